Background: an optimization exercise with open tools, aiming at small area, a short achievable clock period and few clock cycles. Do not read the settings as production practice. RTL that was checked went through simulation tests only; none was proved equivalent to the original. Runs are listed by start time; runs that overlapped did not see each other's results, and the first one shown may already differ from the original design. Not every run is shown, and edits may drop behaviour that the tests do not exercise. Only the layout flow was run in runs 4 to 11, 13 to 22, 25 and 30 to 32; the RTL was not checked for function there. Power is estimated from default activity; no workload was simulated.

==> design/flow/design.v <==
module L1_cache
(
	input clk,
	input rst,
	input [31:0] mem_address, mem_wdata,
	input logic mem_read, mem_write,
	input [3:0] mem_byte_enable,
	output [31:0] mem_rdata,
	output logic mem_resp,
	input logic pmem_resp,
	input [255:0] pmem_rdata,
	output pmem_read, pmem_write,
	output logic [31:0] pmem_address,
	output [255:0] pmem_wdata
);
logic [255:0] line;
logic [26:0] tag;
logic valid, dirty;
logic rd_q, wr_q, resp_q;
logic [2:0] off;
logic [3:0] be;
logic st;
wire idle = ~(rd_q | wr_q | resp_q);
wire req  = mem_read | mem_write;
wire hit  = valid & (tag == mem_address[31:5]);
assign pmem_read    = rd_q;
assign pmem_write   = wr_q;
assign mem_resp     = resp_q;
assign pmem_address = {tag, 5'b0};
assign pmem_wdata   = line;
assign mem_rdata    = line[32*off +: 32];
always_ff @(posedge clk) begin
	if (rst) begin
		rd_q <= 1'b0;
		wr_q <= 1'b0;
		resp_q <= 1'b0;
		valid <= 1'b0;
		dirty <= 1'b0;
	end else begin
		if (idle & req) begin
			if (hit) resp_q <= 1'b1;
			else if (dirty) wr_q <= 1'b1;
			else rd_q <= 1'b1;
		end
		if (wr_q & pmem_resp) begin
			wr_q <= 1'b0;
			rd_q <= 1'b1;
			dirty <= 1'b0;
		end
		if (rd_q & pmem_resp) begin
			rd_q <= 1'b0;
			resp_q <= 1'b1;
			valid <= 1'b1;
		end
		if (resp_q) begin
			resp_q <= 1'b0;
			if (st) dirty <= 1'b1;
		end
	end
end
always_ff @(posedge clk) begin
	if (idle) begin
		off <= mem_address[4:2];
		be <= mem_byte_enable;
		st <= mem_write;
	end
	if ((idle & req & ~dirty) | (wr_q & pmem_resp))
		tag <= mem_address[31:5];
end
always_ff @(posedge clk) begin
	for (int k = 0; k < 32; k++) begin
		logic m;
		m = st & (off == 3'(k / 4)) & be[k % 4] & (rd_q | resp_q);
		if (rd_q | m)
			line[8*k +: 8] <= m ? mem_wdata[8*(k%4) +: 8] : pmem_rdata[8*k +: 8];
	end
end
endmodule
==> design/flow/run.sh <==
#!/bin/bash
# synth_recipe.tcl (not shown) runs the flow's synth.tcl, then flattens the netlist and writes it again
# the make line also repeats each setting of config.mk as NAME=value (left out here)
make -C /OpenROAD-flow-scripts/flow DESIGN_CONFIG=/design/flow/config.mk WORK_HOME=/design/flow/orfs CLKGATE_MAP_FILE= SYNTH_SCRIPT=/design/flow/synth_recipe.tcl finish
==> design/flow/config.mk <==
export PLATFORM = sky130hd
export DESIGN_NAME = L1_cache
export DESIGN_NICKNAME = L1_cache
export VERILOG_FILES = /design/flow/design.v
export SDC_FILE = /design/flow/constraint.sdc
export NUM_CORES = 4
export LEC_CHECK = 0
export CAP_MARGIN = 20
export CORE_MARGIN = 2
export CORE_UTILIZATION = 45
export PLACE_DENSITY = 0.6
export SETUP_SLACK_MARGIN = 0.2
export SLEW_MARGIN = 20
==> design/flow/constraint.sdc <==
create_clock -name core_clock -period 10.0 [get_ports {clk}]
set_input_delay 2.0000 -clock core_clock [delete_from_list [all_inputs] [get_ports {clk}]]
set_output_delay 2.0000 -clock core_clock [all_outputs]
set_load 0.01 [all_outputs]
==> results_dict.tcl, run 1 <==
set metrics [dict create \
    numCtsBuffers 35 \
    hold_class "register to register" \
    reg2reg_depth 5 \
    yosysUniqueCellTypes 37 \
    worst_slew_pin_slew_ns 1.058 \
    grt_max_degree 54 \
    drc 0 \
    finalSetupTns_ns 0 \
    syn2layout_area_growth_pct 54.34 \
    power_w 0.004171 \
    fin_cells 1960 \
    netlist.area_leader.share 0.5950 \
    drtAntennaViolNets 0 \
    cts_tree "yes" \
    post-cts-setup-buffers 0 \
    start_util 0.4537 \
    track_usage 0.3366 \
    synth-seq-area-share 0.6018 \
    portBuffers 644 \
    synth_edf_count 291 \
    cp.arrival_ns 4.18 \
    cp-end-kind "output pin" \
    drive_gt1_frac 0.2869 \
    netlist_area_um2 14690 \
    rsz0062_at_grt "no" \
    period_minus_slack_ns 6.175 \
    path_clk_slew_ns 0.05 \
    clock_latency_ns 0.51 \
    wire_per_inst_um 30.05 \
    drt_pass1_iterations 7 \
    rows 66 \
    worstPathRequired_ns 8.00 \
    start_kind "register" \
    drt_iter0_markers 626 \
    grt_pass1_vias 11400 \
    avgSynthCellArea_um2 17.72 \
    synthFlopType "edfxtp_1" \
    cts_root_buf "clkbuf_16" \
    place.detailed.hpwl_um 46530 \
    setup_violations 0 \
    cts_hold_buffers 0 \
    hold_path_depth 2 \
    post-place-ws_ns 4.219 \
    path_class "register to output pin" \
    yosysWarnings 1 \
    maxCapViolations 0 \
    max_freq_mhz 161.9 \
    fin_worst_skew_ns 0.01805 \
    globalplace.congestion 0.8802 \
    peakVddDrop_mv 0.1763 \
    yosys_register_bits 296 \
    die_x_um 184.7 \
    final_max_slew_viol_count 0 \
    overflow 0 \
    totalWireLength_um 58900 \
    synth_top_area_cell "edfxtp_1" \
    grt_pass1_wl_um 81210 \
    netlist_instances 829 \
    clkSinkCount 296 \
    hold_viol_final 0 \
    fill_cells 2322 \
    nets 1814 \
    status "timing/DRC/antenna clean" \
    fp.coreArea_um2 32370 \
    via_per_inst 5.616 \
    path_max_fanout 40 \
    antenna_found_initial 12 \
    cts-resized-gates 0 \
    dp_cells 1890 \
    dieArea_um2 34100 \
    die_y_um 184.7 \
    h-tree-depth 2 \
    post-route-util 0.7003 \
    vias 11010 \
    synth.area.top_cells "edfxtp_1, mux2_2, mux4_2" \
    ios 652 \
    maxSlewHeadroom 0.2949 \
    fin_crit_sh 0.6175 \
    clk_path_buf_depth 3 \
    async_flop_share 0 \
    power_leakage_nw 7.777 \
    p_per_area_nw_per_um2 184.0 \
    setup_ws_ns 3.825 \
]
per-layer routing:
metal  part of all wire  GRT usage  vias to the layer above
met5                  0          0                        -
met4              0.034     0.1105                        0
met3              0.098     0.1089                      107
met2               0.51     0.5874                      589
met1               0.36     0.3925                     5647
li1                   -          -                     4664
power breakdown:
part	switching [W]	total [W]	leakage [nW]	internal (W)
Sequential	0.000123	0.00172	2.79	0.00160
Combinational	0.000560	0.00125	4.47	0.000685
Clock	0.000501	0.00120	0.522	0.000702
cells by family after synthesis:
group / after synthesis / synth area share
AO/OA/AOI/OAI: 12 / 0.004771
XOR/XNOR: 27 / 0.01610
buffers and inverters: 35 / 0.01201
flip-flops: 296 / 0.6018
multiplexers: 352 / 0.3190
other: 1 / 0.0002553
AND/OR/NAND/NOR: 106 / 0.04609
path summary, 6_finish.rpt:
check | from | endpoint | slack (ns)
max | off[0] | mem_rdata[10] | 3.82
min | valid | valid | 0.49
max reg2reg | off[0] | line[243] | 5.96
min reg2reg | valid | valid | 0.49
cells in the final DEF (no fill, tap or decap), types with 5 or more instances in the layout:
cell type	instances
diode_2	12
buf_4	5
mux4_2	64
nand2_1	10
nand2b_1	18
nor2_1	8
clkbuf_16	37
xnor2_1	27
conb_1	5
mux2_1	17
clkdlybuf4s50_1	644
edfxtp_1	291
nand4_1	11
clkbuf_1	8
nor2_2	16
mux2_2	271
or2_2	16
flip-flops by register name, summed over array words and instances, names as in the netlist, 3 cells and up:
name / count
line: 256
tag: 27
be: 4
off: 3
worst max-delay path, cell delays in order, from the launching register on:
cell,delay [ns]
edfxtp_1,0.97
buf_4,0.80
buf_4,0.51
mux4_2,0.58
mux2_2,0.28
clkdlybuf4s50_1,0.50
cells in the mapped netlist, drive strengths merged, types with 4 or more instances:
master  instances
a21oi           4
nand2b         18
nor2           24
nor2b           4
nand2          18
edfxtp        291
nor4            4
mux2          288
or2            16
xnor2          27
buf            22
dfxtp           5
o21ai           5
mux4           64
nand4          11
clkbuf         12
per-stage QoR:
| step | hold slack (ns) | instance area [um2] |
|---|---|---|
| floorplan | 0.4364 | 14700 |
| global placement | 0.4754 | 21580 |
| detailed placement | 0.4704 | 21580 |
| CTS | 0.4948 | 22640 |
| global route | 0.6016 | 22660 |
| finish | 0.4941 | 22670 |
final cells by class:
type	instances	area, um2	share of cell area
Tap cell	442	553.0	0.02440
Sequential cell	296	8840	0.3900
Clock buffer	49	1011	0.04460
Antenna cell	12	30.03	0.001325
Clock inverter	9	46.29	0.002042
Multi-Input combinational cell	502	5700	0.2515
Timing Repair Buffer	649	6484	0.2860
Inverter	1	3.754	0.0001656
Testbench counts, summed over its fixed seeds: cycles 149,555.
==> run 2, diff against run 1 <==
--- a/design/flow/config.mk
+++ b/design/flow/config.mk
@@ -10,4 +10,4 @@
 export CORE_UTILIZATION = 45
 export PLACE_DENSITY = 0.6
-export SETUP_SLACK_MARGIN = 0.2
+export SETUP_SLACK_MARGIN = 5
 export SLEW_MARGIN = 20
==> run 2 against run 1 <==
Worst setup slack better by 1.3 ns. Clock power is essentially flat. Die area is the same. Still clean on timing, DRC and antenna. Design area rose by 0.34%. Largest power group unchanged. Non-clock buffer count grew 4. Highest routed layer unchanged. Critical path depth is the same. Clock skew is 0.0019 ns higher. Wire length up 0.47%.
==> results_dict.tcl, run 2 <==
set metrics [dict create \
    status "timing/DRC/antenna clean" \
    nets 1818 \
    dp_cells 1890 \
    whs_ns 0.4952 \
    portBuffers 644 \
    synth.area.top_cells "edfxtp_1, mux2_2, mux4_2" \
    final_common_cell "clkdlybuf4s50_1" \
    wire_per_inst_um 30.11 \
    period_minus_slack_ns 4.863 \
    syn2layout_area_growth_pct 54.87 \
    hold_class "register to register" \
    drtAntennaViolNets 0 \
    rsz0062_at_grt "no" \
    place.detailed.hpwl_um 46530 \
    numCtsBuffers 35 \
    synth_edf_count 291 \
    cts_root_buf "clkbuf_16" \
    start_kind "register" \
    totalWireLength_um 59170 \
    cp.arrival_ns 2.86 \
    mostFrequentLayoutCells "clkdlybuf4s50_1, edfxtp_1, mux2_2, mux4_2, clkbuf_16" \
    hold_path_depth 2 \
    maxCapViolations 0 \
    hold_viol_final 0 \
    yosysWarnings 1 \
    overflow 0 \
    top_register "line" \
    rr_startpoint "off[2]" \
    setup_ws_ns 5.137 \
    post-place-ws_ns 4.219 \
    synth-seq-area-share 0.6018 \
    via_per_inst 5.603 \
    synthFlopType "edfxtp_1" \
    ios 652 \
    path_class "register to output pin" \
    cts_tree "yes" \
    slowest_stage "mux4_2" \
    clock_latency_ns 0.51 \
    setup_violations 0 \
    yosysMostFrequentCell "edfxtp_1" \
    fin_cells 1965 \
    track_usage 0.3372 \
    r2r-end "line[165]" \
    clk_path_buf_depth 3 \
    max_freq_mhz 205.6 \
    netlist_top_cells_count "edfxtp_1, mux2_2, mux4_2" \
    die_y_um 184.7 \
    netlist.area_leader.share 0.5950 \
    h-tree-depth 2 \
    rows 66 \
    vias 11010 \
    maxSlewHeadroom 0.4897 \
    grt_pass1_vias 11400 \
    cp-endpoint "mem_rdata[10]" \
    start_util 0.4537 \
    peakVddDrop_mv 0.1769 \
    power_leakage_nw 7.814 \
    netlist_area_um2 14690 \
    largest_register_ffs 256 \
    path_max_fanout 20 \
    fin_crit_sh 0.4863 \
    largestRegisters "line: 256 flops, tag: 27 flops, be: 4 flops" \
    path_clk_slew_ns 0.05 \
    crit_start "off[0]" \
    yosysUniqueCellTypes 37 \
    drc 0 \
    worstPathRequired_ns 8.00 \
    cp-end-kind "output pin" \
    drt_iter0_markers 731 \
    drive_gt1_frac 0.2887 \
    finalSetupTns_ns 0 \
    dieArea_um2 34100 \
    drt_pass1_iterations 8 \
    fin_worst_skew_ns 0.01997 \
    netlist_instances 829 \
    synth_top_area_cell "edfxtp_1" \
    fp.coreArea_um2 32370 \
    globalplace.congestion 0.8802 \
    grt_max_degree 54 \
    reg2reg_depth 4 \
    cts_hold_buffers 0 \
    async_flop_share 0 \
    clkSinkCount 296 \
    antenna_found_initial 12 \
    worst_slew_pin_slew_ns 0.7585 \
    fill_cells 2313 \
    yosys_register_bits 296 \
    cpPeakStageDelay_ns 0.54 \
    cp_cell_sequence "clkbuf_16 -> buf_12 -> mux4_2 -> mux2_2 -> clkdlybuf4s50_1" \
    avgSynthCellArea_um2 17.72 \
    die_x_um 184.7 \
    final_max_slew_viol_count 0 \
    grt_pass1_wl_um 81300 \
    p_per_area_nw_per_um2 184.0 \
    r2r_slack_ns 6.90 \
]
run 2: cell count changes in the layout (fill, tap and decap cells not counted), sizes merged:
cell,before,now
buf,5,8
clkbuf,49,50
diode,12,13
run 2: worst min-delay path by stage:
stage,from,end,slack [ns]
after floorplan,valid,valid,0.44
after global placement,valid,valid,0.48
after detailed placement,valid,valid,0.47
after CTS,valid,valid,0.49
after global routing,valid,valid,0.60
final,valid,valid,0.50
run 2: cell type report:
| cell class | count | area (um2) | share of cell area |
|---|---|---|---|
| Clock inverter | 9 | 46.29 | 0.002035 |
| Clock buffer | 49 | 1011 | 0.04445 |
| Antenna cell | 13 | 32.53 | 0.001430 |
| Multi-Input combinational cell | 502 | 5700 | 0.2506 |
| Sequential cell | 296 | 8840 | 0.3886 |
| Inverter | 1 | 3.754 | 0.0001650 |
| Tap cell | 442 | 553.0 | 0.02431 |
| Timing Repair Buffer | 653 | 6559 | 0.2884 |
run 2: per-layer routing:
| layer | share of wire | global-route usage |
|---|---|---|
| met1 | 0.36 | 0.3961 |
| met4 | 0.036 | 0.1127 |
| met2 | 0.51 | 0.5874 |
| met5 | 0 | 0 |
| met3 | 0.094 | 0.1047 |
run 2: kinds of logic after synthesis:
| kind of cell | share of synthesized area |
|---|---|
| other cells | 0.0002553 |
| flops | 0.6018 |
| compound gates | 0.004771 |
| xor+xnor | 0.01610 |
| buf+inv | 0.01201 |
| mux | 0.3190 |
| simple gates | 0.04609 |
run 2: critical path, delay by kind of cell (launching register included):
kind | cells | cell delay, ns
buf+inv | 3 | 1.04
mux | 2 | 0.82
flops | 1 | 0.47
run 2: timing repair:
item / 4_1_cts / 5_1_grt
setup buffers: 3 / 0
gates cloned: 0 / 1
hold endpoints to repair: 0 / 0
endpoints found under the setup margin: 31 / 11
resized for setup: 6 / 3
run 2: metrics by stage:
stage / power (W) / cell area (um2) / utilization
final: 0.004186 / 22750 / 0.7027
after global routing: 0.004310 / 22730 / 0.7022
after CTS: 0.004190 / 22690 / 0.7009
after detailed placement: 0.002987 / 21580 / 0.6667
after global placement: 0.002974 / 21580 / 0.6667
after floorplan: 0.002237 / 14700 / -
run 2: where the power goes:
group	total [W]	switching (W)	internal, W
clock network	0.00121	0.000504	0.000702
registers	0.00171	0.000113	0.00160
logic	0.00127	0.000576	0.000693
total	0.00419	0.00119	0.00299
==> run 3, diff against run 2 <==
--- a/design/flow/config.mk
+++ b/design/flow/config.mk
@@ -6,8 +6,9 @@
 export NUM_CORES = 4
 export LEC_CHECK = 0
+export ABC_CLOCK_PERIOD_IN_PS = 2500
 export CAP_MARGIN = 20
 export CORE_MARGIN = 2
-export CORE_UTILIZATION = 45
-export PLACE_DENSITY = 0.6
+export CORE_UTILIZATION = 60
+export PLACE_DENSITY = 0.7
 export SETUP_SLACK_MARGIN = 5
 export SLEW_MARGIN = 20
==> run 3 against run 2 <==
The flow now stops in I/O pin placement. Synthesized cell count unchanged. Synthesized area unchanged.
==> results_dict.tcl, run 3 <==
set metrics [dict create \
    die_y_um 160.5 \
    netlist_instances 829 \
    lastStage "I/O pin placement" \
    yosys_register_bits 296 \
    synth-seq-area-share 0.6018 \
    synth_compound_area_frac 0.004771 \
    netlist_area_um2 14690 \
    start_util 0.6075 \
    synth_top_area_cell "edfxtp_1" \
    synthFlopType "edfxtp_1" \
    synthXorXnorAreaFrac 0.01610 \
    rows 57 \
    netlist_top_cells_count "edfxtp_1, mux2_2, mux4_2" \
    synthAdderAreaFrac 0 \
    stop_error "[ERROR PPL-0024] Number of IO pins (652) exceeds maximum number of available positions (574). Increase the die perimeter from 641.82um to 886.72um." \
    synthMuxAreaShare 0.3190 \
    yosysMostFrequentCell "edfxtp_1" \
    status "did not finish" \
    async_flop_share 0 \
    die_x_um 160.5 \
    synth-simple-area-share 0.04609 \
    netlist.area_leader.share 0.5950 \
    avgSynthCellArea_um2 17.72 \
    yosysUniqueCellTypes 37 \
    synth_top_family_by_area "multiplexers" \
    yosysWarnings 1 \
    synth.area.top_cells "edfxtp_1, mux2_2, mux4_2" \
    synth_edf_count 291 \
]
==> run 3: cell families after synthesis <==
family | count (synthesis)
DFF | 296
other | 1
and+or+nand+nor | 106
xor gates and xnor gates | 27
muxes | 352
buffers and inverters | 35
AOI/OAI and AO/OA | 12
==> run 4, diff against run 3 <==
--- a/design/flow/design.v
+++ b/design/flow/design.v
@@ -18,7 +18,6 @@
 logic valid, dirty;
 logic rd_q, wr_q, resp_q;
-logic [2:0] off;
-logic [3:0] be;
-logic st;
+logic [7:0] wsel;      
+logic [3:0] wbe;       
 wire idle = ~(rd_q | wr_q | resp_q);
 wire req  = mem_read | mem_write;
@@ -29,5 +28,9 @@
 assign pmem_address = {tag, 5'b0};
 assign pmem_wdata   = line;
-assign mem_rdata    = line[32*off +: 32];
+always_comb begin
+	mem_rdata = '0;
+	for (int w = 0; w < 8; w++)
+		mem_rdata = mem_rdata | ({32{wsel[w]}} & line[32*w +: 32]);
+end
 always_ff @(posedge clk) begin
 	if (rst) begin
@@ -55,5 +58,5 @@
 		if (resp_q) begin
 			resp_q <= 1'b0;
-			if (st) dirty <= 1'b1;
+			if (|wbe) dirty <= 1'b1;
 		end
 	end
@@ -61,18 +64,24 @@
 always_ff @(posedge clk) begin
 	if (idle) begin
-		off <= mem_address[4:2];
-		be <= mem_byte_enable;
-		st <= mem_write;
+		for (int w = 0; w < 8; w++)
+			wsel[w] <= (mem_address[4:2] == 3'(w));
+		wbe <= mem_write ? mem_byte_enable : 4'b0;
 	end
 	if ((idle & req & ~dirty) | (wr_q & pmem_resp))
 		tag <= mem_address[31:5];
 end
-always_ff @(posedge clk) begin
+logic [255:0] line_d;
+always_comb begin
 	for (int k = 0; k < 32; k++) begin
-		logic m;
-		m = st & (off == 3'(k / 4)) & be[k % 4] & (rd_q | resp_q);
-		if (rd_q | m)
-			line[8*k +: 8] <= m ? mem_wdata[8*(k%4) +: 8] : pmem_rdata[8*k +: 8];
+		logic m, f, h;
+		m = wsel[k / 4] & wbe[k % 4] & (rd_q | resp_q);
+		f = rd_q & ~m;
+		h = ~rd_q & ~m;
+		line_d[8*k +: 8] = ({8{m}} & mem_wdata[8*(k%4) +: 8])
+		                 | ({8{f}} & pmem_rdata[8*k +: 8])
+		                 | ({8{h}} & line[8*k +: 8]);
 	end
 end
+always_ff @(posedge clk)
+	line <= line_d;
 endmodule
==> design/flow/flow/run.sh (new file) <==
#!/bin/bash
# Standard layout, with plain buffers on the ports and timing repair aimed at
# a larger setup margin. The whole ORFS output goes to standard_flow.log.
set -euo pipefail
bash standard.sh "BUFFER_PORTS_ARGS=-buffer_cell sky130_fd_sc_hd__buf_2" SETUP_SLACK_MARGIN=7 finish > standard_flow.log 2>&1
==> design/flow/standard.sh (new file) <==
#!/bin/bash
# synth_recipe.tcl (not shown) runs the flow's synth.tcl, then flattens the netlist and writes it again
# the make line also repeats each setting of config.mk as NAME=value (left out here)
make -C /OpenROAD-flow-scripts/flow DESIGN_CONFIG=/design/flow/config.mk WORK_HOME=/design/flow/orfs CLKGATE_MAP_FILE= SYNTH_SCRIPT=/design/flow/synth_recipe.tcl "${@:-finish}"
==> design/flow/config.mk (replaced) <==
export PLATFORM = sky130hd
export DESIGN_NAME = L1_cache
export DESIGN_NICKNAME = L1_cache
export VERILOG_FILES = /design/flow/design.v
export SDC_FILE = /design/flow/constraint.sdc
export NUM_CORES = 4
export LEC_CHECK = 0
export ABC_AREA = 1
export CAP_MARGIN = 20
export CORE_MARGIN = 2
export CORE_UTILIZATION = 45
export PLACE_DENSITY = 0.6
export SLEW_MARGIN = 20
removed: design/flow/run.sh
==> run 4 against run 3 <==
The flow again stops in I/O pin placement. Synthesized area down 8.5%. Synthesized cell count is 110% higher.
==> results_dict.tcl, run 4 <==
set metrics [dict create \
    die_x_um 176.8 \
    synth-simple-area-share 0.2651 \
    netlist_top_cells_count "nand2_1, dfxtp_1, o211ai_1" \
    synth_edf_count 39 \
    async_flop_share 0 \
    netlist.area_leader.share 0.3888 \
    yosysMostFrequentCell "nand2_1" \
    synth.area.top_cells "dfxtp_1, nand2_1, o211ai_1" \
    stop_error "[ERROR PPL-0024] Number of IO pins (652) exceeds maximum number of available positions (632). Increase the die perimeter from 707.28um to 886.72um." \
    synth_top_area_cell "dfxtp_1" \
    yosys_register_bits 300 \
    netlist_instances 1758 \
    yosysUniqueCellTypes 31 \
    start_util 0.4547 \
    synthAdderAreaFrac 0 \
    die_y_um 176.8 \
    avgSynthCellArea_um2 7.645 \
    synthFlopType "dfxtp_1" \
    synth-seq-area-share 0.4759 \
    lastStage "I/O pin placement" \
    synth_top_family_by_area "simple AND/OR/NAND/NOR gates" \
    yosysWarnings 10 \
    status "did not finish" \
    synthXorXnorAreaFrac 0 \
    rows 63 \
    synthMuxAreaShare 0 \
    netlist_area_um2 13440 \
    synth_compound_area_frac 0.1906 \
]
## run 4: cell types whose count changed after synthesis, moves of 35 or more
cell      delta
o211ai_1   +231
nand3_1     +79
nor2_1      +94
o221ai_1    +35
mux4_2      -64
inv_1      +173
nand2_1    +659
dfxtp_1    +256
edfxtp_1   -252
mux2_2     -271
## run 4: cells by family after synthesis
group / count (synthesis)
compound gates: 337
buf+inv: 230
simple gates: 890
flops: 300
other cells: 1
==> run 5, diff against run 4 <==
==> design/flow/flow/run.sh (replaced) <==
#!/bin/bash
# Standard layout, with plain buffers on the ports and timing repair aimed at
# a larger setup margin. The whole ORFS output goes to standard_flow.log.
set -euo pipefail
bash standard.sh "BUFFER_PORTS_ARGS=-buffer_cell sky130_fd_sc_hd__buf_2" SETUP_SLACK_MARGIN=5 finish > standard_flow.log 2>&1
==> run 5 against run 4 <==
The run again fails in I/O pin placement. Synthesized area unchanged. Synthesized cell count unchanged.
==> results_dict.tcl, run 5 <==
set metrics [dict create \
    die_x_um 176.8 \
    die_y_um 176.8 \
    async_flop_share 0 \
    rows 63 \
    yosysWarnings 10 \
    stop_error "[ERROR PPL-0024] Number of IO pins (652) exceeds maximum number of available positions (632). Increase the die perimeter from 707.28um to 886.72um." \
    synth_top_area_cell "dfxtp_1" \
    netlist.area_leader.share 0.3888 \
    synth-simple-area-share 0.2651 \
    netlist_top_cells_count "nand2_1, dfxtp_1, o211ai_1" \
    avgSynthCellArea_um2 7.645 \
    synth-seq-area-share 0.4759 \
    start_util 0.4547 \
    yosysMostFrequentCell "nand2_1" \
    synthXorXnorAreaFrac 0 \
    synth.area.top_cells "dfxtp_1, nand2_1, o211ai_1" \
    synthAdderAreaFrac 0 \
    synthMuxAreaShare 0 \
    synth_edf_count 39 \
    yosys_register_bits 300 \
    lastStage "I/O pin placement" \
    yosysUniqueCellTypes 31 \
    synth_top_family_by_area "simple AND/OR/NAND/NOR gates" \
    status "did not finish" \
    synth_compound_area_frac 0.1906 \
    netlist_area_um2 13440 \
    synthFlopType "dfxtp_1" \
    netlist_instances 1758 \
]
[run 5: cell families after synthesis]
group,Yosys count
other cells,1
compound gates,337
buf+inv,230
flops,300
simple gates,890
==> run 6, diff against run 5 <==
==> design/flow/flow/run.sh (replaced) <==
#!/bin/bash
# Standard layout, with plain buffers on the ports and timing repair aimed at
# a larger setup margin. The whole ORFS output goes to standard_flow.log.
set -euo pipefail
bash standard.sh "BUFFER_PORTS_ARGS=-buffer_cell sky130_fd_sc_hd__buf_2" SETUP_SLACK_MARGIN=7 finish > standard_flow.log 2>&1
--- a/design/flow/config.mk
+++ b/design/flow/config.mk
@@ -8,6 +8,6 @@
 export ABC_AREA = 1
 export CAP_MARGIN = 20
-export CORE_MARGIN = 2
-export CORE_UTILIZATION = 45
+export CORE_AREA = 4 4 226 226
+export DIE_AREA = 0 0 230 230
 export PLACE_DENSITY = 0.6
 export SLEW_MARGIN = 20
==> run 6 against run 5 <==
The run now finishes clean. Synthesized cell count unchanged. Synthesized area did not move.
==> results_dict.tcl, run 6 <==
set metrics [dict create \
    reg2reg_depth 6 \
    worstPathRequired_ns 8.00 \
    finalSetupTns_ns 0 \
    vias 16690 \
    mostFrequentLayoutCells "nand2_1, buf_2, o211ai_1, buf_6, dfxtp_2" \
    cts_hold_buffers 0 \
    antenna_found_initial 11 \
    globalplace.congestion 0.9547 \
    syn2layout_area_growth_pct 64.38 \
    p_per_area_nw_per_um2 292.7 \
    synth.area.top_cells "dfxtp_1, nand2_1, o211ai_1" \
    netlist_instances 1758 \
    yosysMostFrequentCell "nand2_1" \
    synth-seq-area-share 0.4759 \
    worst_slew_pin_slew_ns 0.8153 \
    rows 81 \
    period_minus_slack_ns 4.184 \
    drtAntennaViolNets 0 \
    grt_max_degree 101 \
    r2r_slack_ns 7.36 \
    setup_violations 0 \
    drive_gt1_frac 0.4539 \
    clk_path_buf_depth 3 \
    multi_input_area_um2 6689 \
    synthFlopType "dfxtp_1" \
    start_kind "register" \
    cts_tree "yes" \
    avgSynthCellArea_um2 7.645 \
    clkSinkCount 300 \
    cp_cell_sequence "buf_12 -> nand2_1 -> o211ai_1 -> a221oi_2 -> nand4_1 -> buf_2" \
    cpPeakStageDelay_ns 0.43 \
    max_freq_mhz 239.0 \
    cts_root_buf "clkbuf_16" \
    crit_start "wsel[0]" \
    seqCellArea_um2 6928 \
    wire_per_inst_um 24.20 \
    largestRegisters "line: 256 flops, tag: 27 flops, wsel: 8 flops" \
    die_y_um 230 \
    async_flop_share 0 \
    top_register "line" \
    yosys_register_bits 300 \
    start_util 0.2751 \
    r2r-end "tag[19]" \
    die_x_um 230 \
    min_to "valid" \
    hold_viol_final 0 \
    synth_edf_count 39 \
    h-tree-depth 2 \
    netlist_area_um2 13440 \
    place.detailed.hpwl_um 53230 \
    track_usage 0.2684 \
    rsz0062_at_grt "yes" \
    dp_cells 3025 \
    power_w 0.006467 \
    portBuffers 644 \
    grt_pass1_wl_um 107300 \
    netlist.area_leader.share 0.3888 \
    internal_power_w 0.003984 \
    rr_startpoint "rd_q" \
    yosysUniqueCellTypes 31 \
    drt_pass1_iterations 5 \
    power_leakage_nw 10.02 \
    yosysWarnings 10 \
    netlist_top_cells_count "nand2_1, dfxtp_1, o211ai_1" \
    power_switching_share 0.3840 \
    p_clk_frac 0.203 \
    nets 2812 \
    status "timing/DRC/antenna clean" \
    fp.coreArea_um2 48850 \
    ios 652 \
    fin_cells 3177 \
    dieArea_um2 52900 \
    drc 0 \
    drt_iter0_markers 1385 \
    via_per_inst 5.253 \
    fill_cells 4769 \
    path_class "register to output pin" \
    slowest_stage "edfxtp_1" \
    maxSlewHeadroom 0.4545 \
    hold_path_depth 2 \
    maxCapViolations 0 \
    synth_top_area_cell "dfxtp_1" \
    overflow 0 \
    clock_latency_ns 0.54 \
    grt_pass1_vias 16290 \
    power_switching_w 0.002483 \
    cp-end-kind "output pin" \
    numCtsBuffers 36 \
    final_max_slew_viol_count 0 \
    p_seq_frac 0.363 \
    cp.arrival_ns 2.18 \
    largest_register_ffs 256 \
    fin_worst_skew_ns 0.02495 \
    fin_crit_sh 0.4184 \
    peakVddDrop_mv 0.1362 \
    hold_class "register to register" \
    hold_start "valid" \
    totalWireLength_um 76870 \
    path_clk_slew_ns 0.06 \
    p_comb_frac 0.434 \
    path_max_fanout 25 \
    final_common_cell "nand2_1" \
]
-- run 6: worst max path at each step --
stage | to | cells after the start
after detailed placement | mem_rdata[26] | 5
after global routing | mem_rdata[26] | 6
after CTS | mem_rdata[8] | 6
final | mem_rdata[26] | 6
after floorplan | mem_rdata[19] | 6
after global placement | mem_rdata[26] | 5
-- run 6: layout make-up --
type	count	area share
antenna	8	0.0009061
clock buffer	56	0.05012
tap	664	0.03760
timing repair buffer	734	0.2591
inverter	177	0.03228
clock inverter	4	0.001982
sequential	300	0.3136
multi-input combinational	1232	0.3028
timing repair inverter	2	0.001642
-- run 6: repair_timing --
action	CTS	global route
buffers inserted	48	26
gates cloned	8	2
setup endpoints to repair	345	332
pin swaps	17	33
gates resized for setup	586	174
-- run 6: critical path, delay by kind of cell (launching register included) --
family,cells,cell delay (ns)
AO/OA/AOI/OAI,2,0.49
flip-flops,1,0.43
buffers and inverters,2,0.41
AND/OR/NAND/NOR,2,0.29
-- run 6: power groups by stage --
| stage | registers [W] | logic (W) | clock network, W |
|---|---|---|---|
| 3_3_place_gp | 0.00211 | 0.00204 | 0 |
| 4_1_cts | 0.00226 | 0.00262 | 0.00133 |
| 2_1_floorplan | 0.00219 | 0.000897 | 0 |
| 3_5_place_dp | 0.00212 | 0.00207 | 0 |
| 6_report | 0.00235 | 0.00281 | 0.00131 |
| 5_1_grt | 0.00238 | 0.00298 | 0.00137 |
-- run 6: kinds of logic after synthesis --
family	share of synthesized area
AOI/OAI and AO/OA	0.1906
and+or+nand+nor	0.2651
DFF	0.4759
other	0.0002790
buffers and inverters	0.06814
-- run 6: per-stage QoR --
stage / hold WS, ns / utilization / worst slack (ns) / area, um2
detailed placement: 0.4563 / 0.3567 / 5.189 / 17420
global route: 0.4866 / 0.4520 / 5.723 / 22080
CTS: 0.4651 / 0.4319 / 5.800 / 21100
global placement: 0.4495 / 0.3567 / 5.214 / 17420
finish: 0.4671 / 0.4523 / 5.816 / 22090
floorplan: 0.4301 / - / 6.857 / 13660
-- run 6: layer usage --
layer / global-route usage / vias to the layer above / part of all wire / wire (um)
li1: - / 7506 / - / -
met1: 0.3364 / 7958 / 0.40 / 30560
met2: 0.4476 / 1036 / 0.47 / 35880
met3: 0.07730 / 181 / 0.10 / 7696
met4: 0.08374 / 8 / 0.035 / 2681
met5: 0 / - / 0.00061 / 47
==> run 7, diff against run 6 <==
==> design/flow/flow/run.sh (replaced) <==
#!/bin/bash
# Standard layout, with plain buffers on the ports and timing repair aimed at
# a larger setup margin. The whole ORFS output goes to standard_flow.log.
set -euo pipefail
bash standard.sh "BUFFER_PORTS_ARGS=-buffer_cell sky130_fd_sc_hd__buf_2" SETUP_SLACK_MARGIN=5 finish > standard_flow.log 2>&1
==> run 7 against run 6 <==
Die area did not move. Design area fell by 16%. Non-clock buffer count fell by 81. Clock skew fell by 0.0014 ns. Hold slack got worse by 0.0035 ns. Final cell count fell by 2.4%. Count of clock-buffer cells in the layout fell by 1. Register-to-register slack got worse by 0.80 ns. Still clean.
==> results_dict.tcl, run 7 <==
set metrics [dict create \
    grtUsageMet1 0.3191 \
    globalplace.congestion 0.9658 \
    largestRegisters "line: 256 flops, tag: 27 flops, wsel: 8 flops" \
    drive_gt1_frac 0.3004 \
    yosysWarnings 10 \
    totalWireLength_um 71420 \
    start_util 0.2751 \
    cts-resized-gates 0 \
    internal_power_w 0.003310 \
    p_per_area_nw_per_um2 299.4 \
    hold_viol_final 0 \
    final_max_slew_viol_count 0 \
    post-cts-setup-buffers 0 \
    synth_top_area_cell "dfxtp_1" \
    fin_worst_skew_ns 0.02359 \
    power_switching_w 0.002268 \
    top_register "line" \
    max_freq_mhz 207.4 \
    whs_ns 0.4636 \
    path_class "register to output pin" \
    vias 15990 \
    clock_latency_ns 0.54 \
    cp_cell_sequence "buf_4 -> inv_1 -> o22ai_1 -> a221oi_1 -> nand3_1 -> buf_2" \
    start_kind "register" \
    grt_max_degree 101 \
    fin_cells 3100 \
    finalSetupTns_ns 0 \
    mostFrequentLayoutCells "nand2_1, buf_2, dfxtp_1, o211ai_1, inv_1" \
    maxSlewHeadroom 0.2703 \
    grt_pass1_vias 15760 \
    track_usage 0.2543 \
    met2_usage 0.4311 \
    synth.area.top_cells "dfxtp_1, nand2_1, o211ai_1" \
    place.detailed.hpwl_um 54660 \
    drt_iter0_markers 1279 \
    numCtsBuffers 37 \
    final_common_cell "nand2_1" \
    period_minus_slack_ns 4.822 \
    crit_buf_inv 3 \
    yosysUniqueCellTypes 31 \
    drc 0 \
    power_switching_share 0.4067 \
    setup_violations 0 \
    grtUsageMet3 0.05897 \
    h-tree-depth 2 \
    worst_slew_pin_slew_ns 1.095 \
    netlist_area_um2 13440 \
    rsz0062_at_grt "no" \
    dieArea_um2 52900 \
    p_clk_frac 0.252 \
    status "timing/DRC/antenna clean" \
    wire_per_inst_um 23.04 \
    p_seq_frac 0.376 \
    fp.coreArea_um2 48850 \
    netlist.area_leader.share 0.3888 \
    fin_crit_sh 0.4822 \
    drt_pass1_iterations 5 \
    via_per_inst 5.157 \
    clk_path_buf_depth 3 \
    clkSinkCount 300 \
    power_leakage_nw 8.803 \
    cts_tree "yes" \
    rows 81 \
    ios 652 \
    yosys_register_bits 300 \
    die_x_um 230 \
    synth-seq-area-share 0.4759 \
    path_clk_slew_ns 0.06 \
    overflow 0 \
    drtAntennaViolNets 0 \
    portBuffers 644 \
    cts_root_buf "clkbuf_16" \
    maxCapViolations 0 \
    hold_class "register to register" \
    largest_register_ffs 256 \
    fill_cells 5176 \
    synth_edf_count 39 \
    cp-end-kind "output pin" \
    cpPeakStageDelay_ns 0.59 \
    syn2layout_area_growth_pct 38.60 \
    avgSynthCellArea_um2 7.645 \
    grt_pass1_wl_um 103000 \
    die_y_um 230 \
    grt.busiest_layer "met2" \
    netlist_instances 1758 \
    dp_cells 3026 \
    cts_hold_buffers 0 \
    cp.arrival_ns 2.82 \
    worstPathRequired_ns 8.00 \
    p_comb_frac 0.372 \
    nets 2730 \
    netlist_top_cells_count "nand2_1, dfxtp_1, o211ai_1" \
    critical_path.top_delay_family "buffers and inverters" \
    async_flop_share 0 \
    synthFlopType "dfxtp_1" \
    peakVddDrop_mv 0.1318 \
    slowest_stage "inv_1" \
    yosysMostFrequentCell "nand2_1" \
    path_max_fanout 26 \
    antenna_found_initial 10 \
]
==> run 7: cell counts after synthesis <==
No cell type changed its count.
==> run 7: layer usage <==
metal | share of wire | vias to the layer above
met3 | 0.089 | 153
met4 | 0.032 | 6
li1 | - | 7318
met1 | 0.40 | 7622
met2 | 0.48 | 888
met5 | 0.00048 | -
==> run 7: layout make-up <==
class                      instances  area [um2]  area share
clock inverter                    13       130.1    0.006985
clock buffer                      55        1146     0.06153
antenna                            6       15.01   0.0008060
multi-input combinational       1232        6146      0.3299
timing repair buffer             653        3291      0.1767
inverter                         177       671.9     0.03607
sequential                       300        6397      0.3434
tap                              664       830.8     0.04460
==> run 7: worst reg2reg max path: stages (launching register included) <==
cell     delay (ns)
dfxtp_2        0.58
inv_8          0.59
nand2_8        0.16
nor2_1         0.82
o21a_1         0.28
nand2_1        0.10
nand2_2        0.53
==> run 7: final timing paths <==
path / startpoint / slack (ns) / depth (start not counted) / end
max: wsel[0] / 5.18 / 6 / mem_rdata[13]
min: valid / 0.46 / 2 / valid
max reg2reg: rd_q / 6.56 / 6 / tag[23]
min reg2reg: valid / 0.46 / 2 / valid
==> run 7: cell families (layout without fill, tap and decap cells) <==
group                  Yosys count  after routing  share of synthesized area
DFF                            300            300                     0.4759
buffers and inverters          230            898                    0.06814
other                            1             11                  0.0002790
AOI/OAI and AO/OA              337            337                     0.1906
and+or+nand+nor                890            890                     0.2651
==> run 7: power by group through the flow <==
stage | Clock (W) | Sequential (W) | Combinational [W]
global placement | 0 | 0.00210 | 0.00205
finish | 0.00141 | 0.00210 | 0.00207
CTS | 0.00144 | 0.00208 | 0.00208
global route | 0.00148 | 0.00214 | 0.00224
floorplan | 0 | 0.00218 | 0.000862
detailed placement | 0 | 0.00210 | 0.00207
==> run 7: stage by stage <==
step / total power, W / instance area (um2) / setup slack, ns / util
floorplan: 0.003045 / 13460 / 6.786 / -
global placement: 0.004144 / 17330 / 5.762 / 0.3548
detailed placement: 0.004175 / 17340 / 5.725 / 0.3549
CTS: 0.005599 / 18610 / 5.133 / 0.3810
global route: 0.005867 / 18620 / 5.005 / 0.3812
finish: 0.005578 / 18630 / 5.178 / 0.3813
==> run 8, diff against run 7 <==
--- a/design/flow/design.v
+++ b/design/flow/design.v
@@ -20,4 +20,5 @@
 logic [7:0] wsel;      
 logic [3:0] wbe;       
+logic [31:0] rdata_q;  
 wire idle = ~(rd_q | wr_q | resp_q);
 wire req  = mem_read | mem_write;
@@ -28,9 +29,5 @@
 assign pmem_address = {tag, 5'b0};
 assign pmem_wdata   = line;
-always_comb begin
-	mem_rdata = '0;
-	for (int w = 0; w < 8; w++)
-		mem_rdata = mem_rdata | ({32{wsel[w]}} & line[32*w +: 32]);
-end
+assign mem_rdata    = rdata_q;
 always_ff @(posedge clk) begin
 	if (rst) begin
@@ -85,3 +82,14 @@
 always_ff @(posedge clk)
 	line <= line_d;
+logic [7:0] rsel;
+logic [31:0] rdata_d;
+always_comb begin
+	for (int w = 0; w < 8; w++)
+		rsel[w] = idle ? (mem_address[4:2] == 3'(w)) : wsel[w];
+	rdata_d = '0;
+	for (int w = 0; w < 8; w++)
+		rdata_d = rdata_d | ({32{rsel[w]}} & line_d[32*w +: 32]);
+end
+always_ff @(posedge clk)
+	rdata_q <= rdata_d;
 endmodule
==> design/flow/flow/run.sh (replaced) <==
#!/bin/bash
# Standard layout, with plain buffers on the ports and timing repair aimed at
# a larger setup margin. The whole ORFS output goes to standard_flow.log.
set -euo pipefail
bash standard.sh "BUFFER_PORTS_ARGS=-buffer_cell sky130_fd_sc_hd__buf_2" SETUP_SLACK_MARGIN=7 finish > standard_flow.log 2>&1
==> run 8 against run 7 <==
Still clean on timing, DRC and antenna. Sequential power is 9.5% higher. Flip-flop and latch count is 32 higher. Global-route usage is 1.9 points higher. Critical path depth is 4 lower. Synthesized area is 13% higher. Non-clock buffer count is 78 higher. Count of clock-buffer cells in the layout is 10 higher. Wire length is 8.3% higher. Synthesized cell count is 28% higher. Die area stayed put. Sequential share of layout area is 2.8 points lower. Critical path type unchanged.
==> results_dict.tcl, run 8 <==
set metrics [dict create \
    fin_worst_skew_ns 0.01063 \
    slowest_stage "dfxtp_4" \
    drt_iter0_markers 1085 \
    cp-end-kind "output pin" \
    overflow 0 \
    fin_crit_sh 0.3145 \
    finalInstanceArea_um2 23250 \
    status "timing/DRC/antenna clean" \
    vias 18080 \
    h-tree-depth 2 \
    hold_viol_final 0 \
    grt_pass1_vias 17910 \
    reg2reg_depth 11 \
    final_max_slew_viol_count 0 \
    path_depth 2 \
    setup_violations 0 \
    rr_startpoint "rd_q" \
    peakVddDrop_mv 0.1572 \
    yosys_register_bits 332 \
    top_register "line" \
    r2r_slack_ns 7.08 \
    crit_buf_inv 2 \
    fill_cells 4922 \
    power_leakage_nw 11.45 \
    clk_path_buf_depth 3 \
    finalSetupTns_ns 0 \
    synth.area.top_cells "dfxtp_1, nand2_1, nand3_1" \
    crit_start "rd_q" \
    drtAntennaViolNets 0 \
    worst_slew_pin_slew_ns 1.098 \
    path_clk_slew_ns 0.06 \
    critical_path.top_delay_family "flip-flops" \
    largestRegisters "line: 256 flops, rdata_q: 32 flops, tag: 27 flops" \
    start_kind "register" \
    cpPeakStageDelay_ns 0.36 \
    grt_pass1_wl_um 111300 \
    cp_cell_sequence "buf_16 -> buf_6" \
    yosysUniqueCellTypes 30 \
    wire_per_inst_um 21.25 \
    portBuffers 644 \
    die_y_um 230 \
    p_per_area_nw_per_um2 269.7 \
    totalWireLength_um 77330 \
    rsz0062_at_grt "yes" \
    max_freq_mhz 317.9 \
    hold_path_depth 2 \
    worstPathRequired_ns 8.00 \
    synth_top_area_cell "dfxtp_1" \
    path_max_fanout 2 \
    globalplace.congestion 0.9651 \
    yosysMostFrequentCell "nand2_1" \
    yosysWarnings 1 \
    clkSinkCount 332 \
    fp.coreArea_um2 48850 \
    path_class "register to output pin" \
    track_usage 0.2737 \
    final_common_cell "nand2_1" \
    clock_latency_ns 0.55 \
    grt_max_degree 64 \
    synth_edf_count 31 \
    cp-endpoint "pmem_read" \
    syn2layout_area_growth_pct 53.02 \
    die_x_um 230 \
    hold_class "register to register" \
    cts_tree "yes" \
    netlist_top_cells_count "nand2_1, nand3_1, dfxtp_1" \
    r2r-end "rdata_q[19]" \
    maxCapViolations 0 \
    async_flop_share 0 \
    antenna_found_initial 14 \
    rows 81 \
    cts_root_buf "clkbuf_16" \
    period_minus_slack_ns 3.145 \
    nets 3268 \
    post-route-util 0.4761 \
    avgSynthCellArea_um2 6.736 \
    via_per_inst 4.969 \
    netlist_area_um2 15200 \
    mostFrequentLayoutCells "nand2_1, nand3_1, buf_2, buf_6, dfxtp_2" \
    place_area_um2 18990 \
    drc 0 \
    drt_pass1_iterations 5 \
    drive_gt1_frac 0.3844 \
    dieArea_um2 52900 \
    start_util 0.3111 \
    synthFlopType "dfxtp_1" \
    netlist.area_leader.share 0.3965 \
    synth-seq-area-share 0.4578 \
    ios 652 \
    largest_register_ffs 256 \
    numCtsBuffers 40 \
    cp.arrival_ns 1.15 \
    place.detailed.hpwl_um 57130 \
    maxSlewHeadroom 0.2651 \
    netlist_instances 2256 \
]
[run 8: cell count changes after synthesis, sizes merged, moves of 40 or more]
| cell | delta |
|---|---|
| nor2 | +58 |
| nand2 | +421 |
| inv | -98 |
| nand3 | +374 |
| dfxtp | +40 |
| o211ai | -231 |
[run 8: how the worst min path moves through the flow]
stage              start         to  slack [ns]
6_report           valid      valid        0.48
5_1_grt         line[12]   line[12]        0.50
4_1_cts            valid      valid        0.48
3_5_place_dp   line[208]  line[208]        0.46
3_3_place_gp   line[109]  line[109]        0.46
2_1_floorplan      valid      valid        0.43
[run 8: power breakdown]
| part | internal [W] | switching [W] |
|---|---|---|
| Combinational | 0.00124 | 0.00128 |
| Sequential | 0.00193 | 0.000374 |
| Clock | 0.000865 | 0.000592 |
[run 8: cell families (layout without fill, tap and decap cells)]
family / count (synthesis) / in the layout / synth area share
AND/OR/NAND/NOR: 1722 / 1723 / 0.4819
flip-flops: 332 / 332 / 0.4578
buffers and inverters: 176 / 879 / 0.04841
AO/OA/AOI/OAI: 19 / 21 / 0.008233
XOR/XNOR: 6 / 6 / 0.003458
other: 1 / 14 / 0.0002468
[run 8: through the flow]
step                hold WS [ns]  total power (W)  setup WS (ns)  instances
floorplan                 0.4301         0.003044          7.009       2260
global placement          0.4598         0.003968          6.394       3478
detailed placement        0.4624         0.003988          6.382       3479
CTS                       0.4810         0.006210          6.812       3602
global route              0.5037         0.006562          6.809       3633
finish                    0.4828         0.006271          6.855       3639
[run 8: timing repair]
| action | CTS | global route |
|---|---|---|
| resized for setup | 634 | 21 |
| pin swaps | 1 | 0 |
| cloned | 4 | 1 |
| hold buffers | 0 | 0 |
| setup buffers | 50 | 26 |
| setup endpoints to repair | 468 | 333 |
| endpoints found under the hold margin | 0 | 0 |
[run 8: final cells by class]
type	count	area, um2	share of cell area
Antenna cell	9	22.52	0.0009685
Clock buffer	65	1197	0.05149
Clock inverter	4	70.07	0.003013
Inverter	79	299.0	0.01286
Multi-Input combinational cell	1755	7637	0.3284
Sequential cell	332	7341	0.3157
Tap cell	664	830.8	0.03573
Timing Repair Buffer	731	5857	0.2519
[run 8: layer usage]
| layer | part of all wire | global-route usage | vias up |
|---|---|---|---|
| met2 | 0.48 | 0.4695 | 888 |
| met3 | 0.083 | 0.06838 | 178 |
| met4 | 0.042 | 0.1098 | 10 |
| met5 | 0.00065 | 0 | - |
| met1 | 0.39 | 0.3288 | 8413 |
| li1 | - | - | 8593 |
[run 8: tightest hold or removal path: cells and delay by family (launching register included)]
| family | cells | cell delay, ns |
|---|---|---|
| flops | 1 | 0.30 |
| buf+inv | 1 | 0.08 |
| compound gates | 1 | 0.07 |
==> run 9, diff against run 8 <==
==> design/flow/flow/run.sh (replaced) <==
#!/bin/bash
# Standard layout, with plain buffers on the ports and timing repair aimed at
# a larger setup margin. The whole ORFS output goes to standard_flow.log.
set -euo pipefail
bash standard.sh "BUFFER_PORTS_ARGS=-buffer_cell sky130_fd_sc_hd__buf_2" SETUP_SLACK_MARGIN=6 finish > standard_flow.log 2>&1
==> run 9 against run 8 <==
Still clean on timing, DRC and antenna. Worst setup slack worse by 0.67 ns. Synthesized area stayed put. Flip-flop and latch count stayed put. Die area stayed put. Highest routed layer unchanged.
==> results_dict.tcl, run 9 <==
set metrics [dict create \
    synthFlopType "dfxtp_1" \
    hold_viol_final 0 \
    dieArea_um2 52900 \
    critical_path.top_delay_family "buffers and inverters" \
    netlist_area_um2 15200 \
    peakVddDrop_mv 0.1322 \
    drc 0 \
    whs_ns 0.4812 \
    h-tree-depth 2 \
    top_register "line" \
    syn2layout_area_growth_pct 34.23 \
    fin_cells 3558 \
    r2r_slack_ns 6.66 \
    wire_per_inst_um 20.91 \
    synthXorXnorAreaFrac 0.003458 \
    cts_tree "yes" \
    netlist_top_cells_count "nand2_1, nand3_1, dfxtp_1" \
    cp.arrival_ns 1.82 \
    drive_gt1_frac 0.2715 \
    yosysWarnings 1 \
    clkSinkCount 332 \
    rows 81 \
    final_max_slew_viol_count 0 \
    grt_pass1_wl_um 108300 \
    max_freq_mhz 261.9 \
    synthMuxAreaShare 0 \
    netlist.area_leader.share 0.3965 \
    mostFrequentLayoutCells "nand2_1, buf_2, nand3_1, dfxtp_1, nor2_1" \
    dr_wl_met2_um 34600 \
    top_layer "met5" \
    cts_root_buf "clkbuf_16" \
    synth_compound_area_frac 0.008233 \
    ios 652 \
    synth_top_area_cell "dfxtp_1" \
    post-cts-setup-buffers 0 \
    hold_class "register to register" \
    drt_pass1_iterations 7 \
    setup_ws_ns 6.182 \
    track_usage 0.2661 \
    reg2reg_depth 10 \
    yosysMostFrequentCell "nand2_1" \
    synthAdderAreaFrac 0 \
    finalSetupTns_ns 0 \
    path_class "register to output pin" \
    period_minus_slack_ns 3.818 \
    cts-resized-gates 1 \
    drtAntennaViolNets 0 \
    slowest_stage "dfxtp_4" \
    numCtsBuffers 40 \
    fin_worst_skew_ns 0.01232 \
    nets 3191 \
    fin_crit_sh 0.3818 \
    route.met3.wl_um 6554 \
    via_per_inst 4.997 \
    status "timing/DRC/antenna clean" \
    rsz0062_at_grt "no" \
    hold_path_depth 2 \
    wl_met1_um 30210 \
    rr_startpoint "rd_q" \
    yosysUniqueCellTypes 30 \
    synth-simple-area-share 0.4819 \
    crit_start "rd_q" \
    netlist_instances 2256 \
    clk_path_buf_depth 3 \
    worst_slew_pin_slew_ns 0.8744 \
    post-place-ws_ns 6.347 \
    synth_top_family_by_area "simple AND/OR/NAND/NOR gates" \
    totalWireLength_um 74410 \
    die_y_um 230 \
    r2r-end "rdata_q[7]" \
    avgSynthCellArea_um2 6.736 \
    async_flop_share 0 \
    dp_cells 3482 \
    start_util 0.3111 \
    yosys_register_bits 332 \
    maxSlewHeadroom 0.4109 \
    grt_max_degree 69 \
    drt_iter0_markers 1255 \
    globalplace.congestion 0.9587 \
    crit_buf_inv 2 \
    cp-endpoint "pmem_read" \
    synth_edf_count 31 \
    largestRegisters "line: 256 flops, rdata_q: 32 flops, tag: 27 flops" \
    cp-end-kind "output pin" \
    worstPathRequired_ns 8.00 \
    p_per_area_nw_per_um2 269.1 \
    path_max_fanout 59 \
    grt_pass1_vias 17170 \
    setup_violations 0 \
    antenna_found_initial 10 \
    largest_register_ffs 256 \
    die_x_um 230 \
    vias 17780 \
    place.detailed.hpwl_um 57440 \
    cpPeakStageDelay_ns 0.54 \
    path_depth 2 \
    portBuffers 644 \
    clock_latency_ns 0.55 \
    maxCapViolations 0 \
    cp_cell_sequence "buf_6 -> buf_2" \
    synth.area.top_cells "dfxtp_1, nand2_1, nand3_1" \
    cts_hold_buffers 0 \
    fp.coreArea_um2 48850 \
    start_kind "register" \
    power_leakage_nw 10.53 \
    final_common_cell "nand2_1" \
    overflow 0 \
    post-route-util 0.4176 \
    path_clk_slew_ns 0.06 \
    synth-seq-area-share 0.4578 \
]
## run 9: cell counts after synthesis
Identical to the previous run, type by type.
## run 9: layout make-up
| cell class | instances | area (um2) |
|---|---|---|
| clock inverter | 9 | 101.3 |
| clock buffer | 62 | 1227 |
| inverter | 79 | 299.0 |
| tap | 664 | 830.8 |
| sequential | 332 | 6960 |
| multi-input combinational | 1752 | 7587 |
| fill | 5236 | 28450 |
| antenna | 3 | 7.507 |
| timing repair buffer | 657 | 3385 |
## run 9: logic make-up after synthesis
| group | after synthesis |
|---|---|
| AND/OR/NAND/NOR | 1722 |
| other | 1 |
| flip-flops | 332 |
| buffers and inverters | 176 |
| XOR/XNOR | 6 |
| AO/OA/AOI/OAI | 19 |
## run 9: per-stage QoR
step | total power, W | instance area [um2]
floorplan | 0.003043 | 15210
global placement | 0.003974 | 18980
detailed placement | 0.003994 | 19000
CTS | 0.005501 | 20340
global route | 0.005779 | 20390
finish | 0.005488 | 20400
## run 9: where the power goes
part	total [W]	internal, W	switching, W	leakage (nW)
combinational	0.00188	0.000663	0.00122	7.05
sequential	0.00212	0.00182	0.000294	2.83
clock	0.00149	0.000896	0.000595	0.653
total	0.00549	0.00338	0.00210	10.5
## run 9: how the worst min path moves through the flow
| stage | to | start |
|---|---|---|
| floorplan | valid | valid |
| global placement | line[205] | line[205] |
| detailed placement | line[251] | line[251] |
| CTS | line[223] | line[223] |
| global route | line[12] | line[12] |
| finish | line[223] | line[223] |
## run 9: worst min-delay path: stages (launching register included)
cell     delay [ns]
dfxtp_1        0.32
nand2_1        0.05
nand3_1        0.08
## run 9: routing by layer
metal  global-route usage  vias up
met3              0.06492      173
li1                     -     8438
met2               0.4391      954
met1               0.3378     8199
met4               0.1000       14
met5                    0        -
==> run 10, diff against run 9 <==
--- a/design/flow/design.v
+++ b/design/flow/design.v
@@ -24,7 +24,8 @@
 wire req  = mem_read | mem_write;
 wire hit  = valid & (tag == mem_address[31:5]);
-assign pmem_read    = rd_q;
-assign pmem_write   = wr_q;
-assign mem_resp     = resp_q;
+logic rd_o, wr_o, resp_o;
+assign pmem_read    = rd_o;
+assign pmem_write   = wr_o;
+assign mem_resp     = resp_o;
 assign pmem_address = {tag, 5'b0};
 assign pmem_wdata   = line;
@@ -57,4 +58,28 @@
 			if (|wbe) dirty <= 1'b1;
 		end
+	end
+end
+wire idle_o = ~(rd_o | wr_o | resp_o);
+always_ff @(posedge clk) begin
+	if (rst) begin
+		rd_o <= 1'b0;
+		wr_o <= 1'b0;
+		resp_o <= 1'b0;
+	end else begin
+		if (idle_o & req) begin
+			if (hit) resp_o <= 1'b1;
+			else if (dirty) wr_o <= 1'b1;
+			else rd_o <= 1'b1;
+		end
+		if (wr_o & pmem_resp) begin
+			wr_o <= 1'b0;
+			rd_o <= 1'b1;
+		end
+		if (rd_o & pmem_resp) begin
+			rd_o <= 1'b0;
+			resp_o <= 1'b1;
+		end
+		if (resp_o)
+			resp_o <= 1'b0;
 	end
 end
==> design/flow/flow/run.sh (replaced) <==
#!/bin/bash
# Standard layout, with plain buffers on the ports and timing repair aimed at
# a larger setup margin. The whole ORFS output goes to standard_flow.log.
set -euo pipefail
bash standard.sh "BUFFER_PORTS_ARGS=-buffer_cell sky130_fd_sc_hd__buf_1" SETUP_SLACK_MARGIN=6.9 finish > standard_flow.log 2>&1
==> run 10 against run 9 <==
Die area did not move. Sequential share of layout area rose by 0.97 points. Critical path depth fell by 1. Global-route usage fell by 1.9 points. Sequential power barely moved. Clock skew fell by 0.0024 ns. Clock power barely moved. Largest cell class unchanged.
==> results_dict.tcl, run 10 <==
set metrics [dict create \
    syn2layout_area_growth_pct 33.21 \
    start_kind "register" \
    nets 3226 \
    synthFlopType "dfxtp_1" \
    yosys_register_bits 335 \
    avgSynthCellArea_um2 6.740 \
    yosysWarnings 1 \
    fp.coreArea_um2 48850 \
    hold_viol_final 0 \
    drt_iter0_markers 1027 \
    path_max_fanout 2 \
    netlist_area_um2 15080 \
    hold_path_depth 2 \
    track_usage 0.2472 \
    async_flop_share 0 \
    grt_pass1_vias 16290 \
    synth.area.top_cells "dfxtp_1, nand2_1, nand3_1" \
    maxCapViolations 0 \
    die_y_um 230 \
    place_area_um2 18190 \
    totalWireLength_um 69070 \
    yosysUniqueCellTypes 31 \
    die_x_um 230 \
    rows 81 \
    largest_register_ffs 256 \
    synth-seq-area-share 0.4654 \
    reg2reg_depth 11 \
    vias 17020 \
    diodes 0 \
    netlist_instances 2237 \
    worst_slew_pin_slew_ns 0.8766 \
    worstPathRequired_ns 8.00 \
    cp-end-kind "output pin" \
    place.detailed.hpwl_um 54120 \
    status "timing/DRC/antenna clean" \
    slowest_stage "edfxtp_1" \
    peakVddDrop_mv 0.1170 \
    cts_root_buf "clkbuf_16" \
    power_leakage_nw 9.648 \
    clock_latency_ns 0.54 \
    globalplace.congestion 0.9725 \
    overflow 0 \
    path_class "register to output pin" \
    clkSinkCount 335 \
    drc 0 \
    p_per_area_nw_per_um2 270.8 \
    final_max_slew_viol_count 0 \
    clk_path_buf_depth 3 \
    multi_input_area_um2 7576 \
    critical_path.top_delay_family "flip-flops" \
    wire_per_inst_um 19.26 \
    largestRegisters "line: 256 flops, rdata_q: 32 flops, tag: 27 flops" \
    path_clk_slew_ns 0.06 \
    synth_top_area_cell "dfxtp_1" \
    rsz0062_at_grt "yes" \
    h-tree-depth 2 \
    grt_pass1_wl_um 100500 \
    cpPeakStageDelay_ns 0.42 \
    cts_tree "yes" \
    top_register "line" \
    maxSlewHeadroom 0.4135 \
    final_common_cell "nand2_1" \
    antenna_found_initial 2 \
    max_freq_mhz 320.1 \
    fin_worst_skew_ns 0.009950 \
    cp.arrival_ns 1.12 \
    seqCellArea_um2 7049 \
    start_util 0.3087 \
    cp_cell_sequence "buf_2" \
    hold_class "register to register" \
    finalSetupTns_ns 0 \
    netlist.area_leader.share 0.4036 \
    synth_edf_count 31 \
    fin_crit_sh 0.3124 \
    netlist_top_cells_count "nand2_1, dfxtp_1, nand3_1" \
    drt_pass1_iterations 5 \
    drive_gt1_frac 0.1372 \
    portBuffers 644 \
    dieArea_um2 52900 \
    cts_hold_buffers 0 \
    numCtsBuffers 39 \
    crit_buf_inv 1 \
    ios 652 \
    path_depth 1 \
    fill_cells 5376 \
    yosysMostFrequentCell "nand2_1" \
    period_minus_slack_ns 3.124 \
    grt_max_degree 35 \
    finalInstanceArea_um2 20090 \
    via_per_inst 4.747 \
    setup_violations 0 \
    mostFrequentLayoutCells "nand2_1, buf_1, dfxtp_1, nand3_1, nor2_1" \
    drtAntennaViolNets 0 \
]
-- run 10: cell types whose count changed after synthesis, moves of 4 or more --
cell	delta
a21oi_1	+4
buf_1	+22
buf_2	-13
clkbuf_1	-34
nand2_1	+188
nand2_2	-7
nand2_4	+5
nand3_1	-190
nor2_1	-9
nor2_2	+8
nor2_4	+5
nor2_8	+7
o21ai_1	+6
o21ai_2	-6
-- run 10: final cells by class --
class	instances	area share
clock buffers	60	0.06167
multi-input cells	1761	0.3772
clock inverters	6	0.004111
flip-flops and latches	335	0.3510
repair buffers	685	0.1504
well taps	664	0.04136
inverters	75	0.01427
-- run 10: logic make-up after synthesis --
family | synth area share
other | 0.0002487
AOI/OAI and AO/OA | 0.007136
and+or+nand+nor | 0.4837
DFF | 0.4654
xor gates and xnor gates | 0.003486
buffers and inverters | 0.04008
-- run 10: repair_timing --
item / in CTS / in global routing
gates resized for setup: 133 / 105
cloned: 0 / 0
setup buffers: 22 / 9
endpoints found under the setup margin: 160 / 136
-- run 10: per-stage QoR --
| step | setup slack (ns) | cells | util | power (W) | hold slack [ns] |
|---|---|---|---|---|---|
| 6_report | 6.876 | 3586 | 0.4112 | 0.005439 | 0.4549 |
| 5_1_grt | 6.825 | 3586 | 0.4112 | 0.005736 | 0.4937 |
| 4_1_cts | 6.844 | 3577 | 0.4065 | 0.005415 | 0.4584 |
| 3_5_place_dp | 6.281 | 3489 | 0.3724 | 0.003854 | 0.4492 |
| 3_3_place_gp | 6.267 | 3489 | 0.3724 | 0.003853 | 0.4430 |
| 2_1_floorplan | 6.945 | 2241 | - | 0.003039 | 0.4301 |
-- run 10: where the power goes --
group	internal [W]	leakage, nW	switching (W)
clock network	0.000900	0.653	0.000588
registers	0.00184	2.86	0.000272
logic	0.000601	6.13	0.00123
total	0.00335	9.65	0.00209
-- run 10: layer usage --
metal	vias to the layer above	GRT usage	routed length (um)
met3	162	0.05178	5035
met5	-	0	13
met4	2	0.1064	3221
li1	8313	-	-
met2	730	0.4209	32780
met1	7816	0.3027	28020
-- run 10: worst paths after layout --
check | startpoint | end | slack, ns
worst min-delay path | valid | valid | 0.45
worst max register to register | rd_q | rdata_q[0] | 7.14
worst max-delay path | tag[1] | pmem_address[6] | 6.88
worst min register to register | valid | valid | 0.45
==> run 11, diff against run 10 <==
==> design/flow/flow/run.sh (replaced) <==
#!/bin/bash
# Standard layout, with plain buffers on the ports and timing repair aimed at
# a larger setup margin. The whole ORFS output goes to standard_flow.log.
set -euo pipefail
bash standard.sh "BUFFER_PORTS_ARGS=-buffer_cell sky130_fd_sc_hd__buf_2" SETUP_SLACK_MARGIN=6.9 finish > standard_flow.log 2>&1
==> run 11 against run 10 <==
Power grew 2.0%. Largest power group unchanged. Count of clock-buffer cells in the layout shrank 2. Final cell count grew 0.50%. Still clean. Highest routed layer unchanged.
==> results_dict.tcl, run 11 <==
set metrics [dict create \
    status "timing/DRC/antenna clean" \
    drt_pass1_iterations 5 \
    finalSetupTns_ns 0 \
    post-place-ws_ns 6.384 \
    clk_path_buf_depth 3 \
    portBuffers 644 \
    largestRegisters "line: 256 flops, rdata_q: 32 flops, tag: 27 flops" \
    power_switching_share 0.3825 \
    async_flop_share 0 \
    fin_worst_skew_ns 0.02440 \
    clkSinkCount 335 \
    p_seq_frac 0.386 \
    dp_cells 3489 \
    final_common_cell "nand2_1" \
    hold_viol_final 0 \
    grt_pass1_vias 17210 \
    h-tree-depth 2 \
    p_comb_frac 0.346 \
    ios 652 \
    die_y_um 230 \
    power_leakage_nw 10.97 \
    grt_pass1_wl_um 104700 \
    peakVddDrop_mv 0.1372 \
    final_max_slew_viol_count 0 \
    cpPeakStageDelay_ns 0.41 \
    cts_hold_buffers 0 \
    rr_startpoint "rd_q" \
    path_max_fanout 2 \
    maxSlewHeadroom 0.4221 \
    top_register "line" \
    totalWireLength_um 71640 \
    syn2layout_area_growth_pct 37.73 \
    p_per_area_nw_per_um2 267.1 \
    cp.arrival_ns 1.14 \
    via_per_inst 4.849 \
    cp_cell_sequence "buf_2" \
    synth_top_area_cell "dfxtp_1" \
    reg2reg_depth 11 \
    path_clk_slew_ns 0.06 \
    dieArea_um2 52900 \
    synth_edf_count 31 \
    cp-end-kind "output pin" \
    max_freq_mhz 318.7 \
    netlist_top_cells_count "nand2_1, dfxtp_1, nand3_1" \
    fin_cells 3604 \
    nets 3233 \
    period_minus_slack_ns 3.138 \
    fp.coreArea_um2 48850 \
    place.detailed.hpwl_um 56300 \
    track_usage 0.2570 \
    clock_latency_ns 0.57 \
    yosys_register_bits 335 \
    netlist.area_leader.share 0.4036 \
    maxCapViolations 0 \
    power_switching_w 0.002122 \
    internal_power_w 0.003426 \
    globalplace.congestion 0.9653 \
    die_x_um 230 \
    synth.area.top_cells "dfxtp_1, nand2_1, nand3_1" \
    mostFrequentLayoutCells "nand2_1, buf_2, nand3_1, dfxtp_1, nor2_1" \
    r2r-end "rdata_q[0]" \
    hold_start "valid" \
    yosysWarnings 1 \
    worst_slew_pin_slew_ns 0.8636 \
    largest_register_ffs 256 \
    p_clk_frac 0.267 \
    wire_per_inst_um 19.88 \
    worstPathRequired_ns 8.00 \
    drt_iter0_markers 1134 \
    synth-seq-area-share 0.4654 \
    rows 81 \
    min_to "valid" \
    start_kind "register" \
    yosysUniqueCellTypes 31 \
    setup_ws_ns 6.862 \
    setup_violations 0 \
    vias 17480 \
    power_w 0.005548 \
    cts_root_buf "clkbuf_16" \
    critical_path.top_delay_family "flip-flops" \
    r2r_slack_ns 7.18 \
    slowest_stage "edfxtp_1" \
    antenna_found_initial 14 \
    yosysMostFrequentCell "nand2_1" \
    netlist_area_um2 15080 \
    path_class "register to output pin" \
    crit_buf_inv 1 \
    fill_cells 5127 \
    cts_tree "yes" \
    fin_crit_sh 0.3138 \
    drc 0 \
    hold_class "register to register" \
    numCtsBuffers 40 \
    drive_gt1_frac 0.3022 \
    drtAntennaViolNets 0 \
    netlist_instances 2237 \
    overflow 0 \
    post-route-util 0.4251 \
    start_util 0.3087 \
    grt_max_degree 35 \
    avgSynthCellArea_um2 6.740 \
    hold_path_depth 2 \
    rsz0062_at_grt "yes" \
    synthFlopType "dfxtp_1" \
]
run 11: cell counts after synthesis:
Identical to the previous run, type by type.
run 11: worst max path at each step:
stage / start / end / slack [ns] / cells past startpoint
finish: tag[12] / pmem_address[17] / 6.86 / 1
global route: tag[23] / pmem_address[28] / 6.82 / 1
CTS: tag[26] / pmem_address[31] / 6.83 / 1
detailed placement: mem_address[2] / rdata_q[20] / 6.38 / 9
global placement: mem_address[2] / rdata_q[20] / 6.39 / 9
floorplan: mem_write / tag[0] / 6.94 / 4
run 11: power by group through the flow:
stage	sequential [W]	clock (W)	combinational, W
final	0.00214	0.00148	0.00192
after CTS	0.00213	0.00150	0.00191
after floorplan	0.00230	0	0.000743
after global placement	0.00213	0	0.00186
after detailed placement	0.00214	0	0.00187
after global routing	0.00218	0.00156	0.00210
run 11: kinds of logic (layout without fill, tap and decap cells):
logic type	after synthesis	after routing	share of synthesized area
xor+xnor	6	6	0.003486
buf+inv	145	833	0.04008
simple gates	1730	1730	0.4837
flops	335	335	0.4654
other cells	1	16	0.0002487
compound gates	20	20	0.007136
run 11: worst register-to-register path: cells and delay by family, from the launching register on:
family | cells | cell delay, ns
compound gates | 1 | 0.20
flops | 1 | 0.35
simple gates | 7 | 1.11
buf+inv | 3 | 1.08
run 11: routing by layer:
metal	up-vias	part of all wire	track usage
met5	-	0.00081	0
met4	8	0.037	0.09452
met3	155	0.082	0.05946
met2	856	0.49	0.4507
met1	8101	0.39	0.3071
li1	8356	-	-
run 11: stage by stage:
stage               instance area, um2  hold slack, ns
floorplan                        15100          0.4301
global placement                 19000          0.4508
detailed placement               19000          0.4538
CTS                              20560          0.4630
global route                     20760          0.4977
finish                           20770          0.4574
run 11: cell type report:
type,instances,area [um2],area share
repair buffers,691,3657,0.1761
clock inverters,9,130.1,0.006266
clock buffers,58,1170,0.05633
flip-flops and latches,335,7089,0.3414
multi-input cells,1761,7574,0.3647
well taps,664,830.8,0.04000
diodes,11,27.53,0.001325
inverters,75,289.0,0.01392
run 11: timing repair:
action,4_1_cts,5_1_grt
endpoints found under the setup margin,90,60
pin swaps,0,0
setup buffers,21,16
gates resized for setup,49,35
==> run 12, diff against run 11 <==
==> design/flow/design.v (replaced) <==
module L1_cache
(
	input clk,
	input rst,
	input [31:0] mem_address, mem_wdata,
	input logic mem_read, mem_write,
	input [3:0] mem_byte_enable,
	output [31:0] mem_rdata,
	output logic mem_resp,
	input logic pmem_resp,
	input [255:0] pmem_rdata,
	output pmem_read, pmem_write,
	output logic [31:0] pmem_address,
	output [255:0] pmem_wdata
);
logic [255:0] line;
logic [26:0] tag;
logic valid, dirty;
logic [7:0] wsel;      
logic [3:0] wbe;       
logic [31:0] rdata_q;  
logic [3:0] s, o;
wire req     = mem_read | mem_write;
wire hit     = valid & (tag == mem_address[31:5]);
wire st_done = s[1] & (|wbe);       
function automatic logic [3:0] next(input logic [3:0] q, input logic rq,
	input logic ht, input logic dn, input logic pr);
	logic rd, wr, rs, pd, cidle, miss, rd_start;
	{rd, wr, rs, pd} = q;
	cidle = ~(rd | rs | pd);
	miss = cidle & rq & ~ht;
	rd_start = (miss & ~dn) | (pd & wr & pr);
	next[3] = rd ? ~pr : rd_start;
	next[2] = wr ? ~pr : (~rd & dn);
	next[1] = (cidle & rq & ht) | (rd & pr);
	next[0] = pd ? ~(wr & pr) : (miss & dn);
endfunction
wire dirty_n = st_done | (dirty & ~(s[2] & pmem_resp));
always_ff @(posedge clk) begin
	if (rst) begin
		s <= 4'b0;
		o <= 4'b0;
		valid <= 1'b0;
		dirty <= 1'b0;
	end else begin
		s <= next(s, req, hit, dirty_n, pmem_resp);
		o <= next(o, req, hit, dirty_n, pmem_resp);
		dirty <= dirty_n;
		if (s[3] & pmem_resp) valid <= 1'b1;
	end
end
assign pmem_read    = o[3];
assign pmem_write   = o[2];
assign mem_resp     = o[1];
assign pmem_address = {tag, 5'b0};
assign pmem_wdata   = line;
assign mem_rdata    = rdata_q;
wire cidle = ~(s[3] | s[1] | s[0]);
always_ff @(posedge clk) begin
	if (cidle) begin
		for (int w = 0; w < 8; w++)
			wsel[w] <= (mem_address[4:2] == 3'(w));
		wbe <= mem_write ? mem_byte_enable : 4'b0;
	end
	if ((cidle & req & ~dirty_n) | (s[0] & s[2] & pmem_resp))
		tag <= mem_address[31:5];
end
logic [255:0] line_d;
always_comb begin
	for (int k = 0; k < 32; k++) begin
		logic m, f, h;
		m = wsel[k / 4] & wbe[k % 4] & (s[3] | s[1]);
		f = s[3] & ~m;
		h = ~s[3] & ~m;
		line_d[8*k +: 8] = ({8{m}} & mem_wdata[8*(k%4) +: 8])
		                 | ({8{f}} & pmem_rdata[8*k +: 8])
		                 | ({8{h}} & line[8*k +: 8]);
	end
end
always_ff @(posedge clk)
	line <= line_d;
logic [7:0] rsel;
logic [31:0] rdata_d;
always_comb begin
	for (int w = 0; w < 8; w++)
		rsel[w] = cidle ? (mem_address[4:2] == 3'(w)) : wsel[w];
	rdata_d = '0;
	for (int w = 0; w < 8; w++)
		rdata_d = rdata_d | ({32{rsel[w]}} & line_d[32*w +: 32]);
end
always_ff @(posedge clk)
	rdata_q <= rdata_d;
endmodule
==> design/flow/flow/run.sh (replaced) <==
#!/bin/bash
# Standard layout, with plain buffers on the ports and timing repair aimed at
# a larger setup margin. The whole ORFS output goes to standard_flow.log.
set -euo pipefail
bash standard.sh "BUFFER_PORTS_ARGS=-buffer_cell sky130_fd_sc_hd__buf_1" SETUP_SLACK_MARGIN=6.9 finish > standard_flow.log 2>&1
==> run 12 against run 11 <==
Worst setup slack gained 0.032 ns. Still clean. Synthesized area grew 1.4%. Sequential share of layout area grew 0.81 points.
==> results_dict.tcl, run 12 <==
set metrics [dict create \
    drive_gt1_frac 0.1586 \
    cts_root_buf "clkbuf_16" \
    netlist_area_um2 15280 \
    fin_crit_sh 0.3105 \
    multi_input_area_um2 7764 \
    hold_class "register to register" \
    dieArea_um2 52900 \
    yosysWarnings 1 \
    synth-simple-area-share 0.4865 \
    grt_max_degree 26 \
    yosys_register_bits 337 \
    totalWireLength_um 71040 \
    fp.coreArea_um2 48850 \
    top_register "line" \
    maxCapViolations 0 \
    rr_startpoint "s[3]" \
    async_flop_share 0 \
    critical_path.top_delay_family "flip-flops" \
    start_util 0.3129 \
    hold_viol_final 0 \
    drc 0 \
    avgSynthCellArea_um2 6.824 \
    status "timing/DRC/antenna clean" \
    path_clk_slew_ns 0.06 \
    r2r_slack_ns 7.16 \
    period_minus_slack_ns 3.105 \
    synthFlopType "dfxtp_1" \
    path_max_fanout 3 \
    synth_top_area_cell "dfxtp_1" \
    worstPathRequired_ns 8.00 \
    netlist_top_cells_count "nand2_1, dfxtp_1, nand3_1" \
    netlist_instances 2240 \
    clkSinkCount 337 \
    grt_pass1_vias 16190 \
    synthMuxAreaShare 0 \
    hold_start "valid" \
    slowest_stage "edfxtp_1" \
    dp_cells 3491 \
    setup_violations 0 \
    fin_cells 3603 \
    worst_slew_pin_slew_ns 0.8984 \
    die_y_um 230 \
    nets 3240 \
    fill_cells 5299 \
    crit_buf_inv 1 \
    h-tree-depth 2 \
    max_freq_mhz 322.0 \
    drt_iter0_markers 1101 \
    min_to "valid" \
    r2r-end "rdata_q[3]" \
    synthAdderAreaFrac 0 \
    synth_edf_count 31 \
    drtAntennaViolNets 0 \
    cts_tree "yes" \
    path_depth 1 \
    maxSlewHeadroom 0.3988 \
    portBuffers 644 \
    largestRegisters "line: 256 flops, rdata_q: 32 flops, tag: 27 flops" \
    p_per_area_nw_per_um2 290.1 \
    grt_pass1_wl_um 102200 \
    rsz0062_at_grt "yes" \
    seqCellArea_um2 7099 \
    synthXorXnorAreaFrac 0.004011 \
    via_per_inst 4.747 \
    track_usage 0.2537 \
    cp_cell_sequence "clkbuf_2" \
    numCtsBuffers 39 \
    mostFrequentLayoutCells "nand2_1, buf_1, dfxtp_1, nand3_1, buf_2" \
    cp.arrival_ns 1.11 \
    cp-end-kind "output pin" \
    fin_worst_skew_ns 0.01814 \
    ios 652 \
    antenna_found_initial 2 \
    die_x_um 230 \
    globalplace.congestion 0.9457 \
    cpPeakStageDelay_ns 0.41 \
    reg2reg_depth 11 \
    synth_compound_area_frac 0.007613 \
    hold_path_depth 2 \
    drt_pass1_iterations 5 \
    synth.area.top_cells "dfxtp_1, nand2_1, nand3_1" \
    clk_path_buf_depth 3 \
    final_max_slew_viol_count 0 \
    wire_per_inst_um 19.72 \
    vias 17100 \
    synth_top_family_by_area "simple AND/OR/NAND/NOR gates" \
    final_common_cell "nand2_1" \
    netlist.area_leader.share 0.4008 \
    place.detailed.hpwl_um 54040 \
    peakVddDrop_mv 0.1455 \
    yosysMostFrequentCell "nand2_1" \
    power_leakage_nw 9.694 \
    path_class "register to output pin" \
    largest_register_ffs 256 \
    finalSetupTns_ns 0 \
    rows 81 \
    yosysUniqueCellTypes 30 \
    syn2layout_area_growth_pct 32.92 \
    clock_latency_ns 0.55 \
    synth-seq-area-share 0.4617 \
    overflow 0 \
    start_kind "register" \
]
==> run 12: logic make-up after synthesis <==
| family | count (synthesis) |
|---|---|
| compound gates | 22 |
| xor+xnor | 7 |
| buf+inv | 145 |
| flops | 337 |
| other cells | 1 |
| simple gates | 1728 |
==> run 12: final cells by class <==
type	instances	area share
Sequential cell	337	0.3494
Clock inverter	14	0.003818
Multi-Input combinational cell	1763	0.3822
Timing Repair Buffer	696	0.1559
Inverter	74	0.01392
Clock buffer	54	0.05377
Antenna cell	1	0.0001232
Tap cell	664	0.04089
==> run 12: worst max-delay path by stage <==
stage,start,slack [ns],end
floorplan,pmem_resp,6.73,tag[0]
global placement,mem_write,5.88,tag[14]
detailed placement,mem_write,5.90,tag[8]
CTS,tag[22],6.86,pmem_address[27]
global route,tag[25],6.85,pmem_address[30]
finish,tag[22],6.89,pmem_address[27]
==> run 12: per-layer routing <==
metal / global-route usage / vias up / wire length, um
met5: 0 / - / 19
met4: 0.08979 / 2 / 2322
met3: 0.05092 / 114 / 5462
met2: 0.4363 / 798 / 34140
met1: 0.3167 / 7834 / 29100
li1: - / 8355 / -
==> run 12: report_power, final <==
part           switching, W  total, W  internal, W
registers          0.000332   0.00228      0.00195
clock network      0.000586   0.00135     0.000763
logic               0.00150   0.00226     0.000764
total               0.00242   0.00589      0.00348
==> run 12: repair_timing <==
action,in CTS,in global routing
gates cloned,1,0
hold buffers,0,0
resized for setup,138,117
endpoints found under the setup margin,209,120
setup buffers,31,11
pin swaps,6,0
==> run 12: stage by stage <==
step                      hold slack [ns]  cell area [um2]  total power (W)    util  setup slack [ns]
after global routing               0.4937            20320         0.006228  0.4159             6.850
after CTS                          0.4736            20060         0.005840  0.4107             6.858
after floorplan                    0.4362            15330         0.003400       -             6.727
after global placement             0.4574            18410         0.004375  0.3769             5.880
final                              0.4648            20320         0.005894  0.4159             6.895
after detailed placement           0.4646            18410         0.004372  0.3769             5.895
Testbench counts for the RTL of run 12, summed over its fixed seeds: cycles 139,757.
==> run 13, diff against run 12 <==
--- a/design/flow/design.v
+++ b/design/flow/design.v
@@ -22,4 +22,5 @@
 logic [3:0] s, o;
 wire req     = mem_read | mem_write;
+wire cidle   = ~(s[3] | s[1] | s[0]);
 wire hit     = valid & (tag == mem_address[31:5]);
 wire st_done = s[1] & (|wbe);       
@@ -48,4 +49,5 @@
 		dirty <= dirty_n;
 		if (s[3] & pmem_resp) valid <= 1'b1;
+		else if (cidle & ~req & ~dirty_n) valid <= 1'b0;
 	end
 end
@@ -56,5 +58,4 @@
 assign pmem_wdata   = line;
 assign mem_rdata    = rdata_q;
-wire cidle = ~(s[3] | s[1] | s[0]);
 always_ff @(posedge clk) begin
 	if (cidle) begin
@@ -63,5 +64,5 @@
 		wbe <= mem_write ? mem_byte_enable : 4'b0;
 	end
-	if ((cidle & req & ~dirty_n) | (s[0] & s[2] & pmem_resp))
+	if ((cidle & ~dirty_n) | (s[0] & s[2] & pmem_resp))
 		tag <= mem_address[31:5];
 end
==> run 13 against run 12 <==
Still clean. Hold slack better by 0.014 ns. Sequential share of layout area is 0.16 points lower. Register-to-register slack worse by 0.16 ns. Synthesized area is 1.8% lower. Worst setup slack worse by 0.016 ns. Largest cell class unchanged.
==> results_dict.tcl, run 13 <==
set metrics [dict create \
    status "timing/DRC/antenna clean" \
    fp.coreArea_um2 48850 \
    grt.busiest_layer "met2" \
    vias 17240 \
    whs_ns 0.4784 \
    p_seq_frac 0.366 \
    antenna_found_initial 5 \
    grtUsageMet1 0.3296 \
    place.detailed.hpwl_um 54270 \
    portBuffers 644 \
    h-tree-depth 2 \
    critical_path.top_delay_family "flip-flops" \
    synth_top_area_cell "dfxtp_1" \
    worstPathRequired_ns 8.00 \
    netlist_area_um2 15000 \
    clk_path_buf_depth 3 \
    maxCapViolations 0 \
    synth.area.top_cells "dfxtp_1, nand2_1, nand3_1" \
    netlist_top_cells_count "nand2_1, dfxtp_1, nand3_1" \
    mostFrequentLayoutCells "nand2_1, buf_1, dfxtp_1, nand3_1, buf_2" \
    internal_power_w 0.003788 \
    totalWireLength_um 71080 \
    hold_viol_final 0 \
    numCtsBuffers 41 \
    p_clk_frac 0.268 \
    max_freq_mhz 320.4 \
    cpPeakStageDelay_ns 0.42 \
    slowest_stage "edfxtp_1" \
    final_max_slew_viol_count 0 \
    largest_register_ffs 256 \
    synthFlopType "dfxtp_1" \
    nets 3239 \
    globalplace.congestion 0.9298 \
    cp.arrival_ns 1.12 \
    drtAntennaViolNets 0 \
    drc 0 \
    start_util 0.3072 \
    grt_max_degree 36 \
    grt_pass1_vias 16590 \
    ios 652 \
    wire_per_inst_um 19.71 \
    yosysUniqueCellTypes 29 \
    path_max_fanout 3 \
    top_register "line" \
    via_per_inst 4.780 \
    drive_gt1_frac 0.1557 \
    cts_tree "yes" \
    start_kind "register" \
    cp_cell_sequence "clkbuf_2" \
    clock_latency_ns 0.55 \
    power_switching_w 0.002430 \
    peakVddDrop_mv 0.1551 \
    syn2layout_area_growth_pct 36.07 \
    synth-seq-area-share 0.4703 \
    fin_cells 3607 \
    place_area_um2 18120 \
    power_w 0.006218 \
    power_leakage_nw 9.709 \
    finalInstanceArea_um2 20420 \
    netlist.area_leader.share 0.4083 \
    met2_usage 0.4285 \
    rsz0062_at_grt "yes" \
    final_common_cell "nand2_1" \
    largestRegisters "line: 256 flops, rdata_q: 32 flops, tag: 27 flops" \
    fin_worst_skew_ns 0.02403 \
    overflow 0 \
    cts_root_buf "clkbuf_16" \
    async_flop_share 0 \
    avgSynthCellArea_um2 6.692 \
    drt_iter0_markers 1040 \
    p_comb_frac 0.365 \
    p_per_area_nw_per_um2 304.5 \
    crit_buf_inv 1 \
    power_switching_share 0.3908 \
    track_usage 0.2547 \
    yosys_register_bits 337 \
    worst_slew_pin_slew_ns 0.7585 \
    clkSinkCount 337 \
    grt_pass1_wl_um 103500 \
    die_y_um 230 \
    cp-end-kind "output pin" \
    yosysMostFrequentCell "nand2_1" \
    finalSetupTns_ns 0 \
    die_x_um 230 \
    period_minus_slack_ns 3.121 \
    dp_cells 3493 \
    yosysWarnings 1 \
    netlist_instances 2242 \
    dieArea_um2 52900 \
    setup_violations 0 \
    grtUsageMet3 0.05748 \
    path_clk_slew_ns 0.06 \
    maxSlewHeadroom 0.4925 \
    drt_pass1_iterations 5 \
    rows 81 \
    cts_hold_buffers 0 \
    synth_edf_count 31 \
    hold_class "register to register" \
    path_class "register to output pin" \
    fin_crit_sh 0.3121 \
]
## run 13: changes by cell type in the layout (fill, tap and decap cells not counted), moves of 7 or more
cell,before,now
nor2_1,81,122
buf_2,100,127
buf_1,438,415
nor2_2,47,24
clkbuf_2,91,78
nor2_4,40,30
dfxtp_2,28,36
nor2_8,8,0
bufinv_16,0,7
## run 13: final timing paths
check,cells past startpoint,startpoint,slack (ns),endpoint
setup / recovery,1,tag[5],6.88,pmem_address[10]
hold / removal,2,line[93],0.48,line[93]
setup reg to reg,12,s[3],7.00,rdata_q[1]
hold reg to reg,2,line[93],0.48,line[93]
## run 13: cell families after synthesis
family                    share of synthesized area
buffers and inverters                       0.03903
and+or+nand+nor                              0.4769
AOI/OAI and AO/OA                          0.009423
other                                     0.0002499
xor gates and xnor gates                   0.004086
DFF                                          0.4703
## run 13: repair_timing
action / CTS / global route
pin swaps: 2 / 1
setup buffers: 24 / 12
gates resized for setup: 184 / 117
cloned: 2 / 0
endpoints found under the setup margin: 257 / 146
## run 13: routing by layer
metal,part of all wire,up-vias,routed length [um]
met4,0.026,8,1851
met3,0.081,118,5768
met1,0.42,8019,29670
met2,0.47,736,33730
li1,-,8362,-
met5,0.00082,-,58
## run 13: area by class of cell
cell class	count	area, um2
timing repair buffer	689	3163
sequential	337	7102
clock inverter	17	266.5
inverter	75	289.0
tap	664	830.8
clock buffer	57	1251
multi-input combinational	1766	7510
fill	5361	28430
antenna	2	5.005
## run 13: power by group through the flow
stage | logic (W) | clock network (W) | registers (W)
6_report | 0.00227 | 0.00167 | 0.00228
5_1_grt | 0.00248 | 0.00175 | 0.00233
4_1_cts | 0.00221 | 0.00170 | 0.00226
3_5_place_dp | 0.00207 | 0 | 0.00228
3_3_place_gp | 0.00207 | 0 | 0.00228
2_1_floorplan | 0.000891 | 0 | 0.00249
## run 13: metrics by stage
step | utilization | setup slack, ns
floorplan | - | 6.701
global placement | 0.3710 | 6.087
detailed placement | 0.3710 | 6.129
CTS | 0.4121 | 6.835
global route | 0.4179 | 6.820
finish | 0.4180 | 6.879
==> run 14, diff against run 13 <==
==> design/flow/flow/run.sh (replaced) <==
#!/bin/bash
# Standard layout, with plain buffers on the ports, a clock tree without
# dummy loads and timing repair aimed at a larger setup margin. The whole
# ORFS output goes to standard_flow.log.
set -euo pipefail
bash standard.sh "BUFFER_PORTS_ARGS=-buffer_cell sky130_fd_sc_hd__buf_1" \
  "CTS_ARGS=-sink_clustering_enable -repair_clock_nets -dont_use_dummy_load -buf_list sky130_fd_sc_hd__clkbuf_8 -root_buf sky130_fd_sc_hd__clkbuf_16" \
  SETUP_SLACK_MARGIN=6.9 finish > standard_flow.log 2>&1
==> run 14 against run 13 <==
Non-clock buffer count decreased by 2. Synthesized cell count unchanged. Wire length about the same. Count of clock-buffer cells in the layout increased by 3. Critical path type unchanged. Clock power decreased by 33%. Largest cell class unchanged. Still clean on timing, DRC and antenna.
==> results_dict.tcl, run 14 <==
set metrics [dict create \
    maxSlewHeadroom 0.4734 \
    cp-endpoint "pmem_address[18]" \
    clock_latency_ns 0.54 \
    cts_tree "yes" \
    largestRegisters "line: 256 flops, rdata_q: 32 flops, tag: 27 flops" \
    max_freq_mhz 321.5 \
    critical_path.top_delay_family "flip-flops" \
    synth_top_area_cell "dfxtp_1" \
    hold_class "register to register" \
    place_area_um2 18120 \
    r2r_slack_ns 7.03 \
    synth-seq-area-share 0.4703 \
    final_max_slew_viol_count 0 \
    worst_slew_pin_slew_ns 0.7870 \
    wire_per_inst_um 19.77 \
    synthFlopType "dfxtp_1" \
    post-place-ws_ns 6.129 \
    cts_root_buf "clkbuf_16" \
    worstPathRequired_ns 8.00 \
    crit_buf_inv 1 \
    netlist_area_um2 15000 \
    mostFrequentLayoutCells "nand2_1, buf_1, dfxtp_1, nand3_1, nor2_1" \
    overflow 0 \
    path_depth 1 \
    status "timing/DRC/antenna clean" \
    portBuffers 644 \
    nets 3256 \
    drtAntennaViolNets 0 \
    globalplace.congestion 0.9298 \
    h-tree-depth 2 \
    die_x_um 230 \
    largest_register_ffs 256 \
    yosys_register_bits 337 \
    crit_start "tag[13]" \
    grt.busiest_layer "met2" \
    reg2reg_depth 12 \
    antenna_found_initial 6 \
    cpPeakStageDelay_ns 0.42 \
    async_flop_share 0 \
    netlist_top_cells_count "nand2_1, dfxtp_1, nand3_1" \
    synth.area.top_cells "dfxtp_1, nand2_1, nand3_1" \
    cp_cell_sequence "buf_6" \
    post-route-util 0.4018 \
    rr_startpoint "s[3]" \
    fp.coreArea_um2 48850 \
    die_y_um 230 \
    place.detailed.hpwl_um 54270 \
    numCtsBuffers 60 \
    yosysWarnings 1 \
    drc 0 \
    r2r-end "rdata_q[1]" \
    finalSetupTns_ns 0 \
    netlist_instances 2242 \
    grtUsageMet3 0.05600 \
    drt_pass1_iterations 6 \
    met2_usage 0.4289 \
    ios 652 \
    top_register "line" \
    yosysMostFrequentCell "nand2_1" \
    dieArea_um2 52900 \
    period_minus_slack_ns 3.110 \
    cp.arrival_ns 1.11 \
    start_kind "register" \
    fin_crit_sh 0.3110 \
    track_usage 0.2551 \
    maxCapViolations 0 \
    clk_path_buf_depth 3 \
    totalWireLength_um 71010 \
    path_max_fanout 3 \
    power_leakage_nw 9.197 \
    finalInstanceArea_um2 19630 \
    grtUsageMet1 0.3280 \
    synth_edf_count 31 \
    start_util 0.3072 \
    power_w 0.005605 \
    final_common_cell "nand2_1" \
    rsz0062_at_grt "yes" \
    grt_pass1_vias 16620 \
    slowest_stage "edfxtp_1" \
    vias 17260 \
    via_per_inst 4.806 \
    peakVddDrop_mv 0.1246 \
    fin_worst_skew_ns 0.03482 \
    rows 81 \
    netlist.area_leader.share 0.4083 \
    setup_ws_ns 6.890 \
    syn2layout_area_growth_pct 30.82 \
    p_per_area_nw_per_um2 285.6 \
    clkSinkCount 337 \
    cp-end-kind "output pin" \
    yosysUniqueCellTypes 29 \
    path_class "register to output pin" \
    path_clk_slew_ns 0.06 \
    hold_viol_final 0 \
    avgSynthCellArea_um2 6.692 \
    setup_violations 0 \
    drive_gt1_frac 0.1231 \
    grt_max_degree 36 \
    grt_pass1_wl_um 103500 \
    drt_iter0_markers 1143 \
]
run 14: worst min-delay path by stage:
stage | from | endpoint | slack [ns] | cells past startpoint
after floorplan | valid | valid | 0.44 | 2
after global placement | line[93] | line[93] | 0.47 | 2
after detailed placement | line[93] | line[93] | 0.47 | 2
after CTS | line[93] | line[93] | 0.48 | 2
after global routing | line[77] | line[77] | 0.50 | 2
final | line[93] | line[93] | 0.48 | 2
run 14: timing repair:
item                                    4_1_cts  5_1_grt
gates cloned                                  2        0
endpoints found under the setup margin      219      107
setup buffers                                21       13
resized for setup                           138       67
pin swaps                                     3        2
hold buffers                                  0        0
run 14: kinds of logic (layout without fill, tap and decap cells):
logic type      count (synthesis)  in the layout  share of synthesized area
flops                         337            337                     0.4703
buf+inv                       145            822                    0.03903
compound gates                 22             23                   0.009423
simple gates                 1730           1731                     0.4769
other cells                     1              7                  0.0002499
xor+xnor                        7              7                   0.004086
run 14: per-layer routing:
layer  share of wire  vias up
li1                -     8362
met1            0.41     7970
met2            0.47      785
met3           0.083      132
met4           0.029       10
met5          0.0010        -
run 14: stage by stage:
step / hold slack [ns] / cells
after detailed placement: 0.4659 / 3493
after floorplan: 0.4399 / 2246
after global routing: 0.5005 / 3589
final: 0.4767 / 3591
after global placement: 0.4661 / 3493
after CTS: 0.4775 / 3576
run 14: tightest hold or removal path, delay by kind of cell, from the launching register on:
family | cells | cell delay, ns
flops | 1 | 0.32
simple gates | 2 | 0.12
run 14: area by class of cell:
class / count / area, um2
fillers: 5466 / 29220
multi-input cells: 1766 / 7517
flip-flops and latches: 337 / 7072
repair buffers: 687 / 3028
clock buffers: 60 / 882.1
well taps: 664 / 830.8
inverters: 75 / 294.0
diodes: 2 / 5.005
run 14: power by group:
group	switching [W]	internal, W
Clock	0.000546	0.000573
Combinational	0.00149	0.000729
Sequential	0.000319	0.00195
==> run 15, diff against run 14 <==
==> design/flow/flow/run.sh (replaced) <==
#!/bin/bash
# Standard layout, with plain buffers on the ports, a clock tree without
# dummy loads and timing repair aimed at a larger setup margin. The whole
# ORFS output goes to standard_flow.log.
set -euo pipefail
bash standard.sh "BUFFER_PORTS_ARGS=-buffer_cell sky130_fd_sc_hd__buf_1" \
  "CTS_ARGS=-sink_clustering_enable -repair_clock_nets -dont_use_dummy_load" \
  SETUP_SLACK_MARGIN=6.9 finish > standard_flow.log 2>&1
==> run 15 against run 14 <==
Sequential share of layout area fell by 0.32 points. Worst setup slack worse by 0.0028 ns. Design area increased by 0.98%. Critical endpoint is now pmem_address[10]. Largest power group unchanged.
==> results_dict.tcl, run 15 <==
set metrics [dict create \
    status "timing/DRC/antenna clean" \
    synth_top_area_cell "dfxtp_1" \
    portBuffers 644 \
    path_clk_slew_ns 0.06 \
    cp-end-kind "output pin" \
    top_register "line" \
    mostFrequentLayoutCells "nand2_1, buf_1, dfxtp_1, nand3_1, nor2_1" \
    avgSynthCellArea_um2 6.692 \
    place.detailed.hpwl_um 54270 \
    track_usage 0.2546 \
    drtAntennaViolNets 0 \
    wire_per_inst_um 19.85 \
    drt_iter0_markers 1076 \
    slowest_stage "edfxtp_1" \
    drc 0 \
    globalplace.congestion 0.9298 \
    yosysUniqueCellTypes 29 \
    hold_class "register to register" \
    dieArea_um2 52900 \
    vias 17220 \
    multi_input_area_um2 7515 \
    r2r_slack_ns 7.03 \
    p_per_area_nw_per_um2 291.3 \
    start_util 0.3072 \
    fp.coreArea_um2 48850 \
    cpPeakStageDelay_ns 0.42 \
    final_common_cell "nand2_1" \
    antenna_found_initial 6 \
    grt_max_degree 36 \
    fin_worst_skew_ns 0.03961 \
    hold_start "line[93]" \
    netlist_instances 2242 \
    path_class "register to output pin" \
    min_to "line[93]" \
    yosys_register_bits 337 \
    synthFlopType "dfxtp_1" \
    netlist_top_cells_count "nand2_1, dfxtp_1, nand3_1" \
    cp_cell_sequence "clkbuf_2" \
    cp.arrival_ns 1.11 \
    setup_ws_ns 6.887 \
    hold_path_depth 2 \
    netlist.area_leader.share 0.4083 \
    rsz0062_at_grt "yes" \
    grt_pass1_wl_um 103200 \
    die_x_um 230 \
    yosysWarnings 1 \
    finalSetupTns_ns 0 \
    path_max_fanout 3 \
    yosysMostFrequentCell "nand2_1" \
    critical_path.top_delay_family "flip-flops" \
    setup_violations 0 \
    whs_ns 0.4791 \
    rows 81 \
    post-place-ws_ns 6.129 \
    worst_slew_pin_slew_ns 0.7784 \
    cts_root_buf "clkbuf_16" \
    clk_path_buf_depth 3 \
    largestRegisters "line: 256 flops, rdata_q: 32 flops, tag: 27 flops" \
    largest_register_ffs 256 \
    syn2layout_area_growth_pct 32.10 \
    fill_cells 5417 \
    clkSinkCount 337 \
    crit_buf_inv 1 \
    maxCapViolations 0 \
    clock_latency_ns 0.55 \
    power_leakage_nw 9.304 \
    netlist_area_um2 15000 \
    peakVddDrop_mv 0.1422 \
    seqCellArea_um2 7078 \
    drt_pass1_iterations 6 \
    grt_pass1_vias 16450 \
    overflow 0 \
    h-tree-depth 2 \
    numCtsBuffers 41 \
    cts_tree "yes" \
    max_freq_mhz 321.2 \
    rr_startpoint "s[3]" \
    synth-seq-area-share 0.4703 \
    fin_crit_sh 0.3113 \
    synth.area.top_cells "dfxtp_1, nand2_1, nand3_1" \
    nets 3239 \
    via_per_inst 4.819 \
    hold_viol_final 0 \
    totalWireLength_um 70920 \
    period_minus_slack_ns 3.113 \
    start_kind "register" \
    power_w 0.005775 \
    reg2reg_depth 12 \
    drive_gt1_frac 0.1248 \
    async_flop_share 0 \
    synth_edf_count 31 \
    maxSlewHeadroom 0.4791 \
    die_y_um 230 \
    ios 652 \
    r2r-end "rdata_q[1]" \
    final_max_slew_viol_count 0 \
    worstPathRequired_ns 8.00 \
]
## run 15: worst max-delay path by stage
stage                         start                to  slack, ns  cells past startpoint
final                        tag[5]  pmem_address[10]       6.89                      1
after global routing         tag[5]  pmem_address[10]       6.83                      1
after CTS                    tag[5]  pmem_address[10]       6.85                      1
after detailed placement  pmem_resp           tag[10]       6.13                      5
after global placement    pmem_resp            tag[2]       6.09                      5
after floorplan           pmem_resp            tag[0]       6.70                      4
## run 15: report_power, final
group / internal, W / leakage [nW] / switching [W] / total (W)
sequential: 0.00195 / 2.88 / 0.000318 / 0.00227
clock: 0.000717 / 0.505 / 0.000549 / 0.00127
combinational: 0.000744 / 5.92 / 0.00150 / 0.00224
## run 15: cell type report
cell class                      count  area share
Sequential cell                   337      0.3571
Clock buffer                       41     0.05176
Inverter                           75     0.01458
Tap cell                          664     0.04191
Antenna cell                        1   0.0001262
Multi-Input combinational cell   1766      0.3791
Timing Repair Buffer              689      0.1554
## run 15: repair_timing
action / 4_1_cts / 5_1_grt
setup buffers: 23 / 13
hold buffers: 0 / 0
gates cloned: 2 / 0
setup endpoints to repair: 224 / 130
gates resized for setup: 142 / 83
hold endpoints to repair: 0 / 0
pin swaps: 2 / 2
## run 15: metal layers
metal	GRT usage	routed length [um]	vias to the layer above
met4	0.07070	1804	10
met2	0.4281	33680	775
met3	0.05810	6026	116
li1	-	-	8335
met1	0.3292	29340	7981
met5	0	69	-
## run 15: per-stage QoR
| stage | area (um2) | utilization | instances |
|---|---|---|---|
| after floorplan | 15040 | - | 2246 |
| after global placement | 18120 | 0.3710 | 3493 |
| after detailed placement | 18120 | 0.3710 | 3493 |
| after CTS | 19560 | 0.4004 | 3559 |
| after global routing | 19820 | 0.4057 | 3572 |
| final | 19820 | 0.4058 | 3573 |
## run 15: kinds of logic (layout without fill, tap and decap cells)
logic type      after synthesis  count (layout)  synth area share
compound gates               22              23          0.009423
buf+inv                     145             805           0.03903
flops                       337             337            0.4703
other cells                   1               6         0.0002499
simple gates               1730            1731            0.4769
xor+xnor                      7               7          0.004086
==> run 16, diff against run 15 <==
--- a/design/flow/flow/run.sh
+++ b/design/flow/flow/run.sh
@@ -5,4 +5,4 @@
 set -euo pipefail
 bash standard.sh "BUFFER_PORTS_ARGS=-buffer_cell sky130_fd_sc_hd__buf_1" \
-  "CTS_ARGS=-sink_clustering_enable -repair_clock_nets -dont_use_dummy_load" \
+  "CTS_ARGS=-sink_clustering_enable -repair_clock_nets -dont_use_dummy_load -buf_list sky130_fd_sc_hd__clkbuf_8 -root_buf sky130_fd_sc_hd__clkbuf_16" \
   SETUP_SLACK_MARGIN=6.9 finish > standard_flow.log 2>&1
--- a/design/flow/config.mk
+++ b/design/flow/config.mk
@@ -10,4 +10,4 @@
 export CORE_AREA = 4 4 226 226
 export DIE_AREA = 0 0 230 230
-export PLACE_DENSITY = 0.6
+export PLACE_DENSITY = 0.45
 export SLEW_MARGIN = 20
==> run 16 against run 15 <==
Via count decreased by 0.19%. First-iteration DRC count rose by 2.0%. Clock skew is 0.015 ns lower. Largest power group unchanged. Highest routed layer unchanged.
==> results_dict.tcl, run 16 <==
set metrics [dict create \
    netlist_area_um2 15000 \
    final_max_slew_viol_count 0 \
    clk_path_buf_depth 3 \
    portBuffers 644 \
    critical_path.top_delay_family "flip-flops" \
    hold_viol_final 0 \
    place.detailed.hpwl_um 57360 \
    cts_tree "yes" \
    largest_register_ffs 256 \
    drt_pass1_iterations 5 \
    grt_pass1_vias 16620 \
    drtAntennaViolNets 0 \
    yosysMostFrequentCell "nand2_1" \
    synth_top_area_cell "dfxtp_1" \
    async_flop_share 0 \
    path_max_fanout 3 \
    r2r_slack_ns 7.22 \
    mostFrequentLayoutCells "nand2_1, buf_1, dfxtp_1, nand3_1, nor2_1" \
    final_common_cell "nand2_1" \
    rows 81 \
    whs_ns 0.4805 \
    p_per_area_nw_per_um2 289.7 \
    largestRegisters "line: 256 flops, rdata_q: 32 flops, tag: 27 flops" \
    nets 3258 \
    rsz0062_at_grt "yes" \
    crit_buf_inv 1 \
    cp-end-kind "output pin" \
    synthFlopType "dfxtp_1" \
    drt_iter0_markers 1098 \
    fin_crit_sh 0.3107 \
    status "timing/DRC/antenna clean" \
    post-route-util 0.4052 \
    start_kind "register" \
    cts_hold_buffers 0 \
    wire_per_inst_um 20.42 \
    synth_edf_count 31 \
    place_area_um2 18200 \
    worst_slew_pin_slew_ns 0.7741 \
    synth.area.top_cells "dfxtp_1, nand2_1, nand3_1" \
    netlist_top_cells_count "nand2_1, dfxtp_1, nand3_1" \
    dp_cells 3492 \
    rr_startpoint "s[3]" \
    period_minus_slack_ns 3.107 \
    vias 17180 \
    yosysUniqueCellTypes 29 \
    hold_class "register to register" \
    path_clk_slew_ns 0.05 \
    finalSetupTns_ns 0 \
    netlist_instances 2242 \
    cpPeakStageDelay_ns 0.41 \
    fin_cells 3595 \
    top_register "line" \
    start_util 0.3072 \
    maxCapViolations 0 \
    netlist.area_leader.share 0.4083 \
    grt_pass1_wl_um 105900 \
    clkSinkCount 337 \
    max_freq_mhz 321.9 \
    power_leakage_nw 9.294 \
    numCtsBuffers 66 \
    clock_latency_ns 0.54 \
    setup_violations 0 \
    fin_worst_skew_ns 0.02440 \
    die_y_um 230 \
    avgSynthCellArea_um2 6.692 \
    globalplace.congestion 0.8928 \
    drive_gt1_frac 0.1274 \
    die_x_um 230 \
    h-tree-depth 3 \
    cts_root_buf "clkbuf_16" \
    maxSlewHeadroom 0.4820 \
    overflow 0 \
    totalWireLength_um 73400 \
    hold_path_depth 2 \
    fp.coreArea_um2 48850 \
    r2r-end "rdata_q[16]" \
    cp.arrival_ns 1.11 \
    syn2layout_area_growth_pct 31.93 \
    synth-seq-area-share 0.4703 \
    reg2reg_depth 11 \
    cp_cell_sequence "clkbuf_2" \
    via_per_inst 4.780 \
    yosys_register_bits 337 \
    track_usage 0.2638 \
    grt_max_degree 36 \
    finalInstanceArea_um2 19800 \
    dieArea_um2 52900 \
    drc 0 \
    min_to "line[181]" \
    yosysWarnings 1 \
    antenna_found_initial 7 \
    hold_start "line[181]" \
    slowest_stage "edfxtp_1" \
    ios 652 \
    worstPathRequired_ns 8.00 \
    peakVddDrop_mv 0.1137 \
    path_class "register to output pin" \
]
## run 16: cell counts after synthesis
Identical to the previous run, type by type.
## run 16: layout make-up
| class | count | area [um2] |
|---|---|---|
| inverter | 75 | 286.5 |
| antenna | 4 | 10.01 |
| fill | 5448 | 29050 |
| tap | 664 | 830.8 |
| sequential | 337 | 7077 |
| clock buffer | 66 | 1010 |
| multi-input combinational | 1766 | 7500 |
| timing repair buffer | 683 | 3082 |
## run 16: what timing repair did
action                     in CTS  in global routing
pin swaps                       2                  1
setup endpoints to repair     271                 85
cloned                          2                  0
resized for setup             152                 56
setup buffers                  19                 12
## run 16: kinds of logic after synthesis
group | Yosys count | share of synthesized area
simple gates | 1730 | 0.4769
compound gates | 22 | 0.009423
xor+xnor | 7 | 0.004086
buf+inv | 145 | 0.03903
flops | 337 | 0.4703
other cells | 1 | 0.0002499
## run 16: worst max path at each step
| stage | start | slack, ns | to | cells after the start |
|---|---|---|---|---|
| 5_1_grt | tag[9] | 6.83 | pmem_address[14] | 1 |
| 3_3_place_gp | pmem_resp | 6.06 | tag[1] | 5 |
| 3_5_place_dp | pmem_resp | 6.04 | tag[1] | 5 |
| 4_1_cts | tag[9] | 6.84 | pmem_address[14] | 1 |
| 6_report | tag[9] | 6.89 | pmem_address[14] | 1 |
| 2_1_floorplan | pmem_resp | 6.70 | tag[0] | 4 |
## run 16: power by group
group	internal [W]	switching, W	total (W)	leakage [nW]
sequential	0.00195	0.000326	0.00228	2.88
combinational	0.000739	0.00149	0.00223	5.89
clock	0.000662	0.000562	0.00122	0.521
total	0.00335	0.00238	0.00573	9.29
## run 16: routing by layer
metal  vias up  wire length [um]  track usage
li1       8371                 -            -
met1      8068             30810       0.3313
met2       617             35220       0.4452
met3       122              5331      0.06492
met4         6              2002      0.08715
met5         -                34            0
## run 16: metrics by stage
| step | worst slack (ns) | power [W] |
|---|---|---|
| finish | 6.893 | 0.005734 |
| global route | 6.831 | 0.006104 |
| CTS | 6.842 | 0.005747 |
| detailed placement | 6.038 | 0.004384 |
| global placement | 6.060 | 0.004361 |
| floorplan | 6.701 | 0.003379 |
==> run 17, diff against run 16 <==
--- a/design/flow/flow/run.sh
+++ b/design/flow/flow/run.sh
@@ -6,3 +6,3 @@
 bash standard.sh "BUFFER_PORTS_ARGS=-buffer_cell sky130_fd_sc_hd__buf_1" \
   "CTS_ARGS=-sink_clustering_enable -repair_clock_nets -dont_use_dummy_load -buf_list sky130_fd_sc_hd__clkbuf_8 -root_buf sky130_fd_sc_hd__clkbuf_16" \
-  SETUP_SLACK_MARGIN=6.9 finish > standard_flow.log 2>&1
+  SETUP_SLACK_MARGIN=7.0 finish > standard_flow.log 2>&1
--- a/design/flow/config.mk
+++ b/design/flow/config.mk
@@ -10,4 +10,4 @@
 export CORE_AREA = 4 4 226 226
 export DIE_AREA = 0 0 230 230
-export PLACE_DENSITY = 0.45
+export PLACE_DENSITY = 0.6
 export SLEW_MARGIN = 20
==> run 17 against run 16 <==
Flip-flop and latch count stayed put. Die area unchanged. Fmax down 0.34%. Register-to-register slack worse by 0.20 ns. Worst setup slack got worse by 0.011 ns. Clock power decreased by 8%. Design area up 12%. Critical path depth stayed put. Synthesized cell count is the same. Wire length down 1.2%. Hold slack gained 0.0022 ns. Sequential power increased by 9.2%. Critical path type unchanged. Largest power group is now combinational logic. Highest routed layer unchanged.
==> results_dict.tcl, run 17 <==
set metrics [dict create \
    status "timing/DRC/antenna clean" \
    drtAntennaViolNets 0 \
    netlist_instances 2242 \
    nets 3283 \
    overflow 0 \
    worstPathRequired_ns 8.00 \
    yosysWarnings 1 \
    cp_cell_sequence "clkbuf_2" \
    max_freq_mhz 320.8 \
    cp.arrival_ns 1.12 \
    start_kind "register" \
    netlist_top_cells_count "nand2_1, dfxtp_1, nand3_1" \
    die_x_um 230 \
    finalSetupTns_ns 0 \
    clk_path_buf_depth 3 \
    r2r_slack_ns 7.02 \
    cp-end-kind "output pin" \
    maxSlewHeadroom 0.5015 \
    synth-seq-area-share 0.4703 \
    drt_iter0_markers 1269 \
    rr_startpoint "s[3]" \
    top_register "line" \
    largest_register_ffs 256 \
    vias 17580 \
    slowest_stage "edfxtp_1" \
    setup_violations 0 \
    portBuffers 644 \
    netlist.area_leader.share 0.4083 \
    crit_start "tag[5]" \
    die_y_um 230 \
    mostFrequentLayoutCells "nand2_1, buf_1, buf_6, dfxtp_2, nand3_1" \
    antenna_found_initial 9 \
    path_class "register to output pin" \
    synthFlopType "dfxtp_1" \
    maxCapViolations 0 \
    path_depth 1 \
    rows 81 \
    final_max_slew_viol_count 0 \
    via_per_inst 4.854 \
    largestRegisters "line: 256 flops, rdata_q: 32 flops, tag: 27 flops" \
    r2r-end "rdata_q[1]" \
    grt_pass1_vias 17190 \
    synth.area.top_cells "dfxtp_1, nand2_1, nand3_1" \
    clock_latency_ns 0.54 \
    cp-endpoint "pmem_address[10]" \
    crit_buf_inv 1 \
    p_per_area_nw_per_um2 294.7 \
    cts_root_buf "clkbuf_16" \
    grt_max_degree 36 \
    worst_slew_pin_slew_ns 0.7450 \
    synth_edf_count 31 \
    syn2layout_area_growth_pct 47.51 \
    drc 0 \
    track_usage 0.2610 \
    h-tree-depth 2 \
    avgSynthCellArea_um2 6.692 \
    peakVddDrop_mv 0.1479 \
    synth_top_area_cell "dfxtp_1" \
    netlist_area_um2 15000 \
    reg2reg_depth 12 \
    dieArea_um2 52900 \
    place_area_um2 18120 \
    drive_gt1_frac 0.2754 \
    totalWireLength_um 72530 \
    fin_crit_sh 0.3117 \
    fp.coreArea_um2 48850 \
    critical_path.top_delay_family "flip-flops" \
    globalplace.congestion 0.9298 \
    power_leakage_nw 10.34 \
    cpPeakStageDelay_ns 0.42 \
    path_clk_slew_ns 0.06 \
    fill_cells 5073 \
    cts_tree "yes" \
    drt_pass1_iterations 5 \
    start_util 0.3072 \
    fin_worst_skew_ns 0.03355 \
    final_common_cell "nand2_1" \
    wire_per_inst_um 20.03 \
    async_flop_share 0 \
    numCtsBuffers 60 \
    ios 652 \
    hold_class "register to register" \
    rsz0062_at_grt "yes" \
    place.detailed.hpwl_um 54270 \
    grt_pass1_wl_um 106200 \
    finalInstanceArea_um2 22130 \
    yosysUniqueCellTypes 29 \
    yosys_register_bits 337 \
    hold_viol_final 0 \
    clkSinkCount 337 \
    period_minus_slack_ns 3.117 \
    yosysMostFrequentCell "nand2_1" \
    path_max_fanout 3 \
]
## run 17: cell counts after synthesis
No cell type changed its count.
## run 17: final cells by class
cell class                 count  area [um2]  share of cell area
sequential                   337        7428              0.3356
multi-input combinational   1766        7537              0.3406
clock buffer                  60       882.1             0.03986
tap                          664       830.8             0.03754
antenna                        5       12.51           0.0005653
timing repair buffer         714        5147              0.2326
inverter                      75       294.0             0.01329
## run 17: kinds of logic (layout without fill, tap and decap cells)
family / count (synthesis) / count (layout) / share of synthesized area
simple gates: 1730 / 1731 / 0.4769
compound gates: 22 / 23 / 0.009423
xor+xnor: 7 / 7 / 0.004086
flops: 337 / 337 / 0.4703
buf+inv: 145 / 849 / 0.03903
other cells: 1 / 10 / 0.0002499
## run 17: worst min path at each step
stage | from | end | slack (ns) | cells after the start
detailed placement | line[93] | line[93] | 0.47 | 2
global placement | line[93] | line[93] | 0.47 | 2
finish | line[93] | line[93] | 0.48 | 2
global route | line[77] | line[77] | 0.50 | 2
CTS | line[93] | line[93] | 0.48 | 2
floorplan | valid | valid | 0.44 | 2
## run 17: repair_timing
action | 4_1_cts | 5_1_grt
setup endpoints to repair | 412 | 323
hold buffers | 0 | 0
setup buffers | 39 | 22
hold endpoints to repair | 0 | 0
pin swaps | 3 | 1
gates cloned | 2 | 0
resized for setup | 909 | 61
## run 17: per-layer routing
layer / track usage / vias up / wire length (um)
met4: 0.08941 / 10 / 2505
met5: 0 / - / 71
met3: 0.05897 / 154 / 6287
met2: 0.4408 / 827 / 34490
met1: 0.3296 / 8174 / 29180
li1: - / 8411 / -
## run 17: metrics by stage
step	util	hold WS [ns]	std cells	setup slack (ns)	power, W
after global placement	0.3710	0.4661	3493	6.087	0.004348
after detailed placement	0.3710	0.4659	3493	6.129	0.004351
after global routing	0.4529	0.5026	3618	6.830	0.006882
after CTS	0.4453	0.4840	3594	6.838	0.006437
after floorplan	-	0.4399	2246	6.701	0.003379
final	0.4531	0.4826	3621	6.883	0.006523
## run 17: power by group
part           total [W]  switching (W)  internal (W)
Combinational    0.00292        0.00152       0.00139
Clock            0.00112       0.000548      0.000573
Sequential       0.00249       0.000424       0.00206
==> run 18, diff against run 17 <==
==> design/flow/flow/run.sh (replaced) <==
#!/bin/bash
# Standard layout, with plain buffers on the ports, a clock tree without
# dummy loads and timing repair aimed at a larger setup margin. The whole
# ORFS output goes to standard_flow.log.
set -euo pipefail
bash standard.sh "BUFFER_PORTS_ARGS=-buffer_cell sky130_fd_sc_hd__buf_1" \
  "CTS_ARGS=-sink_clustering_enable -repair_clock_nets -dont_use_dummy_load -buf_list sky130_fd_sc_hd__clkbuf_8 -root_buf sky130_fd_sc_hd__clkbuf_16 -sink_clustering_size 16 -sink_clustering_max_diameter 60" \
  SETUP_SLACK_MARGIN=6.9 finish > standard_flow.log 2>&1
==> run 18 against run 17 <==
Global-route usage fell by 0.82 points. Synthesized cell count unchanged. Sequential power shrank 8.8%. Wire length fell by 2.9%. Worst setup slack got worse by 0.013 ns. Sequential share of layout area up 3.3 points. Clock skew grew 0.017 ns. Hold slack improved by 0.00060 ns. Die area stayed put. Largest cell class unchanged. Highest routed layer unchanged.
==> results_dict.tcl, run 18 <==
set metrics [dict create \
    h-tree-depth 2 \
    cp.arrival_ns 1.13 \
    synthFlopType "dfxtp_1" \
    fin_cells 3561 \
    grtUsageMet3 0.05810 \
    netlist_top_cells_count "nand2_1, dfxtp_1, nand3_1" \
    yosys_register_bits 337 \
    die_x_um 230 \
    finalInstanceArea_um2 19220 \
    drtAntennaViolNets 0 \
    cp_cell_sequence "buf_6" \
    path_max_fanout 3 \
    cts_root_buf "clkbuf_16" \
    clkSinkCount 337 \
    p_per_area_nw_per_um2 276.7 \
    status "timing/DRC/antenna clean" \
    path_depth 1 \
    setup_violations 0 \
    clk_path_buf_depth 3 \
    power_switching_share 0.4316 \
    final_max_slew_viol_count 0 \
    largest_register_ffs 256 \
    rows 81 \
    grt_pass1_wl_um 102600 \
    p_seq_frac 0.427 \
    dieArea_um2 52900 \
    grtUsageMet1 0.3289 \
    dp_cells 3493 \
    slowest_stage "edfxtp_1" \
    rr_startpoint "s[3]" \
    syn2layout_area_growth_pct 28.09 \
    grt_pass1_vias 16280 \
    drt_iter0_markers 1236 \
    track_usage 0.2528 \
    cp-endpoint "pmem_address[18]" \
    yosysMostFrequentCell "nand2_1" \
    mostFrequentLayoutCells "nand2_1, buf_1, dfxtp_1, nand3_1, nor2_1" \
    r2r_slack_ns 7.05 \
    fin_crit_sh 0.3130 \
    grt_max_degree 36 \
    hold_viol_final 0 \
    async_flop_share 0 \
    yosysUniqueCellTypes 29 \
    start_util 0.3072 \
    cp-end-kind "output pin" \
    yosysWarnings 1 \
    nets 3225 \
    via_per_inst 4.790 \
    p_clk_frac 0.157 \
    r2r-end "rdata_q[14]" \
    internal_power_w 0.003023 \
    drive_gt1_frac 0.1196 \
    drc 0 \
    path_class "register to output pin" \
    clock_latency_ns 0.53 \
    worst_slew_pin_slew_ns 0.7752 \
    power_leakage_nw 8.970 \
    crit_buf_inv 1 \
    drt_pass1_iterations 5 \
    final_common_cell "nand2_1" \
    met2_usage 0.4283 \
    antenna_found_initial 7 \
    hold_class "register to register" \
    netlist_instances 2242 \
    cpPeakStageDelay_ns 0.44 \
    synth_top_area_cell "dfxtp_1" \
    ios 652 \
    synth_edf_count 31 \
    vias 17060 \
    critical_path.top_delay_family "flip-flops" \
    die_y_um 230 \
    grt.busiest_layer "met2" \
    cts_tree "yes" \
    maxSlewHeadroom 0.4813 \
    post-route-util 0.3934 \
    fin_worst_skew_ns 0.05030 \
    avgSynthCellArea_um2 6.692 \
    totalWireLength_um 70430 \
    worstPathRequired_ns 8.00 \
    place.detailed.hpwl_um 54270 \
    rsz0062_at_grt "yes" \
    wire_per_inst_um 19.78 \
    portBuffers 644 \
    synth.area.top_cells "dfxtp_1, nand2_1, nand3_1" \
    max_freq_mhz 319.5 \
    globalplace.congestion 0.9298 \
    netlist_area_um2 15000 \
    reg2reg_depth 12 \
    peakVddDrop_mv 0.1491 \
    synth-seq-area-share 0.4703 \
    netlist.area_leader.share 0.4083 \
    crit_start "tag[13]" \
    numCtsBuffers 34 \
    maxCapViolations 0 \
    p_comb_frac 0.416 \
    period_minus_slack_ns 3.130 \
    path_clk_slew_ns 0.11 \
    start_kind "register" \
    place_area_um2 18120 \
    overflow 0 \
    top_register "line" \
    finalSetupTns_ns 0 \
    power_switching_w 0.002295 \
    largestRegisters "line: 256 flops, rdata_q: 32 flops, tag: 27 flops" \
    fp.coreArea_um2 48850 \
]
[run 18: cell counts after synthesis]
No cell type changed its count.
[run 18: cell type report]
class / count / area, um2
fillers: 5502 / 29630
multi-input cells: 1766 / 7505
flip-flops and latches: 337 / 7094
repair buffers: 682 / 2972
well taps: 664 / 830.8
clock buffers: 34 / 524.3
inverters: 75 / 286.5
diodes: 3 / 7.507
[run 18: metrics by stage]
step / hold WS, ns / setup WS, ns / power, W
floorplan: 0.4399 / 6.701 / 0.003379
global placement: 0.4661 / 6.087 / 0.004348
detailed placement: 0.4659 / 6.129 / 0.004351
CTS: 0.4845 / 6.839 / 0.005266
global route: 0.5034 / 6.817 / 0.005653
finish: 0.4832 / 6.870 / 0.005318
[run 18: power groups by stage]
stage	combinational (W)	clock, W	sequential [W]
floorplan	0.000891	0	0.00249
global placement	0.00207	0	0.00228
detailed placement	0.00207	0	0.00228
CTS	0.00215	0.000859	0.00226
global route	0.00241	0.000911	0.00233
finish	0.00221	0.000836	0.00227
[run 18: cells by family (layout without fill, tap and decap cells)]
family / Yosys count / count (layout) / share of synthesized area
AO/OA/AOI/OAI: 22 / 23 / 0.009423
XOR/XNOR: 7 / 7 / 0.004086
buffers and inverters: 145 / 791 / 0.03903
flip-flops: 337 / 337 / 0.4703
other: 1 / 8 / 0.0002499
AND/OR/NAND/NOR: 1730 / 1731 / 0.4769
[run 18: how the worst min path moves through the flow]
stage,slack (ns),start,to,cells after the start
detailed placement,0.47,line[93],line[93],2
CTS,0.48,line[171],line[171],2
global route,0.50,line[77],line[77],2
floorplan,0.44,valid,valid,2
global placement,0.47,line[93],line[93],2
finish,0.48,line[171],line[171],2
[run 18: repair_timing]
item	4_1_cts	5_1_grt
cloned	2	0
pin swaps	3	3
endpoints found under the setup margin	183	138
hold buffers	0	0
resized for setup	103	111
buffers inserted	15	14
[run 18: metal layers]
| metal | wire length (um) | part of all wire | vias up |
|---|---|---|---|
| li1 | - | - | 8296 |
| met1 | 29370 | 0.42 | 7943 |
| met2 | 33650 | 0.48 | 712 |
| met3 | 5829 | 0.083 | 96 |
| met4 | 1504 | 0.021 | 10 |
| met5 | 78 | 0.0011 | - |
==> run 19, diff against run 18 <==
--- a/design/flow/flow/run.sh
+++ b/design/flow/flow/run.sh
@@ -6,3 +6,3 @@
 bash standard.sh "BUFFER_PORTS_ARGS=-buffer_cell sky130_fd_sc_hd__buf_1" \
   "CTS_ARGS=-sink_clustering_enable -repair_clock_nets -dont_use_dummy_load -buf_list sky130_fd_sc_hd__clkbuf_8 -root_buf sky130_fd_sc_hd__clkbuf_16 -sink_clustering_size 16 -sink_clustering_max_diameter 60" \
-  SETUP_SLACK_MARGIN=6.9 finish > standard_flow.log 2>&1
+  SETUP_SLACK_MARGIN=6.85 finish > standard_flow.log 2>&1
==> run 19 against run 18 <==
Synthesized cell count did not move. Non-clock buffer count fell by 20. Register-to-register slack worse by 0.17 ns. Die area unchanged. First-iteration DRC count shrank 6.6%. Sequential power about the same. Fmax shrank 1.1%. Utilization decreased by 0.81 points. Flip-flop and latch count did not move. Synthesized area did not move. Final cell count is 0.56% lower. Via count fell by 0.81%.
==> results_dict.tcl, run 19 <==
set metrics [dict create \
    cp-end-kind "register" \
    whs_ns 0.4831 \
    overflow 0 \
    netlist_instances 2242 \
    antenna_found_initial 7 \
    track_usage 0.2521 \
    cts_tree "yes" \
    nets 3205 \
    path_max_fanout 24 \
    dr_wl_met2_um 33470 \
    drt_pass1_iterations 7 \
    numCtsBuffers 34 \
    netlist_top_cells_count "nand2_1, dfxtp_1, nand3_1" \
    grt_pass1_vias 16170 \
    worst_slew_pin_slew_ns 0.7844 \
    route.met3.wl_um 5910 \
    path_class "input port to register" \
    p_per_area_nw_per_um2 276.8 \
    clk_path_buf_depth 3 \
    fin_crit_sh 0.3166 \
    mostFrequentLayoutCells "nand2_1, buf_1, dfxtp_1, nand3_1, nor2_1" \
    rows 81 \
    place.detailed.hpwl_um 54270 \
    maxCapViolations 0 \
    synth_compound_area_frac 0.009423 \
    portBuffers 644 \
    peakVddDrop_mv 0.1435 \
    drtAntennaViolNets 0 \
    hold_class "register to register" \
    h-tree-depth 2 \
    drive_gt1_frac 0.05706 \
    final_max_slew_viol_count 0 \
    fill_cells 5547 \
    period_minus_slack_ns 3.166 \
    synth.area.top_cells "dfxtp_1, nand2_1, nand3_1" \
    drt_iter0_markers 1154 \
    top_layer "met5" \
    final_common_cell "nand2_1" \
    largestRegisters "line: 256 flops, rdata_q: 32 flops, tag: 27 flops" \
    async_flop_share 0 \
    grt_max_degree 36 \
    max_freq_mhz 315.9 \
    clock_latency_ns 0.53 \
    syn2layout_area_growth_pct 25.46 \
    wire_per_inst_um 19.84 \
    clkSinkCount 337 \
    r2r_slack_ns 6.88 \
    fp.coreArea_um2 48850 \
    synthAdderAreaFrac 0 \
    via_per_inst 4.778 \
    globalplace.congestion 0.9298 \
    drc 0 \
    yosysMostFrequentCell "nand2_1" \
    yosys_register_bits 337 \
    fin_worst_skew_ns 0.05065 \
    avgSynthCellArea_um2 6.692 \
    synth_edf_count 31 \
    synth_top_family_by_area "simple AND/OR/NAND/NOR gates" \
    path_clk_slew_ns 0.09 \
    status "timing/DRC/antenna clean" \
    synth_top_area_cell "dfxtp_1" \
    netlist_area_um2 15000 \
    worstPathRequired_ns 10.38 \
    synthFlopType "dfxtp_1" \
    largest_register_ffs 256 \
    maxSlewHeadroom 0.4751 \
    rsz0062_at_grt "yes" \
    cts_hold_buffers 0 \
    synth-seq-area-share 0.4703 \
    finalSetupTns_ns 0 \
    yosysWarnings 1 \
    multi_input_area_um2 7497 \
    wl_met1_um 29380 \
    synth-simple-area-share 0.4769 \
    dieArea_um2 52900 \
    cp.arrival_ns 3.55 \
    start_kind "input port" \
    start_util 0.3072 \
    synthXorXnorAreaFrac 0.004086 \
    die_y_um 230 \
    power_leakage_nw 8.439 \
    netlist.area_leader.share 0.4083 \
    vias 16920 \
    seqCellArea_um2 7063 \
    yosysUniqueCellTypes 29 \
    totalWireLength_um 70260 \
    grt_pass1_wl_um 102200 \
    top_register "line" \
    ios 652 \
    synthMuxAreaShare 0 \
    setup_violations 0 \
    cts_root_buf "clkbuf_16" \
    die_x_um 230 \
    hold_viol_final 0 \
]
run 19: routing by layer:
| metal | GRT usage | vias up |
|---|---|---|
| met2 | 0.4263 | 757 |
| met3 | 0.05674 | 91 |
| met5 | 0 | - |
| li1 | - | 8260 |
| met1 | 0.3290 | 7801 |
| met4 | 0.05860 | 10 |
run 19: path summary, 6_finish.rpt:
kind / from / endpoint / depth (start not counted)
setup / recovery: mem_address[3] / rdata_q[1] / 9
hold / removal: line[171] / line[171] / 2
setup reg to reg: s[3] / rdata_q[14] / 12
hold reg to reg: line[171] / line[171] / 2
run 19: kinds of logic after synthesis:
logic type	Yosys count
simple gates	1730
xor+xnor	7
buf+inv	145
compound gates	22
other cells	1
flops	337
run 19: what timing repair did:
item	4_1_cts	5_1_grt
cloned	2	0
pin swaps	2	2
endpoints found under the setup margin	91	45
gates resized for setup	22	19
buffers inserted	2	7
run 19: power by group:
| part | leakage [nW] | switching (W) | internal, W |
|---|---|---|---|
| registers | 2.88 | 0.000324 | 0.00194 |
| logic | 5.29 | 0.00148 | 0.000632 |
| clock network | 0.270 | 0.000485 | 0.000351 |
| total | 8.44 | 0.00229 | 0.00292 |
run 19: cell type report:
type | instances | area share
well taps | 664 | 0.04413
inverters | 75 | 0.01522
flip-flops and latches | 337 | 0.3752
repair buffers | 662 | 0.1389
multi-input cells | 1766 | 0.3983
diodes | 3 | 0.0003988
clock buffers | 34 | 0.02785
run 19: through the flow:
stage               total power (W)  cells  setup slack, ns  utilization  cell area, um2
finish                     0.005211   3541            6.834       0.3854           18820
global route               0.005547   3539            6.738       0.3853           18820
CTS                        0.005215   3531            6.839       0.3834           18730
detailed placement         0.004351   3493            6.129       0.3710           18120
global placement           0.004348   3493            6.087       0.3710           18120
floorplan                  0.003379   2246            6.701            -           15040
run 19: worst max-delay path, stage by stage:
cell     delay (ns)
buf_1          0.18
inv_1          0.12
nand4_1        0.15
o21ai_4        0.15
buf_4          0.32
nand2_1        0.13
nand2_1        0.06
nor2_1         0.30
nand2_1        0.11
==> run 20, diff against run 19 <==
--- a/design/flow/flow/run.sh
+++ b/design/flow/flow/run.sh
@@ -6,3 +6,3 @@
 bash standard.sh "BUFFER_PORTS_ARGS=-buffer_cell sky130_fd_sc_hd__buf_1" \
   "CTS_ARGS=-sink_clustering_enable -repair_clock_nets -dont_use_dummy_load -buf_list sky130_fd_sc_hd__clkbuf_8 -root_buf sky130_fd_sc_hd__clkbuf_16 -sink_clustering_size 16 -sink_clustering_max_diameter 60" \
-  SETUP_SLACK_MARGIN=6.85 finish > standard_flow.log 2>&1
+  SETUP_SLACK_MARGIN=6.8 finish > standard_flow.log 2>&1
==> run 20 against run 19 <==
Still clean on timing, DRC and antenna. Clock power barely moved. First-iteration DRC count is 0.35% higher. Register-to-register slack improved by 0.04 ns. Hold slack improved by 0.0011 ns. Worst setup slack gained 0.0022 ns. Via count about the same. Non-clock buffer count decreased by 9. Power shrank 0.49%. Clock skew increased by 0.0019 ns. Sequential power hardly changed. Synthesized cell count unchanged. Critical endpoint unchanged.
==> results_dict.tcl, run 20 <==
set metrics [dict create \
    status "timing/DRC/antenna clean" \
    grt_pass1_vias 16150 \
    synth-seq-area-share 0.4703 \
    avgSynthCellArea_um2 6.692 \
    reg2reg_depth 12 \
    hold_path_depth 2 \
    synthFlopType "dfxtp_1" \
    dieArea_um2 52900 \
    start_util 0.3072 \
    wire_per_inst_um 19.88 \
    synthXorXnorAreaFrac 0.004086 \
    rr_startpoint "s[3]" \
    setup_violations 0 \
    r2r_slack_ns 6.92 \
    largestRegisters "line: 256 flops, rdata_q: 32 flops, tag: 27 flops" \
    portBuffers 644 \
    cp_cell_sequence "buf_1 -> inv_1 -> nand4_1 -> o21ai_4 -> buf_4 -> nand2_1 -> nand2_1 -> nor2_1 -> nand2_1" \
    clock_latency_ns 0.53 \
    netlist.area_leader.share 0.4083 \
    largest_register_ffs 256 \
    rsz0062_at_grt "yes" \
    synthMuxAreaShare 0 \
    fin_worst_skew_ns 0.05251 \
    p_per_area_nw_per_um2 277.3 \
    die_y_um 230 \
    final_max_slew_viol_count 0 \
    cp.arrival_ns 3.54 \
    cp-end-kind "register" \
    final_common_cell "nand2_1" \
    synth_top_area_cell "dfxtp_1" \
    post-route-util 0.3828 \
    grt_pass1_wl_um 102200 \
    globalplace.congestion 0.9298 \
    power_switching_w 0.002286 \
    hold_start "line[171]" \
    synthAdderAreaFrac 0 \
    h-tree-depth 2 \
    vias 16920 \
    track_usage 0.2520 \
    cp_common_cell "nand2_1" \
    p_comb_frac 0.402 \
    rows 81 \
    slowest_stage "buf_4" \
    drt_pass1_iterations 6 \
    path_max_fanout 24 \
    finalSetupTns_ns 0 \
    die_x_um 230 \
    mostFrequentLayoutCells "nand2_1, buf_1, dfxtp_1, nand3_1, nor2_1" \
    grt_max_degree 36 \
    clkSinkCount 337 \
    via_per_inst 4.792 \
    path_class "input port to register" \
    max_freq_mhz 316.1 \
    peakVddDrop_mv 0.1418 \
    synth_compound_area_frac 0.009423 \
    synth-simple-area-share 0.4769 \
    netlist_instances 2242 \
    r2r-end "rdata_q[14]" \
    internal_power_w 0.002899 \
    finalInstanceArea_um2 18700 \
    totalWireLength_um 70230 \
    async_flop_share 0 \
    maxCapViolations 0 \
    path_clk_slew_ns 0.09 \
    place.detailed.hpwl_um 54270 \
    start_kind "input port" \
    fin_cells 3532 \
    drive_gt1_frac 0.04363 \
    top_register "line" \
    synth.area.top_cells "dfxtp_1, nand2_1, nand3_1" \
    whs_ns 0.4842 \
    post-cts-setup-buffers 0 \
    power_switching_share 0.4409 \
    antenna_found_initial 7 \
    min_to "line[171]" \
    cpPeakStageDelay_ns 0.31 \
    power_leakage_nw 8.308 \
    yosysMostFrequentCell "nand2_1" \
    cts_root_buf "clkbuf_16" \
    syn2layout_area_growth_pct 24.63 \
    nets 3196 \
    worst_slew_pin_slew_ns 0.7606 \
    cts_hold_buffers 0 \
    hold_class "register to register" \
    worstPathRequired_ns 10.38 \
    synth_edf_count 31 \
    p_clk_frac 0.161 \
    cts_tree "yes" \
    yosysWarnings 1 \
    overflow 0 \
    fill_cells 5559 \
    numCtsBuffers 34 \
    hold_viol_final 0 \
    clk_path_buf_depth 3 \
    maxSlewHeadroom 0.4911 \
    dp_cells 3493 \
    synth_top_family_by_area "simple AND/OR/NAND/NOR gates" \
    fin_crit_sh 0.3163 \
    place_area_um2 18120 \
    yosys_register_bits 337 \
    drc 0 \
    fp.coreArea_um2 48850 \
    period_minus_slack_ns 3.163 \
    netlist_area_um2 15000 \
    ios 652 \
    drt_iter0_markers 1158 \
    drtAntennaViolNets 0 \
    netlist_top_cells_count "nand2_1, dfxtp_1, nand3_1" \
    yosysUniqueCellTypes 29 \
    p_seq_frac 0.437 \
]
run 20: cell count changes in the layout (fill, tap and decap cells not counted):
cell,previous run,this run
buf_12,1,0
dfxtp_1,301,305
clkbuf_2,19,3
dfxtp_2,5,1
buf_2,9,0
buf_4,16,8
buf_6,1,0
buf_1,615,641
run 20: how the worst max path moves through the flow:
stage / endpoint / start / slack [ns]
finish: rdata_q[1] / mem_address[3] / 6.84
global route: rdata_q[14] / s[3] / 6.74
CTS: pmem_wdata[48] / line[48] / 6.81
detailed placement: tag[10] / pmem_resp / 6.13
global placement: tag[2] / pmem_resp / 6.09
floorplan: tag[0] / pmem_resp / 6.70
run 20: cell families (layout without fill, tap and decap cells):
family / count (synthesis) / after routing
AND/OR/NAND/NOR: 1730 / 1731
flip-flops: 337 / 337
buffers and inverters: 145 / 762
AO/OA/AOI/OAI: 22 / 23
XOR/XNOR: 7 / 7
other: 1 / 8
run 20: metal layers:
metal | GRT usage | wire, um | vias up
li1 | - | - | 8243
met1 | 0.3290 | 29710 | 7875
met2 | 0.4262 | 33430 | 709
met3 | 0.05686 | 5619 | 87
met4 | 0.05841 | 1390 | 10
met5 | 0 | 78 | -
run 20: repair_timing:
action / in CTS / in global routing
pin swaps: 2 / 0
setup endpoints to repair: 67 / 9
gates resized for setup: 6 / 3
gates cloned: 2 / 0
endpoints found under the hold margin: 0 / 0
run 20: cell type report:
type | count | area [um2] | share of cell area
tap | 664 | 830.8 | 0.04443
antenna | 3 | 7.507 | 0.0004014
inverter | 75 | 286.5 | 0.01532
clock buffer | 34 | 524.3 | 0.02803
sequential | 337 | 7058 | 0.3774
timing repair buffer | 653 | 2496 | 0.1335
multi-input combinational | 1766 | 7497 | 0.4009
run 20: critical path: cells and delay by family:
family	cells	cell delay, ns
buffers and inverters	3	0.61
AND/OR/NAND/NOR	5	0.74
AO/OA/AOI/OAI	1	0.15
run 20: stage by stage:
stage / power [W] / worst slack, ns
after CTS: 0.005206 / 6.810
after global routing: 0.005519 / 6.738
after detailed placement: 0.004351 / 6.129
final: 0.005186 / 6.837
after floorplan: 0.003379 / 6.701
after global placement: 0.004348 / 6.087
run 20: power by group through the flow:
stage	registers (W)	logic, W	clock network (W)
2_1_floorplan	0.00249	0.000891	0
3_3_place_gp	0.00228	0.00207	0
3_5_place_dp	0.00228	0.00207	0
4_1_cts	0.00226	0.00209	0.000859
5_1_grt	0.00232	0.00229	0.000911
6_report	0.00227	0.00208	0.000837
==> run 21, diff against run 20 <==
==> design/flow/flow/run.sh (replaced) <==
#!/bin/bash
# Standard layout, with plain buffers on the ports, a clock tree without
# dummy loads and timing repair aimed at a larger setup margin. The whole
# ORFS output goes to standard_flow.log.
set -euo pipefail
bash standard.sh "BUFFER_PORTS_ARGS=-buffer_cell sky130_fd_sc_hd__buf_1" \
  "CTS_ARGS=-sink_clustering_enable -repair_clock_nets -dont_use_dummy_load -buf_list sky130_fd_sc_hd__clkbuf_16 -root_buf sky130_fd_sc_hd__clkbuf_16 -sink_clustering_size 24 -sink_clustering_max_diameter 120 -distance_between_buffers 400" \
  SETUP_SLACK_MARGIN=6.9 finish > standard_flow.log 2>&1
==> run 21 against run 20 <==
Still clean on timing, DRC and antenna. Hold slack improved by 0.0022 ns. Via count rose by 0.87%. Wire length rose by 0.15%. Flip-flop and latch count did not move. Synthesized area did not move. Power rose by 1.9%. Fmax rose by 1.6%. Design area rose by 2.8%. First-iteration DRC count fell by 4.9%. Critical endpoint is now pmem_address[18]. Largest cell class unchanged.
==> results_dict.tcl, run 21 <==
set metrics [dict create \
    die_y_um 230 \
    synth-seq-area-share 0.4703 \
    globalplace.congestion 0.9298 \
    cp-end-kind "output pin" \
    slowest_stage "edfxtp_1" \
    netlist_area_um2 15000 \
    netlist.area_leader.share 0.4083 \
    crit_start "tag[13]" \
    numCtsBuffers 18 \
    wire_per_inst_um 19.82 \
    drive_gt1_frac 0.1225 \
    clk_path_buf_depth 3 \
    yosysMostFrequentCell "nand2_1" \
    portBuffers 644 \
    drtAntennaViolNets 0 \
    drt_iter0_markers 1101 \
    vias 17070 \
    cpPeakStageDelay_ns 0.43 \
    finalInstanceArea_um2 19220 \
    dp_cells 3493 \
    p_per_area_nw_per_um2 275.0 \
    totalWireLength_um 70330 \
    maxSlewHeadroom 0.4734 \
    fin_crit_sh 0.3114 \
    finalSetupTns_ns 0 \
    path_class "register to output pin" \
    clock_latency_ns 0.54 \
    drc 0 \
    hold_start "valid" \
    cp_cell_sequence "buf_6" \
    cts_root_buf "clkbuf_16" \
    yosysWarnings 1 \
    ios 652 \
    overflow 0 \
    track_usage 0.2503 \
    netlist_top_cells_count "nand2_1, dfxtp_1, nand3_1" \
    nets 3213 \
    rows 81 \
    rsz0062_at_grt "yes" \
    cp-endpoint "pmem_address[18]" \
    die_x_um 230 \
    whs_ns 0.4864 \
    hold_viol_final 0 \
    largestRegisters "line: 256 flops, rdata_q: 32 flops, tag: 27 flops" \
    rr_startpoint "s[3]" \
    yosys_register_bits 337 \
    synth_top_area_cell "dfxtp_1" \
    syn2layout_area_growth_pct 28.13 \
    grt_pass1_vias 16220 \
    path_max_fanout 2 \
    worstPathRequired_ns 8.00 \
    synthFlopType "dfxtp_1" \
    hold_class "register to register" \
    post-route-util 0.3936 \
    netlist_instances 2242 \
    final_common_cell "nand2_1" \
    h-tree-depth 1 \
    path_clk_slew_ns 0.10 \
    peakVddDrop_mv 0.1388 \
    reg2reg_depth 12 \
    cts_tree "yes" \
    period_minus_slack_ns 3.114 \
    antenna_found_initial 7 \
    setup_violations 0 \
    dieArea_um2 52900 \
    avgSynthCellArea_um2 6.692 \
    grt_max_degree 36 \
    largest_register_ffs 256 \
    maxCapViolations 0 \
    place_area_um2 18120 \
    worst_slew_pin_slew_ns 0.7871 \
    yosysUniqueCellTypes 29 \
    power_leakage_nw 9.005 \
    synth.area.top_cells "dfxtp_1, nand2_1, nand3_1" \
    cp.arrival_ns 1.11 \
    crit_buf_inv 1 \
    r2r-end "rdata_q[16]" \
    fin_cells 3548 \
    clkSinkCount 337 \
    drt_pass1_iterations 6 \
    hold_path_depth 2 \
    fp.coreArea_um2 48850 \
    async_flop_share 0 \
    final_max_slew_viol_count 0 \
    status "timing/DRC/antenna clean" \
    max_freq_mhz 321.2 \
    critical_path.top_delay_family "flip-flops" \
    fin_worst_skew_ns 0.04800 \
    fill_cells 5480 \
    synth_edf_count 31 \
    mostFrequentLayoutCells "nand2_1, buf_1, dfxtp_1, nand3_1, nor2_1" \
    place.detailed.hpwl_um 54270 \
    start_kind "register" \
    start_util 0.3072 \
    path_depth 1 \
    via_per_inst 4.811 \
    r2r_slack_ns 7.06 \
    grt_pass1_wl_um 102100 \
    top_register "line" \
]
-- run 21: cell counts after synthesis --
No cell type changed its count.
-- run 21: per-layer routing --
metal / wire length, um / vias up / track usage
met2: 33390 / 727 / 0.4278
met4: 1710 / 10 / 0.06200
met1: 29430 / 7957 / 0.3280
met3: 5730 / 96 / 0.04584
met5: 71 / - / 0
li1: - / 8281 / -
-- run 21: worst min path at each step --
stage,slack (ns),endpoint
floorplan,0.44,valid
global placement,0.47,line[93]
detailed placement,0.47,line[93]
CTS,0.49,line[93]
global route,0.51,line[77]
finish,0.49,valid
-- run 21: logic make-up after synthesis --
family | after synthesis | synth area share
other cells | 1 | 0.0002499
buf+inv | 145 | 0.03903
compound gates | 22 | 0.009423
xor+xnor | 7 | 0.004086
simple gates | 1730 | 0.4769
flops | 337 | 0.4703
-- run 21: area by class of cell --
class / count / area [um2] / share of cell area
tap: 664 / 830.8 / 0.04322
antenna: 2 / 5.005 / 0.0002603
clock buffer: 18 / 450.4 / 0.02343
inverter: 75 / 289.0 / 0.01503
sequential: 337 / 7096 / 0.3691
timing repair buffer: 686 / 3039 / 0.1581
multi-input combinational: 1766 / 7515 / 0.3909
-- run 21: report_power, final --
group / internal (W) / leakage, nW / switching (W)
combinational: 0.000734 / 5.90 / 0.00149
clock: 0.000325 / 0.222 / 0.000469
sequential: 0.00195 / 2.88 / 0.000319
-- run 21: timing repair --
item | in CTS | in global routing
cloned | 2 | 0
setup buffers | 16 | 17
resized for setup | 124 | 116
hold buffers | 0 | 0
pin swaps | 3 | 2
setup endpoints to repair | 208 | 142
-- run 21: through the flow --
step / setup slack (ns) / total power, W
floorplan: 6.701 / 0.003379
global placement: 6.087 / 0.004348
CTS: 6.857 / 0.005223
global route: 6.848 / 0.005606
detailed placement: 6.129 / 0.004351
finish: 6.886 / 0.005286
==> run 22, diff against run 21 <==
==> design/flow/flow/run.sh (replaced) <==
#!/bin/bash
# Standard layout, with plain buffers on the ports, a clock tree without
# dummy loads and timing repair aimed at a larger setup margin. The whole
# ORFS output goes to standard_flow.log.
set -euo pipefail
bash standard.sh "BUFFER_PORTS_ARGS=-buffer_cell sky130_fd_sc_hd__buf_1" \
  "CTS_ARGS=-sink_clustering_enable -repair_clock_nets -dont_use_dummy_load -buf_list sky130_fd_sc_hd__clkbuf_8 -root_buf sky130_fd_sc_hd__clkbuf_16 -sink_clustering_size 12 -sink_clustering_max_diameter 60 -sink_clustering_levels 1" \
  SETUP_SLACK_MARGIN=6.9 finish > standard_flow.log 2>&1
==> run 22 against run 21 <==
Largest cell class unchanged. Hold slack got worse by 0.0015 ns. Final cell count rose by 0.54%. Critical path depth did not move. Worst setup slack got worse by 0.0020 ns. Synthesized area did not move. Global-route usage rose by 0.35 points. Critical path type unchanged. Wire length rose by 0.63%. Combinational power barely moved. Still clean.
==> results_dict.tcl, run 22 <==
set metrics [dict create \
    wire_per_inst_um 19.84 \
    slowest_stage "edfxtp_1" \
    max_freq_mhz 321.0 \
    antenna_found_initial 5 \
    rsz0062_at_grt "yes" \
    hold_class "register to register" \
    die_x_um 230 \
    status "timing/DRC/antenna clean" \
    netlist_top_cells_count "nand2_1, dfxtp_1, nand3_1" \
    top_register "line" \
    avgSynthCellArea_um2 6.692 \
    crit_buf_inv 1 \
    power_switching_w 0.002312 \
    place.detailed.hpwl_um 54270 \
    maxSlewHeadroom 0.4711 \
    p_clk_frac 0.165 \
    synth.area.top_cells "dfxtp_1, nand2_1, nand3_1" \
    multi_input_area_um2 7510 \
    fin_crit_sh 0.3116 \
    grt_pass1_wl_um 103000 \
    yosysMostFrequentCell "nand2_1" \
    nets 3232 \
    clock_latency_ns 0.53 \
    fill_cells 5499 \
    post-route-util 0.3945 \
    via_per_inst 4.805 \
    power_switching_share 0.4313 \
    cp.arrival_ns 1.12 \
    drt_iter0_markers 1035 \
    peakVddDrop_mv 0.1501 \
    p_seq_frac 0.423 \
    mostFrequentLayoutCells "nand2_1, buf_1, dfxtp_1, nand3_1, nor2_1" \
    worstPathRequired_ns 8.00 \
    final_max_slew_viol_count 0 \
    h-tree-depth 2 \
    path_max_fanout 3 \
    post-place-ws_ns 6.129 \
    fin_cells 3567 \
    globalplace.congestion 0.9298 \
    setup_violations 0 \
    cts_root_buf "clkbuf_16" \
    largest_register_ffs 256 \
    clk_path_buf_depth 3 \
    async_flop_share 0 \
    path_class "register to output pin" \
    cp-end-kind "output pin" \
    largestRegisters "line: 256 flops, rdata_q: 32 flops, tag: 27 flops" \
    cp_cell_sequence "buf_6" \
    synth_top_area_cell "dfxtp_1" \
    r2r_slack_ns 6.98 \
    final_common_cell "nand2_1" \
    grt_pass1_vias 16360 \
    track_usage 0.2538 \
    vias 17140 \
    cts_tree "yes" \
    netlist_area_um2 15000 \
    critical_path.top_delay_family "flip-flops" \
    finalSetupTns_ns 0 \
    synth_edf_count 31 \
    clkSinkCount 337 \
    yosysWarnings 1 \
    syn2layout_area_growth_pct 28.44 \
    p_per_area_nw_per_um2 278.1 \
    hold_viol_final 0 \
    netlist.area_leader.share 0.4083 \
    yosysUniqueCellTypes 29 \
    power_leakage_nw 8.980 \
    drc 0 \
    dieArea_um2 52900 \
    internal_power_w 0.003048 \
    worst_slew_pin_slew_ns 0.7904 \
    synth-seq-area-share 0.4703 \
    period_minus_slack_ns 3.116 \
    path_clk_slew_ns 0.09 \
    setup_ws_ns 6.884 \
    drt_pass1_iterations 6 \
    fin_worst_skew_ns 0.04693 \
    start_kind "register" \
    finalInstanceArea_um2 19270 \
    dp_cells 3493 \
    seqCellArea_um2 7076 \
    portBuffers 644 \
    numCtsBuffers 38 \
    ios 652 \
    rows 81 \
    cpPeakStageDelay_ns 0.43 \
    die_y_um 230 \
    place_area_um2 18120 \
    synthFlopType "dfxtp_1" \
    yosys_register_bits 337 \
    overflow 0 \
    drive_gt1_frac 0.1124 \
    netlist_instances 2242 \
    fp.coreArea_um2 48850 \
    p_comb_frac 0.412 \
    totalWireLength_um 70780 \
    drtAntennaViolNets 0 \
    maxCapViolations 0 \
    start_util 0.3072 \
    grt_max_degree 36 \
]
[run 22: cell count changes in the layout (fill, tap and decap cells not counted), sizes merged]
| cell | previous run | this run |
|---|---|---|
| clkbuf | 99 | 119 |
| buf | 605 | 604 |
[run 22: final cells by class]
class                      count  share of cell area
timing repair buffer         685              0.1548
sequential                   337              0.3671
inverter                      75             0.01500
antenna                        2           0.0002597
multi-input combinational   1766              0.3897
tap                          664             0.04311
clock buffer                  38             0.03006
[run 22: power by group through the flow]
stage	registers [W]	logic, W	clock network, W
2_1_floorplan	0.00249	0.000891	0
3_3_place_gp	0.00228	0.00207	0
3_5_place_dp	0.00228	0.00207	0
4_1_cts	0.00225	0.00215	0.000907
5_1_grt	0.00232	0.00241	0.000959
6_report	0.00227	0.00221	0.000886
[run 22: final timing paths]
kind         startpoint               end  depth (start not counted)
max             tag[13]  pmem_address[18]                          1
min            line[93]          line[93]                          2
max reg2reg        s[3]        rdata_q[1]                         12
min reg2reg    line[93]          line[93]                          2
[run 22: per-layer routing]
layer,wire length [um],vias up,part of all wire,GRT usage
met2,33610,775,0.47,0.4277
met5,64,-,0.00090,0
met3,6007,103,0.085,0.05463
li1,-,8311,-,-
met4,1659,8,0.023,0.06427
met1,29430,7944,0.42,0.3320
[run 22: repair_timing]
action	CTS	global route
endpoints found under the setup margin	181	142
buffers inserted	19	13
pin swaps	3	3
hold buffers	0	0
gates cloned	2	0
resized for setup	87	97
[run 22: stage by stage]
stage                     total power (W)  hold WS, ns
after floorplan                  0.003379       0.4399
after detailed placement         0.004351       0.4659
after CTS                        0.005309       0.4849
after global placement           0.004348       0.4661
after global routing             0.005694       0.5075
final                            0.005360       0.4849
[run 22: logic make-up after synthesis]
kind of cell / after synthesis / share of synthesized area
XOR/XNOR: 7 / 0.004086
buffers and inverters: 145 / 0.03903
other: 1 / 0.0002499
AND/OR/NAND/NOR: 1730 / 0.4769
flip-flops: 337 / 0.4703
AO/OA/AOI/OAI: 22 / 0.009423
==> run 23, diff against run 22 <==
--- a/design/flow/design.v
+++ b/design/flow/design.v
@@ -33,9 +33,11 @@
 	rd_start = (miss & ~dn) | (pd & wr & pr);
 	next[3] = rd ? ~pr : rd_start;
-	next[2] = wr ? ~pr : (~rd & dn);
+	next[2] = wr ? ~pr : ((~rd | pr) & dn);
 	next[1] = (cidle & rq & ht) | (rd & pr);
 	next[0] = pd ? ~(wr & pr) : (miss & dn);
 endfunction
-wire dirty_n = st_done | (dirty & ~(s[2] & pmem_resp));
+wire st_hit  = cidle & mem_write & (|mem_byte_enable) & hit;
+wire st_fill = s[3] & pmem_resp & (|wbe);
+wire dirty_n = st_done | st_hit | st_fill | (dirty & ~(s[2] & pmem_resp));
 always_ff @(posedge clk) begin
 	if (rst) begin
==> design/flow/flow/run.sh (replaced) <==
#!/bin/bash
# Standard layout, with plain buffers on the ports, a clock tree without
# dummy loads and timing repair aimed at a larger setup margin. The whole
# ORFS output goes to standard_flow.log.
set -euo pipefail
bash standard.sh "BUFFER_PORTS_ARGS=-buffer_cell sky130_fd_sc_hd__buf_1" \
  "CTS_ARGS=-sink_clustering_enable -repair_clock_nets -dont_use_dummy_load -buf_list sky130_fd_sc_hd__clkbuf_16 -root_buf sky130_fd_sc_hd__clkbuf_16 -sink_clustering_size 24 -sink_clustering_max_diameter 120 -distance_between_buffers 400" \
  SETUP_SLACK_MARGIN=6.9 finish > standard_flow.log 2>&1
==> run 23 against run 22 <==
Still clean on timing, DRC and antenna. Design area is 1.3% lower. Power is 31% higher. Register-to-register slack better by 0.32 ns. Critical path type unchanged. Critical endpoint is now pmem_address[17].
==> results_dict.tcl, run 23 <==
set metrics [dict create \
    cp-end-kind "output pin" \
    power_leakage_nw 8.267 \
    peakVddDrop_mv 0.1471 \
    start_kind "register" \
    yosysMostFrequentCell "nand2_1" \
    maxSlewHeadroom 0.3785 \
    async_flop_share 0 \
    nets 2978 \
    drive_gt1_frac 0.1522 \
    place.detailed.hpwl_um 54900 \
    cp.arrival_ns 1.14 \
    die_y_um 230 \
    hold_class "register to register" \
    status "timing/DRC/antenna clean" \
    netlist_area_um2 14440 \
    synth_edf_count 31 \
    die_x_um 230 \
    grt_pass1_vias 16610 \
    cpPeakStageDelay_ns 0.45 \
    track_usage 0.2503 \
    synthMuxAreaShare 0 \
    vias 16730 \
    max_freq_mhz 318.6 \
    grt_pass1_wl_um 102800 \
    hold_viol_final 0 \
    start_util 0.2956 \
    fp.coreArea_um2 48850 \
    setup_violations 0 \
    cp_cell_sequence "clkbuf_2" \
    synth_compound_area_frac 0.1413 \
    fin_crit_sh 0.3139 \
    post-place-ws_ns 5.905 \
    whs_ns 0.4746 \
    largestRegisters "line: 256 flops, rdata_q: 32 flops, tag: 27 flops" \
    rr_startpoint "s[3]" \
    drt_iter0_markers 1183 \
    cts_tree "yes" \
    final_common_cell "nand2_1" \
    path_class "register to output pin" \
    period_minus_slack_ns 3.139 \
    mostFrequentLayoutCells "nand2_1, buf_1, dfxtp_1, o211ai_1, nor2_1" \
    grt_max_degree 50 \
    synth-simple-area-share 0.3156 \
    finalSetupTns_ns 0 \
    critical_path.top_delay_family "flip-flops" \
    top_register "line" \
    cts_root_buf "clkbuf_16" \
    via_per_inst 5.052 \
    synth_top_area_cell "dfxtp_1" \
    power_w 0.007031 \
    slowest_stage "edfxtp_1" \
    r2r-end "rdata_q[20]" \
    clock_latency_ns 0.54 \
    worst_slew_pin_slew_ns 0.9322 \
    synthFlopType "dfxtp_1" \
    min_to "valid" \
    worstPathRequired_ns 8.00 \
    fill_cells 5310 \
    synth.area.top_cells "dfxtp_1, nand2_1, o211ai_1" \
    synthAdderAreaFrac 0 \
    clkSinkCount 337 \
    netlist.area_leader.share 0.4242 \
    ios 652 \
    setup_ws_ns 6.861 \
    avgSynthCellArea_um2 7.334 \
    path_max_fanout 2 \
    rsz0062_at_grt "yes" \
    wire_per_inst_um 21.41 \
    dieArea_um2 52900 \
    portBuffers 644 \
    path_clk_slew_ns 0.10 \
    reg2reg_depth 12 \
    antenna_found_initial 0 \
    h-tree-depth 1 \
    yosysWarnings 1 \
    globalplace.congestion 0.9616 \
    hold_start "valid" \
    crit_buf_inv 1 \
    yosys_register_bits 337 \
    largest_register_ffs 256 \
    rows 81 \
    maxCapViolations 0 \
    netlist_instances 1969 \
    yosysUniqueCellTypes 28 \
    seqCellArea_um2 7136 \
    cts_hold_buffers 0 \
    drc 0 \
    r2r_slack_ns 7.30 \
    fin_worst_skew_ns 0.06672 \
    synth_top_family_by_area "simple AND/OR/NAND/NOR gates" \
    synthXorXnorAreaFrac 0.007278 \
    overflow 0 \
    drt_pass1_iterations 7 \
    hold_path_depth 2 \
    totalWireLength_um 70900 \
    numCtsBuffers 18 \
    synth-seq-area-share 0.4887 \
    drtAntennaViolNets 0 \
    final_max_slew_viol_count 0 \
    multi_input_area_um2 6854 \
    netlist_top_cells_count "nand2_1, dfxtp_1, o211ai_1" \
    clk_path_buf_depth 3 \
    syn2layout_area_growth_pct 31.73 \
    p_per_area_nw_per_um2 369.6 \
]
## run 23: cell count changes in the layout (fill, tap and decap cells not counted), sizes merged, moves of 3 or more
cell	before	now
a21oi	9	42
buf	604	585
clkbuf	119	130
inv	75	126
nand2	1278	922
nand3	266	85
nand4	8	13
nor2	176	140
o211ai	0	232
xnor2	4	12
xor2	3	0
## run 23: timing repair
action                                  4_1_cts  5_1_grt
resized for setup                           167      170
pin swaps                                     2        1
buffers inserted                             27       16
endpoints found under the setup margin      181      205
cloned                                        1        0
endpoints found under the hold margin         0        0
## run 23: routing by layer
layer  GRT usage  part of all wire  wire length [um]  vias up
li1            -                 -                 -     7841
met4     0.07713             0.033              2345        0
met3     0.04732             0.080              5686      133
met1      0.3135              0.40             28350     7921
met5           0                 0                 0        -
met2      0.4368              0.49             34520      836
## run 23: through the flow
step / cells / utilization / instance area (um2)
6_report: 3312 / 0.3894 / 19020
2_1_floorplan: 1973 / - / 14500
3_3_place_gp: 3248 / 0.3620 / 17680
3_5_place_dp: 3249 / 0.3626 / 17710
4_1_cts: 3295 / 0.3813 / 18630
5_1_grt: 3311 / 0.3894 / 19020
## run 23: cell type report
type	instances	share of cell area
Clock buffer	18	0.02368
Timing Repair Buffer	697	0.1711
Tap cell	664	0.04368
Multi-Input combinational cell	1468	0.3603
Antenna cell	1	0.0001316
Inverter	127	0.02598
Sequential cell	337	0.3751
## run 23: worst max-delay path by stage
stage / start / depth (start not counted) / slack, ns / to
after global placement: mem_address[8] / 11 / 5.94 / tag[24]
after CTS: tag[23] / 1 / 6.84 / pmem_address[28]
final: tag[12] / 1 / 6.86 / pmem_address[17]
after global routing: tag[12] / 1 / 6.82 / pmem_address[17]
after detailed placement: mem_address[8] / 11 / 5.91 / tag[12]
after floorplan: mem_address[8] / 11 / 6.57 / tag[0]
## run 23: worst min-delay path: cells and delay by family (launching register included)
family / cells / cell delay, ns
AO/OA/AOI/OAI: 1 / 0.05
flip-flops: 1 / 0.33
AND/OR/NAND/NOR: 1 / 0.06
## run 23: cells by family (layout without fill, tap and decap cells)
family	Yosys count	in the layout
compound gates	286	287
flops	337	337
simple gates	1164	1164
buf+inv	169	842
xor+xnor	12	12
other cells	1	6
## run 23: power breakdown
part / internal [W] / switching [W]
logic: 0.00130 / 0.00242
registers: 0.00212 / 0.000403
clock network: 0.000324 / 0.000466
total: 0.00374 / 0.00329
Testbench counts for the RTL of run 23, summed over its fixed seeds: cycles 134,489.
==> run 24, diff against run 23 <==
==> design/flow/flow/run.sh (replaced) <==
#!/bin/bash
# Standard layout, with plain buffers on the ports, a clock tree without
# dummy loads and timing repair aimed at a larger setup margin. The whole
# ORFS output goes to standard_flow.log.
set -euo pipefail
bash standard.sh "BUFFER_PORTS_ARGS=-buffer_cell sky130_fd_sc_hd__buf_1" \
  "CTS_ARGS=-sink_clustering_enable -repair_clock_nets -dont_use_dummy_load -buf_list sky130_fd_sc_hd__clkbuf_8 -root_buf sky130_fd_sc_hd__clkbuf_16 -sink_clustering_size 16 -sink_clustering_max_diameter 60" \
  SETUP_SLACK_MARGIN=6.9 finish > standard_flow.log 2>&1
==> run 24 against run 23 <==
Wire length barely moved. Global-route usage rose by 0.16 points. Highest routed layer unchanged. Final cell count rose by 0.51%.
==> results_dict.tcl, run 24 <==
set metrics [dict create \
    status "timing/DRC/antenna clean" \
    crit_buf_inv 1 \
    rsz0062_at_grt "yes" \
    syn2layout_area_growth_pct 30.53 \
    grt_pass1_wl_um 102800 \
    grt_pass1_vias 16730 \
    cts_root_buf "clkbuf_16" \
    slowest_stage "edfxtp_1" \
    yosysWarnings 1 \
    clock_latency_ns 0.54 \
    netlist_area_um2 14440 \
    clkSinkCount 337 \
    netlist.area_leader.share 0.4242 \
    place.detailed.hpwl_um 54900 \
    synth_edf_count 31 \
    largest_register_ffs 256 \
    yosysUniqueCellTypes 28 \
    maxSlewHeadroom 0.3805 \
    drive_gt1_frac 0.1003 \
    hold_viol_final 0 \
    crit_start "tag[23]" \
    peakVddDrop_mv 0.1405 \
    mostFrequentLayoutCells "nand2_1, buf_1, dfxtp_1, o211ai_1, nor2_1" \
    power_leakage_nw 7.930 \
    p_seq_frac 0.359 \
    final_common_cell "nand2_1" \
    cp.arrival_ns 1.11 \
    internal_power_w 0.003670 \
    dieArea_um2 52900 \
    synthFlopType "dfxtp_1" \
    path_depth 1 \
    path_class "register to output pin" \
    drc 0 \
    yosysMostFrequentCell "nand2_1" \
    finalInstanceArea_um2 18850 \
    start_kind "register" \
    start_util 0.2956 \
    grt_max_degree 50 \
    netlist_top_cells_count "nand2_1, dfxtp_1, o211ai_1" \
    synth.area.top_cells "dfxtp_1, nand2_1, o211ai_1" \
    rr_startpoint "s[3]" \
    post-route-util 0.3859 \
    maxCapViolations 0 \
    top_register "line" \
    synth-seq-area-share 0.4887 \
    critical_path.top_delay_family "flip-flops" \
    rows 81 \
    drt_iter0_markers 1224 \
    numCtsBuffers 35 \
    worst_slew_pin_slew_ns 0.9292 \
    totalWireLength_um 70870 \
    max_freq_mhz 321.3 \
    synth_top_area_cell "dfxtp_1" \
    p_clk_frac 0.121 \
    vias 16810 \
    yosys_register_bits 337 \
    p_comb_frac 0.519 \
    netlist_instances 1969 \
    finalSetupTns_ns 0 \
    track_usage 0.2519 \
    ios 652 \
    hold_start "s[2]" \
    power_switching_w 0.003307 \
    cp_cell_sequence "clkbuf_2" \
    r2r_slack_ns 7.33 \
    final_max_slew_viol_count 0 \
    fin_worst_skew_ns 0.05969 \
    period_minus_slack_ns 3.112 \
    cpPeakStageDelay_ns 0.43 \
    async_flop_share 0 \
    clk_path_buf_depth 3 \
    hold_class "register to register" \
    largestRegisters "line: 256 flops, rdata_q: 32 flops, tag: 27 flops" \
    portBuffers 644 \
    wire_per_inst_um 21.29 \
    drtAntennaViolNets 0 \
    worstPathRequired_ns 8.00 \
    globalplace.congestion 0.9616 \
    r2r-end "rdata_q[20]" \
    p_per_area_nw_per_um2 370.2 \
    die_x_um 230 \
    path_clk_slew_ns 0.09 \
    cp-endpoint "pmem_address[28]" \
    fin_crit_sh 0.3112 \
    h-tree-depth 2 \
    place_area_um2 17710 \
    reg2reg_depth 12 \
    cts_tree "yes" \
    path_max_fanout 3 \
    nets 2994 \
    cp-end-kind "output pin" \
    die_y_um 230 \
    antenna_found_initial 1 \
    setup_violations 0 \
    power_switching_share 0.4740 \
    overflow 0 \
    via_per_inst 5.051 \
    drt_pass1_iterations 5 \
    fp.coreArea_um2 48850 \
    avgSynthCellArea_um2 7.334 \
]
-- run 24: cell counts after synthesis --
Identical to the previous run, type by type.
-- run 24: repair_timing --
| item | CTS | global route |
|---|---|---|
| gates resized for setup | 78 | 88 |
| endpoints found under the setup margin | 116 | 136 |
| cloned | 1 | 0 |
| hold buffers | 0 | 0 |
| buffers inserted | 25 | 17 |
| pin swaps | 2 | 1 |
-- run 24: worst min-delay path by stage --
stage | to | slack, ns | cells past startpoint
final | s[2] | 0.47 | 2
after global routing | s[2] | 0.49 | 2
after CTS | s[2] | 0.47 | 2
after detailed placement | s[2] | 0.46 | 2
after global placement | s[2] | 0.45 | 2
after floorplan | valid | 0.43 | 2
-- run 24: power by group through the flow --
stage	Clock, W	Combinational, W	Sequential [W]
after CTS	0.000872	0.00351	0.00249
after global placement	0	0.00330	0.00251
after global routing	0.000916	0.00396	0.00257
after detailed placement	0	0.00334	0.00252
final	0.000848	0.00362	0.00251
after floorplan	0	0.00168	0.00274
-- run 24: tightest hold or removal path, stage by stage (launching register included) --
cell     delay, ns
dfxtp_1       0.32
inv_1         0.05
a21oi_1       0.05
-- run 24: final cells by class --
cell class / count / area [um2]
timing repair buffer: 696 / 3042
tap: 664 / 830.8
multi-input combinational: 1468 / 6854
clock buffer: 35 / 538.0
antenna: 2 / 5.005
fill: 5338 / 30000
sequential: 337 / 7086
inverter: 127 / 494.2
-- run 24: through the flow --
step,std cells,power (W),hold slack (ns),setup WS [ns]
after CTS,3310,0.006875,0.4690,6.841
after global placement,3248,0.005818,0.4509,5.941
after floorplan,1973,0.004424,0.4332,6.570
final,3329,0.006977,0.4699,6.888
after detailed placement,3249,0.005865,0.4604,5.905
after global routing,3328,0.007446,0.4920,6.850
-- run 24: cell families (layout without fill, tap and decap cells) --
family / Yosys count / after routing / share of synthesized area
buffers and inverters: 169 / 858 / 0.04688
other: 1 / 7 / 0.0002597
and+or+nand+nor: 1164 / 1164 / 0.3156
xor gates and xnor gates: 12 / 12 / 0.007278
DFF: 337 / 337 / 0.4887
AOI/OAI and AO/OA: 286 / 287 / 0.1413
-- run 24: layer usage --
metal,wire length (um),track usage,up-vias
met5,0,0,-
met2,34120,0.4318,842
met1,28330,0.3146,7944
li1,-,-,7872
met4,2631,0.08790,0
met3,5781,0.05278,156
==> run 25, diff against run 24 <==
--- a/design/flow/design.v
+++ b/design/flow/design.v
@@ -37,5 +37,5 @@
 	next[0] = pd ? ~(wr & pr) : (miss & dn);
 endfunction
-wire st_hit  = cidle & mem_write & (|mem_byte_enable) & hit;
+wire st_hit  = cidle & (|wbe) & hit;
 wire st_fill = s[3] & pmem_resp & (|wbe);
 wire dirty_n = st_done | st_hit | st_fill | (dirty & ~(s[2] & pmem_resp));
@@ -60,13 +60,12 @@
 assign pmem_wdata   = line;
 assign mem_rdata    = rdata_q;
-always_ff @(posedge clk) begin
-	if (cidle) begin
-		for (int w = 0; w < 8; w++)
-			wsel[w] <= (mem_address[4:2] == 3'(w));
-		wbe <= mem_write ? mem_byte_enable : 4'b0;
-	end
+always_comb begin
+	for (int w = 0; w < 8; w++)
+		wsel[w] = (mem_address[4:2] == 3'(w));
+	wbe = mem_write ? mem_byte_enable : 4'b0;
+end
+always_ff @(posedge clk)
 	if ((cidle & ~dirty_n) | (s[0] & s[2] & pmem_resp))
 		tag <= mem_address[31:5];
-end
 logic [255:0] line_d;
 always_comb begin
@@ -83,12 +82,9 @@
 always_ff @(posedge clk)
 	line <= line_d;
-logic [7:0] rsel;
 logic [31:0] rdata_d;
 always_comb begin
-	for (int w = 0; w < 8; w++)
-		rsel[w] = cidle ? (mem_address[4:2] == 3'(w)) : wsel[w];
 	rdata_d = '0;
 	for (int w = 0; w < 8; w++)
-		rdata_d = rdata_d | ({32{rsel[w]}} & line_d[32*w +: 32]);
+		rdata_d = rdata_d | ({32{wsel[w]}} & line_d[32*w +: 32]);
 end
 always_ff @(posedge clk)
==> run 25 against run 24 <==
Register-to-register slack gained 0.07 ns. First-iteration DRC count rose by 6.2%. Fmax shrank 2.0%. Non-clock buffer count up 57. Sequential power down 6%. Synthesized area down 1.9%. Clock skew up 0.0045 ns. Still clean. Count of clock-buffer cells in the layout is 4 lower.
==> results_dict.tcl, run 25 <==
set metrics [dict create \
    status "timing/DRC/antenna clean" \
    worst_slew_pin_slew_ns 0.9435 \
    clk_path_buf_depth 3 \
    track_usage 0.2520 \
    maxSlewHeadroom 0.3710 \
    portBuffers 644 \
    synth-seq-area-share 0.4785 \
    whs_ns 0.4664 \
    dr_wl_met2_um 34170 \
    period_minus_slack_ns 3.176 \
    avgSynthCellArea_um2 7.130 \
    synth_edf_count 27 \
    fill_cells 5228 \
    synthFlopType "dfxtp_1" \
    die_x_um 230 \
    totalWireLength_um 71760 \
    dieArea_um2 52900 \
    hold_path_depth 2 \
    vias 17260 \
    drtAntennaViolNets 0 \
    hold_class "register to register" \
    cts_root_buf "clkbuf_16" \
    setup_violations 0 \
    netlist.area_leader.share 0.4213 \
    hold_viol_final 0 \
    die_y_um 230 \
    r2r_slack_ns 7.40 \
    synth.area.top_cells "dfxtp_1, nand2_1, o211ai_1" \
    netlist_instances 1986 \
    drive_gt1_frac 0.2225 \
    cp.arrival_ns 3.63 \
    grt_pass1_vias 16680 \
    fin_crit_sh 0.3176 \
    hold_start "s[2]" \
    mostFrequentLayoutCells "nand2_1, buf_1, dfxtp_1, o211ai_1" \
    cp-end-kind "register" \
    final_common_cell "nand2_1" \
    cts_tree "yes" \
    path_clk_slew_ns 0.08 \
    async_flop_share 0 \
    h-tree-depth 1 \
    wl_met1_um 29650 \
    clkSinkCount 325 \
    rr_startpoint "s[3]" \
    drt_iter0_markers 1300 \
    start_kind "input port" \
    overflow 0 \
    place.detailed.hpwl_um 54900 \
    fin_worst_skew_ns 0.06415 \
    min_to "s[2]" \
    grt_max_degree 43 \
    p_per_area_nw_per_um2 292.1 \
    crit_start "mem_address[2]" \
    maxCapViolations 0 \
    yosysUniqueCellTypes 27 \
    nets 3068 \
    largest_register_ffs 256 \
    start_util 0.2899 \
    fp.coreArea_um2 48850 \
    yosysWarnings 1 \
    rsz0062_at_grt "yes" \
    netlist_area_um2 14160 \
    numCtsBuffers 31 \
    clock_latency_ns 0.57 \
    wire_per_inst_um 21.09 \
    max_freq_mhz 314.8 \
    power_leakage_nw 8.723 \
    drc 0 \
    top_layer "met4" \
    finalSetupTns_ns 0 \
    final_max_slew_viol_count 0 \
    via_per_inst 5.071 \
    drt_pass1_iterations 6 \
    reg2reg_depth 11 \
    synth_top_area_cell "dfxtp_1" \
    grt_pass1_wl_um 103400 \
    antenna_found_initial 2 \
    top_register "line" \
    syn2layout_area_growth_pct 40.42 \
    netlist_top_cells_count "nand2_1, dfxtp_1, o211ai_1" \
    worstPathRequired_ns 10.45 \
    yosys_register_bits 325 \
    rows 81 \
    yosysMostFrequentCell "nand2_1" \
    globalplace.congestion 0.9563 \
    path_class "input port to register" \
    path_max_fanout 7 \
    largestRegisters "line: 256 flops, rdata_q: 32 flops, tag: 27 flops" \
    peakVddDrop_mv 0.1511 \
    ios 652 \
    r2r-end "rdata_q[1]" \
    route.met3.wl_um 5614 \
]
-- run 25: cell count changes in the layout (fill, tap and decap cells not counted), sizes merged, moves of 9 or more --
cell      delta
nand2       +48
clkbuf      +35
o211ai      -24
buf         +18
clkinvlp    +14
nand3       +14
a21oi        -9
nand3b       +9
-- run 25: cell type report --
| type | instances | area (um2) | share of cell area |
|---|---|---|---|
| Timing Repair Buffer | 753 | 3722 | 0.1872 |
| Inverter | 142 | 603.1 | 0.03033 |
| Multi-Input combinational cell | 1486 | 7393 | 0.3718 |
| Sequential cell | 325 | 6870 | 0.3455 |
| Antenna cell | 2 | 5.005 | 0.0002517 |
| Clock buffer | 31 | 460.4 | 0.02315 |
| Tap cell | 664 | 830.8 | 0.04178 |
-- run 25: report_power, final --
group / leakage (nW) / switching, W / total (W) / internal [W]
clock: 0.238 / 0.000465 / 0.000768 / 0.000304
combinational: 5.71 / 0.00168 / 0.00268 / 0.000998
sequential: 2.78 / 0.000371 / 0.00236 / 0.00199
total: 8.72 / 0.00252 / 0.00581 / 0.00329
-- run 25: metrics by stage --
step	cells	utilization	area, um2	setup WS (ns)	total power [W]
6_report	3403	0.4071	19890	6.824	0.005808
4_1_cts	3370	0.3941	19250	6.838	0.005661
3_3_place_gp	3269	0.3566	17420	5.707	0.004624
3_5_place_dp	3269	0.3566	17420	5.667	0.004653
2_1_floorplan	1990	-	14270	6.526	0.003585
5_1_grt	3402	0.4070	19880	6.742	0.006130
-- run 25: how the worst max path moves through the flow --
stage	slack (ns)	to	cells after the start
2_1_floorplan	6.53	tag[0]	5
4_1_cts	6.84	pmem_address[30]	1
6_report	6.82	rdata_q[29]	12
3_5_place_dp	5.67	rdata_q[26]	8
3_3_place_gp	5.71	rdata_q[26]	8
5_1_grt	6.74	rdata_q[1]	11
-- run 25: metal layers --
metal,vias up,track usage
met3,144,0.04076
met1,8210,0.3282
met4,0,0.07826
met2,936,0.4292
li1,7966,-
met5,-,0
-- run 25: logic make-up after synthesis --
group,share of synthesized area
simple gates,0.3440
flops,0.4785
compound gates,0.1235
buf+inv,0.04939
xor+xnor,0.004329
other cells,0.0002648
-- run 25: critical path: stages --
cell and delay (ns):
buf_12 0.11, clkinvlp_4 0.10, buf_12 0.12, nand3_4 0.12
buf_6 0.17, nor2_4 0.18, clkinvlp_4 0.24, o211ai_1 0.31
nand2_1 0.09, nand2_1 0.08, nor2_1 0.04, nand4_1 0.06
-- run 25: timing repair --
action / in CTS / in global routing
gates cloned: 1 / 0
endpoints found under the setup margin: 445 / 214
hold buffers: 0 / 0
gates resized for setup: 321 / 201
pin swaps: 45 / 37
buffers inserted: 69 / 31
endpoints found under the hold margin: 0 / 0
==> run 26, diff against run 25 <==
--- a/design/flow/design.v
+++ b/design/flow/design.v
@@ -37,5 +37,5 @@
 	next[0] = pd ? ~(wr & pr) : (miss & dn);
 endfunction
-wire st_hit  = cidle & (|wbe) & hit;
+wire st_hit  = cidle & mem_write & (|mem_byte_enable) & hit;
 wire st_fill = s[3] & pmem_resp & (|wbe);
 wire dirty_n = st_done | st_hit | st_fill | (dirty & ~(s[2] & pmem_resp));
@@ -60,12 +60,13 @@
 assign pmem_wdata   = line;
 assign mem_rdata    = rdata_q;
-always_comb begin
-	for (int w = 0; w < 8; w++)
-		wsel[w] = (mem_address[4:2] == 3'(w));
-	wbe = mem_write ? mem_byte_enable : 4'b0;
-end
-always_ff @(posedge clk)
+always_ff @(posedge clk) begin
+	if (cidle) begin
+		for (int w = 0; w < 8; w++)
+			wsel[w] <= (mem_address[4:2] == 3'(w));
+		wbe <= mem_write ? mem_byte_enable : 4'b0;
+	end
 	if ((cidle & ~dirty_n) | (s[0] & s[2] & pmem_resp))
 		tag <= mem_address[31:5];
+end
 logic [255:0] line_d;
 always_comb begin
@@ -82,9 +83,12 @@
 always_ff @(posedge clk)
 	line <= line_d;
+logic [7:0] rsel;
 logic [31:0] rdata_d;
 always_comb begin
+	for (int w = 0; w < 8; w++)
+		rsel[w] = cidle ? (mem_address[4:2] == 3'(w)) : wsel[w];
 	rdata_d = '0;
 	for (int w = 0; w < 8; w++)
-		rdata_d = rdata_d | ({32{wsel[w]}} & line_d[32*w +: 32]);
+		rdata_d = rdata_d | ({32{rsel[w]}} & line_d[32*w +: 32]);
 end
 always_ff @(posedge clk)
==> design/flow/flow/run.sh (replaced) <==
#!/bin/bash
# Standard layout, with plain buffers on the ports, closer port pins, a
# clock tree without dummy loads and timing repair aimed at a larger setup
# margin. The whole ORFS output goes to standard_flow.log.
set -euo pipefail
bash standard.sh "BUFFER_PORTS_ARGS=-buffer_cell sky130_fd_sc_hd__buf_1" \
  "CTS_ARGS=-sink_clustering_enable -repair_clock_nets -dont_use_dummy_load -buf_list sky130_fd_sc_hd__clkbuf_8 -root_buf sky130_fd_sc_hd__clkbuf_16 -sink_clustering_size 16 -sink_clustering_max_diameter 60" \
  "PLACE_PINS_ARGS=-min_distance 1 -min_distance_in_tracks" \
  SETUP_SLACK_MARGIN=6.9 finish > standard_flow.log 2>&1
--- a/design/flow/config.mk
+++ b/design/flow/config.mk
@@ -8,6 +8,7 @@
 export ABC_AREA = 1
 export CAP_MARGIN = 20
-export CORE_AREA = 4 4 226 226
-export DIE_AREA = 0 0 230 230
-export PLACE_DENSITY = 0.6
+export CORE_AREA = 4 4 181 181
+export DIE_AREA = 0 0 185 185
+export GPL_TIMING_DRIVEN = 0
+export PLACE_DENSITY = 0.75
 export SLEW_MARGIN = 20
==> run 26 against run 25 <==
Flip-flop and latch count rose by 12. Sequential power grew 6%. Power up 19%. Critical endpoint is now pmem_address[12]. Critical path depth shrank 11. Sequential share of layout area is 3.9 points higher. Highest routed layer is now met5. Count of clock-buffer cells in the layout stayed put.
==> results_dict.tcl, run 26 <==
set metrics [dict create \
    cp_cell_sequence "clkbuf_2" \
    maxCapViolations 0 \
    wire_per_inst_um 21.99 \
    synth_top_area_cell "dfxtp_1" \
    rows 64 \
    final_max_slew_viol_count 0 \
    largest_register_ffs 256 \
    post-route-util 0.5987 \
    netlist_area_um2 14440 \
    track_usage 0.3688 \
    grt_max_degree 17 \
    netlist_instances 1969 \
    via_per_inst 5.669 \
    top_register "line" \
    netlist.area_leader.share 0.4242 \
    hold_class "register to register" \
    fp.coreArea_um2 30750 \
    fin_worst_skew_ns 0.04598 \
    fin_crit_sh 0.3138 \
    setup_violations 0 \
    dp_cells 3013 \
    synth_edf_count 31 \
    start_kind "register" \
    rsz0062_at_grt "yes" \
    cp.arrival_ns 1.14 \
    place.detailed.hpwl_um 53090 \
    power_leakage_nw 7.986 \
    critical_path.top_delay_family "flip-flops" \
    h-tree-depth 1 \
    clkSinkCount 337 \
    final_common_cell "nand2_1" \
    fin_cells 3084 \
    mostFrequentLayoutCells "nand2_1, buf_1, dfxtp_1, o211ai_1, nor2_1" \
    drc 0 \
    numCtsBuffers 31 \
    syn2layout_area_growth_pct 27.48 \
    largestRegisters "line: 256 flops, rdata_q: 32 flops, tag: 27 flops" \
    path_max_fanout 3 \
    grt_pass1_wl_um 96650 \
    dieArea_um2 34230 \
    drive_gt1_frac 0.1052 \
    synth.area.top_cells "dfxtp_1, nand2_1, o211ai_1" \
    path_clk_slew_ns 0.09 \
    worstPathRequired_ns 8.00 \
    cp-end-kind "output pin" \
    drt_pass1_iterations 8 \
    worst_slew_pin_slew_ns 0.8749 \
    synthFlopType "dfxtp_1" \
    yosysWarnings 1 \
    avgSynthCellArea_um2 7.334 \
    power_switching_w 0.003316 \
    drt_iter0_markers 1713 \
    internal_power_w 0.003594 \
    p_clk_frac 0.111 \
    die_y_um 185 \
    slowest_stage "edfxtp_1" \
    yosys_register_bits 337 \
    grt_pass1_vias 16420 \
    die_x_um 185 \
    hold_viol_final 0 \
    netlist_top_cells_count "nand2_1, dfxtp_1, o211ai_1" \
    drtAntennaViolNets 0 \
    overflow 0 \
    period_minus_slack_ns 3.138 \
    peakVddDrop_mv 0.1437 \
    globalplace.congestion 1.029 \
    p_per_area_nw_per_um2 375.4 \
    synth-seq-area-share 0.4887 \
    clock_latency_ns 0.55 \
    antenna_found_initial 13 \
    cts_tree "yes" \
    power_switching_share 0.4799 \
    p_seq_frac 0.363 \
    yosysMostFrequentCell "nand2_1" \
    max_freq_mhz 318.7 \
    start_util 0.4696 \
    portBuffers 644 \
    vias 17480 \
    yosysUniqueCellTypes 28 \
    ios 652 \
    path_class "register to output pin" \
    nets 3011 \
    totalWireLength_um 67830 \
    crit_buf_inv 1 \
    p_comb_frac 0.525 \
    status "timing/DRC/antenna clean" \
    clk_path_buf_depth 3 \
    maxSlewHeadroom 0.4167 \
    finalSetupTns_ns 0 \
    cpPeakStageDelay_ns 0.44 \
    async_flop_share 0 \
    cts_root_buf "clkbuf_16" \
]
run 26: cell count changes after synthesis, sizes merged, moves of 5 or more:
cell,delta
nand3b,-9
nand3,-14
nand2,-48
xnor2,+5
a21oi,+9
inv,-16
o211ai,+24
o21ai,+8
dfxtp,+8
nand4,+7
run 26: layout make-up:
cell class              count  area [um2]
diodes                      8       20.02
flip-flops and latches    337        7074
plain buffers              42       212.7
clock buffers              31       460.4
multi-input cells        1468        6785
well taps                 396       495.5
repair buffers            675        2867
fillers                  3041       12340
inverters                 127       494.2
run 26: cells by family after synthesis:
group | after synthesis | synth area share
flip-flops | 337 | 0.4887
buffers and inverters | 169 | 0.04688
AND/OR/NAND/NOR | 1164 | 0.3156
other | 1 | 0.0002597
AO/OA/AOI/OAI | 286 | 0.1413
XOR/XNOR | 12 | 0.007278
run 26: path summary, 6_finish.rpt:
path | from | end | slack (ns) | cells past startpoint
min reg2reg | valid | valid | 0.47 | 2
min | valid | valid | 0.47 | 2
max reg2reg | s[3] | rdata_q[22] | 7.65 | 9
max | tag[7] | pmem_address[12] | 6.86 | 1
run 26: metal layers:
metal / share of wire / track usage / vias up
li1: - / - / 7917
met1: 0.38 / 0.4655 / 8083
met2: 0.43 / 0.5737 / 1209
met3: 0.11 / 0.09544 / 265
met4: 0.073 / 0.2099 / 10
met5: 0.00099 / 0.01143 / -
run 26: timing repair:
action | 4_1_cts | 5_1_grt
cloned | 1 | 0
buffers inserted | 21 | 10
gates resized for setup | 62 | 129
setup endpoints to repair | 120 | 162
hold buffers | 0 | 0
pin swaps | 3 | 1
run 26: power by group through the flow:
stage | registers (W) | clock network, W | logic, W
floorplan | 0.00274 | 0 | 0.00168
global placement | 0.00250 | 0 | 0.00324
detailed placement | 0.00251 | 0 | 0.00330
CTS | 0.00248 | 0.000769 | 0.00344
global route | 0.00256 | 0.000822 | 0.00392
finish | 0.00251 | 0.000770 | 0.00363
run 26: through the flow:
step / setup WS (ns) / total power [W] / cell area (um2) / hold WS (ns)
floorplan: 6.570 / 0.004424 / 14500 / 0.4332
global placement: 5.971 / 0.005744 / 17420 / 0.4494
detailed placement: 5.916 / 0.005810 / 17420 / 0.4610
CTS: 6.861 / 0.006689 / 18140 / 0.4716
global route: 6.825 / 0.007304 / 18410 / 0.4921
finish: 6.862 / 0.006910 / 18410 / 0.4664
Testbench counts for the RTL of run 26, summed over its fixed seeds: cycles 134,489.
==> run 27, diff against run 26 <==
--- a/design/flow/config.mk
+++ b/design/flow/config.mk
@@ -8,7 +8,6 @@
 export ABC_AREA = 1
 export CAP_MARGIN = 20
-export CORE_AREA = 4 4 181 181
-export DIE_AREA = 0 0 185 185
-export GPL_TIMING_DRIVEN = 0
-export PLACE_DENSITY = 0.75
+export CORE_AREA = 4 4 156 156
+export DIE_AREA = 0 0 160 160
+export PLACE_DENSITY = 0.85
 export SLEW_MARGIN = 20
==> run 27 against run 26 <==
Clock skew increased by 0.016 ns. Via count increased by 5.2%. Critical endpoint is now pmem_address[16]. Flip-flop and latch count unchanged. Synthesized area unchanged. Critical path type unchanged. Final cell count decreased by 4.9%. Design area decreased by 1.2%. Worst setup slack got worse by 0.19 ns. Sequential share of layout area increased by 0.59 points. Fmax decreased by 5.7%. Utilization increased by 20 points. Sequential power increased by 2%. Largest cell class unchanged.
==> results_dict.tcl, run 27 <==
set metrics [dict create \
    cts_tree "yes" \
    grt_pass1_wl_um 93400 \
    finalSetupTns_ns 0 \
    die_y_um 160 \
    cp.arrival_ns 1.33 \
    path_max_fanout 2 \
    met2_usage 0.6936 \
    fp.coreArea_um2 22710 \
    fin_worst_skew_ns 0.06155 \
    synthFlopType "dfxtp_1" \
    drive_gt1_frac 0.09383 \
    yosysMostFrequentCell "nand2_1" \
    antenna_found_initial 10 \
    fin_crit_sh 0.3329 \
    hold_class "register to register" \
    largest_register_ffs 256 \
    max_freq_mhz 300.4 \
    totalWireLength_um 65590 \
    clk_path_buf_depth 3 \
    h-tree-depth 1 \
    grtUsageMet1 0.5353 \
    grtUsageMet3 0.1716 \
    cts_root_buf "clkbuf_16" \
    avgSynthCellArea_um2 7.334 \
    final_max_slew_viol_count 0 \
    top_register "line" \
    die_x_um 160 \
    hold_viol_final 0 \
    crit_buf_inv 1 \
    ios 652 \
    start_util 0.6359 \
    seqCellArea_um2 7097 \
    grt_max_degree 50 \
    async_flop_share 0 \
    rows 55 \
    path_class "register to output pin" \
    overflow 0 \
    nets 2974 \
    dieArea_um2 25600 \
    synth-seq-area-share 0.4887 \
    cp_cell_sequence "clkbuf_2" \
    critical_path.top_delay_family "flip-flops" \
    peakVddDrop_mv 0.2233 \
    drtAntennaViolNets 0 \
    track_usage 0.4573 \
    grt.busiest_layer "met2" \
    yosysWarnings 1 \
    netlist_area_um2 14440 \
    drc 0 \
    netlist_instances 1969 \
    yosysUniqueCellTypes 28 \
    p_per_area_nw_per_um2 379.7 \
    synth_edf_count 31 \
    via_per_inst 6.270 \
    start_kind "register" \
    final_common_cell "nand2_1" \
    slowest_stage "edfxtp_1" \
    worst_slew_pin_slew_ns 1.203 \
    fill_cells 1613 \
    place.detailed.hpwl_um 45830 \
    clkSinkCount 337 \
    largestRegisters "line: 256 flops, rdata_q: 32 flops, tag: 27 flops" \
    mostFrequentLayoutCells "nand2_1, buf_1, dfxtp_1, o211ai_1, nor2_1" \
    drt_pass1_iterations 9 \
    synth.area.top_cells "dfxtp_1, nand2_1, o211ai_1" \
    drt_iter0_markers 2823 \
    netlist_top_cells_count "nand2_1, dfxtp_1, o211ai_1" \
    synth_top_area_cell "dfxtp_1" \
    grt_pass1_vias 17240 \
    path_clk_slew_ns 0.11 \
    maxSlewHeadroom 0.1952 \
    status "timing/DRC/antenna clean" \
    clock_latency_ns 0.56 \
    cpPeakStageDelay_ns 0.56 \
    yosys_register_bits 337 \
    multi_input_area_um2 6875 \
    numCtsBuffers 26 \
    globalplace.congestion 1.037 \
    power_w 0.006907 \
    rsz0062_at_grt "yes" \
    vias 18400 \
    netlist.area_leader.share 0.4242 \
    maxCapViolations 0 \
    syn2layout_area_growth_pct 25.97 \
    cp-end-kind "output pin" \
    portBuffers 644 \
    setup_violations 0 \
    power_leakage_nw 7.781 \
    wire_per_inst_um 22.36 \
    worstPathRequired_ns 8.00 \
    period_minus_slack_ns 3.329 \
]
==> run 27: cell counts after synthesis <==
Identical to the previous run, type by type.
==> run 27: cell families after synthesis <==
family,after synthesis,synth area share
other cells,1,0.0002597
flops,337,0.4887
compound gates,286,0.1413
buf+inv,169,0.04688
xor+xnor,12,0.007278
simple gates,1164,0.3156
==> run 27: timing repair <==
action                                  in CTS  in global routing
buffers inserted                            18                 17
gates cloned                                 1                  1
gates resized for setup                     30                142
endpoints found under the setup margin      67                154
hold buffers                                 0                  0
pin swaps                                    2                  3
==> run 27: worst paths after layout <==
| kind | start | endpoint | slack (ns) | depth (start not counted) |
|---|---|---|---|---|
| worst max register to register | s[3] | rdata_q[30] | 7.05 | 10 |
| worst min register to register | valid | valid | 0.49 | 2 |
| worst min-delay path | valid | valid | 0.49 | 2 |
| worst max-delay path | tag[11] | pmem_address[16] | 6.67 | 1 |
==> run 27: final cells by class <==
| type | instances | area share |
|---|---|---|
| antenna | 6 | 0.0008254 |
| clock buffer | 26 | 0.02153 |
| inverter | 127 | 0.02717 |
| multi-input combinational | 1469 | 0.3780 |
| sequential | 337 | 0.3902 |
| tap | 285 | 0.01960 |
| timing repair buffer | 684 | 0.1627 |
==> run 27: power by group <==
part	total [W]	internal, W	leakage [nW]	switching [W]
logic	0.00362	0.00118	4.70	0.00244
clock network	0.000710	0.000262	0.202	0.000449
registers	0.00257	0.00211	2.88	0.000465
==> run 27: per-layer routing <==
metal,up-vias,share of wire,routed length [um]
li1,7818,-,-
met1,8218,0.33,21730
met2,1845,0.42,27560
met3,508,0.16,10220
met4,8,0.092,6032
met5,-,0.00070,46
==> run 27: worst min-delay path, cell delays in order (launching register included) <==
cell and delay [ns]:
dfxtp_1 0.34, nand2_1 0.06, a21oi_1 0.05
==> run 27: through the flow <==
stage	instances	utilization	hold WS [ns]	area [um2]	setup slack, ns
after floorplan	1973	-	0.4332	14500	6.570
after global routing	2932	0.8008	0.4987	18180	6.426
after global placement	2863	0.7552	0.4514	17150	5.973
after CTS	2908	0.7823	0.4832	17770	6.863
after detailed placement	2863	0.7552	0.4701	17150	5.897
final	2934	0.8010	0.4915	18190	6.671
==> run 28, diff against run 27 <==
--- a/design/flow/config.mk
+++ b/design/flow/config.mk
@@ -8,6 +8,6 @@
 export ABC_AREA = 1
 export CAP_MARGIN = 20
-export CORE_AREA = 4 4 156 156
-export DIE_AREA = 0 0 160 160
-export PLACE_DENSITY = 0.85
+export CORE_AREA = 4 4 181 181
+export DIE_AREA = 0 0 185 185
+export PLACE_DENSITY = 0.75
 export SLEW_MARGIN = 20
==> run 28 against run 27 <==
Flip-flop and latch count did not move. Clock skew fell by 0.0078 ns. Via count is 7.9% lower. Still clean on timing, DRC and antenna. Largest cell class unchanged. Fmax grew 6.3%. Register-to-register slack improved by 0.34 ns.
==> results_dict.tcl, run 28 <==
set metrics [dict create \
    top_register "line" \
    netlist_instances 1969 \
    synth_compound_area_frac 0.1413 \
    largestRegisters "line: 256 flops, rdata_q: 32 flops, tag: 27 flops" \
    wire_per_inst_um 20.77 \
    peakVddDrop_mv 0.1705 \
    cpPeakStageDelay_ns 0.45 \
    netlist.area_leader.share 0.4242 \
    final_common_cell "nand2_1" \
    start_util 0.4696 \
    cp-end-kind "output pin" \
    overflow 0 \
    place.detailed.hpwl_um 48460 \
    finalSetupTns_ns 0 \
    fill_cells 2995 \
    min_to "valid" \
    die_y_um 185 \
    seqCellArea_um2 7082 \
    start_kind "register" \
    period_minus_slack_ns 3.131 \
    die_x_um 185 \
    setup_ws_ns 6.869 \
    yosysUniqueCellTypes 28 \
    synthFlopType "dfxtp_1" \
    h-tree-depth 1 \
    clock_latency_ns 0.55 \
    max_freq_mhz 319.3 \
    maxSlewHeadroom 0.3005 \
    yosys_register_bits 337 \
    cp_cell_sequence "clkbuf_2" \
    syn2layout_area_growth_pct 26.96 \
    post-place-ws_ns 5.905 \
    multi_input_area_um2 6859 \
    totalWireLength_um 63040 \
    synth-simple-area-share 0.3156 \
    largest_register_ffs 256 \
    antenna_found_initial 9 \
    hold_viol_final 0 \
    synth-seq-area-share 0.4887 \
    portBuffers 644 \
    crit_buf_inv 1 \
    vias 16940 \
    drt_pass1_iterations 6 \
    synthMuxAreaShare 0 \
    synth_top_family_by_area "simple AND/OR/NAND/NOR gates" \
    netlist_area_um2 14440 \
    r2r_slack_ns 7.39 \
    path_max_fanout 3 \
    path_class "register to output pin" \
    r2r-end "rdata_q[3]" \
    synth_top_area_cell "dfxtp_1" \
    cts_tree "yes" \
    final_max_slew_viol_count 0 \
    dieArea_um2 34230 \
    drc 0 \
    numCtsBuffers 31 \
    setup_violations 0 \
    rows 64 \
    synth.area.top_cells "dfxtp_1, nand2_1, o211ai_1" \
    cts_root_buf "clkbuf_16" \
    via_per_inst 5.580 \
    worstPathRequired_ns 8.00 \
    fp.coreArea_um2 30750 \
    fin_worst_skew_ns 0.05370 \
    hold_class "register to register" \
    drt_iter0_markers 1553 \
    synthAdderAreaFrac 0 \
    rsz0062_at_grt "yes" \
    drive_gt1_frac 0.09377 \
    async_flop_share 0 \
    avgSynthCellArea_um2 7.334 \
    track_usage 0.3431 \
    ios 652 \
    synthXorXnorAreaFrac 0.007278 \
    synth_edf_count 31 \
    worst_slew_pin_slew_ns 1.045 \
    clkSinkCount 337 \
    rr_startpoint "s[1]" \
    power_leakage_nw 7.832 \
    slowest_stage "edfxtp_1" \
    cp.arrival_ns 1.13 \
    hold_start "valid" \
    grt_pass1_vias 15960 \
    netlist_top_cells_count "nand2_1, dfxtp_1, o211ai_1" \
    mostFrequentLayoutCells "nand2_1, buf_1, dfxtp_1, o211ai_1, nor2_1" \
    fin_crit_sh 0.3131 \
    grt_max_degree 50 \
    grt_pass1_wl_um 91540 \
    critical_path.top_delay_family "flip-flops" \
    nets 2965 \
    maxCapViolations 0 \
    yosysWarnings 1 \
    reg2reg_depth 10 \
    drtAntennaViolNets 0 \
    status "timing/DRC/antenna clean" \
    path_clk_slew_ns 0.09 \
    clk_path_buf_depth 3 \
    globalplace.congestion 1.031 \
    yosysMostFrequentCell "nand2_1" \
    hold_path_depth 2 \
    p_per_area_nw_per_um2 370.0 \
]
run 28: area by class of cell:
type                    instances  area share
diodes                          5   0.0006825
clock buffers                  31     0.02512
inverters                     127     0.02696
multi-input cells            1468      0.3741
flip-flops and latches        337      0.3863
well taps                     396     0.02703
repair buffers                671      0.1598
run 28: how the worst max path moves through the flow:
stage / start / endpoint / slack, ns / cells past startpoint
2_1_floorplan: mem_address[8] / tag[0] / 6.57 / 11
4_1_cts: tag[7] / pmem_address[12] / 6.86 / 1
5_1_grt: tag[7] / pmem_address[12] / 6.83 / 1
6_report: tag[7] / pmem_address[12] / 6.87 / 1
3_3_place_gp: mem_address[8] / tag[23] / 5.99 / 11
3_5_place_dp: pmem_resp / tag[1] / 5.91 / 5
run 28: cells by family (layout without fill, tap and decap cells):
| logic type | after synthesis | count (layout) |
|---|---|---|
| simple gates | 1164 | 1164 |
| flops | 337 | 337 |
| compound gates | 286 | 287 |
| buf+inv | 169 | 829 |
| xor+xnor | 12 | 12 |
| other cells | 1 | 10 |
run 28: repair_timing:
item                                    CTS  global route
resized for setup                        78            93
hold buffers                              0             0
endpoints found under the setup margin  107           117
buffers inserted                         12             7
pin swaps                                 3             1
gates cloned                              1             0
run 28: worst min-delay path, delay by kind of cell, from the launching register on:
kind               cells  cell delay (ns)
and+or+nand+nor        1             0.06
DFF                    1             0.32
AOI/OAI and AO/OA      1             0.05
run 28: metrics by stage:
step	total power, W	hold WS, ns	utilization	cells	instance area [um2]
floorplan	0.004424	0.4332	-	1973	14500
global placement	0.005659	0.4520	0.5625	2974	17300
detailed placement	0.005719	0.4559	0.5625	2974	17300
CTS	0.006602	0.4698	0.5851	3018	17990
global route	0.007206	0.4911	0.5961	3034	18330
finish	0.006783	0.4743	0.5962	3035	18330
run 28: power breakdown:
group          internal (W)  switching [W]  leakage, nW
registers           0.00210       0.000412         2.88
clock network      0.000304       0.000460        0.238
logic               0.00117        0.00233         4.72
run 28: per-layer routing:
layer	wire, um	global-route usage	part of all wire	up-vias
met4	4945	0.2073	0.078	10
met5	102	0.01000	0.0016	-
li1	-	-	-	7802
met2	27050	0.5227	0.43	1076
met3	6361	0.08425	0.10	270
met1	24580	0.4401	0.39	7777
==> run 29, diff against run 28 <==
--- a/design/flow/config.mk
+++ b/design/flow/config.mk
@@ -7,7 +7,7 @@
 export LEC_CHECK = 0
 export ABC_AREA = 1
-export CAP_MARGIN = 20
+export CAP_MARGIN = 5
 export CORE_AREA = 4 4 181 181
 export DIE_AREA = 0 0 185 185
 export PLACE_DENSITY = 0.75
-export SLEW_MARGIN = 20
+export SLEW_MARGIN = 5
==> run 29 against run 28 <==
Clock power hardly changed. Via count up 0.49%. Flip-flop and latch count stayed put. Final cell count is essentially flat. Critical path depth stayed put. Hold slack worse by 0.00092 ns. Utilization fell by 0.33 points. Register-to-register slack got worse by 0.11 ns. Synthesized area is the same. Critical path type unchanged. Largest power group unchanged. Highest routed layer unchanged.
==> results_dict.tcl, run 29 <==
set metrics [dict create \
    power_leakage_nw 7.790 \
    start_kind "register" \
    drt_iter0_markers 1540 \
    wire_per_inst_um 20.94 \
    yosysWarnings 1 \
    multi_input_area_um2 6868 \
    syn2layout_area_growth_pct 26.25 \
    cpPeakStageDelay_ns 0.46 \
    netlist_area_um2 14440 \
    avgSynthCellArea_um2 7.334 \
    netlist_top_cells_count "nand2_1, dfxtp_1, o211ai_1" \
    internal_power_w 0.003553 \
    drc 0 \
    critical_path.top_delay_family "flip-flops" \
    synth_edf_count 31 \
    rows 64 \
    grt_pass1_wl_um 91540 \
    drive_gt1_frac 0.09309 \
    antenna_found_initial 9 \
    die_y_um 185 \
    hold_start "s[2]" \
    grt_max_degree 50 \
    worstPathRequired_ns 8.00 \
    peakVddDrop_mv 0.1733 \
    p_per_area_nw_per_um2 371.2 \
    portBuffers 644 \
    period_minus_slack_ns 3.137 \
    slowest_stage "edfxtp_1" \
    rsz0062_at_grt "yes" \
    netlist.area_leader.share 0.4242 \
    mostFrequentLayoutCells "nand2_1, buf_1, dfxtp_1, o211ai_1, nor2_1" \
    cts_root_buf "clkbuf_16" \
    h-tree-depth 1 \
    start_util 0.4696 \
    fp.coreArea_um2 30750 \
    fin_worst_skew_ns 0.05945 \
    overflow 0 \
    post-route-util 0.5929 \
    hold_path_depth 2 \
    cp.arrival_ns 1.14 \
    reg2reg_depth 9 \
    power_switching_w 0.003215 \
    clk_path_buf_depth 3 \
    synth-seq-area-share 0.4887 \
    p_clk_frac 0.113 \
    power_switching_share 0.4751 \
    rr_startpoint "s[1]" \
    die_x_um 185 \
    largestRegisters "line: 256 flops, rdata_q: 32 flops, tag: 27 flops" \
    dp_cells 2974 \
    cts_tree "yes" \
    seqCellArea_um2 7082 \
    globalplace.congestion 1.031 \
    hold_class "register to register" \
    place.detailed.hpwl_um 48460 \
    setup_ws_ns 6.863 \
    netlist_instances 1969 \
    p_comb_frac 0.515 \
    ios 652 \
    grt_pass1_vias 15960 \
    min_to "s[2]" \
    hold_viol_final 0 \
    largest_register_ffs 256 \
    synthFlopType "dfxtp_1" \
    track_usage 0.3431 \
    maxSlewHeadroom 0.1384 \
    totalWireLength_um 63510 \
    max_freq_mhz 318.8 \
    clkSinkCount 337 \
    crit_buf_inv 1 \
    numCtsBuffers 31 \
    async_flop_share 0 \
    fill_cells 3013 \
    post-place-ws_ns 5.905 \
    dieArea_um2 34230 \
    final_common_cell "nand2_1" \
    yosysUniqueCellTypes 28 \
    setup_violations 0 \
    fin_cells 3033 \
    via_per_inst 5.611 \
    fin_crit_sh 0.3137 \
    maxCapViolations 0 \
    vias 17020 \
    top_register "line" \
    clock_latency_ns 0.56 \
    finalSetupTns_ns 0 \
    path_clk_slew_ns 0.09 \
    cp-end-kind "output pin" \
    synth.area.top_cells "dfxtp_1, nand2_1, o211ai_1" \
    path_max_fanout 3 \
    p_seq_frac 0.371 \
    final_max_slew_viol_count 0 \
    r2r-end "rdata_q[14]" \
    drtAntennaViolNets 0 \
    whs_ns 0.4734 \
    path_class "register to output pin" \
    nets 2963 \
    yosys_register_bits 337 \
    worst_slew_pin_slew_ns 1.292 \
    yosysMostFrequentCell "nand2_1" \
    r2r_slack_ns 7.28 \
    status "timing/DRC/antenna clean" \
    synth_top_area_cell "dfxtp_1" \
    drt_pass1_iterations 5 \
    cp_cell_sequence "clkbuf_2" \
]
## run 29: cell counts after synthesis
No cell type changed its count.
## run 29: cell families after synthesis
family / Yosys count / synth area share
buffers and inverters: 169 / 0.04688
AO/OA/AOI/OAI: 286 / 0.1413
flip-flops: 337 / 0.4887
AND/OR/NAND/NOR: 1164 / 0.3156
other: 1 / 0.0002597
XOR/XNOR: 12 / 0.007278
## run 29: repair_timing
item                                    4_1_cts  5_1_grt
pin swaps                                     3        1
setup buffers                                12        9
hold buffers                                  0        0
gates resized for setup                      78       93
endpoints found under the setup margin      107      115
gates cloned                                  1        1
## run 29: area by class of cell
class,instances,area share
multi-input cells,1469,0.3767
diodes,5,0.0006863
well taps,396,0.02718
flip-flops and latches,337,0.3884
clock buffers,31,0.02526
repair buffers,668,0.1546
inverters,127,0.02711
## run 29: through the flow
stage,instance area [um2],total power [W]
3_5_place_dp,17300,0.005719
6_report,18230,0.006768
3_3_place_gp,17300,0.005659
4_1_cts,17990,0.006602
2_1_floorplan,14500,0.004424
5_1_grt,18230,0.007184
## run 29: worst max path at each step
stage | startpoint | to | slack (ns) | depth (start not counted)
detailed placement | pmem_resp | tag[1] | 5.91 | 5
CTS | tag[7] | pmem_address[12] | 6.86 | 1
global route | tag[7] | pmem_address[12] | 6.83 | 1
floorplan | mem_address[8] | tag[0] | 6.57 | 11
finish | tag[7] | pmem_address[12] | 6.86 | 1
global placement | mem_address[8] | tag[23] | 5.99 | 11
## run 29: layer usage
| metal | vias to the layer above | track usage | wire, um |
|---|---|---|---|
| met5 | - | 0.01000 | 101 |
| met4 | 10 | 0.2073 | 4729 |
| met3 | 262 | 0.08425 | 6655 |
| met2 | 1110 | 0.5227 | 27390 |
| met1 | 7842 | 0.4401 | 24630 |
| li1 | 7794 | - | - |
## run 29: power by group through the flow
| stage | registers [W] | clock network [W] | logic (W) |
|---|---|---|---|
| 4_1_cts | 0.00248 | 0.000774 | 0.00335 |
| 3_3_place_gp | 0.00251 | 0 | 0.00315 |
| 3_5_place_dp | 0.00251 | 0 | 0.00321 |
| 2_1_floorplan | 0.00274 | 0 | 0.00168 |
| 5_1_grt | 0.00256 | 0.000818 | 0.00380 |
| 6_report | 0.00251 | 0.000767 | 0.00349 |
==> run 30, diff against run 29 <==
--- a/design/flow/design.v
+++ b/design/flow/design.v
@@ -87,5 +87,5 @@
 always_comb begin
 	for (int w = 0; w < 8; w++)
-		rsel[w] = cidle ? (mem_address[4:2] == 3'(w)) : wsel[w];
+		rsel[w] = (mem_address[4:2] == 3'(w));
 	rdata_d = '0;
 	for (int w = 0; w < 8; w++)
==> run 30 against run 29 <==
Still clean on timing, DRC and antenna. Power fell by 1.2%. Count of clock-buffer cells in the layout fell by 1. Fmax fell by 0.88%. Design area rose by 1.7%. Hold slack got worse by 0.0044 ns. Non-clock buffer count rose by 33. Synthesized cell count rose by 0.25%. Critical path depth rose by 10. Sequential share of layout area fell by 0.28 points. First-iteration DRC count fell by 9.0%. Register-to-register slack got worse by 0.17 ns. Clock skew fell by 0.016 ns. Critical path type is now input port to register. Largest cell class unchanged.
==> results_dict.tcl, run 30 <==
set metrics [dict create \
    path_clk_slew_ns 0.09 \
    globalplace.congestion 1.003 \
    reg2reg_depth 11 \
    netlist_top_cells_count "nand2_1, dfxtp_1, o211ai_1" \
    fin_crit_sh 0.3164 \
    worstPathRequired_ns 10.25 \
    h-tree-depth 1 \
    hold_path_depth 2 \
    start_util 0.4711 \
    drive_gt1_frac 0.09561 \
    internal_power_w 0.003572 \
    via_per_inst 5.593 \
    power_switching_share 0.4661 \
    p_per_area_nw_per_um2 360.9 \
    portBuffers 644 \
    power_switching_w 0.003117 \
    top_register "line" \
    final_common_cell "nand2_1" \
    wire_per_inst_um 21.08 \
    grt_max_degree 36 \
    synth_top_area_cell "dfxtp_1" \
    grt_pass1_vias 16230 \
    yosysWarnings 1 \
    dieArea_um2 34230 \
    nets 2998 \
    fp.coreArea_um2 30750 \
    avgSynthCellArea_um2 7.339 \
    die_y_um 185 \
    synth.area.top_cells "dfxtp_1, nand2_1, o211ai_1" \
    cp.arrival_ns 3.41 \
    yosys_register_bits 337 \
    totalWireLength_um 64710 \
    fill_cells 2995 \
    yosysUniqueCellTypes 30 \
    largest_register_ffs 256 \
    period_minus_slack_ns 3.164 \
    worst_slew_pin_slew_ns 0.9961 \
    vias 17170 \
    clk_path_buf_depth 3 \
    hold_viol_final 0 \
    status "timing/DRC/antenna clean" \
    whs_ns 0.4690 \
    peakVddDrop_mv 0.1732 \
    hold_class "register to register" \
    p_comb_frac 0.507 \
    path_max_fanout 5 \
    place.detailed.hpwl_um 48510 \
    start_kind "input port" \
    p_clk_frac 0.112 \
    final_max_slew_viol_count 0 \
    syn2layout_area_growth_pct 27.96 \
    largestRegisters "line: 256 flops, rdata_q: 32 flops, tag: 27 flops" \
    cts_hold_buffers 0 \
    drt_pass1_iterations 6 \
    synthFlopType "dfxtp_1" \
    clkSinkCount 337 \
    async_flop_share 0 \
    die_x_um 185 \
    synth_edf_count 39 \
    overflow 0 \
    mostFrequentLayoutCells "nand2_1, buf_1, dfxtp_1, o211ai_1, inv_1" \
    netlist.area_leader.share 0.4118 \
    seqCellArea_um2 7149 \
    cp-end-kind "register" \
    netlist_instances 1974 \
    maxCapViolations 0 \
    cts_root_buf "clkbuf_16" \
    finalSetupTns_ns 0 \
    setup_violations 0 \
    drc 0 \
    drt_iter0_markers 1401 \
    multi_input_area_um2 6798 \
    power_leakage_nw 8.049 \
    cts_tree "yes" \
    netlist_area_um2 14490 \
    rsz0062_at_grt "yes" \
    path_class "input port to register" \
    clock_latency_ns 0.54 \
    drtAntennaViolNets 0 \
    p_seq_frac 0.381 \
    grt_pass1_wl_um 93010 \
    yosysMostFrequentCell "nand2_1" \
    ios 652 \
    track_usage 0.3482 \
    maxSlewHeadroom 0.3359 \
    numCtsBuffers 30 \
    rows 64 \
    antenna_found_initial 13 \
    synth-seq-area-share 0.4927 \
    max_freq_mhz 316.0 \
    fin_worst_skew_ns 0.04382 \
]
run 30: changes by cell type after synthesis, moves of 8 or more:
| cell | delta |
|---|---|
| dfxtp_1 | -8 |
| edfxtp_1 | +8 |
| inv_1 | +11 |
| nand3_1 | -8 |
| nand4_1 | -9 |
| nor3_1 | +9 |
| o211ai_1 | +16 |
| xnor2_1 | -11 |
run 30: area by class of cell:
cell class / count / share of cell area
sequential: 337 / 0.3857
multi-input combinational: 1460 / 0.3667
timing repair buffer: 701 / 0.1671
inverter: 139 / 0.02869
tap: 396 / 0.02673
clock buffer: 30 / 0.02410
antenna: 7 / 0.0009450
run 30: cells by family after synthesis:
group / share of synthesized area
flip-flops: 0.4927
AO/OA/AOI/OAI: 0.1468
AND/OR/NAND/NOR: 0.3091
other: 0.0002589
XOR/XNOR: 0.001814
buffers and inverters: 0.04932
run 30: per-layer routing:
| layer | GRT usage | part of all wire | up-vias |
|---|---|---|---|
| met5 | 0 | 0.0013 | - |
| met4 | 0.1820 | 0.063 | 12 |
| met3 | 0.1005 | 0.11 | 255 |
| met2 | 0.5532 | 0.45 | 1138 |
| met1 | 0.4308 | 0.38 | 7868 |
| li1 | - | - | 7898 |
run 30: path summary, 6_finish.rpt:
| check | end | start | slack (ns) |
|---|---|---|---|
| setup / recovery | tag[23] | mem_address[5] | 6.84 |
| hold / removal | s[2] | s[2] | 0.47 |
| setup reg to reg | rdata_q[12] | s[3] | 7.11 |
| hold reg to reg | s[2] | s[2] | 0.47 |
run 30: critical path, stage by stage:
cell and delay [ns]:
clkbuf_4 0.15, inv_8 0.03, or2_4 0.21, o21ai_1 0.10, nor2_1 0.06, nand2_1 0.12, nor2_4 0.08, nand3_4 0.12
nand2_8 0.08, o21ai_4 0.24, clkbuf_16 0.19
run 30: metrics by stage:
stage                     cell area, um2  worst slack [ns]  total power (W)  utilization  instances
after floorplan                    14540             6.479         0.004329            -       1978
after global placement             17390             5.910         0.005513       0.5656       2987
after detailed placement           17390             5.899         0.005579       0.5656       2987
after CTS                          18170             6.868         0.006482       0.5910       3042
after global routing               18530             6.773         0.007108       0.6026       3067
final                              18540             6.836         0.006689       0.6028       3070
run 30: power by group through the flow:
stage                     Clock [W]  Sequential, W  Combinational, W
after detailed placement          0        0.00258           0.00300
after floorplan                   0        0.00276           0.00157
after global routing       0.000807        0.00261           0.00369
after CTS                  0.000756        0.00253           0.00320
final                      0.000748        0.00255           0.00339
after global placement            0        0.00257           0.00294
run 30: what timing repair did:
| action | 4_1_cts | 5_1_grt |
|---|---|---|
| pin swaps | 4 | 9 |
| resized for setup | 52 | 112 |
| gates cloned | 1 | 1 |
| buffers inserted | 24 | 20 |
| setup endpoints to repair | 126 | 162 |
==> run 31, diff against run 30 <==
--- a/design/flow/design.v
+++ b/design/flow/design.v
@@ -39,5 +39,6 @@
 wire st_hit  = cidle & mem_write & (|mem_byte_enable) & hit;
 wire st_fill = s[3] & pmem_resp & (|wbe);
-wire dirty_n = st_done | st_hit | st_fill | (dirty & ~(s[2] & pmem_resp));
+wire dirty_w = dirty & ~(s[2] & pmem_resp);    
+wire dirty_n = st_done | st_hit | st_fill | dirty_w;
 always_ff @(posedge clk) begin
 	if (rst) begin
@@ -51,5 +52,5 @@
 		dirty <= dirty_n;
 		if (s[3] & pmem_resp) valid <= 1'b1;
-		else if (cidle & ~req & ~dirty_n) valid <= 1'b0;
+		else if (cidle & ~req & ~dirty_w) valid <= 1'b0;
 	end
 end
@@ -66,5 +67,5 @@
 		wbe <= mem_write ? mem_byte_enable : 4'b0;
 	end
-	if ((cidle & ~dirty_n) | (s[0] & s[2] & pmem_resp))
+	if ((cidle & ~dirty_w) | (s[0] & s[2] & pmem_resp))
 		tag <= mem_address[31:5];
 end
==> run 31 against run 30 <==
Die area unchanged. Via count about the same. Hold slack better by 0.0042 ns. Combinational power down 4%. Largest cell class unchanged.
==> results_dict.tcl, run 31 <==
set metrics [dict create \
    yosysUniqueCellTypes 28 \
    netlist_area_um2 14560 \
    cts_hold_buffers 0 \
    grt_pass1_wl_um 91710 \
    period_minus_slack_ns 3.154 \
    yosys_register_bits 337 \
    cpPeakStageDelay_ns 0.45 \
    synth_edf_count 39 \
    maxCapViolations 0 \
    max_freq_mhz 317.1 \
    finalSetupTns_ns 0 \
    fp.coreArea_um2 30750 \
    final_max_slew_viol_count 0 \
    synth-seq-area-share 0.4901 \
    min_to "valid" \
    dieArea_um2 34230 \
    cp_cell_sequence "clkbuf_2" \
    grt_max_degree 68 \
    yosysWarnings 1 \
    power_leakage_nw 8.046 \
    drive_gt1_frac 0.07949 \
    top_register "line" \
    clkSinkCount 337 \
    post-route-util 0.5977 \
    slowest_stage "edfxtp_1" \
    cp-end-kind "output pin" \
    ios 652 \
    setup_violations 0 \
    netlist_top_cells_count "nand2_1, dfxtp_1, o211ai_1" \
    track_usage 0.3446 \
    overflow 0 \
    drt_pass1_iterations 5 \
    worstPathRequired_ns 8.00 \
    status "timing/DRC/antenna clean" \
    rsz0062_at_grt "yes" \
    mostFrequentLayoutCells "nand2_1, buf_1, dfxtp_1, o211ai_1, nor2_1" \
    via_per_inst 5.551 \
    crit_buf_inv 1 \
    netlist.area_leader.share 0.4097 \
    rr_startpoint "s[3]" \
    path_class "register to output pin" \
    cts_tree "yes" \
    vias 17180 \
    largestRegisters "line: 256 flops, rdata_q: 32 flops, tag: 27 flops" \
    p_per_area_nw_per_um2 355.8 \
    cp.arrival_ns 1.15 \
    synth_top_area_cell "dfxtp_1" \
    hold_start "valid" \
    globalplace.congestion 1.003 \
    grt_pass1_vias 16110 \
    rows 64 \
    maxSlewHeadroom 0.4373 \
    hold_path_depth 2 \
    worst_slew_pin_slew_ns 0.8441 \
    portBuffers 644 \
    drc 0 \
    die_y_um 185 \
    die_x_um 185 \
    fill_cells 3026 \
    path_clk_slew_ns 0.11 \
    whs_ns 0.4731 \
    critical_path.top_delay_family "flip-flops" \
    fin_worst_skew_ns 0.05973 \
    hold_class "register to register" \
    clk_path_buf_depth 3 \
    wire_per_inst_um 20.63 \
    h-tree-depth 1 \
    start_util 0.4736 \
    reg2reg_depth 10 \
    netlist_instances 2015 \
    synth.area.top_cells "dfxtp_1, nand2_1, o211ai_1" \
    peakVddDrop_mv 0.1909 \
    fin_crit_sh 0.3154 \
    totalWireLength_um 63850 \
    path_max_fanout 3 \
    drtAntennaViolNets 0 \
    hold_viol_final 0 \
    start_kind "register" \
    antenna_found_initial 11 \
    r2r_slack_ns 7.15 \
    cts_root_buf "clkbuf_16" \
    largest_register_ffs 256 \
    async_flop_share 0 \
    syn2layout_area_growth_pct 26.20 \
    r2r-end "rdata_q[11]" \
    numCtsBuffers 30 \
    synthFlopType "dfxtp_1" \
    drt_iter0_markers 1399 \
    yosysMostFrequentCell "nand2_1" \
    avgSynthCellArea_um2 7.227 \
    final_common_cell "nand2_1" \
    nets 3023 \
    clock_latency_ns 0.54 \
    place.detailed.hpwl_um 49250 \
]
[run 31: cell count changes in the layout (fill, tap and decap cells not counted), sizes merged, moves of 17 or more]
cell | before | now
a21oi | 42 | 23
nand3 | 77 | 60
clkbuf | 129 | 96
buf | 602 | 619
nand2 | 921 | 986
nor2 | 135 | 159
[run 31: power breakdown]
part | switching (W) | internal (W) | total (W)
clock network | 0.000450 | 0.000296 | 0.000746
registers | 0.000432 | 0.00212 | 0.00255
logic | 0.00217 | 0.00107 | 0.00324
total | 0.00305 | 0.00348 | 0.00654
[run 31: what timing repair did]
item                       4_1_cts  5_1_grt
cloned                           1        0
buffers inserted                14       13
setup endpoints to repair      109      139
pin swaps                        2        2
gates resized for setup         52       93
[run 31: through the flow]
stage	power [W]	cell area [um2]	setup slack, ns	std cells
2_1_floorplan	0.004307	14590	6.919	2019
6_report	0.006539	18380	6.846	3095
3_5_place_dp	0.005546	17460	6.099	3030
3_3_place_gp	0.005480	17460	6.165	3030
4_1_cts	0.006352	18110	6.833	3075
5_1_grt	0.006931	18370	6.808	3093
[run 31: how the worst max path moves through the flow]
stage / startpoint / to / slack [ns] / depth (start not counted)
after floorplan: pmem_resp / tag[0] / 6.92 / 4
after global placement: mem_address[3] / rdata_q[10] / 6.17 / 8
after detailed placement: mem_address[3] / rdata_q[15] / 6.10 / 8
after CTS: tag[15] / pmem_address[20] / 6.83 / 1
after global routing: tag[25] / pmem_address[30] / 6.81 / 1
final: tag[15] / pmem_address[20] / 6.85 / 1
[run 31: kinds of logic after synthesis]
family	Yosys count	synth area share
other	1	0.0002575
buffers and inverters	178	0.04777
AND/OR/NAND/NOR	1219	0.3219
AO/OA/AOI/OAI	277	0.1382
XOR/XNOR	3	0.001805
flip-flops	337	0.4901
[run 31: area by class of cell]
class | instances | area (um2) | area share
clock buffer | 30 | 446.7 | 0.02431
timing repair buffer | 685 | 2910 | 0.1584
tap | 396 | 495.5 | 0.02696
sequential | 337 | 7166 | 0.3899
multi-input combinational | 1505 | 6833 | 0.3718
antenna | 7 | 17.52 | 0.0009532
inverter | 135 | 509.2 | 0.02771
[run 31: per-layer routing]
| layer | part of all wire | wire (um) | GRT usage | vias to the layer above |
|---|---|---|---|---|
| li1 | - | - | - | 7964 |
| met1 | 0.38 | 24230 | 0.4295 | 7873 |
| met2 | 0.45 | 28710 | 0.5468 | 1095 |
| met3 | 0.11 | 6897 | 0.08877 | 237 |
| met4 | 0.062 | 3950 | 0.1903 | 10 |
| met5 | 0.00089 | 57 | 0 | - |
==> run 32, diff against run 31 <==
--- a/design/flow/design.v
+++ b/design/flow/design.v
@@ -88,5 +88,5 @@
 always_comb begin
 	for (int w = 0; w < 8; w++)
-		rsel[w] = (mem_address[4:2] == 3'(w));
+		rsel[w] = cidle ? (mem_address[4:2] == 3'(w)) : wsel[w];
 	rdata_d = '0;
 	for (int w = 0; w < 8; w++)
==> run 32 against run 31 <==
Largest cell class unchanged. Power rose by 3.4%. Hold slack worse by 0.0033 ns. Wire length decreased by 0.93%. Still clean on timing, DRC and antenna. Count of clock-buffer cells in the layout rose by 1. Highest routed layer unchanged. Sequential share of layout area shrank 0.42 points.
==> results_dict.tcl, run 32 <==
set metrics [dict create \
    clk_path_buf_depth 3 \
    hold_viol_final 0 \
    rows 64 \
    status "timing/DRC/antenna clean" \
    die_x_um 185 \
    synth_compound_area_frac 0.1381 \
    synth-simple-area-share 0.3241 \
    synth_edf_count 31 \
    start_util 0.4784 \
    final_common_cell "nand2_1" \
    maxCapViolations 0 \
    power_leakage_nw 7.990 \
    synthMuxAreaShare 0 \
    max_freq_mhz 319.2 \
    yosys_register_bits 337 \
    path_clk_slew_ns 0.10 \
    avgSynthCellArea_um2 7.325 \
    dieArea_um2 34230 \
    largest_register_ffs 256 \
    netlist_instances 2008 \
    grt_pass1_wl_um 91660 \
    peakVddDrop_mv 0.2409 \
    p_per_area_nw_per_um2 368.0 \
    path_max_fanout 3 \
    cp_cell_sequence "buf_6" \
    cts_tree "yes" \
    mostFrequentLayoutCells "nand2_1, buf_1, dfxtp_1, o211ai_1, inv_1" \
    clock_latency_ns 0.54 \
    start_kind "register" \
    worstPathRequired_ns 8.00 \
    yosysMostFrequentCell "nand2_1" \
    synth_top_family_by_area "simple AND/OR/NAND/NOR gates" \
    track_usage 0.3421 \
    drive_gt1_frac 0.09611 \
    numCtsBuffers 31 \
    fill_cells 3003 \
    synthFlopType "dfxtp_1" \
    netlist.area_leader.share 0.4165 \
    finalSetupTns_ns 0 \
    drt_pass1_iterations 6 \
    totalWireLength_um 63250 \
    globalplace.congestion 1.029 \
    setup_ws_ns 6.867 \
    final_max_slew_viol_count 0 \
    crit_buf_inv 1 \
    fin_worst_skew_ns 0.04125 \
    path_class "register to output pin" \
    clkSinkCount 337 \
    yosysWarnings 1 \
    cp-end-kind "output pin" \
    h-tree-depth 1 \
    die_y_um 185 \
    synthAdderAreaFrac 0 \
    synthXorXnorAreaFrac 0.003573 \
    drtAntennaViolNets 0 \
    worst_slew_pin_slew_ns 1.291 \
    largestRegisters "line: 256 flops, rdata_q: 32 flops, tag: 27 flops" \
    fin_crit_sh 0.3133 \
    critical_path.top_delay_family "flip-flops" \
    place.detailed.hpwl_um 47910 \
    synth-seq-area-share 0.4798 \
    nets 3005 \
    netlist_top_cells_count "nand2_1, dfxtp_1, o211ai_1" \
    grt_pass1_vias 16220 \
    cpPeakStageDelay_ns 0.44 \
    fp.coreArea_um2 30750 \
    rsz0062_at_grt "yes" \
    cts_root_buf "clkbuf_16" \
    netlist_area_um2 14710 \
    grt_max_degree 50 \
    async_flop_share 0 \
    synth_top_area_cell "dfxtp_1" \
    portBuffers 644 \
    top_register "line" \
    setup_violations 0 \
    hold_class "register to register" \
    period_minus_slack_ns 3.133 \
    slowest_stage "edfxtp_1" \
    overflow 0 \
    drc 0 \
    maxSlewHeadroom 0.1361 \
    drt_iter0_markers 1244 \
    cp.arrival_ns 1.13 \
    antenna_found_initial 10 \
    post-place-ws_ns 6.346 \
    ios 652 \
    wire_per_inst_um 20.57 \
    vias 16990 \
    synth.area.top_cells "dfxtp_1, nand2_1, o211ai_1" \
    via_per_inst 5.524 \
    power_w 0.006761 \
    yosysUniqueCellTypes 27 \
    syn2layout_area_growth_pct 24.91 \
]
run 32: changes by cell type after synthesis, moves of 17 or more:
cell,change
a21oi_1,+18
nor2_2,+26
nand3_1,+25
nor2_1,-45
buf_2,+17
nand2_1,-37
clkbuf_1,-26
run 32: stage by stage:
stage	utilization	cells	hold WS (ns)	cell area, um2
6_report	0.5975	3075	0.4698	18370
5_1_grt	0.5973	3073	0.4994	18370
4_1_cts	0.5887	3057	0.4729	18100
3_5_place_dp	0.5679	3010	0.4561	17460
3_3_place_gp	0.5679	3010	0.4524	17460
2_1_floorplan	-	2012	0.4331	14740
run 32: path summary, 6_finish.rpt:
kind	cells after the start	startpoint	end	slack [ns]
worst min-delay path	2	s[2]	s[2]	0.47
worst max register to register	10	s[3]	rdata_q[7]	7.08
worst min register to register	2	s[2]	s[2]	0.47
worst max-delay path	1	tag[14]	pmem_address[19]	6.87
run 32: repair_timing:
item,CTS,global route
endpoints found under the hold margin,0,0
gates cloned,0,1
pin swaps,0,1
gates resized for setup,35,118
setup buffers,16,12
hold buffers,0,0
endpoints found under the setup margin,52,156
run 32: area by class of cell:
cell class	instances	area, um2	area share
timing repair buffer	674	2823	0.1536
multi-input combinational	1490	6957	0.3786
clock buffer	31	460.4	0.02506
antenna	5	12.51	0.0006810
tap	396	495.5	0.02697
sequential	337	7087	0.3857
inverter	142	538.0	0.02928
run 32: layer usage:
| layer | up-vias | part of all wire | global-route usage |
|---|---|---|---|
| li1 | 7905 | - | - |
| met1 | 7786 | 0.39 | 0.4282 |
| met2 | 1067 | 0.45 | 0.5512 |
| met3 | 218 | 0.11 | 0.08445 |
| met4 | 10 | 0.054 | 0.1732 |
| met5 | - | 0.0011 | 0 |
run 32: logic make-up (layout without fill, tap and decap cells):
logic type,after synthesis,in the layout
compound gates,283,284
xor+xnor,6,6
buf+inv,186,847
flops,337,337
other cells,1,10
simple gates,1195,1195
run 32: where the power goes:
group          switching [W]  leakage [nW]  internal [W]
clock               0.000452         0.238      0.000305
combinational        0.00235          4.87       0.00113
sequential          0.000423          2.88       0.00210
run 32: tightest hold or removal path: stages, from the launching register on:
cell and delay, ns:
dfxtp_1 0.34, inv_1 0.05, a21oi_1 0.05

[what the ideal ports hide]
The results above use ideal ports. As a check the final layouts listed here were re-extracted and re-timed, cells and wires unchanged. Step 1 (the two cells are an assumption about what drives the block):
set clk [get_ports {clk}]
set_driving_cell -lib_cell sky130_fd_sc_hd__clkbuf_16 $clk
set_driving_cell -lib_cell sky130_fd_sc_hd__buf_2 [delete_from_list [all_inputs] $clk]
Step 2 times the ports against the registers' clock, not the clock port: input delays grow and output delays shrink by t, the midpoint of the rising clock arrivals with the driver on. a / b / c = no drivers / after step 1 / after step 2; a / b = the first two.
run	t (ns)	setup WS [ns]	hold WS [ns]	slew at the worst register clock pin (ns)
run 1	0.553	3.825 / 3.771 / 4.324	0.494 / 0.494 / 0.494	0.06 / 0.06
run 2	0.553	5.137 / 5.085 / 5.638	0.495 / 0.495 / 0.495	0.06 / 0.06
run 6	0.589	5.816 / 5.757 / 6.346	0.467 / 0.467 / 0.467	0.06 / 0.06
run 7	0.580	5.178 / 5.128 / 5.708	0.464 / 0.464 / 0.464	0.06 / 0.06
run 8	0.603	6.855 / 6.799 / 6.426	0.483 / 0.483 / 0.483	0.06 / 0.06
run 9	0.601	6.182 / 6.128 / 6.267	0.481 / 0.481 / 0.481	0.06 / 0.06
run 10	0.593	6.876 / 6.817 / 6.380	0.455 / 0.455 / 0.455	0.07 / 0.07
run 11	0.611	6.862 / 6.804 / 6.401	0.457 / 0.457 / 0.457	0.07 / 0.07
run 12	0.596	6.895 / 6.837 / 6.360	0.465 / 0.465 / 0.465	0.06 / 0.06
run 13	0.601	6.879 / 6.821 / 6.301	0.478 / 0.478 / 0.478	0.06 / 0.06
run 14	0.582	6.890 / 6.832 / 6.313	0.477 / 0.477 / 0.477	0.07 / 0.07
run 15	0.587	6.887 / 6.830 / 6.317	0.479 / 0.479 / 0.479	0.06 / 0.06
run 16	0.587	6.893 / 6.833 / 6.361	0.480 / 0.480 / 0.480	0.06 / 0.06
run 17	0.582	6.883 / 6.824 / 6.344	0.483 / 0.483 / 0.483	0.06 / 0.06
run 18	0.566	6.870 / 6.812 / 6.351	0.483 / 0.483 / 0.483	0.11 / 0.11
run 19	0.564	6.834 / 6.814 / 6.252	0.483 / 0.483 / 0.483	0.11 / 0.11
run 20	0.566	6.837 / 6.790 / 6.255	0.484 / 0.484 / 0.484	0.11 / 0.11
run 21	0.577	6.886 / 6.829 / 6.402	0.486 / 0.486 / 0.486	0.11 / 0.11
run 22	0.563	6.884 / 6.827 / 6.316	0.485 / 0.485 / 0.485	0.09 / 0.09
run 23	0.563	6.861 / 6.808 / 6.371	0.475 / 0.475 / 0.475	0.11 / 0.11
run 24	0.564	6.888 / 6.834 / 6.336	0.470 / 0.470 / 0.470	0.11 / 0.11
run 25	0.584	6.824 / 6.782 / 6.198	0.466 / 0.466 / 0.466	0.11 / 0.11
run 26	0.578	6.862 / 6.808 / 6.308	0.466 / 0.466 / 0.466	0.11 / 0.11
run 27	0.581	6.671 / 6.618 / 6.180	0.492 / 0.492 / 0.492	0.11 / 0.11
run 28	0.570	6.869 / 6.819 / 6.370	0.474 / 0.474 / 0.474	0.10 / 0.10
run 29	0.573	6.863 / 6.812 / 6.335	0.473 / 0.473 / 0.473	0.11 / 0.11
run 30	0.565	6.836 / 6.792 / 6.291	0.469 / 0.469 / 0.469	0.10 / 0.10
run 31	0.552	6.846 / 6.800 / 6.422	0.473 / 0.473 / 0.473	0.11 / 0.11
run 32	0.562	6.867 / 6.819 / 6.401	0.470 / 0.470 / 0.470	0.11 / 0.11
After both steps every run listed still meets setup and hold. The setup slack of run 25, which loses most, moves by -0.042 ns with the drivers and by -0.626 ns with both steps.
